This is an optimization exercise on Yosys and OpenROAD, whose aim is small area, a short achievable clock period and few clock cycles per item, not a production implementation.
At most, simulation tests tie the RTL to the original design; equivalence was not proved.
The runs stand in the order in which they began. Some may have run side by side, so a run need not build on the results above it, and the first need not be the original design.
Not every run is shown, and edits may drop behaviour that the tests do not exercise.
For runs 2 to 4, only the layout was checked, not whether the RTL still works.

`design/flow/config.mk`:
```
export PLATFORM = sky130hd
export DESIGN_NAME = SHA256
export DESIGN_NICKNAME = SHA256
export VERILOG_FILES = /design/flow/design.v
export SDC_FILE = /design/flow/constraint.sdc
export NUM_CORES = 4
export LEC_CHECK = 0
export CAP_MARGIN = 20
export CORE_MARGIN = 2
export CORE_UTILIZATION = 40
export SLEW_MARGIN = 20
```
`design/flow/constraint.sdc`:
```
create_clock -name core_clock -period 11.0 [get_ports {clk}]
set_input_delay 2.2000 -clock core_clock [delete_from_list [all_inputs] [get_ports {clk}]]
set_output_delay 2.2000 -clock core_clock [all_outputs]
set_load 0.01 [all_outputs]
```
`design/flow/design.v`:
```
module d_ff (
	input wire d, clk, clr,
	output reg q,
	output wire qBar
);
	always @(posedge clk) begin
		if (clr)
			q <= 1'b0;
		else
			q <= d;
	end
	assign qBar = ~q;
endmodule
module counter #(
	parameter n = 8) (
	input wire [n-1:0] in,
	input wire D, en, load, rst, clk,
	output wire [n-1:0] out,
	output wire cout
);
	wire [n-1:0] Dout, Din;
	wire [n-2:0] Cout;
	HAS has0 (	.D(D),
				.Q(out[0]),
				.Cin(en),
				.Dout(Dout[0]),
				.Cout(Cout[0])
	);
	HAS has_n_1 (  	.D(D),
					.Q(out[n-1]),
					.Cin(Cout[n-2]),
					.Dout(Dout[n-1]),
					.Cout(cout)
	);
	generate
		genvar i;
		for (i=1; i<n-1; i=i+1) begin: HAS
			HAS has_i (	 	.Dout(Dout[i]),
							.Cout(Cout[i]),
							.D(D),
							.Q(out[i]),
							.Cin(Cout[i-1])
			);
		end 
		for (i=0; i<n; i=i+1) begin: MUX
			Mux2_1Bit mux_i (  .Y(Din[i]),
									   	   .D0(Dout[i]),
									       .D1(in[i]),
									       .S(load)
			);
		end
		for (i=0; i<n; i=i+1) begin: DFF
			d_ff dff_i (	 .d(Din[i]),
								    .clk(clk),
								    .q(out[i]),
								    .clr(rst)
			);
		end
	endgenerate
endmodule
module HAS (
	input wire D, Q, Cin,
	output wire Dout, Cout
);
	wire QBar, DBar, w1, w2;
	not n0 (QBar, Q);
	not n1 (DBar, D);
	and a0 (w1, D, Cin, QBar);
	and a1 (w2, Q, Cin, DBar);
	xor x0 (Dout, Q, Cin);
	or o0 (Cout, w1, w2);
endmodule
module Mux2_1Bit(
	input wire D0, D1, S,
	output wire Y
);
	wire Sbar, w0, w1;
	not n0 (Sbar, S);
	and a0 (w0, Sbar, D0);
	and a1 (w1, S, D1);
	or (Y, w0, w1);
endmodule
module comparator (
    input wire [7:0] a, b,
    output wire g, e, l
);
    assign g = a > b ? 1'b1 : 1'b0;
    assign e = a == b ? 1'b1 : 1'b0;
    assign l = a < b ? 1'b1 : 1'b0;
endmodule
module rotr #(
    parameter n = 1)(
    input wire [31:0] in,
    output wire [31:0] out
);
    assign out = { in[n-1:0], in[31:n] };
endmodule
module shr #(
    parameter n = 1)(
    input wire [31:0] in,
    output wire [31:0] out
);
    assign out = { {n{1'b0}}, in[31:n] };
endmodule
module sigma0 (
    input wire [31:0] in,
    output wire [31:0] out
);
    wire [31:0] rsl [2:0];
    rotr #(7) inst_0 (in, rsl[0]);
    rotr #(18) inst_1 (in, rsl[1]);
    shr #(3) inst_2 (in, rsl[2]);
    assign out = rsl[0] ^ rsl[1] ^ rsl[2];  
endmodule
module sigma1 (
    input wire [31:0] in,
    output wire [31:0] out
);
    wire [31:0] rsl [2:0];
    rotr #(17) inst_0 (in, rsl[0]);
    rotr #(19) inst_1 (in, rsl[1]);
    shr #(10) inst_2 (in, rsl[2]);
    assign out = rsl[0] ^ rsl[1] ^ rsl[2];  
endmodule
module usigma0 (
    input wire [31:0] in,
    output wire [31:0] out
);
    wire [31:0] rsl [2:0];
    rotr #(2) inst_0 (in, rsl[0]);
    rotr #(13) inst_1 (in, rsl[1]);
    rotr #(22) inst_2 (in, rsl[2]);
    assign out = rsl[0] ^ rsl[1] ^ rsl[2];  
endmodule
module usigma1 (
    input wire [31:0] in,
    output wire [31:0] out
);
    wire [31:0] rsl [2:0];
    rotr #(6) inst_0 (in, rsl[0]);
    rotr #(11) inst_1 (in, rsl[1]);
    rotr #(25) inst_2 (in, rsl[2]);
    assign out = rsl[0] ^ rsl[1] ^ rsl[2];  
endmodule
module ch (
    input wire [31:0] e, f, g,
    output wire [31:0] out
);
    assign out = (e & f) ^ (~e & g);
endmodule
module maj (
    input wire [31:0] a, b, c,
    output wire [31:0] out
);
    assign out = (a & b) ^ (a & c) ^ (b & c);
endmodule
module K (
	input wire [5:0] in,
	output reg [31:0] out
);
	always @(*) begin
		case (in)
			6'd0: out = 32'h428a2f98;
			6'd1: out = 32'h71374491;
			6'd2: out = 32'hb5c0fbcf;
			6'd3: out = 32'he9b5dba5;
			6'd4: out = 32'h3956c25b;
			6'd5: out = 32'h59f111f1;
			6'd6: out = 32'h923f82a4;
			6'd7: out = 32'hab1c5ed5;
			6'd8: out = 32'hd807aa98;
			6'd9: out = 32'h12835b01;
			6'd10: out = 32'h243185be;
			6'd11: out = 32'h550c7dc3;
			6'd12: out = 32'h72be5d74;
			6'd13: out = 32'h80deb1fe;
			6'd14: out = 32'h9bdc06a7;
			6'd15: out = 32'hc19bf174;
			6'd16: out = 32'he49b69c1;
			6'd17: out = 32'hefbe4786;
			6'd18: out = 32'h0fc19dc6;
			6'd19: out = 32'h240ca1cc;
			6'd20: out = 32'h2de92c6f;
			6'd21: out = 32'h4a7484aa;
			6'd22: out = 32'h5cb0a9dc;
			6'd23: out = 32'h76f988da;
			6'd24: out = 32'h983e5152;
			6'd25: out = 32'ha831c66d;
			6'd26: out = 32'hb00327c8;
			6'd27: out = 32'hbf597fc7;
			6'd28: out = 32'hc6e00bf3;
			6'd29: out = 32'hd5a79147;
			6'd30: out = 32'h06ca6351;
			6'd31: out = 32'h14292967;
			6'd32: out = 32'h27b70a85;
			6'd33: out = 32'h2e1b2138;
			6'd34: out = 32'h4d2c6dfc;
			6'd35: out = 32'h53380d13;
			6'd36: out = 32'h650a7354;
			6'd37: out = 32'h766a0abb;
			6'd38: out = 32'h81c2c92e;
			6'd39: out = 32'h92722c85;
			6'd40: out = 32'ha2bfe8a1;
			6'd41: out = 32'ha81a664b;
			6'd42: out = 32'hc24b8b70;
			6'd43: out = 32'hc76c51a3;
			6'd44: out = 32'hd192e819;
			6'd45: out = 32'hd6990624;
			6'd46: out = 32'hf40e3585;
			6'd47: out = 32'h106aa070;
			6'd48: out = 32'h19a4c116;
			6'd49: out = 32'h1e376c08;
			6'd50: out = 32'h2748774c;
			6'd51: out = 32'h34b0bcb5;
			6'd52: out = 32'h391c0cb3;
			6'd53: out = 32'h4ed8aa4a;
			6'd54: out = 32'h5b9cca4f;
			6'd55: out = 32'h682e6ff3;
			6'd56: out = 32'h748f82ee;
			6'd57: out = 32'h78a5636f;
			6'd58: out = 32'h84c87814;
			6'd59: out = 32'h8cc70208;
			6'd60: out = 32'h90befffa;
			6'd61: out = 32'ha4506ceb;
			6'd62: out = 32'hbef9a3f7;
			6'd63: out = 32'hc67178f2;
			default: out = 32'h0;
		endcase
	end
endmodule
module message_scheduler(
  input wire over_15, clk, en,
  input wire [31:0] padded_message,
  output wire [31:0] W
);
  wire [31:0] sig0, sig1;
  reg [31:0] Reg [15:0];
  sigma0 inst0 (  .in(Reg[1]),
                  .out(sig0)
  );
  sigma1 inst1 (  .in(Reg[14]),
                  .out(sig1)
  );  
  assign W = over_15 ? sig1 + Reg[9] + sig0 + Reg[0] : padded_message;
  always @(posedge clk) begin 
    if (en) begin
    Reg[15] <= W;
    Reg[14] <= Reg[15];
    Reg[13] <= Reg[14];
    Reg[12] <= Reg[13];
    Reg[11] <= Reg[12];
    Reg[10] <= Reg[11];
    Reg[9] <= Reg[10];
    Reg[8] <= Reg[9];
    Reg[7] <= Reg[8];
    Reg[6] <= Reg[7];
    Reg[5] <= Reg[6];
    Reg[4] <= Reg[5];
    Reg[3] <= Reg[4];
    Reg[2] <= Reg[3];
    Reg[1] <= Reg[2];
    Reg[0] <= Reg[1];
    end
  end
endmodule
module hash_computation (
	input wire clk, en, select_value,
	input wire [31:0] Wi, Ki, 
	input wire [255:0] digest_in,
	output wire [255:0]	digest_out
);	
	reg [31:0] a, b, c, d, e, f, g, h;
	wire [31:0]	maj_rsl, ch_rsl, usig0, usig1, w0, w1, w2, w3, w4, w5, ai, bi, ci, di, ei, fi, gi, hi;
	usigma0 inst0 (	.in(a),
					.out(usig0)
	);
	usigma1 inst1 (	.in(e),
					.out(usig1)
	);
	maj inst2 (	.a(a),
				.b(b),
				.c(c),
				.out(maj_rsl)
	);
	ch inst3 (	.e(e),
				.f(f),
				.g(g),
				.out(ch_rsl)
	);
	assign w0 = Ki + usig1;
	assign w1 = Wi + ch_rsl;
	assign w2 = h + usig0;
	assign w3 = h + d;
	assign w4 = w0 + w1;
	assign w5 = w2 + maj_rsl;
	assign ai = w4 + w5;
	assign bi = a;
	assign ci = b;
	assign di = c;
	assign ei = w4 + w3;
	assign fi = e;
	assign gi = f;
	assign hi = g;
	always@ (posedge clk) begin
		if (select_value | en) begin
		a <= select_value ? digest_in[255:224] 	: ai;
		b <= select_value ? digest_in[223:192] 	: bi;
		c <= select_value ? digest_in[191:160] 	: ci;
		d <= select_value ? digest_in[159:128] 	: di;
		e <= select_value ? digest_in[127:96] 	: ei;
		f <= select_value ? digest_in[95:64] 	: fi;
		g <= select_value ? digest_in[63:32] 	: gi;
		h <= select_value ? digest_in[31:0] 	: hi;
		end
	end
	assign digest_out = {a, b, c, d, e, f, g, h};
endmodule
module core (
	input wire en, clk, rst, load_hash_val, initial_hash_val, update_hash_val, done,
	input wire [31:0] padded_message,
	output wire [255:0] hash_val,
	output wire finish_loop,
	output wire [4:0] addr
);
	reg [255:0] result;
	wire [255:0] digest_in, digest_out, H0;
	wire [31:0] Wi, Ki;
	wire [7:0] index;
	wire over_15;
	assign H0 = { 32'h6a09e667, 32'hbb67ae85, 32'h3c6ef372, 32'ha54ff53a, 32'h510e527f, 32'h9b05688c, 32'h1f83d9ab, 32'h5be0cd19 };
	counter inst0 (	.in(8'b10000000),
					.D(1'b0), 
					.en(en),
					.load(1'b0), 
					.rst(rst),
					.clk(clk), 
					.out(index)
	);
	assign addr = index[6] ? index[4:0] + 5'd16 : index[4:0];
	comparator inst1 (	.a(8'd63),
						.b({ 2'b0, index[5:0] }),
						.e(finish_loop)
	);
	comparator inst2 (	.a(8'd15),
						.b({ 2'b0, index[5:0] }),
						.l(over_15)
	);
	K inst3 (	.in(index[5:0]),
				.out(Ki)
	);
	message_scheduler inst4 (	.over_15(over_15),
								.clk(clk),
								.en(en),
								.padded_message(padded_message),
								.W(Wi)
	);
	assign digest_in = initial_hash_val ? H0 : result;
	hash_computation inst5 (	.clk(clk),
							.en(en),
							.select_value(load_hash_val),
							.Wi(Wi),
							.Ki(Ki),
							.digest_in(digest_in),
							.digest_out(digest_out)
	);
	always @(posedge clk) begin
		if (initial_hash_val)
			result <= H0;
		else if (update_hash_val)
			result <= {	result[255:224] + digest_out[255:224],
						result[223:192] + digest_out[223:192],
						result[191:160] + digest_out[191:160],
						result[159:128] + digest_out[159:128],
						result[127:96] + digest_out[127:96],
						result[95:64] + digest_out[95:64],
						result[63:32] + digest_out[63:32],
						result[31:0] + digest_out[31:0]};
	end
	assign hash_val = result;
endmodule
module Regfile_8to32b(
	input wire clk, rst,
	input wire [7:0] data,addr_wr,
	input wire [4:0] addr_rd,
	output wire [31:0] data_rd
);
reg [7:0] Reg [127:0];
integer i;
assign data_rd = addr_rd == 5'd0 ? {Reg[0], Reg[1], Reg[2], Reg[3]} : 
				 addr_rd == 5'd1 ? {Reg[4], Reg[5], Reg[6], Reg[7]} : 
				 addr_rd == 5'd2 ? {Reg[8], Reg[9], Reg[10], Reg[11]} :
				 addr_rd == 5'd3 ? {Reg[12], Reg[13], Reg[14], Reg[15]} :
				 addr_rd == 5'd4 ? {Reg[16], Reg[17], Reg[18], Reg[19]} :
				 addr_rd == 5'd5 ? {Reg[20], Reg[21], Reg[22], Reg[23]} :
				 addr_rd == 5'd6 ? {Reg[24], Reg[25], Reg[26], Reg[27]} :
				 addr_rd == 5'd7 ? {Reg[28], Reg[29], Reg[30], Reg[31]} :
				 addr_rd == 5'd8 ? {Reg[32], Reg[33], Reg[34], Reg[35]} :
				 addr_rd == 5'd9 ? {Reg[36], Reg[37], Reg[38], Reg[39]} :
				 addr_rd == 5'd10 ? {Reg[40], Reg[41], Reg[42], Reg[43]} :
				 addr_rd == 5'd11 ? {Reg[44], Reg[45], Reg[46], Reg[47]} :
				 addr_rd == 5'd12 ? {Reg[48], Reg[49], Reg[50], Reg[51]} :
				 addr_rd == 5'd13 ? {Reg[52], Reg[53], Reg[54], Reg[55]} :
				 addr_rd == 5'd14 ? {Reg[56], Reg[57], Reg[58], Reg[59]} :
				 addr_rd == 5'd15 ? {Reg[60], Reg[61], Reg[62], Reg[63]} :
				 addr_rd == 5'd16 ? {Reg[64], Reg[65], Reg[66], Reg[67]} :
				 addr_rd == 5'd17 ? {Reg[68], Reg[69], Reg[70], Reg[71]} :
				 addr_rd == 5'd18 ? {Reg[72], Reg[73], Reg[74], Reg[75]} :
				 addr_rd == 5'd19 ? {Reg[76], Reg[77], Reg[78], Reg[79]} :
				 addr_rd == 5'd20 ? {Reg[80], Reg[81], Reg[82], Reg[83]} :
				 addr_rd == 5'd21 ? {Reg[84], Reg[85], Reg[86], Reg[87]} :
				 addr_rd == 5'd22 ? {Reg[88], Reg[89], Reg[90], Reg[91]} :
				 addr_rd == 5'd23 ? {Reg[92], Reg[93], Reg[94], Reg[95]} :
				 addr_rd == 5'd24 ? {Reg[96], Reg[97], Reg[98], Reg[99]} :
				 addr_rd == 5'd25 ? {Reg[100], Reg[101], Reg[102], Reg[103]} :
				 addr_rd == 5'd26 ? {Reg[104], Reg[105], Reg[106], Reg[107]} :
				 addr_rd == 5'd27 ? {Reg[108], Reg[109], Reg[110], Reg[111]} :
				 addr_rd == 5'd28 ? {Reg[112], Reg[113], Reg[114], Reg[115]} :
				 addr_rd == 5'd29 ? {Reg[116], Reg[117], Reg[118], Reg[119]} :
				 addr_rd == 5'd30 ? {Reg[120], Reg[121], Reg[122], Reg[123]} :
				 addr_rd == 5'd31 ? {Reg[124], Reg[125], Reg[126], Reg[127]} : 0;
always @(posedge clk) begin
   if (rst) begin
     for (i = 0; i < 128; i = i + 1)begin
       Reg[i] <= 0;
     end
   end
 else begin
     Reg[addr_wr[6:0]] <= data;
  end
end 
endmodule
module padding (
	input wire en, data_valid, data_len_sel, clk, rst, select,
	input wire [4:0] addr_rd,
	input wire [7:0] data,
	output wire [1:0] blocks_num,
	output wire[31:0] padded_message
);
	wire [7:0] a, b, d, e, count_out;
	wire [15:0] count_a;
	counter count (	.clk(clk),
					.en(en & data_valid),
					.rst(rst),
					.out(count_out),
					.D(1'b0),
					.load(1'b0),
					.in(8'hff)
	);
	comparator comp(.a(count_out),
					.b(8'd55),
					.g(blocks_num[0])
	);
	assign count_a = { 5'b0, count_out, 3'b0 };
	assign a = (en & data_valid) ? data : 8'b10000000; 
	assign b = data_len_sel == 0 ? a : (select == 0 ? count_a[15:8] : count_a[7:0]);
	assign d = blocks_num[0] ? (select == 0 ? 8'd126 : 8'd127) : (select == 0 ? 8'd62 : 8'd63);
	assign e = data_len_sel == 0 ? count_out : d;
	Regfile_8to32b RF(	.addr_rd(addr_rd), 
						.clk(clk),
						.addr_wr(e),
						.rst(rst),
						.data(b),
						.data_rd(padded_message)
	);
	assign blocks_num[1] = 1'b0;
endmodule
module datapath (
    input wire clk,
    input wire [7:0] message,
    input wire padding_en, padding_clr, rst, core_rst, core_en, load_hash_val, initial_hash_val, update_hash_val, load_blocks_num, len_hi_lo_sel, data_len_sel, data_valid, done,
    output wire finish_loop, is_zero,
    output wire [255:0] result
);
    wire[31:0] padded_message;
    wire [4:0] addr_rd;
    wire [1:0] blocks_num, block_index;
    padding inst0 ( .data_valid(data_valid),
                    .data_len_sel(data_len_sel),
                    .clk(clk),
                    .rst(rst | padding_clr),
                    .en(padding_en),
                    .select(len_hi_lo_sel),
                    .addr_rd(addr_rd),
                    .data(message),
                    .blocks_num(blocks_num),
                    .padded_message(padded_message)
    );
    core inst1 (    .rst(core_rst),
                    .en(core_en),
                    .clk(clk),
                    .load_hash_val(load_hash_val),
                    .initial_hash_val(initial_hash_val),
                    .update_hash_val(update_hash_val),
                    .done(done),
                    .padded_message(padded_message),
                    .finish_loop(finish_loop),
                    .addr(addr_rd),
                    .hash_val(result)
    );
    counter #(2) inst2 (    .clk(clk),
                            .in(blocks_num + 2'b1),
                            .D(1'b1),
                            .en(finish_loop & core_en),
                            .load(load_blocks_num),
                            .rst(rst),
                            .out(block_index)
    );
    assign is_zero = ~(block_index[1] | block_index[0]);
endmodule
module next_state(
    input wire [3:0] in,
    input wire start, data_valid, is_zero, finish_loop,
    output wire [3:0] out
);
    assign out =    in == 4'd0 ? (start ? 4'd1 : 4'd0) :
                    in == 4'd1 ? (data_valid ? 4'd1 : 4'd2) :
                    in == 4'd2 ? 4'd3 :
                    in == 4'd3 ? 4'd4 :
                    in == 4'd4 ? 4'd5 :
                    in == 4'd5 ? 4'd6 :
                    in == 4'd6 ? 4'd7 :
                    in == 4'd7 ? (finish_loop ? 4'd8 : 4'd7) :
                    in == 4'd8 ? (is_zero ? 4'd9 : 4'd6) :
                    in == 4'd9 ? 4'd0 : 4'd0;
endmodule
module current_state (
    input wire [3:0] in,
    input wire clk, rst,
    output wire [3:0] out
);
    d_ff ff [3:0] ( .d(in),
                    .clk(clk),
                    .clr(rst),
                    .q(out)
    );
endmodule
module Output (
    input wire [3:0] in,
    output reg padding_en, padding_clr, core_rst, core_en, load_hash_val, initial_hash_val, update_hash_val, load_blocks_num, len_hi_lo_sel, data_len_sel, done
);
    always@ (in) begin
        padding_en      = 1'b0;
        padding_clr     = 1'b0;
        core_rst        = 1'b0;
        core_en         = 1'b0;
        load_hash_val   = 1'b0;
        initial_hash_val= 1'b0;
        update_hash_val = 1'b0;
        load_blocks_num = 1'b0;
        len_hi_lo_sel   = 1'b0;
        data_len_sel    = 1'b0;
        done            = 1'b0;
        case (in)
            4'd0: begin
                padding_clr = 1'b1;
            end
            4'd1: begin
                padding_en = 1'b1;
            end
            4'd2: begin
                core_rst = 1'b1;
                load_blocks_num = 1'b1;
            end
            4'd3: begin
                len_hi_lo_sel = 1'b0;
                data_len_sel = 1'b1;
            end
            4'd4: begin
                len_hi_lo_sel = 1'b1;
                data_len_sel = 1'b1;
            end
            4'd5: begin
                initial_hash_val = 1'b1;
                load_hash_val = 1'b1;
            end
            4'd6: begin
                load_hash_val = 1'b1;
            end
            4'd7: begin
                core_en = 1'b1; 
            end
            4'd8: begin
                update_hash_val = 1'b1;
            end
            4'd9: begin
                done = 1'b1;
            end
            default: begin
            end
        endcase
    end
endmodule
module control_unit(
    input wire start, rst, clk, data_valid, is_zero, finish_loop,
    output wire padding_en, padding_clr, core_rst, core_en, load_hash_val, initial_hash_val, update_hash_val, load_blocks_num, len_hi_lo_sel, data_len_sel, done
);
    wire [3:0] q, qNext;
    next_state inst0 (  .in(q),
                        .start(start),
                        .data_valid(data_valid),
                        .is_zero(is_zero),
                        .finish_loop(finish_loop),
                        .out(qNext)
    );
    current_state inst1 (   .in(qNext),
                            .clk(clk),
                            .rst(rst),
                            .out(q)
    );
    Output inst2 (  .in(q),
                    .padding_en(padding_en),
                    .padding_clr(padding_clr),
                    .core_rst(core_rst),
                    .core_en(core_en),
                    .load_hash_val(load_hash_val),
                    .initial_hash_val(initial_hash_val),
                    .update_hash_val(update_hash_val),
                    .load_blocks_num(load_blocks_num),
                    .len_hi_lo_sel(len_hi_lo_sel),
                    .data_len_sel(data_len_sel),
                    .done(done)
    );
endmodule
module SHA256 (
    input wire start, rst, clk, data_valid,
    input wire [7:0] in,
    output wire [255:0] result,
    output wire done
);
    wire padding_en, padding_clr, core_rst, core_en, load_hash_val, initial_hash_val, update_hash_val, load_blocks_num, len_hi_lo_sel, data_len_sel, finish_loop, is_zero;
    control_unit inst0 (    .start(start),
                            .rst(rst),
                            .clk(clk),
                            .data_valid(data_valid),
                            .is_zero(is_zero),
                            .finish_loop(finish_loop),
                            .padding_en(padding_en),
                            .padding_clr(padding_clr),
                            .core_rst(core_rst),
                            .core_en(core_en),
                            .load_hash_val(load_hash_val),
                            .initial_hash_val(initial_hash_val),
                            .update_hash_val(update_hash_val),
                            .load_blocks_num(load_blocks_num),
                            .len_hi_lo_sel(len_hi_lo_sel),
                            .data_len_sel(data_len_sel),
                            .done(done)
    );
    datapath inst1 (    .message(in),
                        .data_valid(data_valid),
                        .clk(clk),
                        .rst(rst),
                        .padding_en(padding_en),
                        .padding_clr(padding_clr),
                        .core_rst(core_rst),
                        .core_en(core_en),
                        .load_hash_val(load_hash_val),
                        .initial_hash_val(initial_hash_val),
                        .update_hash_val(update_hash_val),
                        .load_blocks_num(load_blocks_num),
                        .len_hi_lo_sel(len_hi_lo_sel),
                        .data_len_sel(data_len_sel),
                        .finish_loop(finish_loop),
                        .is_zero(is_zero),
                        .result(result),
                        .done(done)
    );
endmodule
```
`design/flow/run.sh`:
```
#!/bin/bash
# synth_recipe.tcl (not shown) runs the flow's synth.tcl, then flattens the netlist and writes it again
# the make line also repeats each setting of config.mk as NAME=value (left out here)
make -C /OpenROAD-flow-scripts/flow DESIGN_CONFIG=/design/flow/config.mk WORK_HOME=/design/flow/orfs CLKGATE_MAP_FILE= SYNTH_SCRIPT=/design/flow/synth_recipe.tcl finish
```
==> key figures, run 1 <==
Floorplan
  – Die height: 529.9 µm
  – Core area: 275800 µm²
  – Die area: 280800 µm²
  – IO Pins: 269
  – Die W: 529.9 µm
  – Initial Util: 40.12%
  – Row count: 193

Yosys
  – Cells after Synth: 10390
  – Synth cell types: 94
  – Async S/R FF share, synth: 0%
  – Ys flop type: edfxtp_1
  – Synth area leader: edfxtp_1
  – Synthesis Warnings: 13
  – Post-synth top area share: 48.64%
  – Synth area leaders: edfxtp_1, dfxtp_1, nor2_1, ha_1, fa_1
  – Number of synthesized flops with an enable pin: 1792
  – #FFs+latches synth: 2101
  – Avg Cell Area, Syn: 10.65 µm²
  – Syn Nets: 11030
  – Sequential share of the synthesized area: 54.23%
  – Post-Syn Area: 110600 µm²

Finish
  – Post-layout util: 45.80%
  – Layout cells sized above 1: 8.556%
  – Post-Layout Inst Area: 126300 µm²
  – Final nets: 11300
  – Fillers: 25610
  – Area Growth Syn to Fin: 14.16%

Clock tree
  – H-Tree Depth: 4
  – Clock-pin slew of the registers on the worst-case setup and hold paths: 0.06 ns
  – Clk sinks: 2101
  – Setup Fix Bufs, Post-CTS: 0
  – Clk root buf: clkbuf_16
  – Clock tree buffer depth: 4
  – CTS Buf Count: 227
  – Post-CTS Hold Buffers: 0
  – Worst skew pair latency: 0.94 ns
  – TritonCTS clock tree: done

Min path
  – Hold Crit Class: reg2reg
  – WHS Path Cells: 0

GRT
  – GRT Total Usage: 30.35%
  – First-pass GRT wire length: 615300 µm
  – Largest net degree at the start of global routing: 189
  – Total congestion overflow: 0
  – Vias in the first global route: 82860
  – Initial antenna violation count: 19

STA
  – Tightest Pin Transition: 1.311 ns
  – # setup viols final: 0
  – Tmin final: 10.72 ns
  – Max Fclk: 93.33 MHz
  – Rel. slew slack: 12.60%
  – Final Hold Fails: 0
  – Slew Viols, Final: 0
  – Max Clock Skew: 0.08980 ns
  – Tcrit/Tclk final: 97.41%
  – RSZ-0062 raised after global routing: no

Route
  – DR pass1 iterations: 9
  – Wire length per cell: 30.13 µm
  – Post-DRT Antenna Nets: 0
  – Via-per-instance ratio: 6.081
  – Drt initial violations: 13570
  – Post-route DRC violation count: 0
  – Vias after detailed routing: 88500
  – Final wirelength: 438500 µm

Worst setup path
  – Worst path most repeated cell: a21oi_1
  – CP max-delay cell: a2111oi_1
  – Startpoint types: flip-flop
  – CP Capture Type: flip-flop
  – Crit path kind: reg2reg
  – Worst stage delay on the critical path: 0.93 ns
  – Cell depth of the worst flop-to-flop path: 36
  – Critical path arrival: 11.50 ns
  – Worst Path Required: 11.79 ns
  – CP Max Fanout: 32

Flow run
  – Max cap viols: 0

Run status
  – Status: finished clean

Placed design
  – GP Congestion: 1.012
  – Post-DP HPWL: 314100 µm
  – IO Port Bufs: 268
  – Placed instance area: 118900 µm²
==> logic make-up (layout without fill, tap and decap cells) <==
group           Yosys count  in the layout  synth area share [%]
mux                     151            151                 1.814
fa+ha+maj               660            660                 8.934
buf+inv                1117           1566                 3.836
simple gates           3386           3386                 13.10
xor+xnor                561            561                 4.460
other cells               0             13                     0
flops                  2101           2101                 54.23
compound gates         2410           2410                 13.63
==> final timing paths <==
path,from,endpoint,slack (ns)
setup / recovery,inst1.inst1.inst0.DFF[0].dff_i.q$_SDFF_PP0_,inst1.inst1.inst5.a[31]$_DFFE_PP_,0.28
hold / removal,inst1.inst1.inst4.Reg[11][1]$_DFFE_PP_,inst1.inst1.inst4.Reg[10][1]$_DFFE_PP_,0.36
setup reg to reg,inst1.inst1.inst0.DFF[0].dff_i.q$_SDFF_PP0_,inst1.inst1.inst5.a[31]$_DFFE_PP_,0.28
hold reg to reg,inst1.inst1.inst4.Reg[11][1]$_DFFE_PP_,inst1.inst1.inst4.Reg[10][1]$_DFFE_PP_,0.36
==> cell type report <==
| type | instances | area (µm²) | area share [%] |
|---|---|---|---|
| Sequential cell | 2101 | 60010 | 47.51 |
| Timing Repair Buffer | 643 | 5660 | 4.482 |
| Multi-Input combinational cell | 7168 | 46830 | 37.08 |
| Inverter | 511 | 1927 | 1.526 |
| Clock buffer | 274 | 5938 | 4.702 |
| Tap cell | 3705 | 4636 | 3.670 |
| Clock inverter | 138 | 1271 | 1.006 |
| Antenna cell | 13 | 32.53 | 0.02576 |
==> layout by cell type, fill, tap and decap left out, types with 71 or more instances in the layout <==
cell	netlist	routed
inv_1	508	505
nor3_1	139	134
edfxtp_1	1792	1792
a21oi_1	642	640
o211ai_1	132	132
o21a_1	78	78
clkdlybuf4s50_1	0	268
o21ai_1	7	77
o22ai_1	101	101
nand3_1	124	119
a22oi_1	75	71
nand2_1	1200	1190
xnor2_1	373	371
fa_1	226	226
a21o_1	128	128
clkbuf_16	0	228
ha_1	406	403
o21ai_0	679	599
nand3b_1	128	128
xor2_1	186	185
a31oi_1	80	77
dfxtp_1	309	306
buf_4	3	362
nor2_1	1444	1438
==> metrics by stage <==
stage                     TNS [ns]  worst slack [ns]  hold WS (ns)  std cells
after global placement    -0.01086          -0.01086        0.4003      14130
after CTS                        0           0.02788        0.3559      14540
after floorplan            -0.1076          -0.05558        0.4003      10390
after detailed placement  -0.02639          -0.02639        0.4045      14130
after global routing             0          0.004873        0.3494      14540
final                            0            0.2849        0.3577      14550
==> timing repair <==
| item | CTS | global route |
|---|---|---|
| endpoints found under the hold margin | 0 | 0 |
| gates resized for setup | 1 | 15 |
| pin swaps | 0 | 0 |
| setup endpoints to repair | 1 | 16 |
| cloned | 0 | 0 |
==> worst max-delay path: cells and delay by family (launching register included) <==
family	cells	cell delay, ns
AO/OA/AOI/OAI	19	5.61
adder cells (fa/ha/maj)	5	2.10
XOR/XNOR	2	0.40
AND/OR/NAND/NOR	4	0.56
multiplexers	1	0.58
buffers and inverters	5	0.78
flip-flops	1	0.48
==> routing by layer <==
layer  routed length (µm)  vias up  global-route usage (%)
li1                     -    37730                       -
met1               175500    43540                   42.61
met4                26400        6                   14.67
met5                   41        -                       0
met2               184500     6015                   44.21
met3                52090     1202                   6.762
==> synth_stat cells (22+ instances only) <==
cell	instances
inv_1	508
a21o_1	128
or3_1	39
o21ai_0	679
or2_2	22
edfxtp_1	1792
o221ai_1	40
o21bai_1	38
nor3_1	139
and2_1	26
nand3_1	124
nand2_1	1200
ha_1	406
xor2_1	186
a31oi_1	80
fa_1	226
clkbuf_1	528
o211ai_1	132
nor4_1	31
buf_1	43
o22ai_1	101
and3_1	36
mux2i_1	70
nand4_1	25
xnor2_1	373
mux2_2	46
nor2_1	1444
buf_2	32
a221oi_1	64
nand3b_1	128
a21oi_1	642
maj3_1	28
o21a_1	78
nor2b_1	57
a22oi_1	75
a222oi_1	26
mux4_2	35
o31ai_1	37
a211oi_1	61
dfxtp_1	309
nand2b_1	64
==> state kept, by name, summed over array words and instances, names as in the netlist <==
signal and flops:
inst1.inst0.count.DFF.dff_i.q 8, inst1.inst1.inst5.c 32, inst1.inst1.inst0.DFF.dff_i.q 7, inst1.inst1.inst4.Reg 512
inst1.inst1.inst5.a 32, inst1.inst1.inst5.g 32, inst1.inst1.inst5.d 32, inst1.inst1.result 256
inst1.inst0.RF.Reg 1024, inst1.inst1.inst5.b 32, inst1.inst1.inst5.f 32, inst1.inst2.DFF.dff_i.q 2
inst1.inst1.inst5.h 32, inst1.inst1.inst5.e 32, inst1.inst1.inst5.Ki 32, inst0.inst1.ff.q 4
Testbench counts, summed over its fixed seeds: cycles 55,465, messages 320.
Power of run 1 is not shown: the default activity estimate is doubtful for this run.
==> run 2: changes to the inputs <==
==> design/flow/design.v (replaced) <==
module SHA256 (
    input wire start, rst, clk, data_valid,
    input wire [7:0] in,
    output wire [255:0] result,
    output wire done
);
    localparam [255:0] H0 = { 32'h6a09e667, 32'hbb67ae85, 32'h3c6ef372, 32'ha54ff53a,
                              32'h510e527f, 32'h9b05688c, 32'h1f83d9ab, 32'h5be0cd19 };
    function [31:0] kconst(input [5:0] i);
        case (i)
            6'd0: kconst = 32'h428a2f98;  6'd1: kconst = 32'h71374491;  6'd2: kconst = 32'hb5c0fbcf;  6'd3: kconst = 32'he9b5dba5;
            6'd4: kconst = 32'h3956c25b;  6'd5: kconst = 32'h59f111f1;  6'd6: kconst = 32'h923f82a4;  6'd7: kconst = 32'hab1c5ed5;
            6'd8: kconst = 32'hd807aa98;  6'd9: kconst = 32'h12835b01;  6'd10: kconst = 32'h243185be; 6'd11: kconst = 32'h550c7dc3;
            6'd12: kconst = 32'h72be5d74; 6'd13: kconst = 32'h80deb1fe; 6'd14: kconst = 32'h9bdc06a7; 6'd15: kconst = 32'hc19bf174;
            6'd16: kconst = 32'he49b69c1; 6'd17: kconst = 32'hefbe4786; 6'd18: kconst = 32'h0fc19dc6; 6'd19: kconst = 32'h240ca1cc;
            6'd20: kconst = 32'h2de92c6f; 6'd21: kconst = 32'h4a7484aa; 6'd22: kconst = 32'h5cb0a9dc; 6'd23: kconst = 32'h76f988da;
            6'd24: kconst = 32'h983e5152; 6'd25: kconst = 32'ha831c66d; 6'd26: kconst = 32'hb00327c8; 6'd27: kconst = 32'hbf597fc7;
            6'd28: kconst = 32'hc6e00bf3; 6'd29: kconst = 32'hd5a79147; 6'd30: kconst = 32'h06ca6351; 6'd31: kconst = 32'h14292967;
            6'd32: kconst = 32'h27b70a85; 6'd33: kconst = 32'h2e1b2138; 6'd34: kconst = 32'h4d2c6dfc; 6'd35: kconst = 32'h53380d13;
            6'd36: kconst = 32'h650a7354; 6'd37: kconst = 32'h766a0abb; 6'd38: kconst = 32'h81c2c92e; 6'd39: kconst = 32'h92722c85;
            6'd40: kconst = 32'ha2bfe8a1; 6'd41: kconst = 32'ha81a664b; 6'd42: kconst = 32'hc24b8b70; 6'd43: kconst = 32'hc76c51a3;
            6'd44: kconst = 32'hd192e819; 6'd45: kconst = 32'hd6990624; 6'd46: kconst = 32'hf40e3585; 6'd47: kconst = 32'h106aa070;
            6'd48: kconst = 32'h19a4c116; 6'd49: kconst = 32'h1e376c08; 6'd50: kconst = 32'h2748774c; 6'd51: kconst = 32'h34b0bcb5;
            6'd52: kconst = 32'h391c0cb3; 6'd53: kconst = 32'h4ed8aa4a; 6'd54: kconst = 32'h5b9cca4f; 6'd55: kconst = 32'h682e6ff3;
            6'd56: kconst = 32'h748f82ee; 6'd57: kconst = 32'h78a5636f; 6'd58: kconst = 32'h84c87814; 6'd59: kconst = 32'h8cc70208;
            6'd60: kconst = 32'h90befffa; 6'd61: kconst = 32'ha4506ceb; 6'd62: kconst = 32'hbef9a3f7; default: kconst = 32'hc67178f2;
        endcase
    endfunction
    function [31:0] bsig0(input [31:0] x);
        bsig0 = {x[1:0], x[31:2]} ^ {x[12:0], x[31:13]} ^ {x[21:0], x[31:22]};
    endfunction
    function [31:0] bsig1(input [31:0] x);
        bsig1 = {x[5:0], x[31:6]} ^ {x[10:0], x[31:11]} ^ {x[24:0], x[31:25]};
    endfunction
    function [31:0] ssig0(input [31:0] x);
        ssig0 = {x[6:0], x[31:7]} ^ {x[17:0], x[31:18]} ^ {3'b000, x[31:3]};
    endfunction
    function [31:0] ssig1(input [31:0] x);
        ssig1 = {x[16:0], x[31:17]} ^ {x[18:0], x[31:19]} ^ {10'b0, x[31:10]};
    endfunction
    reg        run;       
    reg        rx;        
    reg  [6:0] cnt;       
    reg        blk;       
    reg  [5:0] t1;        
    reg        s1stop;    
    reg        lastf;     
    reg        v2, v3;    
    reg  [5:0] k2, k3;    
    reg        finp;      
    reg        done_r;
    wire idle    = ~run;
    wire go      = idle & start;
    wire ended   = ~rx;
    wire two     = cnt >= 7'd56;              
    wire s1_ok   = ~s1stop | (finp & ~lastf);
    wire avail   = t1[5] | t1[4] | blk | ended | (cnt[6:2] > {1'b0, t1[3:0]});
    wire s1go    = run & s1_ok & avail;
    always @(posedge clk) begin
        if (rst) begin
            run <= 1'b0; rx <= 1'b0; v2 <= 1'b0; v3 <= 1'b0; finp <= 1'b0; done_r <= 1'b0;
            s1stop <= 1'b0;
        end else begin
            v2     <= s1go;
            v3     <= v2;
            finp   <= v3 & (k3 == 6'd63);
            done_r <= finp & lastf;
            if (go) begin
                run <= 1'b1; rx <= 1'b1; s1stop <= 1'b0;
            end else begin
                if (done_r) run <= 1'b0;
                if (rx & ~data_valid) rx <= 1'b0;
                if (s1go & (t1 == 6'd63)) s1stop <= 1'b1;
                else if (finp & ~lastf) s1stop <= 1'b0;
            end
        end
    end
    always @(posedge clk) begin
        k2 <= t1;
        k3 <= k2;
        if (go) begin
            cnt <= 7'd0; blk <= 1'b0; t1 <= 6'd0;
        end else begin
            if (rx & data_valid) cnt <= cnt + 7'd1;
            if (s1go) begin
                t1 <= t1 + 6'd1;
                if (t1 == 6'd63) begin
                    lastf <= blk | ~two;
                    if (~blk & two) blk <= 1'b1;
                end
            end
        end
    end
    reg [7:0] dl [0:50];
    integer i;
    always @(posedge clk) begin
        dl[0] <= in;
        for (i = 1; i <= 50; i = i + 1) dl[i] <= dl[i-1];
    end
    reg [7:0] r0, r1, r2, r3;
    always @(*) begin
        if (blk) begin
            case (t1[3:0])
                4'd0:  begin r0 = dl[50]; r1 = dl[49]; r2 = dl[48]; r3 = dl[47]; end
                4'd1:  begin r0 = dl[47]; r1 = dl[46]; r2 = dl[45]; r3 = dl[44]; end
                4'd2:  begin r0 = dl[44]; r1 = dl[43]; r2 = dl[42]; r3 = dl[41]; end
                4'd3:  begin r0 = dl[41]; r1 = dl[40]; r2 = dl[39]; r3 = dl[38]; end
                4'd4:  begin r0 = dl[38]; r1 = dl[37]; r2 = dl[36]; r3 = dl[35]; end
                4'd5:  begin r0 = dl[35]; r1 = dl[34]; r2 = dl[33]; r3 = dl[32]; end
                4'd6:  begin r0 = dl[32]; r1 = dl[31]; r2 = dl[30]; r3 = dl[29]; end
                4'd7:  begin r0 = dl[29]; r1 = dl[28]; r2 = dl[27]; r3 = dl[26]; end
                4'd8:  begin r0 = dl[26]; r1 = dl[25]; r2 = dl[24]; r3 = dl[23]; end
                4'd9:  begin r0 = dl[23]; r1 = dl[22]; r2 = dl[21]; r3 = dl[20]; end
                4'd10: begin r0 = dl[20]; r1 = dl[19]; r2 = dl[18]; r3 = dl[17]; end
                4'd11: begin r0 = dl[17]; r1 = dl[16]; r2 = dl[15]; r3 = dl[14]; end
                4'd12: begin r0 = dl[14]; r1 = dl[13]; r2 = dl[12]; r3 = dl[11]; end
                default: begin r0 = dl[11]; r1 = dl[10]; r2 = dl[9]; r3 = dl[8]; end
            endcase
        end else begin
            r0 = ~ended ? dl[3] : (cnt[1:0] == 2'd1) ? dl[1] : (cnt[1:0] == 2'd2) ? dl[2] : dl[3];
            r1 = (ended & (cnt[1:0] == 2'd2)) ? dl[1] : dl[2];
            r2 = dl[1];
            r3 = dl[0];
        end
    end
    wire [6:0] pos0 = {blk, t1[3:0], 2'd0};
    function [7:0] padb(input [7:0] d, input [6:0] pos, input [6:0] n);
        padb = (pos < n) ? d : (pos == n) ? 8'h80 : 8'h00;
    endfunction
    wire [31:0] mword = (t1[3:0] == 4'd15 && (blk | ~two)) ? {22'd0, cnt, 3'd0} :
                        { padb(r0, pos0, cnt), padb(r1, pos0 | 7'd1, cnt),
                          padb(r2, pos0 | 7'd2, cnt), padb(r3, pos0 | 7'd3, cnt) };
    reg [31:0] w [0:15];
    wire [31:0] wsched = ssig1(w[14]) + w[9] + ssig0(w[1]) + w[0];
    wire [31:0] wnew = (t1[5] | t1[4]) ? wsched : mword;
    always @(posedge clk) begin
        if (s1go) begin
            for (i = 0; i < 15; i = i + 1) w[i] <= w[i+1];
            w[15] <= wnew;
        end
    end
    reg [31:0] a, b, c, d, e, f, g, h;
    reg [31:0] P, Q;
    reg [255:0] H;
    wire [31:0] hsel = v3 ? g : h;
    wire [31:0] dsel = v3 ? c : d;
    wire [31:0] kw = kconst(k2) + w[15];
    always @(posedge clk) begin
        P <= hsel + kw;
        Q <= hsel + dsel + kw;
    end
    wire [31:0] ch  = (e & f) ^ (~e & g);
    wire [31:0] mj  = (a & b) | (c & (a | b));
    wire [31:0] t1s = bsig1(e) + ch;
    wire [31:0] an  = P + t1s + bsig0(a) + mj;
    wire [31:0] en  = Q + t1s;
    wire [255:0] fsum = { H[255:224] + a, H[223:192] + b, H[191:160] + c, H[159:128] + d,
                          H[127:96]  + e, H[95:64]    + f, H[63:32]    + g, H[31:0]    + h };
    always @(posedge clk) begin
        if (go) begin
            {a, b, c, d, e, f, g, h} <= H0;
            H <= H0;
        end else if (v3) begin
            a <= an; b <= a; c <= b; d <= c;
            e <= en; f <= e; g <= f; h <= g;
        end else if (finp) begin
            {a, b, c, d, e, f, g, h} <= fsum;
            if (~lastf) H <= fsum;
        end
    end
    assign result = {a, b, c, d, e, f, g, h};
    assign done = done_r;
endmodule
==> key figures, run 2 <==
Yosys
  – Synth cell types: 90 (was 94)
  – Largest family of logic cells by synthesized area: compound AO/OA/AOI/OAI gates (unchanged)
  – Ys flop type: dfxtp_1 (was edfxtp_1)
  – Number of synthesized flops with an enable pin: 513 (was 1792)
  – Post-Syn Area: 80830 µm² (was 110600 µm²)
  – Synth Area in XOR/XNOR: 7.477% (was 4.460%)
  – Synth area leaders: dfxtp_1, edfxtp_1, ha_1, xnor2_1, a21oi_1 (was edfxtp_1, dfxtp_1, nor2_1, ha_1, fa_1)
  – Syn Nets: 8872 (was 11030)
  – Synth area leader: dfxtp_1 (was edfxtp_1)
  – Synthesis Warnings: 3 (was 13)
  – Sequential share of the synthesized area: 45.04% (was 54.23%)
  – Avg Cell Area, Syn: 9.852 µm² (was 10.65 µm²)
  – Cells after Synth: 8204 (was 10390)
  – #FFs+latches synth: 1562 (was 2101)
  – Mux cell area share after synthesis: 2.968% (was 1.814%)
  – Simple-Gate Fraction of Synth Area: 10.84% (was 13.10%)
  – Post-synth top cells: dfxtp_1, nand2_1, a21oi_1 (was edfxtp_1, nor2_1, nand2_1)
  – Async S/R FF share, synth: 0% (unchanged)
  – Post-synth top area share: 25.98% (was 48.64%)
  – Synthesized-area fraction occupied by adder cells: 12.00% (was 8.934%)
  – Top-count cell post-synth: dfxtp_1 (was edfxtp_1)
  – Synth Area in Compound Gates: 18.19% (was 13.63%)

Route
  – Final wirelength: 281500 µm (was 438500 µm)
  – Wire length per cell: 25.30 µm (was 30.13 µm)
  – Vias after detailed routing: 64060 (was 88500)
  – Drt initial violations: 6955 (was 13570)
  – Post-route DRC violation count: 0 (unchanged)
  – Via-per-instance ratio: 5.758 (was 6.081)
  – DR pass1 iterations: 6 (was 9)
  – Post-DRT Antenna Nets: 0 (unchanged)

STA
  – Setup_tns: 0 ns (unchanged)
  – Slew Viols, Final: 0 (unchanged)
  – Rel. slew slack: 18.70% (was 12.60%)
  – Final Hold Fails: 0 (unchanged)
  – Tmin final: 7.912 ns (was 10.72 ns)
  – Tcrit/Tclk final: 71.93% (was 97.41%)
  – Max Fclk: 126.4 MHz (was 93.33 MHz)
  – Max Clock Skew: 0.03920 ns (was 0.08980 ns)
  – RSZ-0062 raised after global routing: no (unchanged)
  – Tightest Pin Transition: 1.207 ns (was 1.311 ns)
  – # setup viols final: 0 (unchanged)

Worst setup path
  – CP Capture Type: flip-flop (unchanged)
  – Cell depth of the worst flop-to-flop path: 25 (was 36)
  – CP Max Fanout: 8 (was 32)
  – Worst Path Required: 11.78 ns (was 11.79 ns)
  – Crit path kind: reg2reg (unchanged)
  – Critical path arrival: 8.69 ns (was 11.50 ns)
  – Startpoint types: flip-flop (unchanged)

Floorplan
  – Die height: 453.5 µm (was 529.9 µm)
  – Initial Util: 40.36% (was 40.12%)
  – Core area: 200300 µm² (was 275800 µm²)
  – Die area: 205700 µm² (was 280800 µm²)
  – IO Pins: 269 (unchanged)
  – Die W: 453.5 µm (was 529.9 µm)
  – Row count: 164 (was 193)

Run status
  – Status: finished clean (unchanged)

Clock tree
  – Post-CTS Hold Buffers: 0 (unchanged)
  – Clk sinks: 1562 (was 2101)
  – Clock tree buffer depth: 3 (was 4)
  – TritonCTS clock tree: done (unchanged)
  – Resized Gates After CTS: 0 (was 1)
  – Clk root buf: clkbuf_16 (unchanged)
  – CTS Buf Count: 170 (was 227)
  – Worst skew pair latency: 0.86 ns (was 0.94 ns)
  – Setup Fix Bufs, Post-CTS: 0 (unchanged)
  – H-Tree Depth: 4 (unchanged)
  – Clock-pin slew of the registers on the worst-case setup and hold paths: 0.06 ns (about the same)

GRT
  – Total congestion overflow: 0 (unchanged)
  – Largest net degree at the start of global routing: 199 (was 189)
  – First-pass GRT wire length: 410600 µm (was 615300 µm)
  – Initial antenna violation count: 11 (was 19)
  – GRT Total Usage: 26.71% (was 30.35%)
  – Vias in the first global route: 60630 (was 82860)

Placed design
  – Post-DP HPWL: 205100 µm (was 314100 µm)
  – GP Congestion: 0.9562 (was 1.012)
  – IO Port Bufs: 268 (unchanged)
  – Placed instance area: 86260 µm² (was 118900 µm²)

Finish
  – Largest register by flop count: w (was inst1.inst0.RF.Reg)
  – Post-Layout Inst Area: 91960 µm² (was 126300 µm²)
  – Post-layout util: 45.92% (was 45.80%)
  – Final nets: 9002 (was 11300)
  – Commonest non-fill, non-tap cell in the layout: dfxtp_1 (was edfxtp_1)
  – Area Growth Syn to Fin: 13.78% (was 14.16%)
  – Layout cells sized above 1: 5.741% (was 8.556%)
  – Largest regs: w (512), dl (408), H (256) (was inst1.inst0.RF.Reg (1024), inst1.inst1.inst4.Reg (512), inst1.inst1.result (256))
  – Sequential cell area: 36420 µm² (was 60010 µm²)
  – Largest register FFs: 512 (was 1024)
  – Most frequent cells in the layout: dfxtp_1, nand2_1, a21oi_1 (was edfxtp_1, nor2_1, nand2_1)
  – Fillers: 18830 (was 25610)
  – Multi-input gate area: 41730 µm² (was 46830 µm²)

Min path
  – WHS Path Cells: 0 (unchanged)
  – Hold Crit Class: reg2reg (unchanged)

Flow run
  – Max cap viols: 0 (unchanged)
-- run 2: changes by cell type after synthesis, sizes merged, moves of 172 or more --
cell,delta
clkbuf,-172
dfxtp,+740
edfxtp,-1279
inv,-180
nand2,-414
nor2,-904
o21ai,-248
-- run 2: kinds of logic (layout without fill, tap and decap cells) --
logic type | after synthesis | after routing
adders and majority gates | 684 | 684
other | 0 | 2
xor gates and xnor gates | 690 | 690
buffers and inverters | 748 | 1010
and+or+nand+nor | 1968 | 1968
DFF | 1562 | 1562
muxes | 233 | 233
AOI/OAI and AO/OA | 2319 | 2319
-- run 2: routing by layer --
layer	track usage [%]	vias up	part of all wire, %
met3	4.474	451	7.6
met2	39.87	2689	43
li1	-	29680	-
met5	0	-	0.020
met4	10.65	8	4.1
met1	38.31	31230	45
-- run 2: path summary, 6_finish.rpt --
check / slack, ns / end / startpoint
hold / removal: 0.32 / dl[7][4]$_DFF_P_ / dl[6][4]$_DFF_P_
hold reg to reg: 0.32 / dl[7][4]$_DFF_P_ / dl[6][4]$_DFF_P_
setup reg to reg: 3.09 / a[30]$_SDFFE_PP1P_ / e[0]$_SDFFE_PP1P_
setup / recovery: 3.09 / a[30]$_SDFFE_PP1P_ / e[0]$_SDFFE_PP1P_
-- run 2: worst max-delay path: stages (launching register included) --
cell	delay, ns
dfxtp_1	0.54
mux2_2	0.41
ha_1	0.25
fa_1	0.47
a21oi_1	0.23
o2111ai_1	0.24
o2111a_1	0.37
or2_2	0.33
a21o_1	0.18
a21oi_1	0.16
xnor2_1	0.34
fa_1	0.55
fa_1	0.45
ha_1	0.35
a21o_1	0.18
a21o_1	0.19
a21o_1	0.16
a221oi_1	0.58
o211ai_1	0.22
a31oi_1	0.30
nor2_1	0.08
a2111oi_0	0.71
nor2b_1	0.14
nor2_1	0.15
a211oi_1	0.06
a211oi_1	0.19
-- run 2: cell type report --
class	count	share of cell area, %
antenna	2	0.005442
clock buffer	234	5.194
clock inverter	70	0.9769
inverter	332	1.361
multi-input combinational	5894	45.37
sequential	1562	39.61
tap	2656	3.614
timing repair buffer	374	3.869
-- run 2: per-stage QoR --
stage	worst slack, ns	instances	hold WS (ns)
floorplan	-0.7898	8204	0.3096
global placement	3.197	10820	0.3095
detailed placement	3.266	10820	0.3121
CTS	3.255	11120	0.3252
global route	2.729	11120	0.3287
finish	3.088	11120	0.3234
Power of run 2 is not shown: the default activity estimate is doubtful for this run.
==> run 3: changes to the inputs <==
--- a/design/flow/design.v
+++ b/design/flow/design.v
@@ -39,4 +39,7 @@
         ssig1 = {x[16:0], x[31:17]} ^ {x[18:0], x[31:19]} ^ {10'b0, x[31:10]};
     endfunction
+    function [63:0] csa(input [31:0] x, input [31:0] y, input [31:0] z);
+        csa = { ((x & y) | (z & (x | y))) << 1, x ^ y ^ z };
+    endfunction
     reg        run;       
     reg        rx;        
@@ -50,4 +53,5 @@
     reg        finp;      
     reg        done_r;
+    reg        go_d;      
     wire idle    = ~run;
     wire go      = idle & start;
@@ -59,7 +63,8 @@
     always @(posedge clk) begin
         if (rst) begin
-            run <= 1'b0; rx <= 1'b0; v2 <= 1'b0; v3 <= 1'b0; finp <= 1'b0; done_r <= 1'b0;
+            run <= 1'b0; rx <= 1'b0; go_d <= 1'b0; v2 <= 1'b0; v3 <= 1'b0; finp <= 1'b0; done_r <= 1'b0;
             s1stop <= 1'b0;
         end else begin
+            go_d   <= go;
             v2     <= s1go;
             v3     <= v2;
@@ -132,5 +137,7 @@
                           padb(r2, pos0 | 7'd2, cnt), padb(r3, pos0 | 7'd3, cnt) };
     reg [31:0] w [0:15];
-    wire [31:0] wsched = ssig1(w[14]) + w[9] + ssig0(w[1]) + w[0];
+    wire [63:0] ws1 = csa(ssig1(w[14]), w[9], ssig0(w[1]));
+    wire [63:0] ws2 = csa(ws1[31:0], ws1[63:32], w[0]);
+    wire [31:0] wsched = ws2[31:0] + ws2[63:32];
     wire [31:0] wnew = (t1[5] | t1[4]) ? wsched : mword;
     always @(posedge clk) begin
@@ -142,32 +149,46 @@
     reg [31:0] a, b, c, d, e, f, g, h;
     reg [31:0] P, Q;
-    reg [255:0] H;
+    reg [31:0] ha [0:3];
+    reg [31:0] he [0:3];
     wire [31:0] hsel = v3 ? g : h;
     wire [31:0] dsel = v3 ? c : d;
-    wire [31:0] kw = kconst(k2) + w[15];
+    wire [63:0] pk = csa(hsel, kconst(k2), w[15]);
+    wire [63:0] qk = csa(pk[31:0], pk[63:32], dsel);
     always @(posedge clk) begin
-        P <= hsel + kw;
-        Q <= hsel + dsel + kw;
+        P <= pk[31:0] + pk[63:32];
+        Q <= qk[31:0] + qk[63:32];
     end
     wire [31:0] ch  = (e & f) ^ (~e & g);
     wire [31:0] mj  = (a & b) | (c & (a | b));
-    wire [31:0] t1s = bsig1(e) + ch;
-    wire [31:0] an  = P + t1s + bsig0(a) + mj;
-    wire [31:0] en  = Q + t1s;
-    wire [255:0] fsum = { H[255:224] + a, H[223:192] + b, H[191:160] + c, H[159:128] + d,
-                          H[127:96]  + e, H[95:64]    + f, H[63:32]    + g, H[31:0]    + h };
+    wire [31:0] s1e = bsig1(e);
+    wire [63:0] a1  = csa(P, ch, mj);
+    wire [63:0] a2  = csa(a1[31:0], a1[63:32], s1e);
+    wire [63:0] a3  = csa(a2[31:0], a2[63:32], bsig0(a));
+    wire [31:0] an  = a3[31:0] + a3[63:32];
+    wire [63:0] e1  = csa(Q, ch, s1e);
+    wire [31:0] en  = e1[31:0] + e1[63:32];
+    wire hstep = (v3 & (k3[5:2] == 4'd15) & (k3[1:0] != 2'd0)) | finp;
+    wire [31:0] suma = a + ha[3];
+    wire [31:0] sume = e + he[3];
     always @(posedge clk) begin
-        if (go) begin
-            {a, b, c, d, e, f, g, h} <= H0;
-            H <= H0;
-        end else if (v3) begin
+        if (go_d) begin
+            {ha[0], ha[1], ha[2], ha[3], he[0], he[1], he[2], he[3]} <= H0;
+        end else if (hstep) begin
+            ha[0] <= suma; ha[1] <= ha[0]; ha[2] <= ha[1]; ha[3] <= ha[2];
+            he[0] <= sume; he[1] <= he[0]; he[2] <= he[1]; he[3] <= he[2];
+        end
+    end
+    always @(posedge clk) begin
+        if (v3) begin
             a <= an; b <= a; c <= b; d <= c;
             e <= en; f <= e; g <= f; h <= g;
+        end else if (go_d) begin
+            {a, b, c, d, e, f, g, h} <= H0;
         end else if (finp) begin
-            {a, b, c, d, e, f, g, h} <= fsum;
-            if (~lastf) H <= fsum;
+            a <= suma; b <= ha[0]; c <= ha[1]; d <= ha[2];
+            e <= sume; f <= he[0]; g <= he[1]; h <= he[2];
         end
     end
-    assign result = {a, b, c, d, e, f, g, h};
+    assign result = {ha[0], ha[1], ha[2], ha[3], he[0], he[1], he[2], he[3]};
     assign done = done_r;
 endmodule
==> key figures, run 3 <==
Run status
  – Status: finished clean (unchanged)

Clock tree
  – Setup Fix Bufs, Post-CTS: 0 (unchanged)
  – Post-CTS Hold Buffers: 0 (unchanged)
  – Worst skew pair latency: 0.83 ns (was 0.86 ns)
  – Clk root buf: clkbuf_16 (unchanged)
  – TritonCTS clock tree: done (unchanged)
  – Resized Gates After CTS: 0 (unchanged)
  – CTS Buf Count: 169 (was 170)
  – Clock tree buffer depth: 3 (unchanged)
  – H-Tree Depth: 4 (unchanged)
  – Clk sinks: 1563 (was 1562)
  – Clock-pin slew of the registers on the worst-case setup and hold paths: 0.07 ns (was 0.06 ns)

Finish
  – Largest register by flop count: w (unchanged)
  – Area Growth Syn to Fin: 14.87% (was 13.78%)
  – Fillers: 16530 (was 18830)
  – Multi-input gate area: 30730 µm² (was 41730 µm²)
  – Largest regs: w (512), dl (408) (was w (512), dl (408), H (256))
  – Sequential cell area: 39010 µm² (was 36420 µm²)
  – Most frequent cells in the layout: nand2_1, dfxtp_1, edfxtp_1 (was dfxtp_1, nand2_1, a21oi_1)
  – Largest register FFs: 512 (unchanged)
  – Final nets: 7366 (was 9002)
  – Layout cells sized above 1: 6.171% (was 5.741%)
  – Commonest non-fill, non-tap cell in the layout: nand2_1 (was dfxtp_1)

STA
  – Setup_tns: 0 ns (unchanged)
  – Slew Viols, Final: 0 (unchanged)
  – RSZ-0062 raised after global routing: no (unchanged)
  – Tightest Pin Transition: 1.344 ns (was 1.207 ns)
  – Tmin final: 5.852 ns (was 7.912 ns)
  – Rel. slew slack: 10.40% (was 18.70%)
  – Max Clock Skew: 0.04539 ns (was 0.03920 ns)
  – # setup viols final: 0 (unchanged)
  – Final Hold Fails: 0 (unchanged)
  – Max Fclk: 170.9 MHz (was 126.4 MHz)
  – Tcrit/Tclk final: 53.20% (was 71.93%)

Worst setup path
  – Worst path most repeated cell: o21ai_0 (was a21o_1)
  – CP max-delay cell: edfxtp_1 (was a2111oi_0)
  – CP delay by family, top: compound AO/OA/AOI/OAI gates (unchanged)
  – CP Max Fanout: 7 (was 8)
  – Worst Path Buf+Inv: 3 (was 0)
  – CP Depth: 19 (was 25)
  – Crit path kind: reg2reg (unchanged)
  – CP Capture Type: flip-flop (unchanged)
  – Worst Path Required: 11.53 ns (was 11.78 ns)
  – Cell depth of the worst flop-to-flop path: 19 (was 25)
  – Critical path arrival: 6.38 ns (was 8.69 ns)
  – Startpoint types: flip-flop (unchanged)
  – Worst stage delay on the critical path: 0.72 ns (was 0.71 ns)
  – Worst-path cell chain: a21o_1 -> o21ai_0 -> fa_1 -> inv_1 -> fa_1 -> inv_1 -> fa_1 -> inv_1 -> ha_1 -> o21ai_0 -> o21bai_1 -> a31oi_1 -> o21bai_1 -> a2111o_1 -> a311oi_2 -> o21ai_0 -> o21ai_0 -> xor2_1 -> a22oi_1

GRT
  – Vias in the first global route: 50400 (was 60630)
  – Total congestion overflow: 0 (unchanged)
  – Largest net degree at the start of global routing: 191 (was 199)
  – First-pass GRT wire length: 355300 µm (was 410600 µm)
  – GRT Total Usage: 26.07% (was 26.71%)
  – Initial antenna violation count: 12 (was 11)

Min path
  – Hold Crit Class: reg2reg (unchanged)
  – WHS Path Cells: 0 (unchanged)

Yosys
  – Synth cell types: 92 (was 90)
  – Number of synthesized flops with an enable pin: 769 (was 513)
  – Syn Nets: 7233 (was 8872)
  – Top-count cell post-synth: nand2_1 (was dfxtp_1)
  – Ys flop type: dfxtp_1 (unchanged)
  – Cells after Synth: 6723 (was 8204)
  – Synth area leader: edfxtp_1 (was dfxtp_1)
  – Synthesis Warnings: 5 (was 3)
  – Post-synth top area share: 31.79% (was 25.98%)
  – Sequential share of the synthesized area: 53.67% (was 45.04%)
  – #FFs+latches synth: 1563 (was 1562)
  – Async S/R FF share, synth: 0% (unchanged)
  – Post-synth top cells: nand2_1, dfxtp_1, edfxtp_1 (was dfxtp_1, nand2_1, a21oi_1)
  – Synth area leaders: edfxtp_1, dfxtp_1, fa_1, nand2_1, ha_1 (was dfxtp_1, edfxtp_1, ha_1, xnor2_1, a21oi_1)
  – Post-Syn Area: 72640 µm² (was 80830 µm²)
  – Avg Cell Area, Syn: 10.80 µm² (was 9.852 µm²)

Route
  – Final wirelength: 245500 µm (was 281500 µm)
  – Highest Signal Layer: met5 (unchanged)
  – Drt initial violations: 6716 (was 6955)
  – Vias after detailed routing: 52900 (was 64060)
  – Wire length on met2: 106800 µm (was 121000 µm)
  – Met1 WL: 108000 µm (was 127400 µm)
  – Post-route DRC violation count: 0 (unchanged)
  – WL met3: 19700 µm (was 21330 µm)
  – DR pass1 iterations: 7 (was 6)
  – Post-DRT Antenna Nets: 0 (unchanged)
  – Via-per-instance ratio: 5.642 (was 5.758)
  – Wire length per cell: 26.18 µm (was 25.30 µm)

Floorplan
  – Die area: 185000 µm² (was 205700 µm²)
  – Die W: 430.1 µm (was 453.5 µm)
  – IO Pins: 269 (unchanged)
  – Initial Util: 40.23% (was 40.36%)
  – Die height: 430.1 µm (was 453.5 µm)
  – Row count: 156 (was 164)
  – Core area: 180500 µm² (was 200300 µm²)

Flow run
  – Max cap viols: 0 (unchanged)

Placed design
  – IO Port Bufs: 268 (unchanged)
  – Post-DP HPWL: 182200 µm (was 205100 µm)
  – GP Congestion: 1.018 (was 0.9562)
run 3: changes by cell type in the layout (fill, tap and decap cells not counted), sizes merged, moves of 90 or more:
cell	change
nand2	+126
xnor2	-218
nor2	-231
a21oi	-372
ha	-248
inv	+114
mux2i	-149
dfxtp	-255
edfxtp	+256
a21o	-126
fa	+90
run 3: final timing paths:
| check | start | endpoint | slack, ns |
|---|---|---|---|
| worst min-delay path | dl[5][0]$_DFF_P_ | dl[6][0]$_DFF_P_ | 0.32 |
| worst max-delay path | a[8]$_DFFE_PP_ | a[30]$_DFFE_PP_ | 5.15 |
| worst max register to register | a[8]$_DFFE_PP_ | a[30]$_DFFE_PP_ | 5.15 |
| worst min register to register | dl[5][0]$_DFF_P_ | dl[6][0]$_DFF_P_ | 0.32 |
run 3: worst register-to-register path: stages (launching register included):
cell and delay [ns]:
edfxtp_1 0.72, a21o_1 0.18, o21ai_0 0.18, fa_1 0.57, inv_1 0.05, fa_1 0.50, inv_1 0.05, fa_1 0.47
inv_1 0.05, ha_1 0.34, o21ai_0 0.22, o21bai_1 0.14, a31oi_1 0.49, o21bai_1 0.22, a2111o_1 0.50, a311oi_2 0.35
o21ai_0 0.13, o21ai_0 0.11, xor2_1 0.19, a22oi_1 0.10
run 3: final cells by class:
type                       instances  share of cell area [%]
sequential                      1563                   46.75
timing repair buffer             329                   3.839
inverter                         441                   2.002
multi-input combinational       4352                   36.82
antenna                            6                 0.01799
clock buffer                     235                   5.778
tap                             2370                   3.554
clock inverter                    81                   1.237
run 3: metrics by stage:
stage          utilization [%]  instance area (µm²)  setup WS, ns  std cells  hold WS [ns]
6_report                 46.21                83440         5.148       9377        0.3219
2_1_floorplan                -                72770       -0.7890       6723        0.3096
5_1_grt                  46.21                83430         4.752       9373        0.3321
3_3_place_gp             42.96                77570         5.200       9055        0.3121
3_5_place_dp             42.96                77570         5.195       9055        0.3121
4_1_cts                  46.21                83430         5.166       9371        0.3247
run 3: routing by layer:
layer  track usage [%]  up-vias
li1                  -    23870
met1             37.51    26090
met2             38.86     2498
met3             4.387      437
met4             10.78        6
met5                 0        -
run 3: kinds of logic after synthesis:
kind of cell | count (synthesis) | share of synthesized area (%)
DFF | 1563 | 53.67
buffers and inverters | 808 | 4.179
and+or+nand+nor | 1713 | 10.20
AOI/OAI and AO/OA | 1588 | 13.83
xor gates and xnor gates | 458 | 5.522
muxes | 79 | 1.202
adders and majority gates | 514 | 11.39
Power of run 3 is not shown: the default activity estimate is doubtful for this run.
==> run 4: changes to the inputs <==
--- a/design/flow/config.mk
+++ b/design/flow/config.mk
@@ -9,3 +9,4 @@
 export CORE_MARGIN = 2
 export CORE_UTILIZATION = 40
+export SETUP_SLACK_MARGIN = 5
 export SLEW_MARGIN = 20
==> key figures, run 4 <==
Placed design
  – GP Congestion: 0.9958 (was 1.018)
  – IO Port Bufs: 268 (unchanged)
  – Post-DP HPWL: 180400 µm (was 182200 µm)
  – Dpl ws: 5.136 ns (was 5.195 ns)

Yosys
  – Sequential share of the synthesized area: 53.67% (unchanged)
  – Synth cell types: 92 (unchanged)
  – Top-count cell post-synth: nand2_1 (unchanged)
  – Post-synth top cells: nand2_1, dfxtp_1, edfxtp_1 (unchanged)
  – Synthesized-area fraction occupied by adder cells: 11.39% (unchanged)
  – Avg Cell Area, Syn: 10.80 µm² (unchanged)
  – Async S/R FF share, synth: 0% (unchanged)
  – Syn Nets: 7233 (unchanged)
  – Post-Syn Area: 72640 µm² (unchanged)
  – Synth Area in Compound Gates: 13.83% (unchanged)
  – Synth area leaders: edfxtp_1, dfxtp_1, fa_1, nand2_1, ha_1 (unchanged)
  – Synthesis Warnings: 5 (unchanged)
  – Synth area leader: edfxtp_1 (unchanged)
  – Number of synthesized flops with an enable pin: 769 (unchanged)
  – Post-synth top area share: 31.79% (unchanged)
  – #FFs+latches synth: 1563 (unchanged)
  – Ys flop type: dfxtp_1 (unchanged)
  – Mux cell area share after synthesis: 1.202% (unchanged)
  – Cells after Synth: 6723 (unchanged)
  – Largest family of logic cells by synthesized area: compound AO/OA/AOI/OAI gates (unchanged)
  – Synth Area in XOR/XNOR: 5.522% (unchanged)
  – Simple-Gate Fraction of Synth Area: 10.20% (unchanged)

Route
  – Drt initial violations: 6372 (was 6716)
  – Via-per-instance ratio: 5.631 (was 5.642)
  – Post-DRT Antenna Nets: 0 (unchanged)
  – DR pass1 iterations: 6 (was 7)
  – Vias after detailed routing: 52850 (was 52900)
  – Wire length per cell: 25.89 µm (was 26.18 µm)
  – Final wirelength: 243000 µm (was 245500 µm)
  – Post-route DRC violation count: 0 (unchanged)

STA
  – Final Hold Fails: 0 (unchanged)
  – Worst setup margin: 5.324 ns (was 5.148 ns)
  – Rel. slew slack: 24.32% (was 10.40%)
  – Tmin final: 5.676 ns (was 5.852 ns)
  – Slew Viols, Final: 0 (unchanged)
  – Setup_tns: 0 ns (unchanged)
  – Max Clock Skew: 0.03613 ns (was 0.04539 ns)
  – Tightest Pin Transition: 1.123 ns (was 1.344 ns)
  – Max Fclk: 176.2 MHz (was 170.9 MHz)
  – # setup viols final: 0 (unchanged)
  – RSZ-0062 raised after global routing: no (unchanged)
  – Tcrit/Tclk final: 51.60% (was 53.20%)

Clock tree
  – Clk root buf: clkbuf_16 (unchanged)
  – Clk sinks: 1563 (unchanged)
  – Worst skew pair latency: 0.85 ns (was 0.83 ns)
  – Post-CTS Hold Buffers: 0 (unchanged)
  – CTS Buf Count: 169 (unchanged)
  – Clock tree buffer depth: 3 (unchanged)
  – Setup Fix Bufs, Post-CTS: 0 (unchanged)
  – H-Tree Depth: 4 (unchanged)
  – Clock-pin slew of the registers on the worst-case setup and hold paths: 0.06 ns (was 0.07 ns)
  – TritonCTS clock tree: done (unchanged)
  – Resized Gates After CTS: 0 (unchanged)

Flow run
  – Max cap viols: 0 (unchanged)

Worst setup path
  – Worst-path cell chain: o21ai_0 -> fa_1 -> fa_1 -> fa_1 -> inv_1 -> ha_1 -> inv_1 -> fa_1 -> nor2b_1 -> o31a_1 -> o211ai_1 -> o211ai_1 -> o2bb2ai_1 -> o41a_1 -> a21o_1 -> o41a_1 -> xnor2_1 -> a21o_1 (was a21o_1 -> o21ai_0 -> fa_1 -> inv_1 -> fa_1 -> inv_1 -> fa_1 -> inv_1 -> ha_1 -> o21ai_0 -> o21bai_1 -> a31oi_1 -> o21bai_1 -> a2111o_1 -> a311oi_2 -> o21ai_0 -> o21ai_0 -> xor2_1 -> a22oi_1)
  – Worst stage delay on the critical path: 0.57 ns (was 0.72 ns)
  – Worst Path Buf+Inv: 2 (was 3)
  – CP max-delay cell: edfxtp_1 (unchanged)
  – Worst Setup SP: a[1]$_DFFE_PP_ (was a[8]$_DFFE_PP_)
  – Worst r2r src: a[1]$_DFFE_PP_ (was a[8]$_DFFE_PP_)
  – CP delay by family, top: compound AO/OA/AOI/OAI gates (unchanged)
  – Worst Path Required: 11.58 ns (was 11.53 ns)
  – Startpoint types: flip-flop (unchanged)
  – Crit path kind: reg2reg (unchanged)
  – Worst path most repeated cell: fa_1 (was o21ai_0)
  – Critical path arrival: 6.26 ns (was 6.38 ns)
  – CP Capture Type: flip-flop (unchanged)
  – CP Max Fanout: 7 (unchanged)

GRT
  – Busiest grt layer: met2 (unchanged)
  – First-pass GRT wire length: 351100 µm (was 355300 µm)
  – Met2 usage in global routing: 38.70% (was 38.86%)
  – Grt met3 use: 4.561% (was 4.387%)
  – Vias in the first global route: 50200 (was 50400)
  – Initial antenna violation count: 8 (was 12)
  – Met1 track demand over resource: 36.90% (was 37.51%)
  – Total congestion overflow: 0 (unchanged)
  – Largest net degree at the start of global routing: 174 (was 191)
  – GRT Total Usage: 25.76% (was 26.07%)

Finish
  – Area Growth Syn to Fin: 15.08% (was 14.87%)
  – Commonest non-fill, non-tap cell in the layout: nand2_1 (unchanged)
  – Largest register by flop count: w (unchanged)
  – Layout cells sized above 1: 6.462% (was 6.171%)
  – Final nets: 7374 (was 7366)
  – Largest register FFs: 512 (unchanged)
  – Largest regs: w (512), dl (408) (unchanged)
  – Most frequent cells in the layout: nand2_1, dfxtp_1, edfxtp_1 (unchanged)

Floorplan
  – Core area: 180500 µm² (unchanged)
  – IO Pins: 269 (unchanged)
  – Die W: 430.1 µm (unchanged)
  – Die height: 430.1 µm (unchanged)
  – Die area: 185000 µm² (unchanged)
  – Initial Util: 40.23% (unchanged)
  – Row count: 156 (unchanged)

Run status
  – Status: finished clean (unchanged)

Min path
  – Hold wc startpoint: dl[4][5]$_DFF_P_ (was dl[5][0]$_DFF_P_)
  – Hold Crit Class: reg2reg (unchanged)
==> run 4: cell families (layout without fill, tap and decap cells) <==
kind of cell	Yosys count	in the layout
AOI/OAI and AO/OA	1588	1588
xor gates and xnor gates	458	458
adders and majority gates	514	514
buffers and inverters	808	1095
DFF	1563	1563
muxes	79	79
other	0	5
and+or+nand+nor	1713	1713
==> run 4: worst paths after layout <==
path / endpoint / slack (ns) / cells after the start
min: dl[5][5]$_DFF_P_ / 0.32 / 0
max: a[31]$_DFFE_PP_ / 5.32 / 18
min reg2reg: dl[5][5]$_DFF_P_ / 0.32 / 0
max reg2reg: a[31]$_DFFE_PP_ / 5.32 / 18
==> run 4: layer usage <==
layer / up-vias / wire, µm
met1: 26290 / 106500
met3: 394 / 19150
met5: - / 38
met2: 2267 / 107200
li1: 23890 / -
met4: 6 / 10180
==> run 4: final cells by class <==
type                       instances  area, µm²
clock buffer                     221       4737
timing repair buffer             337       3271
tap                             2370       2965
sequential                      1563      39010
multi-input combinational       4352      30750
fill                           16690      96960
inverter                         441       1670
clock inverter                    96       1179
antenna                            5      12.51
==> run 4: through the flow <==
step | instance area [µm²] | hold WS, ns | std cells | utilization, %
2_1_floorplan | 72780 | 0.3096 | 6723 | -
3_3_place_gp | 77620 | 0.3107 | 9062 | 42.99
3_5_place_dp | 77620 | 0.3121 | 9062 | 42.99
4_1_cts | 83530 | 0.3207 | 9379 | 46.27
5_1_grt | 83580 | 0.3321 | 9381 | 46.29
6_report | 83590 | 0.3216 | 9385 | 46.30
Power of run 4 is not shown: the default activity estimate is doubtful for this run.
==> run 5: changes to the inputs <==
--- a/design/flow/design.v
+++ b/design/flow/design.v
@@ -7,24 +7,22 @@
     localparam [255:0] H0 = { 32'h6a09e667, 32'hbb67ae85, 32'h3c6ef372, 32'ha54ff53a,
                               32'h510e527f, 32'h9b05688c, 32'h1f83d9ab, 32'h5be0cd19 };
-    function [31:0] kconst(input [5:0] i);
-        case (i)
-            6'd0: kconst = 32'h428a2f98;  6'd1: kconst = 32'h71374491;  6'd2: kconst = 32'hb5c0fbcf;  6'd3: kconst = 32'he9b5dba5;
-            6'd4: kconst = 32'h3956c25b;  6'd5: kconst = 32'h59f111f1;  6'd6: kconst = 32'h923f82a4;  6'd7: kconst = 32'hab1c5ed5;
-            6'd8: kconst = 32'hd807aa98;  6'd9: kconst = 32'h12835b01;  6'd10: kconst = 32'h243185be; 6'd11: kconst = 32'h550c7dc3;
-            6'd12: kconst = 32'h72be5d74; 6'd13: kconst = 32'h80deb1fe; 6'd14: kconst = 32'h9bdc06a7; 6'd15: kconst = 32'hc19bf174;
-            6'd16: kconst = 32'he49b69c1; 6'd17: kconst = 32'hefbe4786; 6'd18: kconst = 32'h0fc19dc6; 6'd19: kconst = 32'h240ca1cc;
-            6'd20: kconst = 32'h2de92c6f; 6'd21: kconst = 32'h4a7484aa; 6'd22: kconst = 32'h5cb0a9dc; 6'd23: kconst = 32'h76f988da;
-            6'd24: kconst = 32'h983e5152; 6'd25: kconst = 32'ha831c66d; 6'd26: kconst = 32'hb00327c8; 6'd27: kconst = 32'hbf597fc7;
-            6'd28: kconst = 32'hc6e00bf3; 6'd29: kconst = 32'hd5a79147; 6'd30: kconst = 32'h06ca6351; 6'd31: kconst = 32'h14292967;
-            6'd32: kconst = 32'h27b70a85; 6'd33: kconst = 32'h2e1b2138; 6'd34: kconst = 32'h4d2c6dfc; 6'd35: kconst = 32'h53380d13;
-            6'd36: kconst = 32'h650a7354; 6'd37: kconst = 32'h766a0abb; 6'd38: kconst = 32'h81c2c92e; 6'd39: kconst = 32'h92722c85;
-            6'd40: kconst = 32'ha2bfe8a1; 6'd41: kconst = 32'ha81a664b; 6'd42: kconst = 32'hc24b8b70; 6'd43: kconst = 32'hc76c51a3;
-            6'd44: kconst = 32'hd192e819; 6'd45: kconst = 32'hd6990624; 6'd46: kconst = 32'hf40e3585; 6'd47: kconst = 32'h106aa070;
-            6'd48: kconst = 32'h19a4c116; 6'd49: kconst = 32'h1e376c08; 6'd50: kconst = 32'h2748774c; 6'd51: kconst = 32'h34b0bcb5;
-            6'd52: kconst = 32'h391c0cb3; 6'd53: kconst = 32'h4ed8aa4a; 6'd54: kconst = 32'h5b9cca4f; 6'd55: kconst = 32'h682e6ff3;
-            6'd56: kconst = 32'h748f82ee; 6'd57: kconst = 32'h78a5636f; 6'd58: kconst = 32'h84c87814; 6'd59: kconst = 32'h8cc70208;
-            6'd60: kconst = 32'h90befffa; 6'd61: kconst = 32'ha4506ceb; 6'd62: kconst = 32'hbef9a3f7; default: kconst = 32'hc67178f2;
-        endcase
-    endfunction
+    localparam [2047:0] KT = {
+        32'hc67178f2, 32'hbef9a3f7, 32'ha4506ceb, 32'h90befffa,
+        32'h8cc70208, 32'h84c87814, 32'h78a5636f, 32'h748f82ee,
+        32'h682e6ff3, 32'h5b9cca4f, 32'h4ed8aa4a, 32'h391c0cb3,
+        32'h34b0bcb5, 32'h2748774c, 32'h1e376c08, 32'h19a4c116,
+        32'h106aa070, 32'hf40e3585, 32'hd6990624, 32'hd192e819,
+        32'hc76c51a3, 32'hc24b8b70, 32'ha81a664b, 32'ha2bfe8a1,
+        32'h92722c85, 32'h81c2c92e, 32'h766a0abb, 32'h650a7354,
+        32'h53380d13, 32'h4d2c6dfc, 32'h2e1b2138, 32'h27b70a85,
+        32'h14292967, 32'h06ca6351, 32'hd5a79147, 32'hc6e00bf3,
+        32'hbf597fc7, 32'hb00327c8, 32'ha831c66d, 32'h983e5152,
+        32'h76f988da, 32'h5cb0a9dc, 32'h4a7484aa, 32'h2de92c6f,
+        32'h240ca1cc, 32'h0fc19dc6, 32'hefbe4786, 32'he49b69c1,
+        32'hc19bf174, 32'h9bdc06a7, 32'h80deb1fe, 32'h72be5d74,
+        32'h550c7dc3, 32'h243185be, 32'h12835b01, 32'hd807aa98,
+        32'hab1c5ed5, 32'h923f82a4, 32'h59f111f1, 32'h3956c25b,
+        32'he9b5dba5, 32'hb5c0fbcf, 32'h71374491, 32'h428a2f98
+    };
     function [31:0] bsig0(input [31:0] x);
         bsig0 = {x[1:0], x[31:2]} ^ {x[12:0], x[31:13]} ^ {x[21:0], x[31:22]};
@@ -51,4 +49,5 @@
     reg        v2, v3;    
     reg  [5:0] k2, k3;    
+    reg [31:0] kreg;      
     reg        finp;      
     reg        done_r;
@@ -83,4 +82,5 @@
     always @(posedge clk) begin
         k2 <= t1;
+        kreg <= KT[{t1, 5'd0} +: 32];
         k3 <= k2;
         if (go) begin
@@ -148,15 +148,10 @@
     end
     reg [31:0] a, b, c, d, e, f, g, h;
-    reg [31:0] P, Q;
+    reg [31:0] P;
     reg [31:0] ha [0:3];
     reg [31:0] he [0:3];
     wire [31:0] hsel = v3 ? g : h;
-    wire [31:0] dsel = v3 ? c : d;
-    wire [63:0] pk = csa(hsel, kconst(k2), w[15]);
-    wire [63:0] qk = csa(pk[31:0], pk[63:32], dsel);
-    always @(posedge clk) begin
-        P <= pk[31:0] + pk[63:32];
-        Q <= qk[31:0] + qk[63:32];
-    end
+    wire [63:0] pk = csa(hsel, kreg, w[15]);
+    always @(posedge clk) P <= pk[31:0] + pk[63:32];
     wire [31:0] ch  = (e & f) ^ (~e & g);
     wire [31:0] mj  = (a & b) | (c & (a | b));
@@ -166,6 +161,7 @@
     wire [63:0] a3  = csa(a2[31:0], a2[63:32], bsig0(a));
     wire [31:0] an  = a3[31:0] + a3[63:32];
-    wire [63:0] e1  = csa(Q, ch, s1e);
-    wire [31:0] en  = e1[31:0] + e1[63:32];
+    wire [63:0] e1  = csa(P, ch, d);
+    wire [63:0] e2  = csa(e1[31:0], e1[63:32], s1e);
+    wire [31:0] en  = e2[31:0] + e2[63:32];
     wire hstep = (v3 & (k3[5:2] == 4'd15) & (k3[1:0] != 2'd0)) | finp;
     wire [31:0] suma = a + ha[3];
--- a/design/flow/config.mk
+++ b/design/flow/config.mk
@@ -8,5 +8,7 @@
 export CAP_MARGIN = 20
 export CORE_MARGIN = 2
-export CORE_UTILIZATION = 40
+export CORE_UTILIZATION = 55
+export CTS_CLUSTER_DIAMETER = 60
+export CTS_CLUSTER_SIZE = 25
 export SETUP_SLACK_MARGIN = 5
 export SLEW_MARGIN = 20
==> key figures, run 5 <==
Placed design
  – Post-DP HPWL: 165900 µm (was 180400 µm)
  – Dpl ws: 5.156 ns (was 5.136 ns)
  – IO Port Bufs: 268 (unchanged)
  – GP Congestion: 1.007 (was 0.9958)

Finish
  – Largest regs: w (512), dl (408) (unchanged)
  – Layout cells sized above 1: 5.691% (was 6.462%)
  – Area Growth Syn to Fin: 12.01% (was 15.08%)
  – Sequential cell area: 38370 µm² (was 39010 µm²)
  – Largest register by flop count: w (unchanged)
  – Most frequent cells in the layout: nand2_1, edfxtp_1, dfxtp_1 (was nand2_1, dfxtp_1, edfxtp_1)
  – Final nets: 7090 (was 7374)
  – Fillers: 10400 (was 16690)
  – Post-layout util: 62.06% (was 46.30%)
  – Commonest non-fill, non-tap cell in the layout: nand2_1 (unchanged)
  – Largest register FFs: 512 (unchanged)
  – Multi-input gate area: 29390 µm² (was 30750 µm²)

Route
  – Wire length per cell: 26.89 µm (was 25.89 µm)
  – Vias after detailed routing: 51090 (was 52850)
  – Drt initial violations: 6673 (was 6372)
  – Final wirelength: 225300 µm (was 243000 µm)
  – Via-per-instance ratio: 6.098 (was 5.631)
  – Post-route DRC violation count: 0 (unchanged)
  – DR pass1 iterations: 7 (was 6)
  – Post-DRT Antenna Nets: 0 (unchanged)

Yosys
  – Synth area leaders: edfxtp_1, dfxtp_1, fa_1, nand2_1, ha_1 (unchanged)
  – #FFs+latches synth: 1531 (was 1563)
  – Number of synthesized flops with an enable pin: 769 (unchanged)
  – Avg Cell Area, Syn: 10.83 µm² (was 10.80 µm²)
  – Post-synth top cells: nand2_1, edfxtp_1, dfxtp_1 (was nand2_1, dfxtp_1, edfxtp_1)
  – Post-synth top area share: 32.64% (was 31.79%)
  – Synth area leader: edfxtp_1 (unchanged)
  – Top-count cell post-synth: nand2_1 (unchanged)
  – Async S/R FF share, synth: 0% (unchanged)
  – Synth cell types: 91 (was 92)
  – Cells after Synth: 6531 (was 6723)
  – Synthesis Warnings: 5 (unchanged)
  – Ys flop type: edfxtp_1 (was dfxtp_1)
  – Sequential share of the synthesized area: 54.21% (was 53.67%)
  – Post-Syn Area: 70740 µm² (was 72640 µm²)
  – Syn Nets: 7008 (was 7233)

STA
  – Setup_tns: 0 ns (unchanged)
  – Hold Slack: 0.3271 ns (was 0.3216 ns)
  – RSZ-0062 raised after global routing: no (unchanged)
  – Tightest Pin Transition: 1.190 ns (was 1.123 ns)
  – Worst setup margin: 5.234 ns (was 5.324 ns)
  – # setup viols final: 0 (unchanged)
  – Max Fclk: 173.4 MHz (was 176.2 MHz)
  – Final Hold Fails: 0 (unchanged)
  – Slew Viols, Final: 0 (unchanged)
  – Rel. slew slack: 20.10% (was 24.32%)
  – Max Clock Skew: 0.04237 ns (was 0.03613 ns)
  – Tcrit/Tclk final: 52.42% (was 51.60%)
  – Tmin final: 5.766 ns (was 5.676 ns)

Floorplan
  – Die area: 131500 µm² (was 185000 µm²)
  – Core area: 127700 µm² (was 180500 µm²)
  – IO Pins: 269 (unchanged)
  – Initial Util: 55.40% (was 40.23%)
  – Row count: 131 (was 156)
  – Die height: 362.6 µm (was 430.1 µm)
  – Die W: 362.6 µm (was 430.1 µm)

Clock tree
  – Clk root buf: clkbuf_16 (unchanged)
  – Post-CTS Hold Buffers: 0 (unchanged)
  – H-Tree Depth: 3 (was 4)
  – CTS Buf Count: 118 (was 169)
  – Clock tree buffer depth: 3 (unchanged)
  – Clk sinks: 1531 (was 1563)
  – Clock-pin slew of the registers on the worst-case setup and hold paths: 0.09 ns (was 0.06 ns)
  – TritonCTS clock tree: done (unchanged)
  – Worst skew pair latency: 0.78 ns (was 0.85 ns)

Min path
  – Hold wc startpoint: k2[1]$_DFF_P_ (was dl[4][5]$_DFF_P_)
  – Hold Crit Class: reg2reg (unchanged)

GRT
  – Initial antenna violation count: 12 (was 8)
  – GRT Total Usage: 33.86% (was 25.76%)
  – Total congestion overflow: 0 (unchanged)
  – First-pass GRT wire length: 326300 µm (was 351100 µm)
  – Largest net degree at the start of global routing: 204 (was 174)
  – Vias in the first global route: 47680 (was 50200)

Worst setup path
  – Startpoint types: flip-flop (unchanged)
  – Crit path kind: reg2reg (unchanged)
  – CP Max Fanout: 6 (was 7)
  – Worst r2r src: e[10]$_DFFE_PP_ (was a[1]$_DFFE_PP_)
  – CP Capture Type: flip-flop (unchanged)
  – Worst Path Required: 11.47 ns (was 11.58 ns)
  – Critical path arrival: 6.24 ns (was 6.26 ns)
  – Worst Setup SP: e[10]$_DFFE_PP_ (was a[1]$_DFFE_PP_)

Flow run
  – Max cap viols: 0 (unchanged)

Run status
  – Status: finished clean (unchanged)
run 5: changes by cell type in the layout (fill, tap and decap cells not counted), moves of 18 or more:
cell	before	now
a21oi_1	409	373
inv_1	437	462
dfxtp_1	787	753
o21ai_0	454	399
o211ai_1	61	36
ha_1	246	214
clkbuf_16	175	122
clkbuf_1	26	3
inv_12	0	18
xnor2_1	302	277
clkinv_2	28	6
a22o_1	66	48
o22ai_1	14	32
run 5: kinds of logic (layout without fill, tap and decap cells):
| group | after synthesis | after routing | share of synthesized area [%] |
|---|---|---|---|
| AO/OA/AOI/OAI | 1498 | 1498 | 13.45 |
| other | 0 | 3 | 0 |
| buffers and inverters | 840 | 1021 | 4.476 |
| AND/OR/NAND/NOR | 1677 | 1677 | 10.17 |
| flip-flops | 1531 | 1531 | 54.21 |
| adder cells (fa/ha/maj) | 480 | 480 | 11.09 |
| multiplexers | 78 | 78 | 1.319 |
| XOR/XNOR | 427 | 427 | 5.287 |
run 5: final cells by class:
cell class,count,area share (%)
well taps,1662,2.624
multi-input cells,4160,37.09
clock buffers,128,3.919
inverters,470,2.239
clock inverters,91,1.630
repair buffers,332,4.069
diodes,3,0.009474
flip-flops and latches,1531,48.42
run 5: repair_timing:
item | CTS | global route
buffers inserted | 0 | 5
setup endpoints to repair | 0 | 3
gates resized for setup | 0 | 6
run 5: metrics by stage:
stage | area (µm²) | std cells
floorplan | 70820 | 6531
CTS | 79110 | 8367
global placement | 74680 | 8147
detailed placement | 74720 | 8148
global route | 79230 | 8374
finish | 79240 | 8377
run 5: path summary, 6_finish.rpt:
kind / end / slack (ns) / cells after the start
worst max register to register: a[30]$_DFFE_PP_ / 5.23 / 18
worst min-delay path: k3[1]$_DFF_P_ / 0.33 / 0
worst max-delay path: a[30]$_DFFE_PP_ / 5.23 / 18
worst min register to register: k3[1]$_DFF_P_ / 0.33 / 0
run 5: routing by layer:
layer | vias to the layer above | track usage, % | wire [µm]
li1 | 22950 | - | -
met1 | 25200 | 50.32 | 98930
met2 | 2516 | 49.24 | 95870
met3 | 409 | 7.884 | 22570
met4 | 14 | 10.17 | 7782
met5 | - | 0 | 103
run 5: worst max-delay path: stages, from the launching register on:
cell and delay [ns]:
edfxtp_1 0.55, mux2i_1 0.54, inv_1 0.12, fa_1 0.41
fa_1 0.55, inv_1 0.05, fa_1 0.47, inv_1 0.04
ha_1 0.37, a21oi_1 0.19, o21a_1 0.20, nor4b_2 0.36
o21ai_1 0.26, o311a_1 0.38, nor2_1 0.25, o21ai_1 0.12
a221oi_1 0.35, xor2_1 0.19, a211oi_1 0.09
Testbench counts for the RTL of run 5, summed over its fixed seeds: cycles 46,059, messages 320.
Power of run 5 is not shown: the default activity estimate is doubtful for this run.
==> run 6: changes to the inputs <==
==> design/flow/flow/run.sh (new file) <==
#!/bin/bash
set -euo pipefail
bash standard.sh SETUP_SLACK_MARGIN=7 finish > orfs_flow.log 2>&1
==> design/flow/standard.sh (new file) <==
#!/bin/bash
# synth_recipe.tcl (not shown) runs the flow's synth.tcl, then flattens the netlist and writes it again
# the make line also repeats each setting of config.mk as NAME=value (left out here)
make -C /OpenROAD-flow-scripts/flow DESIGN_CONFIG=/design/flow/config.mk WORK_HOME=/design/flow/orfs CLKGATE_MAP_FILE= SYNTH_SCRIPT=/design/flow/synth_recipe.tcl "${@:-finish}"
--- a/design/flow/config.mk
+++ b/design/flow/config.mk
@@ -6,4 +6,5 @@
 export NUM_CORES = 4
 export LEC_CHECK = 0
+export ABC_AREA = 1
 export CAP_MARGIN = 20
 export CORE_MARGIN = 2
removed: design/flow/run.sh
==> key figures, run 6 <==
Finish
  – Largest register FFs: 512 (unchanged)
  – Commonest non-fill, non-tap cell in the layout: nand2_1 (unchanged)
  – Area Growth Syn to Fin: 18.04% (was 12.01%)
  – Post-layout util: 65.61% (was 62.06%)
  – Layout cells sized above 1: 13.82% (was 5.691%)
  – Final nets: 9050 (was 7090)
  – Most frequent cells in the layout: nand2_1, inv_1, edfxtp_1 (was nand2_1, edfxtp_1, dfxtp_1)
  – Fillers: 10680 (was 10400)
  – Largest regs: w (512), dl (408) (unchanged)
  – Largest register by flop count: w (unchanged)

Yosys
  – Synthesis Warnings: 5 (unchanged)
  – Synth cell types: 60 (was 91)
  – Async S/R FF share, synth: 0% (unchanged)
  – Syn Nets: 8644 (was 7008)
  – Top-count cell post-synth: nand2_1 (unchanged)
  – Post-synth top area share: 31.05% (was 32.64%)
  – Cells after Synth: 8167 (was 6531)
  – #FFs+latches synth: 1531 (unchanged)
  – Post-Syn Area: 74370 µm² (was 70740 µm²)
  – Synth Area in XOR/XNOR: 3.721% (was 5.287%)
  – Number of synthesized flops with an enable pin: 769 (unchanged)
  – Sequential share of the synthesized area: 51.56% (was 54.21%)
  – Synthesized-area fraction occupied by adder cells: 10.54% (was 11.09%)
  – Largest family of logic cells by synthesized area: simple AND/OR/NAND/NOR gates (was compound AO/OA/AOI/OAI gates)
  – Avg Cell Area, Syn: 9.106 µm² (was 10.83 µm²)
  – Synth Area in Compound Gates: 8.954% (was 13.45%)
  – Ys flop type: edfxtp_1 (unchanged)
  – Mux cell area share after synthesis: 0.01346% (was 1.319%)
  – Simple-Gate Fraction of Synth Area: 18.19% (was 10.17%)
  – Post-synth top cells: nand2_1, inv_1, edfxtp_1 (was nand2_1, edfxtp_1, dfxtp_1)
  – Synth area leaders: edfxtp_1, dfxtp_1, nand2_1, fa_1, inv_1 (was edfxtp_1, dfxtp_1, fa_1, nand2_1, ha_1)
  – Synth area leader: edfxtp_1 (unchanged)

Floorplan
  – IO Pins: 269 (unchanged)
  – Core area: 133800 µm² (was 127700 µm²)
  – Die area: 138200 µm² (was 131500 µm²)
  – Row count: 134 (was 131)
  – Initial Util: 55.59% (was 55.40%)
  – Die height: 371.7 µm (was 362.6 µm)
  – Die W: 371.7 µm (was 362.6 µm)

Worst setup path
  – CP max-delay cell: fa_1 (was edfxtp_1)
  – CP Max Fanout: 3 (was 6)
  – Crit path kind: reg2reg (unchanged)
  – Worst-path cell chain: inv_1 -> o21ai_0 -> o21ai_2 -> fa_1 -> inv_1 -> fa_1 -> fa_1 -> ha_1 -> inv_1 -> o21bai_1 -> a21oi_1 -> nand2_1 -> a21oi_1 -> nand2_1 -> inv_1 -> nand2_1 -> nand3_1 -> nand2_1 (was mux2i_1 -> inv_1 -> fa_1 -> fa_1 -> inv_1 -> fa_1 -> inv_1 -> ha_1 -> a21oi_1 -> o21a_1 -> nor4b_2 -> o21ai_1 -> o311a_1 -> nor2_1 -> o21ai_1 -> a221oi_1 -> xor2_1 -> a211oi_1)
  – Critical path arrival: 4.78 ns (was 6.24 ns)
  – Startpoint types: flip-flop (unchanged)
  – CP Capture Type: flip-flop (unchanged)
  – Worst Path Required: 11.54 ns (was 11.47 ns)
  – Worst stage delay on the critical path: 0.60 ns (was 0.55 ns)

Min path
  – Hold Crit Class: reg2reg (unchanged)

Clock tree
  – H-Tree Depth: 3 (unchanged)
  – Clk sinks: 1531 (unchanged)
  – Clock-pin slew of the registers on the worst-case setup and hold paths: 0.09 ns (about the same)
  – CTS Buf Count: 104 (was 118)
  – Clock tree buffer depth: 3 (unchanged)
  – Post-CTS Hold Buffers: 0 (unchanged)
  – TritonCTS clock tree: done (unchanged)
  – Worst skew pair latency: 0.81 ns (was 0.78 ns)
  – Clk root buf: clkbuf_16 (unchanged)

Flow run
  – Max cap viols: 0 (unchanged)

GRT
  – Total congestion overflow: 0 (unchanged)
  – First-pass GRT wire length: 392000 µm (was 326300 µm)
  – Largest net degree at the start of global routing: 184 (was 204)
  – Vias in the first global route: 57770 (was 47680)
  – Met2 usage in global routing: 58.62% (was 49.24%)
  – Busiest grt layer: met2 (was met1)
  – Initial antenna violation count: 13 (was 12)
  – Grt met3 use: 8.584% (was 7.884%)
  – GRT Total Usage: 38.99% (was 33.86%)
  – Met1 track demand over resource: 54.86% (was 50.32%)

Route
  – Via-per-instance ratio: 5.966 (was 6.098)
  – Post-DRT Antenna Nets: 0 (unchanged)
  – Final wirelength: 280800 µm (was 225300 µm)
  – Drt initial violations: 8496 (was 6673)
  – DR pass1 iterations: 9 (was 7)
  – Post-route DRC violation count: 0 (unchanged)
  – Wire length per cell: 26.93 µm (was 26.89 µm)
  – Vias after detailed routing: 62220 (was 51090)

STA
  – Max Clock Skew: 0.07505 ns (was 0.04237 ns)
  – Setup_tns: 0 ns (unchanged)
  – # setup viols final: 0 (unchanged)
  – Slew Viols, Final: 0 (unchanged)
  – Tmin final: 4.241 ns (was 5.766 ns)
  – Max Fclk: 235.8 MHz (was 173.4 MHz)
  – Final Hold Fails: 0 (unchanged)
  – Tightest Pin Transition: 1.180 ns (was 1.190 ns)
  – Tcrit/Tclk final: 38.55% (was 52.42%)
  – RSZ-0062 raised after global routing: yes (was no)
  – Rel. slew slack: 20.49% (was 20.10%)

Placed design
  – IO Port Bufs: 268 (unchanged)
  – GP Congestion: 1.015 (was 1.007)
  – Post-DP HPWL: 202000 µm (was 165900 µm)

Run status
  – Status: finished clean (unchanged)
==> run 6: area by class of cell <==
type	count	area (µm²)	share of cell area, %
inverter	1088	4163	4.742
timing repair buffer	573	5152	5.869
tap	1768	2212	2.520
clock inverter	76	1121	1.277
antenna	1	2.502	0.002851
sequential	1531	38630	44.00
multi-input combinational	5275	33820	38.53
clock buffer	117	2683	3.056
==> run 6: metrics by stage <==
| stage | std cells | area [µm²] | hold WS (ns) | worst slack [ns] |
|---|---|---|---|---|
| floorplan | 8167 | 74470 | 0.3096 | 1.501 |
| global placement | 9990 | 78710 | 0.3103 | 6.183 |
| detailed placement | 9990 | 78710 | 0.3132 | 6.102 |
| CTS | 10330 | 85120 | 0.3233 | 6.752 |
| global route | 10430 | 87780 | 0.3316 | 6.592 |
| finish | 10430 | 87780 | 0.3282 | 6.759 |
==> run 6: cell families after synthesis <==
logic type	count (synthesis)
xor+xnor	316
compound gates	1181
simple gates	3298
buf+inv	1361
fa+ha+maj	479
mux	1
flops	1531
==> run 6: per-layer routing <==
metal	part of all wire (%)	routed length [µm]	vias up
met1	39	110100	30030
met2	44	122500	3968
met4	5.4	15260	16
met3	12	32830	768
li1	-	-	27430
met5	0.040	113	-
==> run 6: worst paths after layout <==
kind | from | end | slack [ns] | depth (start not counted)
worst max-delay path | a[29]$_DFFE_PP_ | a[31]$_DFFE_PP_ | 6.76 | 18
worst min-delay path | dl[4][3]$_DFF_P_ | dl[5][3]$_DFF_P_ | 0.33 | 0
worst max register to register | a[29]$_DFFE_PP_ | a[31]$_DFFE_PP_ | 6.76 | 18
worst min register to register | dl[4][3]$_DFF_P_ | dl[5][3]$_DFF_P_ | 0.33 | 0
==> run 6: critical path: cells and delay by family (launching register included) <==
family / cells / cell delay (ns)
simple gates: 5 / 0.40
flops: 1 / 0.57
buf+inv: 4 / 0.38
compound gates: 5 / 0.64
fa+ha+maj: 4 / 2.03
==> run 6: what timing repair did <==
item | CTS | global route
buffers inserted | 149 | 96
pin swaps | 75 | 145
endpoints found under the setup margin | 516 | 235
gates resized for setup | 523 | 479
Power of run 6 is not shown: the default activity estimate is doubtful for this run.
==> run 7: changes to the inputs <==
--- a/design/flow/design.v
+++ b/design/flow/design.v
@@ -43,11 +43,13 @@
     reg        rx;        
     reg  [6:0] cnt;       
+    reg  [6:0] len;       
     reg        blk;       
     reg  [5:0] t1;        
+    reg [13:0] tsel;      
     reg        s1stop;    
     reg        lastf;     
     reg        v2, v3;    
+    reg        cons;      
     reg  [5:0] k2, k3;    
-    reg [31:0] kreg;      
     reg        finp;      
     reg        done_r;
@@ -56,25 +58,24 @@
     wire go      = idle & start;
     wire ended   = ~rx;
-    wire two     = cnt >= 7'd56;              
+    wire two     = rx | (len >= 7'd56);
     wire s1_ok   = ~s1stop | (finp & ~lastf);
     wire avail   = t1[5] | t1[4] | blk | ended | (cnt[6:2] > {1'b0, t1[3:0]});
-    wire s1go    = run & s1_ok & avail;
+    wire s1go    = run & ~go_d & s1_ok & avail;
     always @(posedge clk) begin
         if (rst) begin
-            run <= 1'b0; rx <= 1'b0; go_d <= 1'b0; v2 <= 1'b0; v3 <= 1'b0; finp <= 1'b0; done_r <= 1'b0;
-            s1stop <= 1'b0;
+            run <= 1'b0; rx <= 1'b0; go_d <= 1'b0; v2 <= 1'b0; v3 <= 1'b0; cons <= 1'b0;
+            finp <= 1'b0; done_r <= 1'b0;
         end else begin
             go_d   <= go;
             v2     <= s1go;
             v3     <= v2;
+            cons   <= v2 & s1go;
             finp   <= v3 & (k3 == 6'd63);
             done_r <= finp & lastf;
             if (go) begin
-                run <= 1'b1; rx <= 1'b1; s1stop <= 1'b0;
+                run <= 1'b1; rx <= 1'b1;
             end else begin
                 if (done_r) run <= 1'b0;
-                if (rx & ~data_valid) rx <= 1'b0;
-                if (s1go & (t1 == 6'd63)) s1stop <= 1'b1;
-                else if (finp & ~lastf) s1stop <= 1'b0;
+                if (~data_valid) rx <= 1'b0;
             end
         end
@@ -82,15 +83,23 @@
     always @(posedge clk) begin
         k2 <= t1;
-        kreg <= KT[{t1, 5'd0} +: 32];
         k3 <= k2;
-        if (go) begin
-            cnt <= 7'd0; blk <= 1'b0; t1 <= 6'd0;
+        if (go_d) begin
+            cnt <= 7'd1; len <= 7'd0; blk <= 1'b0; t1 <= 6'd0; s1stop <= 1'b0;
         end else begin
-            if (rx & data_valid) cnt <= cnt + 7'd1;
+            if (rx) begin
+                cnt <= cnt + 7'd1;
+                len <= cnt;
+            end
+            if (s1go & (t1 == 6'd63)) s1stop <= 1'b1;
+            else if (finp & ~lastf) s1stop <= 1'b0;
             if (s1go) begin
                 t1 <= t1 + 6'd1;
+                tsel <= {tsel[12:0], 1'b0};
                 if (t1 == 6'd63) begin
                     lastf <= blk | ~two;
-                    if (~blk & two) blk <= 1'b1;
+                    if (~blk & two) begin
+                        blk <= 1'b1;
+                        tsel <= 14'd1;
+                    end
                 end
             end
@@ -104,25 +113,17 @@
     end
     reg [7:0] r0, r1, r2, r3;
+    integer j;
     always @(*) begin
         if (blk) begin
-            case (t1[3:0])
-                4'd0:  begin r0 = dl[50]; r1 = dl[49]; r2 = dl[48]; r3 = dl[47]; end
-                4'd1:  begin r0 = dl[47]; r1 = dl[46]; r2 = dl[45]; r3 = dl[44]; end
-                4'd2:  begin r0 = dl[44]; r1 = dl[43]; r2 = dl[42]; r3 = dl[41]; end
-                4'd3:  begin r0 = dl[41]; r1 = dl[40]; r2 = dl[39]; r3 = dl[38]; end
-                4'd4:  begin r0 = dl[38]; r1 = dl[37]; r2 = dl[36]; r3 = dl[35]; end
-                4'd5:  begin r0 = dl[35]; r1 = dl[34]; r2 = dl[33]; r3 = dl[32]; end
-                4'd6:  begin r0 = dl[32]; r1 = dl[31]; r2 = dl[30]; r3 = dl[29]; end
-                4'd7:  begin r0 = dl[29]; r1 = dl[28]; r2 = dl[27]; r3 = dl[26]; end
-                4'd8:  begin r0 = dl[26]; r1 = dl[25]; r2 = dl[24]; r3 = dl[23]; end
-                4'd9:  begin r0 = dl[23]; r1 = dl[22]; r2 = dl[21]; r3 = dl[20]; end
-                4'd10: begin r0 = dl[20]; r1 = dl[19]; r2 = dl[18]; r3 = dl[17]; end
-                4'd11: begin r0 = dl[17]; r1 = dl[16]; r2 = dl[15]; r3 = dl[14]; end
-                4'd12: begin r0 = dl[14]; r1 = dl[13]; r2 = dl[12]; r3 = dl[11]; end
-                default: begin r0 = dl[11]; r1 = dl[10]; r2 = dl[9]; r3 = dl[8]; end
-            endcase
+            r0 = 8'd0; r1 = 8'd0; r2 = 8'd0; r3 = 8'd0;
+            for (j = 0; j < 14; j = j + 1) begin
+                r0 = r0 | ({8{tsel[j]}} & dl[50-3*j]);
+                r1 = r1 | ({8{tsel[j]}} & dl[49-3*j]);
+                r2 = r2 | ({8{tsel[j]}} & dl[48-3*j]);
+                r3 = r3 | ({8{tsel[j]}} & dl[47-3*j]);
+            end
         end else begin
-            r0 = ~ended ? dl[3] : (cnt[1:0] == 2'd1) ? dl[1] : (cnt[1:0] == 2'd2) ? dl[2] : dl[3];
-            r1 = (ended & (cnt[1:0] == 2'd2)) ? dl[1] : dl[2];
+            r0 = ~ended ? dl[3] : (len[1:0] == 2'd1) ? dl[1] : (len[1:0] == 2'd2) ? dl[2] : dl[3];
+            r1 = (ended & (len[1:0] == 2'd2)) ? dl[1] : dl[2];
             r2 = dl[1];
             r3 = dl[0];
@@ -130,14 +131,15 @@
     end
     wire [6:0] pos0 = {blk, t1[3:0], 2'd0};
-    function [7:0] padb(input [7:0] d, input [6:0] pos, input [6:0] n);
-        padb = (pos < n) ? d : (pos == n) ? 8'h80 : 8'h00;
+    function [7:0] padb(input [7:0] d, input [6:0] pos, input [6:0] n, input e);
+        padb = (~e | pos < n) ? d : (pos == n) ? 8'h80 : 8'h00;
     endfunction
-    wire [31:0] mword = (t1[3:0] == 4'd15 && (blk | ~two)) ? {22'd0, cnt, 3'd0} :
-                        { padb(r0, pos0, cnt), padb(r1, pos0 | 7'd1, cnt),
-                          padb(r2, pos0 | 7'd2, cnt), padb(r3, pos0 | 7'd3, cnt) };
+    wire [31:0] mword = (t1[3:0] == 4'd15 && (blk | ~two)) ? {22'd0, len, 3'd0} :
+                        { padb(r0, pos0, len, ended), padb(r1, pos0 | 7'd1, len, ended),
+                          padb(r2, pos0 | 7'd2, len, ended), padb(r3, pos0 | 7'd3, len, ended) };
     reg [31:0] w [0:15];
-    wire [63:0] ws1 = csa(ssig1(w[14]), w[9], ssig0(w[1]));
-    wire [63:0] ws2 = csa(ws1[31:0], ws1[63:32], w[0]);
-    wire [31:0] wsched = ws2[31:0] + ws2[63:32];
+    reg  [31:0] wy;
+    wire [63:0] wy1 = csa(w[10], ssig0(w[2]), w[1]);
+    always @(posedge clk) wy <= wy1[31:0] + wy1[63:32];
+    wire [31:0] wsched = ssig1(w[14]) + wy;
     wire [31:0] wnew = (t1[5] | t1[4]) ? wsched : mword;
     always @(posedge clk) begin
@@ -151,6 +153,6 @@
     reg [31:0] ha [0:3];
     reg [31:0] he [0:3];
-    wire [31:0] hsel = v3 ? g : h;
-    wire [63:0] pk = csa(hsel, kreg, w[15]);
+    wire [31:0] hsel = cons ? g : h;
+    wire [63:0] pk = csa(hsel, KT[{k2, 5'd0} +: 32], w[15]);
     always @(posedge clk) P <= pk[31:0] + pk[63:32];
     wire [31:0] ch  = (e & f) ^ (~e & g);
==> design/flow/flow/run.sh (replaced) <==
#!/bin/bash
# The standard layout (standard.sh, ORFS synthesis to finish) with two
# changes to how it is made:
#  - ADDER_MAP_FILE is emptied, so synthesis does not extract full/half adder
#    cells and ABC maps the adder logic with the rest (the registers are the
#    same as the standard synthesis's);
set -euo pipefail
bash standard.sh ADDER_MAP_FILE= SETUP_SLACK_MARGIN=7 finish > orfs_flow.log 2>&1
--- a/design/flow/config.mk
+++ b/design/flow/config.mk
@@ -9,7 +9,7 @@
 export CAP_MARGIN = 20
 export CORE_MARGIN = 2
-export CORE_UTILIZATION = 55
-export CTS_CLUSTER_DIAMETER = 60
-export CTS_CLUSTER_SIZE = 25
+export CORE_UTILIZATION = 60
+export CTS_CLUSTER_DIAMETER = 50
+export CTS_CLUSTER_SIZE = 20
 export SETUP_SLACK_MARGIN = 5
 export SLEW_MARGIN = 20
==> key figures, run 7 <==
Run status
  – Status: finished clean (unchanged)

Clock tree
  – Clk sinks: 1521 (was 1531)
  – TritonCTS clock tree: done (unchanged)
  – Clock-pin slew of the registers on the worst-case setup and hold paths: 0.09 ns (about the same)
  – Clk root buf: clkbuf_16 (unchanged)
  – Clock tree buffer depth: 3 (unchanged)
  – Worst skew pair latency: 0.81 ns (about the same)
  – CTS Buf Count: 136 (was 104)
  – H-Tree Depth: 4 (was 3)

Yosys
  – Avg Cell Area, Syn: 7.730 µm² (was 9.106 µm²)
  – Synth area leader: edfxtp_1 (unchanged)
  – Post-Syn Area: 76400 µm² (was 74370 µm²)
  – Synth cell types: 72 (was 60)
  – #FFs+latches synth: 1521 (was 1531)
  – Async S/R FF share, synth: 0% (unchanged)
  – Synth area leaders: edfxtp_1, dfxtp_1, nand2_1, inv_1, nand3_1 (was edfxtp_1, dfxtp_1, nand2_1, fa_1, inv_1)
  – Top-count cell post-synth: nand2_1 (unchanged)
  – Syn Nets: 9895 (was 8644)
  – Synthesis Warnings: 5 (unchanged)
  – Cells after Synth: 9883 (was 8167)
  – Sequential share of the synthesized area: 49.70% (was 51.56%)
  – Number of synthesized flops with an enable pin: 751 (was 769)
  – Ys flop type: dfxtp_1 (was edfxtp_1)
  – Post-synth top cells: nand2_1, inv_1, nor2_1 (was nand2_1, inv_1, edfxtp_1)
  – Post-synth top area share: 29.52% (was 31.05%)

Worst setup path
  – CP Capture Type: flip-flop (unchanged)
  – CP Max Fanout: 5 (was 3)
  – Startpoint types: flip-flop (unchanged)
  – Critical path arrival: 4.68 ns (was 4.78 ns)
  – Worst Path Required: 11.54 ns (about the same)
  – Crit path kind: reg2reg (unchanged)

GRT
  – Vias in the first global route: 65830 (was 57770)
  – Total congestion overflow: 0 (unchanged)
  – Largest net degree at the start of global routing: 218 (was 184)
  – GRT Total Usage: 42.28% (was 38.99%)
  – Initial antenna violation count: 6 (was 13)
  – First-pass GRT wire length: 414800 µm (was 392000 µm)

STA
  – Slew Viols, Final: 0 (unchanged)
  – Tcrit/Tclk final: 37.56% (was 38.55%)
  – Rel. slew slack: 13.49% (was 20.49%)
  – Max Fclk: 242.0 MHz (was 235.8 MHz)
  – Worst setup margin: 6.868 ns (was 6.759 ns)
  – Max Clock Skew: 0.06339 ns (was 0.07505 ns)
  – Tightest Pin Transition: 1.289 ns (was 1.180 ns)
  – Tmin final: 4.132 ns (was 4.241 ns)
  – RSZ-0062 raised after global routing: yes (unchanged)
  – Setup_tns: 0 ns (unchanged)
  – # setup viols final: 0 (unchanged)
  – Final Hold Fails: 0 (unchanged)

Floorplan
  – Die height: 360.8 µm (was 371.7 µm)
  – Die W: 360.8 µm (was 371.7 µm)
  – Die area: 130200 µm² (was 138200 µm²)
  – IO Pins: 269 (unchanged)
  – Initial Util: 60.61% (was 55.59%)
  – Row count: 130 (was 134)
  – Core area: 126100 µm² (was 133800 µm²)

Finish
  – Area Growth Syn to Fin: 13.54% (was 18.04%)
  – Largest register FFs: 480 (was 512)
  – Most frequent cells in the layout: nand2_1, inv_1, nor2_1 (was nand2_1, inv_1, edfxtp_1)
  – Commonest non-fill, non-tap cell in the layout: nand2_1 (unchanged)
  – Fillers: 9746 (was 10680)
  – Layout cells sized above 1: 7.312% (was 13.82%)
  – Post-layout util: 68.81% (was 65.61%)
  – Largest register by flop count: w (unchanged)
  – Final nets: 10150 (was 9050)
  – Post-Layout Inst Area: 86740 µm² (was 87780 µm²)
  – Largest regs: w (480), dl (408) (was w (512), dl (408))

Placed design
  – IO Port Bufs: 268 (unchanged)
  – Dpl ws: 6.635 ns (was 6.102 ns)
  – Post-DP HPWL: 207100 µm (was 202000 µm)
  – GP Congestion: 1.073 (was 1.015)
  – Placed instance area: 80310 µm² (was 78710 µm²)

Route
  – Final wirelength: 285900 µm (was 280800 µm)
  – Via-per-instance ratio: 6.137 (was 5.966)
  – Drt initial violations: 12490 (was 8496)
  – Post-route DRC violation count: 0 (unchanged)
  – Post-DRT Antenna Nets: 0 (unchanged)
  – Vias after detailed routing: 73030 (was 62220)
  – DR pass1 iterations: 12 (was 9)
  – Wire length per cell: 24.03 µm (was 26.93 µm)

Min path
  – Hold Crit Class: reg2reg (unchanged)

Flow run
  – Max cap viols: 0 (unchanged)
==> run 7: changes by cell type after synthesis, sizes merged, moves of 21 or more <==
cell	previous run	this run
nand3b	15	42
ha	215	0
fa	250	0
o21ai	545	522
a221oi	2	75
or2	22	78
nor2	721	930
o22ai	30	9
nand3	439	747
xnor2	121	161
nand2	1918	3255
o21bai	32	53
xor2	195	313
==> run 7: critical path, cell delays in order (launching register included) <==
cell      delay [ns]
edfxtp_1        0.50
buf_4           0.23
xnor2_1         0.20
xor2_1          0.61
inv_1           0.20
xor2_1          0.24
inv_1           0.06
nand2_1         0.21
nand2_1         0.14
nor2_1          0.26
nand2_1         0.11
nand2_1         0.16
inv_1           0.08
o21bai_1        0.41
nand2_1         0.18
nand3_1         0.10
nand2_1         0.05
nand3_1         0.06
nand2_1         0.06
==> run 7: logic make-up after synthesis <==
logic type               count (synthesis)  share of synthesized area [%]
flip-flops                            1521                          49.70
XOR/XNOR                               474                          5.444
buffers and inverters                 1395                          7.065
multiplexers                             1                        0.01310
adder cells (fa/ha/maj)                  2                        0.02620
AO/OA/AOI/OAI                         1257                          9.636
AND/OR/NAND/NOR                       5233                          28.12
==> run 7: area by class of cell <==
type                            instances  area, µm²  area share [%]
Multi-Input combinational cell       6967      33660           38.81
Tap cell                             1650       2064           2.380
Sequential cell                      1521      38240           44.09
Inverter                             1096       4159           4.795
Antenna cell                            7      17.52         0.02019
Timing Repair Buffer                  419       3911           4.509
Clock inverter                         80       1005           1.158
Clock buffer                          160       3681           4.244
==> run 7: final timing paths <==
| check | startpoint | end | slack (ns) | cells after the start |
|---|---|---|---|---|
| setup / recovery | e[9]$_DFFE_PP_ | e[25]$_DFFE_PP_ | 6.87 | 18 |
| setup reg to reg | e[9]$_DFFE_PP_ | e[25]$_DFFE_PP_ | 6.87 | 18 |
| hold / removal | dl[4][6]$_DFF_P_ | dl[5][6]$_DFF_P_ | 0.33 | 0 |
| hold reg to reg | dl[4][6]$_DFF_P_ | dl[5][6]$_DFF_P_ | 0.33 | 0 |
==> run 7: per-layer routing <==
metal,GRT usage [%],wire (µm),vias to the layer above
met2,59.76,115900,5497
met1,61.23,114500,33920
li1,-,-,32640
met4,17.03,14190,6
met3,11.44,41330,978
met5,0,38,-
==> run 7: per-stage QoR <==
step | std cells | hold slack [ns]
5_1_grt | 11890 | 0.3344
3_3_place_gp | 11550 | 0.3100
3_5_place_dp | 11550 | 0.3128
4_1_cts | 11790 | 0.3309
6_report | 11900 | 0.3309
2_1_floorplan | 9883 | 0.3096
==> run 7: repair_timing <==
| action | 4_1_cts | 5_1_grt |
|---|---|---|
| buffers inserted | 3 | 102 |
| hold buffers | 0 | 0 |
| resized for setup | 285 | 159 |
| setup endpoints to repair | 331 | 506 |
| gates cloned | 0 | 0 |
| pin swaps | 0 | 6 |
Testbench counts for the RTL of run 7, summed over its fixed seeds: cycles 46,059, messages 320.
Power of run 7 is not shown: the default activity estimate is doubtful for this run.
==> run 8: changes to the inputs <==
--- a/design/flow/design.v
+++ b/design/flow/design.v
@@ -59,5 +59,6 @@
     wire ended   = ~rx;
     wire two     = rx | (len >= 7'd56);
-    wire s1_ok   = ~s1stop | (finp & ~lastf);
+    wire s3last  = v3 & (k3 == 6'd63);         
+    wire s1_ok   = ~s1stop | (s3last & ~lastf);
     wire avail   = t1[5] | t1[4] | blk | ended | (cnt[6:2] > {1'b0, t1[3:0]});
     wire s1go    = run & ~go_d & s1_ok & avail;
@@ -71,5 +72,5 @@
             v3     <= v2;
             cons   <= v2 & s1go;
-            finp   <= v3 & (k3 == 6'd63);
+            finp   <= s3last;
             done_r <= finp & lastf;
             if (go) begin
@@ -92,5 +93,5 @@
             end
             if (s1go & (t1 == 6'd63)) s1stop <= 1'b1;
-            else if (finp & ~lastf) s1stop <= 1'b0;
+            else if (s3last & ~lastf) s1stop <= 1'b0;
             if (s1go) begin
                 t1 <= t1 + 6'd1;
@@ -106,9 +107,9 @@
         end
     end
-    reg [7:0] dl [0:50];
+    reg [7:0] dl [0:49];
     integer i;
     always @(posedge clk) begin
         dl[0] <= in;
-        for (i = 1; i <= 50; i = i + 1) dl[i] <= dl[i-1];
+        for (i = 1; i <= 49; i = i + 1) dl[i] <= dl[i-1];
     end
     reg [7:0] r0, r1, r2, r3;
@@ -118,8 +119,8 @@
             r0 = 8'd0; r1 = 8'd0; r2 = 8'd0; r3 = 8'd0;
             for (j = 0; j < 14; j = j + 1) begin
-                r0 = r0 | ({8{tsel[j]}} & dl[50-3*j]);
-                r1 = r1 | ({8{tsel[j]}} & dl[49-3*j]);
-                r2 = r2 | ({8{tsel[j]}} & dl[48-3*j]);
-                r3 = r3 | ({8{tsel[j]}} & dl[47-3*j]);
+                r0 = r0 | ({8{tsel[j]}} & dl[49-3*j]);
+                r1 = r1 | ({8{tsel[j]}} & dl[48-3*j]);
+                r2 = r2 | ({8{tsel[j]}} & dl[47-3*j]);
+                r3 = r3 | ({8{tsel[j]}} & dl[46-3*j]);
             end
         end else begin
@@ -153,5 +154,5 @@
     reg [31:0] ha [0:3];
     reg [31:0] he [0:3];
-    wire [31:0] hsel = cons ? g : h;
+    wire [31:0] hsel = cons ? g : finp ? he[2] : h;
     wire [63:0] pk = csa(hsel, KT[{k2, 5'd0} +: 32], w[15]);
     always @(posedge clk) P <= pk[31:0] + pk[63:32];
@@ -178,9 +179,9 @@
     end
     always @(posedge clk) begin
-        if (v3) begin
+        if (go_d) begin
+            {a, b, c, d, e, f, g, h} <= H0;
+        end else if (v3) begin
             a <= an; b <= a; c <= b; d <= c;
             e <= en; f <= e; g <= f; h <= g;
-        end else if (go_d) begin
-            {a, b, c, d, e, f, g, h} <= H0;
         end else if (finp) begin
             a <= suma; b <= ha[0]; c <= ha[1]; d <= ha[2];
==> key figures, run 8 <==
Run status
  – Status: finished clean (unchanged)

Clock tree
  – Clk root buf: clkbuf_16 (unchanged)
  – Clock tree buffer depth: 3 (unchanged)
  – TritonCTS clock tree: done (unchanged)
  – H-Tree Depth: 4 (unchanged)
  – Clock-pin slew of the registers on the worst-case setup and hold paths: 0.08 ns (was 0.09 ns)
  – Clk sinks: 1513 (was 1521)
  – Worst skew pair latency: 0.81 ns (about the same)
  – Post-CTS Hold Buffers: 0 (unchanged)
  – CTS Buf Count: 137 (was 136)

Min path
  – Hold Crit Class: reg2reg (unchanged)
  – Hold wc startpoint: dl[4][6]$_DFF_P_ (unchanged)

Yosys
  – Synth area leader: dfxtp_1 (was edfxtp_1)
  – Number of synthesized flops with an enable pin: 495 (was 751)
  – Sequential share of the synthesized area: 46.09% (was 49.70%)
  – Ys flop type: dfxtp_1 (unchanged)
  – Synth area leaders: dfxtp_1, edfxtp_1, nand2_1, inv_1, nand3_1 (was edfxtp_1, dfxtp_1, nand2_1, inv_1, nand3_1)
  – Top-count cell post-synth: nand2_1 (unchanged)
  – Post-Syn Area: 76460 µm² (was 76400 µm²)
  – Syn Nets: 10360 (was 9895)
  – Synth cell types: 76 (was 72)
  – Post-synth top cells: nand2_1, inv_1, dfxtp_1 (was nand2_1, inv_1, nor2_1)
  – #FFs+latches synth: 1513 (was 1521)
  – Cells after Synth: 10350 (was 9883)
  – Synthesis Warnings: 5 (unchanged)
  – Avg Cell Area, Syn: 7.390 µm² (was 7.730 µm²)
  – Async S/R FF share, synth: 0% (unchanged)
  – Post-synth top area share: 26.65% (was 29.52%)

Worst setup path
  – Worst Setup SP: ha[0][10]$_SDFFE_PP1P_ (was e[9]$_DFFE_PP_)
  – Worst stage delay on the critical path: 0.57 ns (was 0.61 ns)
  – CP delay by family, top: buffers and inverters (was simple AND/OR/NAND/NOR gates)
  – Crit path kind: reg2out (was reg2reg)
  – Critical path arrival: 1.78 ns (was 4.68 ns)
  – CP Max Fanout: 4 (was 5)
  – Worst Path Required: 8.80 ns (was 11.54 ns)
  – Worst Path Buf+Inv: 1 (was 4)
  – CP Capture Type: output pin (was flip-flop)
  – CP max-delay cell: clkdlybuf4s50_1 (was xor2_1)
  – Startpoint types: flip-flop (unchanged)
  – Worst r2r src: e[23]$_SDFFE_PP0P_ (was e[9]$_DFFE_PP_)
  – Worst-path cell chain: clkdlybuf4s50_1 (was buf_4 -> xnor2_1 -> xor2_1 -> inv_1 -> xor2_1 -> inv_1 -> nand2_1 -> nand2_1 -> nor2_1 -> nand2_1 -> nand2_1 -> inv_1 -> o21bai_1 -> nand2_1 -> nand3_1 -> nand2_1 -> nand3_1 -> nand2_1)

Finish
  – Largest register FFs: 480 (unchanged)
  – Most frequent cells in the layout: nand2_1, inv_1, dfxtp_1 (was nand2_1, inv_1, nor2_1)
  – Layout cells sized above 1: 7.628% (was 7.312%)
  – Final Non-Filler Cells: 12220 (was 11900)
  – N_diodes: 0 (was 7)
  – Post-layout util: 68.17% (was 68.81%)
  – Area Growth Syn to Fin: 12.39% (was 13.54%)
  – Largest regs: w (480), dl (400) (was w (480), dl (408))
  – Commonest non-fill, non-tap cell in the layout: nand2_1 (unchanged)
  – Largest register by flop count: w (unchanged)
  – Final nets: 10470 (was 10150)

Floorplan
  – Initial Util: 60.66% (was 60.61%)
  – Core area: 126100 µm² (unchanged)
  – IO Pins: 269 (unchanged)
  – Die area: 130300 µm² (was 130200 µm²)
  – Die W: 361.0 µm (was 360.8 µm)
  – Row count: 130 (unchanged)
  – Die height: 361.0 µm (was 360.8 µm)

STA
  – Tcrit/Tclk final: 36.23% (was 37.56%)
  – Rel. slew slack: 18.72% (was 13.49%)
  – Tightest Pin Transition: 1.219 ns (was 1.289 ns)
  – Max Fclk: 250.9 MHz (was 242.0 MHz)
  – Final Hold Fails: 0 (unchanged)
  – # setup viols final: 0 (unchanged)
  – Max Clock Skew: 0.04594 ns (was 0.06339 ns)
  – Tmin final: 3.985 ns (was 4.132 ns)
  – Slew Viols, Final: 0 (unchanged)
  – Setup_tns: 0 ns (unchanged)
  – RSZ-0062 raised after global routing: yes (unchanged)

GRT
  – Total congestion overflow: 0 (unchanged)
  – Largest net degree at the start of global routing: 233 (was 218)
  – Initial antenna violation count: 9 (was 6)
  – GRT Total Usage: 40.25% (was 42.28%)
  – Vias in the first global route: 66150 (was 65830)
  – First-pass GRT wire length: 400300 µm (was 414800 µm)

Route
  – Vias after detailed routing: 72370 (was 73030)
  – Via-per-instance ratio: 5.924 (was 6.137)
  – Post-route DRC violation count: 0 (unchanged)
  – Post-DRT Antenna Nets: 0 (unchanged)
  – DR pass1 iterations: 9 (was 12)
  – Final wirelength: 270900 µm (was 285900 µm)
  – Wire length per cell: 22.17 µm (was 24.03 µm)
  – Drt initial violations: 9953 (was 12490)

Placed design
  – Post-DP HPWL: 202600 µm (was 207100 µm)
  – IO Port Bufs: 268 (unchanged)
  – GP Congestion: 1.041 (was 1.073)
  – DP Cell Count: 11960 (was 11550)

Flow run
  – Max cap viols: 0 (unchanged)
==> run 8: changes by cell type in the layout (fill, tap and decap cells not counted), moves of 85 or more <==
| cell | delta |
|---|---|
| edfxtp_1 | -256 |
| dfxtp_1 | +202 |
| nor2_1 | -201 |
| nand2_1 | +166 |
| a21oi_1 | +131 |
| o211ai_1 | +94 |
| buf_4 | -85 |
==> run 8: through the flow <==
stage,hold WS [ns],area (µm²),setup slack [ns]
2_1_floorplan,0.3096,76490,2.522
3_3_place_gp,0.3100,80140,6.304
3_5_place_dp,0.3121,80140,6.171
4_1_cts,0.3056,85390,7.000
5_1_grt,0.3266,85940,6.924
6_report,0.3098,85940,7.015
==> run 8: cell families (layout without fill, tap and decap cells) <==
group                      count (synthesis)  in the layout  synth area share (%)
adders and majority gates                  1              1               0.01309
DFF                                     1513           1513                 46.09
and+or+nand+nor                         5290           5290                 28.84
AOI/OAI and AO/OA                       1490           1490                 11.43
xor gates and xnor gates                 470            470                 5.413
buffers and inverters                   1566           1785                 7.997
muxes                                     17             17                0.2242
==> run 8: path summary, 6_finish.rpt <==
check,to,slack [ns],cells after the start
setup / recovery,result[234],7.02,1
hold reg to reg,dl[5][6]$_DFF_P_,0.31,0
hold / removal,dl[5][6]$_DFF_P_,0.31,0
setup reg to reg,e[24]$_SDFFE_PP1P_,7.11,19
==> run 8: layer usage <==
metal / track usage [%] / wire length, µm / share of wire (%)
met1: 54.92 / 107800 / 40
met2: 58.82 / 112700 / 42
met3: 9.924 / 33240 / 12
met4: 21.64 / 17060 / 6.3
met5: 0 / 90 / 0.033
==> run 8: layout make-up <==
| cell class | instances | area, µm² |
|---|---|---|
| Clock buffer | 153 | 3592 |
| Tap cell | 1650 | 2064 |
| Inverter | 1208 | 4592 |
| Timing Repair inverter | 1 | 7.507 |
| Clock inverter | 94 | 1346 |
| Sequential cell | 1513 | 35620 |
| Fill cell | 10400 | 40120 |
| Multi-Input combinational cell | 7268 | 35430 |
| Timing Repair Buffer | 329 | 3291 |
==> run 8: what timing repair did <==
item	in CTS	in global routing
endpoints found under the setup margin	579	218
resized for setup	249	163
cloned	2	0
setup buffers	1	6
pin swaps	0	3
Testbench counts for the RTL of run 8, summed over its fixed seeds: cycles 45,877, messages 320.
Power of run 8 is not shown: the default activity estimate is doubtful for this run.
==> run 9: changes to the inputs <==
--- a/design/flow/flow/run.sh
+++ b/design/flow/flow/run.sh
@@ -6,3 +6,3 @@
 #    same as the standard synthesis's);
 set -euo pipefail
-bash standard.sh ADDER_MAP_FILE= SETUP_SLACK_MARGIN=7 finish > orfs_flow.log 2>&1
+bash standard.sh ADDER_MAP_FILE= SETUP_SLACK_MARGIN=7.5 finish > orfs_flow.log 2>&1
--- a/design/flow/config.mk
+++ b/design/flow/config.mk
@@ -14,2 +14,3 @@
 export SETUP_SLACK_MARGIN = 5
 export SLEW_MARGIN = 20
+export TNS_END_PERCENT = 10
==> key figures, run 9 <==
Finish
  – Largest register FFs: 480 (unchanged)
  – Final nets: 10590 (was 10470)
  – Final Non-Filler Cells: 12330 (was 12220)
  – Most frequent cells in the layout: nand2_1, inv_1, nand3_1 (was nand2_1, inv_1, dfxtp_1)
  – Area Growth Syn to Fin: 15.83% (was 12.39%)
  – Largest register by flop count: w (unchanged)
  – Layout cells sized above 1: 13.64% (was 7.628%)
  – Commonest non-fill, non-tap cell in the layout: nand2_1 (unchanged)
  – Largest regs: w (480), dl (400) (unchanged)

STA
  – Hold Slack: 0.3232 ns (was 0.3098 ns)
  – Worst setup margin: 7.313 ns (was 7.015 ns)
  – RSZ-0062 raised after global routing: yes (unchanged)
  – Rel. slew slack: 13.86% (was 18.72%)
  – Setup_tns: 0 ns (unchanged)
  – Tmin final: 3.687 ns (was 3.985 ns)
  – Tcrit/Tclk final: 33.52% (was 36.23%)
  – Slew Viols, Final: 0 (unchanged)
  – # setup viols final: 0 (unchanged)
  – Tightest Pin Transition: 1.292 ns (was 1.219 ns)
  – Final Hold Fails: 0 (unchanged)
  – Max Clock Skew: 0.04467 ns (was 0.04594 ns)
  – Max Fclk: 271.2 MHz (was 250.9 MHz)

Run status
  – Status: finished clean (unchanged)

Yosys
  – Cells after Synth: 10350 (unchanged)
  – Post-Syn Area: 76460 µm² (unchanged)
  – Syn Nets: 10360 (unchanged)
  – Ys flop type: dfxtp_1 (unchanged)
  – Synth area leaders: dfxtp_1, edfxtp_1, nand2_1, inv_1, nand3_1 (unchanged)
  – Top-count cell post-synth: nand2_1 (unchanged)
  – Avg Cell Area, Syn: 7.390 µm² (unchanged)
  – Number of synthesized flops with an enable pin: 495 (unchanged)
  – Async S/R FF share, synth: 0% (unchanged)
  – Sequential share of the synthesized area: 46.09% (unchanged)
  – Post-synth top cells: nand2_1, inv_1, dfxtp_1 (unchanged)
  – Synth cell types: 76 (unchanged)
  – Synthesis Warnings: 5 (unchanged)
  – Post-synth top area share: 26.65% (unchanged)
  – Synth area leader: dfxtp_1 (unchanged)
  – #FFs+latches synth: 1513 (unchanged)

Floorplan
  – Die height: 361.0 µm (unchanged)
  – IO Pins: 269 (unchanged)
  – Row count: 130 (unchanged)
  – Core area: 126100 µm² (unchanged)
  – Initial Util: 60.66% (unchanged)
  – Die W: 361.0 µm (unchanged)
  – Die area: 130300 µm² (unchanged)

Route
  – Final wirelength: 288600 µm (was 270900 µm)
  – Post-DRT Antenna Nets: 0 (unchanged)
  – Drt initial violations: 11900 (was 9953)
  – DR pass1 iterations: 10 (was 9)
  – Post-route DRC violation count: 0 (unchanged)
  – Vias after detailed routing: 75090 (was 72370)
  – Via-per-instance ratio: 6.088 (was 5.924)
  – Wire length per cell: 23.40 µm (was 22.17 µm)

Flow run
  – Max cap viols: 0 (unchanged)

Worst setup path
  – CP delay by family, top: flip-flops (was buffers and inverters)
  – Terminus of the critical flop-to-flop path: a[26]$_SDFFE_PP0P_ (was e[24]$_SDFFE_PP1P_)
  – Startpoint types: flip-flop (unchanged)
  – R2r setup slk: 7.39 ns (was 7.11 ns)
  – Worst Path Required: 8.80 ns (about the same)
  – CP Max Fanout: 2 (was 4)
  – Worst Path Buf+Inv: 1 (unchanged)
  – CP max-delay cell: dfxtp_1 (was clkdlybuf4s50_1)
  – Crit path kind: reg2out (unchanged)
  – Worst stage delay on the critical path: 0.38 ns (was 0.57 ns)
  – Worst-path cell chain: dlygate4sd2_1 (was clkdlybuf4s50_1)
  – CP Capture Type: output pin (unchanged)
  – Critical path arrival: 1.49 ns (was 1.78 ns)
  – Cell depth of the worst flop-to-flop path: 20 (was 19)
  – Worst r2r src: e[18]$_SDFFE_PP1P_ (was e[23]$_SDFFE_PP0P_)

Clock tree
  – Clock-pin slew of the registers on the worst-case setup and hold paths: 0.09 ns (was 0.08 ns)
  – Post-CTS Hold Buffers: 0 (unchanged)
  – Worst skew pair latency: 0.82 ns (was 0.81 ns)
  – H-Tree Depth: 4 (unchanged)
  – Clock tree buffer depth: 3 (unchanged)
  – TritonCTS clock tree: done (unchanged)
  – Clk root buf: clkbuf_16 (unchanged)
  – Clk sinks: 1513 (unchanged)
  – CTS Buf Count: 135 (was 137)

GRT
  – GRT Total Usage: 41.56% (was 40.25%)
  – Vias in the first global route: 66500 (was 66150)
  – Largest net degree at the start of global routing: 214 (was 233)
  – Total congestion overflow: 0 (unchanged)
  – First-pass GRT wire length: 410800 µm (was 400300 µm)
  – Initial antenna violation count: 12 (was 9)

Min path
  – Hold Crit Class: reg2reg (unchanged)
  – WHS Path Cells: 0 (unchanged)
  – Hold wc startpoint: dl[0][7]$_DFF_P_ (was dl[4][6]$_DFF_P_)
  – Worst Hold Endpoint: dl[1][7]$_DFF_P_ (was dl[5][6]$_DFF_P_)

Placed design
  – GP Congestion: 1.053 (was 1.041)
  – Post-DP HPWL: 208800 µm (was 202600 µm)
  – DP Cell Count: 11960 (about the same)
  – IO Port Bufs: 268 (unchanged)
  – Dpl ws: 6.431 ns (was 6.171 ns)
## run 9: cell counts after synthesis
Identical to the previous run, type by type.
## run 9: worst max path at each step
stage | slack [ns] | end | cells past startpoint | startpoint
6_report | 7.31 | result[187] | 1 | ha[2][27]$_SDFFE_PP1P_
5_1_grt | 7.27 | result[187] | 1 | ha[2][27]$_SDFFE_PP1P_
4_1_cts | 7.22 | result[172] | 1 | ha[2][12]$_SDFFE_PP1P_
3_5_place_dp | 6.43 | w[3][14]$_DFFE_PP_ | 8 | v3$_SDFF_PP0_
3_3_place_gp | 6.62 | w[6][15]$_DFFE_PP_ | 8 | v3$_SDFF_PP0_
2_1_floorplan | 2.52 | w[10][0]$_DFFE_PP_ | 8 | cnt[2]$_SDFFE_PP0P_
## run 9: metal layers
metal | wire, µm | part of all wire (%) | GRT usage (%) | vias up
met3 | 38010 | 13 | 9.736 | 1151
met4 | 18770 | 6.5 | 21.33 | 10
met5 | 76 | 0.026 | 0 | -
met1 | 110200 | 38 | 56.74 | 34670
met2 | 121500 | 42 | 61.55 | 5265
li1 | - | - | - | 34000
## run 9: cell type report
cell class / instances / area [µm²]
fill: 9779 / 37490
multi-input combinational: 7268 / 37250
sequential: 1513 / 35930
inverter: 1208 / 4661
timing repair buffer: 447 / 3891
clock buffer: 154 / 3616
tap: 1650 / 2064
clock inverter: 87 / 1135
timing repair inverter: 2 / 12.51
antenna: 5 / 12.51
## run 9: timing repair
action | CTS | global route
pin swaps | 1 | 53
gates cloned | 3 | 5
resized for setup | 526 | 1026
endpoints found under the setup margin | 1055 | 951
buffers inserted | 4 | 119
## run 9: kinds of logic after synthesis
logic type,after synthesis,share of synthesized area [%]
AND/OR/NAND/NOR,5290,28.84
multiplexers,17,0.2242
adder cells (fa/ha/maj),1,0.01309
AO/OA/AOI/OAI,1490,11.43
XOR/XNOR,470,5.413
flip-flops,1513,46.09
buffers and inverters,1566,7.997
## run 9: worst register-to-register path: stages (launching register included)
cell     delay [ns]
dfxtp_4        0.46
xor2_1         0.67
xor2_4         0.37
inv_1          0.11
nand3_1        0.15
nand2_1        0.08
nand2_1        0.12
nand3_1        0.11
nand2_1        0.08
nand2_1        0.09
nand2_2        0.13
inv_1          0.07
nand2_1        0.12
nor2_1         0.08
nor2_1         0.14
nand2_1        0.09
a21oi_2        0.13
nand2_1        0.07
nand2_1        0.06
nand3_1        0.14
a21oi_1        0.22
## run 9: per-stage QoR
step	util, %	instance area, µm²
final	70.26	88570
after global routing	70.25	88560
after CTS	67.60	85210
after detailed placement	63.58	80150
after global placement	63.57	80140
after floorplan	-	76490
Power of run 9 is not shown: the default activity estimate is doubtful for this run.
==> run 10: changes to the inputs <==
--- a/design/flow/config.mk
+++ b/design/flow/config.mk
@@ -9,8 +9,8 @@
 export CAP_MARGIN = 20
 export CORE_MARGIN = 2
-export CORE_UTILIZATION = 60
+export CORE_UTILIZATION = 55
 export CTS_CLUSTER_DIAMETER = 50
 export CTS_CLUSTER_SIZE = 20
 export SETUP_SLACK_MARGIN = 5
 export SLEW_MARGIN = 20
-export TNS_END_PERCENT = 10
+export TNS_END_PERCENT = 5
==> key figures, run 10 <==
Floorplan
  – Row count: 136 (was 130)
  – Die height: 376.9 µm (was 361.0 µm)
  – Die W: 376.9 µm (was 361.0 µm)
  – Die area: 142000 µm² (was 130300 µm²)
  – IO Pins: 269 (unchanged)
  – Initial Util: 55.55% (was 60.66%)
  – Core area: 137700 µm² (was 126100 µm²)

Worst setup path
  – Critical path arrival: 4.27 ns (was 1.49 ns)
  – CP Max Fanout: 18 (was 2)
  – Worst stage delay on the critical path: 0.75 ns (was 0.38 ns)
  – Worst Path Required: 11.66 ns (was 8.80 ns)
  – CP delay by family, top: simple AND/OR/NAND/NOR gates (was flip-flops)
  – Startpoint types: flip-flop (unchanged)
  – CP Capture Type: flip-flop (was output pin)
  – Crit path kind: reg2reg (was reg2out)
  – Worst path most repeated cell: nand2_1
  – Worst Path Buf+Inv: 2 (was 1)
  – CP Depth: 15 (was 1)
  – CP max-delay cell: o21ai_0 (was dfxtp_1)
  – Cell depth of the worst flop-to-flop path: 15 (was 20)
  – Worst-path cell chain: clkinvlp_4 -> nand2_1 -> nand2_1 -> o21ai_0 -> nand2_1 -> nand2_1 -> nand2_1 -> nand3b_1 -> nand2_2 -> nor2_2 -> nand2_1 -> inv_1 -> a21oi_2 -> nand2_2 -> xnor2_1 (was dlygate4sd2_1)

GRT
  – Total congestion overflow: 0 (unchanged)
  – Initial antenna violation count: 3 (was 12)
  – GRT Total Usage: 38.22% (was 41.56%)
  – Largest net degree at the start of global routing: 168 (was 214)
  – First-pass GRT wire length: 408800 µm (was 410800 µm)
  – Vias in the first global route: 65440 (was 66500)

STA
  – Max Fclk: 277.3 MHz (was 271.2 MHz)
  – Final Hold Fails: 0 (unchanged)
  – Rel. slew slack: 19.41% (was 13.86%)
  – RSZ-0062 raised after global routing: yes (unchanged)
  – Tcrit/Tclk final: 32.78% (was 33.52%)
  – Tmin final: 3.606 ns (was 3.687 ns)
  – # setup viols final: 0 (unchanged)
  – Slew Viols, Final: 0 (unchanged)
  – Tightest Pin Transition: 1.209 ns (was 1.292 ns)
  – Setup_tns: 0 ns (unchanged)
  – Max Clock Skew: 0.06574 ns (was 0.04467 ns)

Route
  – Wire length per cell: 22.63 µm (was 23.40 µm)
  – Post-route DRC violation count: 0 (unchanged)
  – Final wirelength: 285000 µm (was 288600 µm)
  – DR pass1 iterations: 8 (was 10)
  – Drt initial violations: 9668 (was 11900)
  – Post-DRT Antenna Nets: 0 (unchanged)
  – Via-per-instance ratio: 5.850 (was 6.088)
  – Vias after detailed routing: 73660 (was 75090)

Finish
  – Post-layout util: 64.67% (was 70.26%)
  – Layout cells sized above 1: 15.99% (was 13.64%)
  – Area Growth Syn to Fin: 16.43% (was 15.83%)
  – Sequential cell area: 36120 µm² (was 35930 µm²)
  – Largest regs: w (480), dl (400) (unchanged)
  – Commonest non-fill, non-tap cell in the layout: nand2_1 (unchanged)
  – Largest register by flop count: w (unchanged)
  – Fillers: 11910 (was 9779)
  – Most frequent cells in the layout: nand2_1, inv_1, nand3_1 (unchanged)
  – Final nets: 10700 (was 10590)
  – Largest register FFs: 480 (unchanged)
  – Multi-input gate area: 37060 µm² (was 37250 µm²)

Yosys
  – Post-synth top area share: 26.65% (unchanged)
  – Synthesis Warnings: 5 (unchanged)
  – Number of synthesized flops with an enable pin: 495 (unchanged)
  – Ys flop type: dfxtp_1 (unchanged)
  – Post-Syn Area: 76460 µm² (unchanged)
  – Async S/R FF share, synth: 0% (unchanged)
  – Sequential share of the synthesized area: 46.09% (unchanged)
  – Top-count cell post-synth: nand2_1 (unchanged)
  – Cells after Synth: 10350 (unchanged)
  – Post-synth top cells: nand2_1, inv_1, dfxtp_1 (unchanged)
  – Avg Cell Area, Syn: 7.390 µm² (unchanged)
  – Synth area leaders: dfxtp_1, edfxtp_1, nand2_1, inv_1, nand3_1 (unchanged)
  – #FFs+latches synth: 1513 (unchanged)
  – Synth area leader: dfxtp_1 (unchanged)
  – Syn Nets: 10360 (unchanged)
  – Synth cell types: 76 (unchanged)

Clock tree
  – Clock-pin slew of the registers on the worst-case setup and hold paths: 0.07 ns (was 0.09 ns)
  – Clk sinks: 1513 (unchanged)
  – Post-CTS Hold Buffers: 0 (unchanged)
  – TritonCTS clock tree: done (unchanged)
  – Clk root buf: clkbuf_16 (unchanged)
  – H-Tree Depth: 4 (unchanged)
  – CTS Buf Count: 136 (was 135)
  – Worst skew pair latency: 0.83 ns (was 0.82 ns)
  – Clock tree buffer depth: 3 (unchanged)

Placed design
  – IO Port Bufs: 268 (unchanged)
  – Post-DP HPWL: 209000 µm (was 208800 µm)
  – GP Congestion: 1.040 (was 1.053)

Min path
  – Hold Crit Class: reg2reg (unchanged)
  – WHS Path Cells: 0 (unchanged)

Flow run
  – Max cap viols: 0 (unchanged)

Run status
  – Status: finished clean (unchanged)
-- run 10: layout make-up --
| cell class | instances | area share, % |
|---|---|---|
| antenna | 2 | 0.005622 |
| clock buffer | 149 | 3.980 |
| clock inverter | 93 | 1.377 |
| inverter | 1208 | 5.199 |
| multi-input combinational | 7268 | 41.63 |
| sequential | 1513 | 40.57 |
| tap | 1794 | 2.521 |
| timing repair buffer | 563 | 4.704 |
| timing repair inverter | 2 | 0.01124 |
-- run 10: worst paths after layout --
kind                          from          endpoint  slack, ns
setup reg to reg   finp$_SDFF_PP0_     P[14]$_DFF_P_       7.39
hold / removal    dl[6][0]$_DFF_P_  dl[7][0]$_DFF_P_       0.32
setup / recovery   finp$_SDFF_PP0_     P[14]$_DFF_P_       7.39
hold reg to reg   dl[6][0]$_DFF_P_  dl[7][0]$_DFF_P_       0.32
-- run 10: metrics by stage --
step / setup slack, ns / hold WS (ns) / std cells / instance area [µm²]
after floorplan: 2.522 / 0.3096 / 10350 / 76490
after global placement: 6.332 / 0.3117 / 12110 / 80370
after detailed placement: 6.240 / 0.3121 / 12110 / 80370
after CTS: 7.345 / 0.3290 / 12420 / 86730
after global routing: 7.345 / 0.3305 / 12590 / 89020
final: 7.394 / 0.3216 / 12590 / 89030
-- run 10: cells by family (layout without fill, tap and decap cells) --
kind of cell | after synthesis | count (layout) | share of synthesized area, %
buffers and inverters | 1566 | 2015 | 7.997
multiplexers | 17 | 17 | 0.2242
other | 0 | 2 | 0
flip-flops | 1513 | 1513 | 46.09
adder cells (fa/ha/maj) | 1 | 1 | 0.01309
XOR/XNOR | 470 | 470 | 5.413
AND/OR/NAND/NOR | 5290 | 5290 | 28.84
AO/OA/AOI/OAI | 1490 | 1490 | 11.43
-- run 10: routing by layer --
metal | part of all wire, % | GRT usage (%)
met5 | 0.0091 | 0
met4 | 5.6 | 18.15
met3 | 11 | 8.437
met2 | 42 | 54.98
met1 | 42 | 54.32
-- run 10: repair_timing --
action	CTS	global route
pin swaps	3	48
buffers inserted	62	171
endpoints found under the hold margin	0	0
cloned	4	2
setup endpoints to repair	887	740
gates resized for setup	1175	792
Power of run 10 is not shown: the default activity estimate is doubtful for this run.

-- re-timing with driven ports --
No port has a modelled driver above. Below, the same layouts with a new extraction and two added sets of constraints. Step 1 assumes that a clkbuf_16 drives the clock port and a buf_2 every other input. Step 2 moves the port delays by t, midway between the first and last clock arrival at a register: inputs arrive t later, outputs are due t later. That takes back most of the time a late clock gives input paths. a / b / c = ideal / step 1 / step 2; a / b = the first two.
| run | shift t [ns] | setup WS [ns] | worst register clock-pin slew, ns | worst slew at a driven data input, ns | cell pins on the clock port's net |
|---|---|---|---|---|---|
| run 1 | 1.009 | 0.285 / 0.285 / 0.285 | 0.08 / 0.08 | 0.19 | 1 |
| run 2 | 0.921 | 3.088 / 3.088 / 3.088 | 0.07 / 0.07 | 0.14 | 1 |
| run 3 | 0.903 | 5.148 / 5.148 / 5.148 | 0.07 / 0.07 | 0.13 | 1 |
| run 4 | 0.916 | 5.324 / 5.324 / 5.324 | 0.07 / 0.07 | 0.13 | 1 |
| run 5 | 0.847 | 5.234 / 5.234 / 5.234 | 0.10 / 0.10 | 0.03 | 1 |
| run 6 | 0.859 | 6.759 / 6.759 / 6.759 | 0.12 / 0.12 | 0.06 | 1 |
| run 7 | 0.865 | 6.868 / 6.868 / 6.868 | 0.09 / 0.09 | 0.05 | 1 |
| run 8 | 0.877 | 7.015 / 6.926 / 7.112 | 0.09 / 0.09 | 0.07 | 1 |
| run 9 | 0.885 | 7.313 / 7.230 / 7.385 | 0.09 / 0.09 | 0.04 | 1 |
| run 10 | 0.883 | 7.394 / 7.314 / 7.268 | 0.08 / 0.08 | 0.05 | 1 |
After both steps setup and hold are still met in every run listed. For run 10, which loses most, drivers alone change the setup slack by -0.080 ns; drivers and shift together by -0.126 ns.
